Source: an optimization exercise on an open RTL-to-GDS flow (aim: small area). Production flows keep margins and buffers that such runs may drop. Where RTL was checked, it was by simulation tests only, not by an equivalence proof against the original. Order is by start time. A run may have started before the one above it ended, and the first run may already hold edits. The series may have gaps, and a smaller design here may also do less where the tests do not look. Function not checked in run 3: the RTL went through the layout flow alone. Power and IR drop assume default switching activity.

File: flow/run.sh
#!/bin/bash
# synth_recipe.tcl (not shown) runs the flow's synth.tcl, then flattens the netlist and writes it again
# the make line also repeats each setting of config.mk as NAME=value (left out here)
make -C /OpenROAD-flow-scripts/flow DESIGN_CONFIG=/design/flow/config.mk WORK_HOME=/design/flow/orfs CLKGATE_MAP_FILE= SYNTH_SCRIPT=/design/flow/synth_recipe.tcl finish
File: flow/config.mk
export PLATFORM = sky130hd
export DESIGN_NAME = ym3438
export DESIGN_NICKNAME = ym3438
export VERILOG_FILES = /design/flow/design.v
export SDC_FILE = /design/flow/constraint.sdc
export NUM_CORES = 4
export LEC_CHECK = 0
export CAP_MARGIN = 20
export CORE_MARGIN = 2
export CORE_UTILIZATION = 40
export SLEW_MARGIN = 20
File: flow/constraint.sdc
create_clock -name core_clock -period 10.0 [get_ports {MCLK}]
set_input_delay 2.0000 -clock core_clock [delete_from_list [all_inputs] [get_ports {MCLK}]]
set_output_delay 2.0000 -clock core_clock [all_outputs]
set_load 0.01 [all_outputs]
File: flow/design.v
module ym3438_sr_bit #(parameter SR_LENGTH = 1)
	(
	input MCLK,
	input c1,
	input c2,
	input bit_in,
	output sr_out
	);
	reg [SR_LENGTH-1:0] v1;
	reg [SR_LENGTH-1:0] v2;
	assign sr_out = v2[SR_LENGTH-1];
	always @(posedge MCLK)
	begin
		if (c1)
		begin
			if (SR_LENGTH == 1)
				v1 <= bit_in;
			else
				v1 <= { v2[SR_LENGTH-2:0], bit_in };
		end
		if (c2)
			v2 <= v1;
	end
endmodule
module ym3438_sr_bit_array #(parameter SR_LENGTH = 1, DATA_WIDTH = 16)
	(
	input MCLK,
	input c1,
	input c2,
	input [DATA_WIDTH-1:0] data_in,
	output [DATA_WIDTH-1:0] data_out
	);
	wire out[0:DATA_WIDTH-1];
	generate
		genvar i;
		for (i = 0; i < DATA_WIDTH; i = i + 1)
		begin : l1
			ym3438_sr_bit #(.SR_LENGTH(SR_LENGTH)) sr (
			.MCLK(MCLK),
			.c1(c1),
			.c2(c2),
			.bit_in(data_in[i]),
			.sr_out(out[i])
			);
			assign data_out[i] = out[i];
		end
	endgenerate
endmodule
module ym3438_cnt_bit #(parameter DATA_WIDTH = 1)
	(
	input MCLK,
	input c1,
	input c2,
	input c_in,
	input reset,
	output [DATA_WIDTH-1:0] val,
	output c_out
	);
	wire [DATA_WIDTH-1:0] data_in;
	wire [DATA_WIDTH-1:0] data_out;
	wire [DATA_WIDTH:0] sum;
	ym3438_sr_bit_array #(.DATA_WIDTH(DATA_WIDTH)) mem
		(
		.MCLK(MCLK),
		.c1(c1),
		.c2(c2),
		.data_in(data_in),
		.data_out(data_out)
		);
	assign sum = data_out + c_in;
	assign val = data_out;
	assign data_in = reset ? {DATA_WIDTH{1'h0}} : sum[DATA_WIDTH-1:0];
	assign c_out = sum[DATA_WIDTH];
endmodule
module ym3438_dlatch_1 #(parameter DATA_WIDTH = 1)
	(
	input MCLK,
	input c1,
	input [DATA_WIDTH-1:0] inp,
	output [DATA_WIDTH-1:0] val,
	output [DATA_WIDTH-1:0] nval
	);
	reg [DATA_WIDTH-1:0] mem;
	always @(posedge MCLK)
	begin
		if (c1)
			mem <= inp;
	end
	assign val = mem;
	assign nval = ~mem;
endmodule
module ym3438_dlatch_2 #(parameter DATA_WIDTH = 1)
	(
	input MCLK,
	input c2,
	input [DATA_WIDTH-1:0] inp,
	output [DATA_WIDTH-1:0] val,
	output [DATA_WIDTH-1:0] nval
	);
	reg [DATA_WIDTH-1:0] mem;
	always @(posedge MCLK)
	begin
		if (c2)
			mem <= inp;
	end
	assign val = mem;
	assign nval = ~mem;
endmodule
module ym3438_edge_detect
	(
	input MCLK,
	input c1,
	input inp,
	output outp
	);
	wire prev_out;
	ym3438_dlatch_1 prev
		(
		.MCLK(MCLK),
		.c1(c1),
		.inp(inp),
		.val(prev_out),
		.nval()
		);
	assign outp = ~(prev_out | ~inp);
endmodule
module ym3438_slatch #(parameter DATA_WIDTH = 1)
	(
	input MCLK,
	input en,
	input [DATA_WIDTH-1:0] inp,
	output [DATA_WIDTH-1:0] val,
	output [DATA_WIDTH-1:0] nval
	);
	reg [DATA_WIDTH-1:0] mem;
	always @(posedge MCLK)
	begin
		if (en)
			mem <= inp;
	end
	assign val = mem;
	assign nval = ~mem;
endmodule
module ym3438_rs_trig
	(
	input MCLK,
	input set,
	input rst,
	output reg q,
	output reg nq
	);
	always @(posedge MCLK)
	begin
		if (rst)
			q <= 0;
		else if (set)
			q <= 1;
		if (set)
			nq <= 0;
		else if (rst)
			nq <= 1;
	end
endmodule
module ym3438_rs_trig_sync
	(
	input MCLK,
	input set,
	input rst,
	input c1,
	output reg q,
	output reg nq
	);
	always @(posedge MCLK)
	begin
		if (c1)
		begin
			if (rst)
				q <= 0;
			else if (set)
				q <= 1;
			if (set)
				nq <= 0;
			else if (rst)
				nq <= 1;
		end
	end
endmodule
module ym3438_cnt_bit_load #(parameter DATA_WIDTH = 1)
	(
	input MCLK,
	input c1,
	input c2,
	input c_in,
	input reset,
	input load,
	input [DATA_WIDTH-1:0] load_val,
	output [DATA_WIDTH-1:0] val,
	output c_out
	);
	wire [DATA_WIDTH-1:0] data_in;
	wire [DATA_WIDTH-1:0] data_out;
	wire [DATA_WIDTH:0] sum;
	ym3438_sr_bit_array #(.DATA_WIDTH(DATA_WIDTH)) mem
		(
		.MCLK(MCLK),
		.c1(c1),
		.c2(c2),
		.data_in(data_in),
		.data_out(data_out)
		);
	wire [DATA_WIDTH-1:0] base_val = load ? load_val : data_out;
	assign sum = base_val + c_in;
	assign data_in = reset ? {DATA_WIDTH{1'h0}} : sum[DATA_WIDTH-1:0];
	assign val = data_out;
	assign c_out = sum[DATA_WIDTH];
endmodule
module ym3438_dbg_read #(parameter DATA_WIDTH = 1)
	(
	input MCLK,
	input c1,
	input c2,
	input prev,
	input load,
	input [DATA_WIDTH-1:0] load_val,
	output next
	);
	wire [DATA_WIDTH-1:0] data_in;
	wire [DATA_WIDTH-1:0] data_out;
	ym3438_sr_bit_array #(.DATA_WIDTH(DATA_WIDTH)) mem
		(
		.MCLK(MCLK),
		.c1(c1),
		.c2(c2),
		.data_in(data_in),
		.data_out(data_out)
		);
	wire [DATA_WIDTH-1:0] chain;
	assign data_in = chain | (load ? load_val : {DATA_WIDTH{1'h0}});
	generate
		if (DATA_WIDTH == 1)
			assign chain = prev;
		else
			assign chain = { prev, data_out[DATA_WIDTH-1:1] };
	endgenerate
	assign next = data_out[0];
endmodule
module ym3438_dbg_read_eg #(parameter DATA_WIDTH = 1)
	(
	input MCLK,
	input c1,
	input c2,
	input prev,
	input load,
	input [DATA_WIDTH-1:0] load_val,
	output next
	);
	wire [DATA_WIDTH-1:0] data_in;
	wire [DATA_WIDTH-1:0] data_out;
	ym3438_sr_bit_array #(.DATA_WIDTH(DATA_WIDTH)) mem
		(
		.MCLK(MCLK),
		.c1(c1),
		.c2(c2),
		.data_in(data_in),
		.data_out(data_out)
		);
	wire [DATA_WIDTH-1:0] chain;
	assign data_in = chain | (load ? load_val : {DATA_WIDTH{1'h0}});
	generate
		if (DATA_WIDTH == 1)
			assign chain = prev;
		else
			assign chain = { data_out[DATA_WIDTH-2:0], prev };
	endgenerate
	assign next = data_out[DATA_WIDTH-1];
endmodule
module ym3438_prescaler(
	input MCLK,
	input PHI,
	input IC,
	output c1, c2,
	output reset_fsm
	);
	wire nIC = ~IC;
	wire pc1 = ~PHI;
	wire pc2 = PHI;
	wire ic_latch_out;
	ym3438_sr_bit #(.SR_LENGTH(12)) ic_latch(
		.MCLK(MCLK),
		.bit_in(nIC),
		.sr_out(ic_latch_out),
		.c1(pc1),
		.c2(pc2)
		);
	wire fsm_reset_and = nIC & ~ic_latch_out;
	wire fsm_res_latch_out;
	ym3438_sr_bit #(.SR_LENGTH(4)) fsm_res_latch(
		.MCLK(MCLK),
		.bit_in(fsm_reset_and),
		.sr_out(fsm_res_latch_out),
		.c1(pc1),
		.c2(pc2)
		);
	assign reset_fsm = fsm_res_latch_out;
	wire [5:0] clkgen_sr_in;
	wire [5:0] clkgen_sr_out;
	genvar i;
	generate
		for (i = 0; i < 6; i=i+1)
		begin : l1
			ym3438_sr_bit clkgen_sr(
				.MCLK(MCLK),
				.bit_in(clkgen_sr_in[i]),
				.sr_out(clkgen_sr_out[i]),
				.c1(pc1),
				.c2(pc2)
				);
			if (i != 0)
				assign clkgen_sr_in[i] = clkgen_sr_out[i-1];
		end
	endgenerate
	wire clkgen_bit = ~(fsm_reset_and | (clkgen_sr_out[4:0] != 4'b0));
	assign clkgen_sr_in[0] = clkgen_bit;
	wire c1_in = clkgen_sr_out[0] | clkgen_sr_out[5];
	wire c2_in = clkgen_sr_out[2] | clkgen_sr_out[3];
	ym3438_sr_bit c1_sr(
		.MCLK(MCLK),
		.bit_in(c1_in),
		.sr_out(c1),
		.c1(pc1),
		.c2(pc2)
		);
	ym3438_sr_bit c2_sr(
		.MCLK(MCLK),
		.bit_in(c2_in),
		.sr_out(c2),
		.c1(pc1),
		.c2(pc2)
		);
endmodule
module ym3438_fsm
	(
	input MCLK,
	input c1,
	input c2,
	input fsm_reset,
	input [2:0] connect,
	output fsm_sel0_o,
	output fsm_sel1_o,
	output fsm_sel2_o,
	output fsm_sel23_o,
	output fsm_timer_ed_o,
	output fsm_op1_sel_o,
	output fsm_op2_sel_o,
	output fsm_ch3_sel_o,
	output alg_fb_sel_o,
	output alg_op2_o,
	output alg_cur1_o,
	output alg_cur2_o,
	output alg_op1_0_o,
	output alg_out_o,
	output fsm_dac_load,
	output fsm_dac_out_sel,
	output fsm_dac_ch6
	);
	wire [1:0] cnt_low_out;
	wire [2:0] cnt_high_out;
	wire [4:0] fsm_cnt;
	wire reset_low_cnt = fsm_reset | cnt_low_out[1];
	ym3438_cnt_bit #(.DATA_WIDTH(2)) cnt_low
		(
		.MCLK(MCLK),
		.c1(c1),
		.c2(c2),
		.c_in(1'h1),
		.reset(reset_low_cnt),
		.val(cnt_low_out),
		.c_out()
		);
	ym3438_cnt_bit #(.DATA_WIDTH(3)) cnt_high
		(
		.MCLK(MCLK),
		.c1(c1),
		.c2(c2),
		.c_in(cnt_low_out[1]),
		.reset(fsm_reset),
		.val(cnt_high_out),
		.c_out()
		);
	assign fsm_cnt = { cnt_high_out, cnt_low_out };
	wire [23:0] fsm_sel;
	genvar i, j;
	generate
		for (i = 0; i < 8; i=i+1)
		begin : l1
			for (j = 0; j < 3; j=j+1)
			begin : l2
				assign fsm_sel[i*3+j] = (cnt_high_out == i) & (cnt_low_out == j);
			end
		end
	endgenerate
	wire fsm_sel0 = fsm_sel[0];
	wire fsm_op4_sel = fsm_sel[0] | fsm_sel[1] | fsm_sel[2] | fsm_sel[3] | fsm_sel[4] | fsm_sel[5];
	wire fsm_op1_sel = fsm_sel[6] | fsm_sel[7] | fsm_sel[8] | fsm_sel[9] | fsm_sel[10] | fsm_sel[11];
	wire fsm_op3_sel = fsm_sel[12] | fsm_sel[13] | fsm_sel[14] | fsm_sel[15] | fsm_sel[16] | fsm_sel[17];
	wire fsm_op2_sel = fsm_sel[18] | fsm_sel[19] | fsm_sel[20] | fsm_sel[21] | fsm_sel[22] | fsm_sel[23];
	wire fsm_sel2 = fsm_sel[2];
	wire fsm_sel23 = fsm_sel[23];
	wire fsm_ch3_sel = fsm_sel[2] | fsm_sel[8] | fsm_sel[14] | fsm_sel[20];
	assign fsm_dac_load = fsm_sel[0] | fsm_sel[4] | fsm_sel[8] | fsm_sel[12] | fsm_sel[16] | fsm_sel[20];
	assign fsm_dac_out_sel = fsm_sel[12] | fsm_sel[13] | fsm_sel[14] | fsm_sel[15] | fsm_sel[16] | fsm_sel[17]
							| fsm_sel[18] | fsm_sel[19] | fsm_sel[20] | fsm_sel[21] | fsm_sel[22] | fsm_sel[23];
	assign fsm_dac_ch6 = fsm_sel[4] | fsm_sel[5] | fsm_sel[6] | fsm_sel[7];
	wire fsm_sel1 = fsm_sel[1];
	wire fsm_timer_ed;
	ym3438_edge_detect ed
		(
		.MCLK(MCLK),
		.c1(c1),
		.inp(fsm_sel[2]),
		.outp(fsm_timer_ed)
		);
	wire alg_fb_sel_sr_out;
	wire alg_fb_sel = ~alg_fb_sel_sr_out;
	ym3438_sr_bit alg_fb_sel_sr
		(
		.MCLK(MCLK),
		.c1(c1),
		.c2(c2),
		.bit_in(fsm_op2_sel),
		.sr_out(alg_fb_sel_sr_out)
		);
	wire [7:0] alg_sel;
	generate
		for (i = 0; i < 8; i=i+1)
		begin : l3
			assign alg_sel[i] = connect == i;
		end
	endgenerate
	wire alg_567 = alg_sel[5] | alg_sel[6] | alg_sel[7];
	wire alg_4567 = alg_sel[4] | alg_sel[5] | alg_sel[6] | alg_sel[7];
	wire alg_25 = alg_sel[2] | alg_sel[5];
	wire alg_15 = alg_sel[1] | alg_sel[5];
	wire alg_03456 = alg_sel[0] | alg_sel[3] | alg_sel[4] | alg_sel[5] | alg_sel[6];
	wire alg_0134 = alg_sel[0] | alg_sel[1] | alg_sel[3] | alg_sel[4];
	wire alg_012 = alg_sel[0] | alg_sel[1] | alg_sel[2];
	wire alg_op2 = (fsm_op4_sel & alg_012) | (fsm_op3_sel & alg_sel[3]);
	wire alg_cur1 = (fsm_op3_sel & alg_sel[2]);
	wire alg_cur2 = (fsm_op1_sel & alg_03456) | (fsm_op3_sel & alg_0134);
	wire alg_op1_0 = (fsm_op4_sel & alg_15) | (fsm_op3_sel & alg_25) | fsm_op2_sel;
	wire alg_out = (fsm_op1_sel & alg_sel[7]) | (fsm_op3_sel & alg_567) | (fsm_op2_sel & alg_4567) | fsm_op4_sel;
	assign fsm_sel0_o = fsm_sel0;
	assign fsm_sel1_o = fsm_sel1;
	assign fsm_sel2_o = fsm_sel2;
	assign fsm_sel23_o = fsm_sel23;
	assign fsm_timer_ed_o = fsm_timer_ed;
	assign fsm_op1_sel_o = fsm_op1_sel;
	assign fsm_op2_sel_o = fsm_op2_sel;
	assign fsm_ch3_sel_o = fsm_ch3_sel;
	assign alg_fb_sel_o = alg_fb_sel;
	assign alg_op2_o = alg_op2;
	assign alg_cur1_o = alg_cur1;
	assign alg_cur2_o = alg_cur2;
	assign alg_op1_0_o = alg_op1_0;
	assign alg_out_o = alg_out;
endmodule
module ym3438_io
	(
	input MCLK,
	input c1,
	input c2,
	input [1:0] address,
	input [7:0] data,
	input CS,
	input WR,
	input RD,
	input IC,
	input timer_a,
	input timer_b,
	input [7:0] reg_21,
	input [7:3] reg_2c,
	input pg_dbg,
	input eg_dbg,
	input eg_dbg_inc,
	input [13:0] op_dbg,
	input [8:0] ch_dbg,
	output write_addr_en,
	output write_data_en,
	output [7:0] data_bus,
	output bank,
	output [7:0] data_o,
	output io_dir,
	output irq
	);
	wire read_en = ~RD & IC & ~CS;
	wire write_addr = (~WR & ~CS & ~address[0]) | ~IC;
	wire write_data = ~WR & ~CS & address[0] & IC;
	wire io_IC = IC;
	wire write_a_tr1_q, write_a_tr1_nq;
	wire write_a_sig;
	ym3438_rs_trig write_a_tr1
		(
		.MCLK(MCLK),
		.set(write_addr),
		.rst(write_a_sig),
		.q(write_a_tr1_q),
		.nq(write_a_tr1_nq)
		);
	wire write_a_tr2_q;
	ym3438_rs_trig_sync write_a_tr2
		(
		.MCLK(MCLK),
		.set(write_a_tr1_q),
		.rst(write_a_tr1_nq),
		.c1(c1),
		.q(write_a_tr2_q),
		.nq()
		);
	ym3438_slatch write_a_sl
		(
		.MCLK(MCLK),
		.en(c2),
		.inp(write_a_tr2_q),
		.val(write_a_sig),
		.nval()
		);
	wire write_a_sig_delay;
	ym3438_sr_bit write_a_sr
		(
		.MCLK(MCLK),
		.c1(c1),
		.c2(c2),
		.bit_in(write_a_sig),
		.sr_out(write_a_sig_delay)
		);
	assign write_addr_en = write_a_sig & ~write_a_sig_delay;
	wire write_d_tr1_q, write_d_tr1_nq;
	wire write_d_sig;
	ym3438_rs_trig write_d_tr1
		(
		.MCLK(MCLK),
		.set(write_data),
		.rst(write_d_sig),
		.q(write_d_tr1_q),
		.nq(write_d_tr1_nq)
		);
	wire write_d_tr2_q;
	ym3438_rs_trig_sync write_d_tr2
		(
		.MCLK(MCLK),
		.set(write_d_tr1_q),
		.rst(write_d_tr1_nq),
		.c1(c1),
		.q(write_d_tr2_q),
		.nq()
		);
	ym3438_slatch write_d_sl
		(
		.MCLK(MCLK),
		.en(c2),
		.inp(write_d_tr2_q),
		.val(write_d_sig),
		.nval()
		);
	wire write_d_sig_delay;
	ym3438_sr_bit write_d_sr
		(
		.MCLK(MCLK),
		.c1(c1),
		.c2(c2),
		.bit_in(write_d_sig),
		.sr_out(write_d_sig_delay)
		);
	assign write_data_en = write_d_sig & ~write_d_sig_delay;
	wire [8:0] data_l_out;
	wire [8:0] data_in = { address[1], data };
	wire data_l_en = ~WR & ~CS;
	ym3438_slatch data_l[0:8]
		(
		.MCLK(MCLK),
		.en(data_l_en),
		.inp(data_in),
		.val(data_l_out),
		.nval()
		);
	wire busy_of;
	wire busy_state_o;
	ym3438_cnt_bit #(.DATA_WIDTH(5)) busy_cnt
		(
		.MCLK(MCLK),
		.c1(c1),
		.c2(c2),
		.c_in(~busy_state_o),
		.reset(~io_IC),
		.val(),
		.c_out(busy_of)
		);
	wire busy_state_i = ~(write_data_en | (~busy_state_o & ~(busy_of | ~io_IC)));
	ym3438_sr_bit busy_sr
		(
		.MCLK(MCLK),
		.c1(c1),
		.c2(c2),
		.bit_in(busy_state_i),
		.sr_out(busy_state_o)
		);
	assign io_dir = ~(IC & ~RD & ~CS);
	assign data_bus = (io_dir & IC) ? data_l_out[7:0] : 8'h00;  
	assign bank = data_l_out[8];
	wire read_status = ~reg_21[6] & read_en;
	wire read_debug = reg_21[6] & read_en;
	wire timer_a_status_sl_out;
	ym3438_slatch timer_a_status_sl
		(
		.MCLK(MCLK),
		.en(~read_en),
		.inp(timer_a),
		.val(),
		.nval(timer_a_status_sl_out)
		);
	wire timer_b_status_sl_out;
	ym3438_slatch timer_b_status_sl
		(
		.MCLK(MCLK),
		.en(~read_en),
		.inp(timer_b),
		.val(),
		.nval(timer_b_status_sl_out)
		);
	assign data_o =
		(read_status ? { ~busy_state_o, 5'h0, timer_b_status_sl_out, timer_a_status_sl_out } : 8'h0) |
		(read_debug ? debug_data : 8'h0);
	assign irq = ~(timer_a_status_sl_out | timer_b_status_sl_out);
	wire [7:0] debug_data;
	wire [15:0] debug_data_w;
	wire [6:0] debug_data1_1;
	wire [6:0] debug_data1_2;
	assign debug_data = reg_21[7] ? debug_data_w[15:8] : debug_data_w[7:0];
	wire [8:0] ch_dbg_sr_o;
	ym3438_sr_bit_array #(.DATA_WIDTH(9)) ch_dbg_sr
		(
		.MCLK(MCLK),
		.c1(c1),
		.c2(c2),
		.data_in(ch_dbg),
		.data_out(ch_dbg_sr_o)
		);
	assign debug_data_w[15] = pg_dbg;
	assign debug_data_w[14] = reg_21[0] ? eg_dbg : eg_dbg_inc;
	assign debug_data_w[13:0] = reg_2c[4] ? { 5'h0, ch_dbg_sr_o } : op_dbg;
endmodule
module ym3438_reg_ctrl
	(
	input MCLK,
	input c1,
	input c2,
	input [7:0] data,
	input bank,
	input write_addr_en,
	input write_data_en,
	input IC,
	input fsm_sel_23,
	input fsm_sel_1,
	input timer_ed,
	input ch3_sel,
	input [1:0] rate_sel,
	input fsm_dac_load,
	input fsm_dac_out_sel,
	output [3:0] multi,
	output [2:0] dt,
	output [6:0] tl,
	output [1:0] ks,
	output [4:0] sl,
	output ssg_enable,
	output ssg_inv,
	output ssg_repeat,
	output ssg_holdup,
	output ssg_type0,
	output ssg_type2,
	output ssg_type3,
	output [4:0] rate,
	output [10:0] fnum,
	output [2:0] block,
	output [1:0] note,
	output [2:0] connect,
	output [2:0] fb,
	output [2:0] pms,
	output [1:0] ams,
	output [1:0] pan_o,
	output [7:0] reg_21,
	output [3:0] lfo,
	output [7:0] dac,
	output dac_en,
	output [7:3] reg_2c,
	output kon,
	output kon_csm,
	output mode_csm,
	output timer_a_status,
	output timer_b_status
	);
	wire fm_addr_write = (data[7:4] != 0) & write_addr_en;
	wire fm_addr_sr_o;
	ym3438_sr_bit fm_addr_sr
		(
		.MCLK(MCLK),
		.c1(c1),
		.c2(c2),
		.bit_in(~((~write_addr_en & ~fm_addr_sr_o) | fm_addr_write)),
		.sr_out(fm_addr_sr_o)
		);
	wire fm_data_write = ~fm_addr_sr_o & write_data_en;
	wire fm_data_sr_o2;
	wire fm_data_sr_o = ~fm_data_sr_o2;
	ym3438_sr_bit fm_data_sr
		(
		.MCLK(MCLK),
		.c1(c1),
		.c2(c2),
		.bit_in(~((~write_addr_en & fm_data_sr_o) | fm_data_write)),
		.sr_out(fm_data_sr_o2)
		);
	wire nIC = ~IC;
	wire [8:0] fm_address_in;
	wire [8:0] fm_address_out;
	assign fm_address_in = nIC ? 9'h000 : (fm_addr_write ? { bank, data } : fm_address_out); 
	ym3438_sr_bit_array #(.DATA_WIDTH(9)) fm_address
		(
		.MCLK(MCLK),
		.c1(c1),
		.c2(c2),
		.data_in(fm_address_in),
		.data_out(fm_address_out)
		);
	wire [7:0] fm_data_in;
	wire [7:0] fm_data_out;
	assign fm_data_in = nIC ? 8'h00 : (fm_data_write ? data : fm_data_out); 
	ym3438_sr_bit_array #(.DATA_WIDTH(8)) fm_data
		(
		.MCLK(MCLK),
		.c1(c1),
		.c2(c2),
		.data_in(fm_data_in),
		.data_out(fm_data_out)
		);
	wire [1:0] cnt_low_out;
	wire [2:0] cnt_high_out;
	wire [4:0] reg_cnt = { cnt_high_out, cnt_low_out };
	wire cnt_reset = nIC | fsm_sel_23;
	wire reset_low_cnt = cnt_reset | cnt_low_out[1];
	ym3438_cnt_bit #(.DATA_WIDTH(2)) cnt_low
		(
		.MCLK(MCLK),
		.c1(c1),
		.c2(c2),
		.c_in(1'h1),
		.reset(reset_low_cnt),
		.val(cnt_low_out),
		.c_out()
		);
	ym3438_cnt_bit #(.DATA_WIDTH(3)) cnt_high
		(
		.MCLK(MCLK),
		.c1(c1),
		.c2(c2),
		.c_in(cnt_low_out[1]),
		.reset(cnt_reset),
		.val(cnt_high_out),
		.c_out()
		);
	wire ch_match = ~((reg_cnt[0] ^ fm_address_out[0]) | (reg_cnt[1] ^ fm_address_out[1]) | (reg_cnt[2] ^ fm_address_out[8]));
	wire ch_write = ch_match & fm_data_sr_o;
	wire ch_writeA0 = ch_write & (fm_address_out[7:2] == 6'h28);
	wire ch_writeA4 = ch_write & (fm_address_out[7:2] == 6'h29);
	wire ch_writeA8 = ch_write & (fm_address_out[7:2] == 6'h2a);
	wire ch_writeAC = ch_write & (fm_address_out[7:2] == 6'h2b);
	wire ch_writeB0 = ch_write & (fm_address_out[7:2] == 6'h2c);
	wire ch_writeB4 = ch_write & (fm_address_out[7:2] == 6'h2d);
	wire op_match = ~((reg_cnt[0] ^ fm_address_out[0]) | (reg_cnt[1] ^ fm_address_out[1]) | (reg_cnt[3] ^ fm_address_out[2]) | (reg_cnt[2] ^ fm_address_out[8]));
	wire op_write = op_match & fm_data_sr_o;
	wire op_write30 = op_write & (fm_address_out[7:4] == 4'h3);
	wire op_write40 = op_write & (fm_address_out[7:4] == 4'h4);
	wire op_write50 = op_write & (fm_address_out[7:4] == 4'h5);
	wire op_write60 = op_write & (fm_address_out[7:4] == 4'h6);
	wire op_write70 = op_write & (fm_address_out[7:4] == 4'h7);
	wire op_write80 = op_write & (fm_address_out[7:4] == 4'h8);
	wire op_write90 = op_write & (fm_address_out[7:4] == 4'h9);
	wire [3:0] reg_multi_o;
	ym3438_sr_bit_array #(.DATA_WIDTH(4), .SR_LENGTH(2)) reg_multi_sr
		(
		.MCLK(MCLK),
		.c1(c1),
		.c2(c2),
		.data_in(reg_multi_o),
		.data_out(multi)
		);
	ym3438_op_register #(.DATA_WIDTH(4)) reg_multi
		(
		.MCLK(MCLK),
		.c1(c1),
		.c2(c2),
		.data(fm_data_out[3:0]),
		.write_en(op_write30),
		.rst(nIC),
		.bank(fm_address_out[3]),
		.obank(reg_cnt[4]),
		.data_o(reg_multi_o)
		);
	ym3438_op_register #(.DATA_WIDTH(3)) reg_dt
		(
		.MCLK(MCLK),
		.c1(c1),
		.c2(c2),
		.data(fm_data_out[6:4]),
		.write_en(op_write30),
		.rst(nIC),
		.bank(fm_address_out[3]),
		.obank(reg_cnt[4]),
		.data_o(dt)
		);
	ym3438_op_register #(.DATA_WIDTH(7)) reg_tl
		(
		.MCLK(MCLK),
		.c1(c1),
		.c2(c2),
		.data(fm_data_out[6:0]),
		.write_en(op_write40),
		.rst(nIC),
		.bank(fm_address_out[3]),
		.obank(reg_cnt[4]),
		.data_o(tl)
		);
	wire [4:0] ar;
	ym3438_op_register #(.DATA_WIDTH(5)) reg_ar
		(
		.MCLK(MCLK),
		.c1(c1),
		.c2(c2),
		.data(fm_data_out[4:0]),
		.write_en(op_write50),
		.rst(nIC),
		.bank(fm_address_out[3]),
		.obank(reg_cnt[4]),
		.data_o(ar)
		);
	ym3438_op_register #(.DATA_WIDTH(2)) reg_ks
		(
		.MCLK(MCLK),
		.c1(c1),
		.c2(c2),
		.data(fm_data_out[7:6]),
		.write_en(op_write50),
		.rst(nIC),
		.bank(fm_address_out[3]),
		.obank(reg_cnt[4]),
		.data_o(ks)
		);
	wire [4:0] dr;
	ym3438_op_register #(.DATA_WIDTH(5)) reg_dr
		(
		.MCLK(MCLK),
		.c1(c1),
		.c2(c2),
		.data(fm_data_out[4:0]),
		.write_en(op_write60),
		.rst(nIC),
		.bank(fm_address_out[3]),
		.obank(reg_cnt[4]),
		.data_o(dr)
		);
	wire am;
	ym3438_op_register #(.DATA_WIDTH(1)) reg_am
		(
		.MCLK(MCLK),
		.c1(c1),
		.c2(c2),
		.data(fm_data_out[7:7]),
		.write_en(op_write60),
		.rst(nIC),
		.bank(fm_address_out[3]),
		.obank(reg_cnt[4]),
		.data_o(am)
		);
	wire [4:0] sr;
	ym3438_op_register #(.DATA_WIDTH(5)) reg_sr
		(
		.MCLK(MCLK),
		.c1(c1),
		.c2(c2),
		.data(fm_data_out[4:0]),
		.write_en(op_write70),
		.rst(nIC),
		.bank(fm_address_out[3]),
		.obank(reg_cnt[4]),
		.data_o(sr)
		);
	wire [3:0] rr;
	ym3438_op_register #(.DATA_WIDTH(4)) reg_rr
		(
		.MCLK(MCLK),
		.c1(c1),
		.c2(c2),
		.data(fm_data_out[3:0]),
		.write_en(op_write80),
		.rst(nIC),
		.bank(fm_address_out[3]),
		.obank(reg_cnt[4]),
		.data_o(rr)
		);
	ym3438_op_register #(.DATA_WIDTH(4)) reg_sl
		(
		.MCLK(MCLK),
		.c1(c1),
		.c2(c2),
		.data(fm_data_out[7:4]),
		.write_en(op_write80),
		.rst(nIC),
		.bank(fm_address_out[3]),
		.obank(reg_cnt[4]),
		.data_o(sl[3:0])
		);
	assign sl[4] = sl[3:0] == 4'hf;
	wire [3:0] ssgeg;
	ym3438_op_register #(.DATA_WIDTH(4)) reg_ssgeg
		(
		.MCLK(MCLK),
		.c1(c1),
		.c2(c2),
		.data(fm_data_out[3:0]),
		.write_en(op_write90),
		.rst(nIC),
		.bank(fm_address_out[3]),
		.obank(reg_cnt[4]),
		.data_o(ssgeg)
		);
	assign ssg_enable = ssgeg[3];
	assign ssg_inv = ssgeg[2] & ssg_enable;
	assign ssg_repeat = ~ssgeg[0];
	assign ssg_holdup = ssgeg[2:0] == 3'h3 | ssgeg[2:0] == 3'h5;
	assign ssg_type0 = ssgeg[1:0] == 2'h0;
	assign ssg_type2 = ssgeg[1:0] == 2'h2;
	assign ssg_type3 = ssgeg[1:0] == 2'h3;
	wire [5:0] reg_a4_in;
	wire [5:0] reg_a4_out;
	ym3438_sr_bit_array #(.DATA_WIDTH(6)) reg_a4
		(
		.MCLK(MCLK),
		.c1(c1),
		.c2(c2),
		.data_in(reg_a4_in),
		.data_out(reg_a4_out)
		);
	assign reg_a4_in = nIC ? 6'h00 : (ch_writeA4 ? fm_data_out[5:0] : reg_a4_out);
	wire [5:0] reg_ac_in;
	wire [5:0] reg_ac_out;
	ym3438_sr_bit_array #(.DATA_WIDTH(6)) reg_ac
		(
		.MCLK(MCLK),
		.c1(c1),
		.c2(c2),
		.data_in(reg_ac_in),
		.data_out(reg_ac_out)
		);
	assign reg_ac_in = nIC ? 6'h00 : (ch_writeAC ? fm_data_out[5:0] : reg_ac_out);
	wire [10:0] reg_fnum_o;
	ym3438_ch_register #(.DATA_WIDTH(11)) reg_fnum
		(
		.MCLK(MCLK),
		.c1(c1),
		.c2(c2),
		.data({reg_a4_out[2:0], fm_data_out}),
		.write_en(ch_writeA0),
		.rst(nIC),
		.data_o_4(reg_fnum_o)
		);
	wire [2:0] reg_block_o;
	ym3438_ch_register #(.DATA_WIDTH(3)) reg_block
		(
		.MCLK(MCLK),
		.c1(c1),
		.c2(c2),
		.data(reg_a4_out[5:3]),
		.write_en(ch_writeA0),
		.rst(nIC),
		.data_o_4(reg_block_o)
		);
	wire [10:0] reg_fnum_ch3_o_0;
	wire [10:0] reg_fnum_ch3_o_4;
	wire [10:0] reg_fnum_ch3_o_5;
	ym3438_ch_register #(.DATA_WIDTH(11)) reg_fnum_ch3
		(
		.MCLK(MCLK),
		.c1(c1),
		.c2(c2),
		.data({reg_ac_out[2:0], fm_data_out}),
		.write_en(ch_writeA8),
		.rst(nIC),
		.data_o_0(reg_fnum_ch3_o_0),
		.data_o_4(reg_fnum_ch3_o_4),
		.data_o_5(reg_fnum_ch3_o_5)
		);
	wire [2:0] reg_block_ch3_o_0;
	wire [2:0] reg_block_ch3_o_4;
	wire [2:0] reg_block_ch3_o_5;
	ym3438_ch_register #(.DATA_WIDTH(3)) reg_block_ch3
		(
		.MCLK(MCLK),
		.c1(c1),
		.c2(c2),
		.data(reg_ac_out[5:3]),
		.write_en(ch_writeA8),
		.rst(nIC),
		.data_o_0(reg_block_ch3_o_0),
		.data_o_4(reg_block_ch3_o_4),
		.data_o_5(reg_block_ch3_o_5)
		);
	ym3438_ch_register #(.DATA_WIDTH(3)) reg_connect
		(
		.MCLK(MCLK),
		.c1(c1),
		.c2(c2),
		.data(fm_data_out[2:0]),
		.write_en(ch_writeB0),
		.rst(nIC),
		.data_o_5(connect)
		);
	ym3438_ch_register #(.DATA_WIDTH(3)) reg_fb
		(
		.MCLK(MCLK),
		.c1(c1),
		.c2(c2),
		.data(fm_data_out[5:3]),
		.write_en(ch_writeB0),
		.rst(nIC),
		.data_o_0(fb)
		);
	ym3438_ch_register #(.DATA_WIDTH(3)) reg_pms
		(
		.MCLK(MCLK),
		.c1(c1),
		.c2(c2),
		.data(fm_data_out[2:0]),
		.write_en(ch_writeB4),
		.rst(nIC),
		.data_o_5(pms)
		);
	wire [1:0] ams_o;
	assign ams = am ? ams_o : 2'h0;
	ym3438_ch_register #(.DATA_WIDTH(2)) reg_ams
		(
		.MCLK(MCLK),
		.c1(c1),
		.c2(c2),
		.data(fm_data_out[5:4]),
		.write_en(ch_writeB4),
		.rst(nIC),
		.data_o_5(ams_o)
		);
	wire [1:0] pan_o1;
	wire [1:0] pan_o2;
	ym3438_ch_register #(.DATA_WIDTH(2)) reg_pan
		(
		.MCLK(MCLK),
		.c1(c1),
		.c2(c2),
		.data(~fm_data_out[7:6]),
		.write_en(ch_writeB4),
		.rst(nIC),
		.data_o_4(pan_o1),
		.data_o_5(pan_o2)
		);
	wire [1:0] pan_sel = fsm_dac_out_sel ? ~pan_o2 : ~pan_o1;
	wire load_ed_o;
	ym3438_edge_detect load_ed
		(
		.MCLK(MCLK),
		.c1(c1),
		.inp(fsm_dac_load),
		.outp(load_ed_o)
		);
	ym3438_slatch #(.DATA_WIDTH(2)) pan_lock
		(
		.MCLK(MCLK),
		.en(load_ed_o),
		.inp(pan_sel),
		.val(pan_o),
		.nval()
		);
	wire reg_21_wr;
	ym3438_reg_wr_ctrl #(.REG_ADDRESS(8'h21)) reg_21_ctrl
		(
		.MCLK(MCLK),
		.c1(c1),
		.c2(c2),
		.data(data),
		.bank(bank),
		.write_addr_en(write_addr_en),
		.write_data_en(write_data_en),
		.reg_wr(reg_21_wr)
		);
	ym3438_reg_data #(.DATA_WIDTH(8)) reg_21_data
		(
		.MCLK(MCLK),
		.c1(c1),
		.c2(c2),
		.data(data[7:0]),
		.reg_wr(reg_21_wr),
		.rst(nIC),
		.data_o(reg_21)
		);
	wire reg_22_wr;
	ym3438_reg_wr_ctrl #(.REG_ADDRESS(8'h22)) reg_22_ctrl
		(
		.MCLK(MCLK),
		.c1(c1),
		.c2(c2),
		.data(data),
		.bank(bank),
		.write_addr_en(write_addr_en),
		.write_data_en(write_data_en),
		.reg_wr(reg_22_wr)
		);
	ym3438_reg_data #(.DATA_WIDTH(4)) reg_22_data
		(
		.MCLK(MCLK),
		.c1(c1),
		.c2(c2),
		.data(data[3:0]),
		.reg_wr(reg_22_wr),
		.rst(nIC),
		.data_o(lfo)
		);
	wire [9:0] reg_timer_a_o;
	wire reg_24_wr;
	ym3438_reg_wr_ctrl #(.REG_ADDRESS(8'h24)) reg_24_ctrl
		(
		.MCLK(MCLK),
		.c1(c1),
		.c2(c2),
		.data(data),
		.bank(bank),
		.write_addr_en(write_addr_en),
		.write_data_en(write_data_en),
		.reg_wr(reg_24_wr)
		);
	ym3438_reg_data #(.DATA_WIDTH(8)) reg_24_data
		(
		.MCLK(MCLK),
		.c1(c1),
		.c2(c2),
		.data(data[7:0]),
		.reg_wr(reg_24_wr),
		.rst(nIC),
		.data_o(reg_timer_a_o[9:2])
		);
	wire reg_25_wr;
	ym3438_reg_wr_ctrl #(.REG_ADDRESS(8'h25)) reg_25_ctrl
		(
		.MCLK(MCLK),
		.c1(c1),
		.c2(c2),
		.data(data),
		.bank(bank),
		.write_addr_en(write_addr_en),
		.write_data_en(write_data_en),
		.reg_wr(reg_25_wr)
		);
	ym3438_reg_data #(.DATA_WIDTH(2)) reg_25_data
		(
		.MCLK(MCLK),
		.c1(c1),
		.c2(c2),
		.data(data[1:0]),
		.reg_wr(reg_25_wr),
		.rst(nIC),
		.data_o(reg_timer_a_o[1:0])
		);
	wire [7:0] reg_timer_b_o;
	wire reg_26_wr;
	ym3438_reg_wr_ctrl #(.REG_ADDRESS(8'h26)) reg_26_ctrl
		(
		.MCLK(MCLK),
		.c1(c1),
		.c2(c2),
		.data(data),
		.bank(bank),
		.write_addr_en(write_addr_en),
		.write_data_en(write_data_en),
		.reg_wr(reg_26_wr)
		);
	ym3438_reg_data #(.DATA_WIDTH(8)) reg_26_data
		(
		.MCLK(MCLK),
		.c1(c1),
		.c2(c2),
		.data(data[7:0]),
		.reg_wr(reg_26_wr),
		.rst(nIC),
		.data_o(reg_timer_b_o)
		);
	wire reg_27_wr;
	ym3438_reg_wr_ctrl #(.REG_ADDRESS(8'h27)) reg_27_ctrl
		(
		.MCLK(MCLK),
		.c1(c1),
		.c2(c2),
		.data(data),
		.bank(bank),
		.write_addr_en(write_addr_en),
		.write_data_en(write_data_en),
		.reg_wr(reg_27_wr)
		);
	wire [3:0] reg_27_timer_ctrl_o;
	ym3438_reg_data #(.DATA_WIDTH(4)) reg_27_timer_ctrl
		(
		.MCLK(MCLK),
		.c1(c1),
		.c2(c2),
		.data(data[3:0]),
		.reg_wr(reg_27_wr),
		.rst(nIC),
		.data_o(reg_27_timer_ctrl_o)
		);
	wire [1:0] reg_27_timer_reset_o;
	ym3438_sr_bit_array #(.DATA_WIDTH(2)) reg_27_timer_reset
		(
		.MCLK(MCLK),
		.c1(c1),
		.c2(c2),
		.data_in(reg_27_wr ? data[5:4] : 2'h0),
		.data_out(reg_27_timer_reset_o)
		);
	wire [1:0] reg_27_mode_o;
	ym3438_reg_data #(.DATA_WIDTH(2)) reg_27_mode
		(
		.MCLK(MCLK),
		.c1(c1),
		.c2(c2),
		.data(data[7:6]),
		.reg_wr(reg_27_wr),
		.rst(nIC),
		.data_o(reg_27_mode_o)
		);
	wire reg_28_wr;
	ym3438_reg_wr_ctrl #(.REG_ADDRESS(8'h28)) reg_28_ctrl
		(
		.MCLK(MCLK),
		.c1(c1),
		.c2(c2),
		.data(data),
		.bank(bank),
		.write_addr_en(write_addr_en),
		.write_data_en(write_data_en),
		.reg_wr(reg_28_wr)
		);
	wire [2:0] reg_28_ch_o;
	wire [3:0] reg_28_slot_o;
	ym3438_reg_data #(.DATA_WIDTH(3)) reg_28_ch
		(
		.MCLK(MCLK),
		.c1(c1),
		.c2(c2),
		.data(data[2:0]),
		.reg_wr(reg_28_wr),
		.rst(nIC),
		.data_o(reg_28_ch_o)
		);
	ym3438_reg_data #(.DATA_WIDTH(4)) reg_28_slot
		(
		.MCLK(MCLK),
		.c1(c1),
		.c2(c2),
		.data(data[7:4]),
		.reg_wr(reg_28_wr),
		.rst(nIC),
		.data_o(reg_28_slot_o)
		);
	wire reg_2a_wr;
	ym3438_reg_wr_ctrl #(.REG_ADDRESS(8'h2a)) reg_2a_ctrl
		(
		.MCLK(MCLK),
		.c1(c1),
		.c2(c2),
		.data(data),
		.bank(bank),
		.write_addr_en(write_addr_en),
		.write_data_en(write_data_en),
		.reg_wr(reg_2a_wr)
		);
	ym3438_reg_data #(.DATA_WIDTH(7)) reg_2a_dac
		(
		.MCLK(MCLK),
		.c1(c1),
		.c2(c2),
		.data(data[6:0]),
		.reg_wr(reg_2a_wr),
		.rst(nIC),
		.data_o(dac[6:0])
		);
	wire reg_dac_msb_in;
	wire reg_dac_msb_out;
	ym3438_sr_bit reg_dac_msb
		(
		.MCLK(MCLK),
		.c1(c1),
		.c2(c2),
		.bit_in(reg_dac_msb_in),
		.sr_out(reg_dac_msb_out)
		);
	assign reg_dac_msb_in = nIC ? 1'h0 : (reg_2a_wr ? ~data[7] : reg_dac_msb_out);
	assign dac[7] = ~reg_dac_msb_out;
	wire reg_2b_wr;
	ym3438_reg_wr_ctrl #(.REG_ADDRESS(8'h2b)) reg_2b_ctrl
		(
		.MCLK(MCLK),
		.c1(c1),
		.c2(c2),
		.data(data),
		.bank(bank),
		.write_addr_en(write_addr_en),
		.write_data_en(write_data_en),
		.reg_wr(reg_2b_wr)
		);
	ym3438_reg_data #(.DATA_WIDTH(1)) reg_2b_dac_en
		(
		.MCLK(MCLK),
		.c1(c1),
		.c2(c2),
		.data(data[7]),
		.reg_wr(reg_2b_wr),
		.rst(nIC),
		.data_o(dac_en)
		);
	wire reg_2c_wr;
	ym3438_reg_wr_ctrl #(.REG_ADDRESS(8'h2c)) reg_2c_ctrl
		(
		.MCLK(MCLK),
		.c1(c1),
		.c2(c2),
		.data(data),
		.bank(bank),
		.write_addr_en(write_addr_en),
		.write_data_en(write_data_en),
		.reg_wr(reg_2c_wr)
		);
	ym3438_reg_data #(.DATA_WIDTH(5)) reg_2c_data
		(
		.MCLK(MCLK),
		.c1(c1),
		.c2(c2),
		.data(data[7:3]),
		.reg_wr(reg_2c_wr),
		.rst(nIC),
		.data_o(reg_2c)
		);
	wire kon_sr1_in;
	wire kon_sr1_out;
	ym3438_sr_bit #(.SR_LENGTH(6)) kon_sr1
		(
		.MCLK(MCLK),
		.c1(c1),
		.c2(c2),
		.bit_in(kon_sr1_in),
		.sr_out(kon_sr1_out)
		);
	wire kon_sr2_in;
	wire kon_sr2_out;
	ym3438_sr_bit #(.SR_LENGTH(6)) kon_sr2
		(
		.MCLK(MCLK),
		.c1(c1),
		.c2(c2),
		.bit_in(kon_sr2_in),
		.sr_out(kon_sr2_out)
		);
	wire kon_sr3_in;
	wire kon_sr3_out;
	ym3438_sr_bit #(.SR_LENGTH(6)) kon_sr3
		(
		.MCLK(MCLK),
		.c1(c1),
		.c2(c2),
		.bit_in(kon_sr3_in),
		.sr_out(kon_sr3_out)
		);
	wire kon_sr4_in;
	wire kon_sr4_out;
	ym3438_sr_bit #(.SR_LENGTH(6)) kon_sr4
		(
		.MCLK(MCLK),
		.c1(c1),
		.c2(c2),
		.bit_in(kon_sr4_in),
		.sr_out(kon_sr4_out)
		);
	wire kon_ch_match = ~nIC & (reg_cnt == { 2'h0, reg_28_ch_o });
	assign kon_sr1_in = kon_ch_match ? reg_28_slot_o[0] : (~nIC & kon_sr4_out);
	assign kon_sr2_in = kon_ch_match ? reg_28_slot_o[3] : kon_sr1_out;
	assign kon_sr3_in = kon_ch_match ? reg_28_slot_o[1] : kon_sr2_out;
	assign kon_sr4_in = kon_ch_match ? reg_28_slot_o[2] : kon_sr3_out;
	assign kon = kon_sr4_out | kon_csm;
	assign mode_csm = reg_27_mode_o == 2'b10;
	wire mode_ch3 = reg_27_mode_o != 2'b00;
	wire timer_test = reg_21[2];
	wire timer_a_inc;
	wire timer_a_load;
	wire timer_a_load_cnt;
	wire timer_a_cout;
	wire timer_a_load_sr_o;
	wire timer_a_of_sr_o;
	wire timer_a_load_cnt_i;
	ym3438_cnt_bit_load #(.DATA_WIDTH(10)) timer_a_cnt
		(
		.MCLK(MCLK),
		.c1(c1),
		.c2(c2),
		.c_in(timer_a_inc),
		.reset(~timer_a_load),
		.load(timer_a_load_cnt),
		.load_val(reg_timer_a_o),
		.val(),
		.c_out(timer_a_cout)
		);
	assign timer_a_inc = (timer_a_load & fsm_sel_1) | timer_test;
	ym3438_slatch timer_a_load_l
		(
		.MCLK(MCLK),
		.en(timer_ed),
		.inp(reg_27_timer_ctrl_o[0]),
		.val(timer_a_load),
		.nval()
		);
	ym3438_sr_bit timer_a_load_sr
		(
		.MCLK(MCLK),
		.c1(c1),
		.c2(c2),
		.bit_in(timer_a_load),
		.sr_out(timer_a_load_sr_o)
		);
	ym3438_sr_bit timer_a_of_sr
		(
		.MCLK(MCLK),
		.c1(c1),
		.c2(c2),
		.bit_in(timer_a_cout),
		.sr_out(timer_a_of_sr_o)
		);
	assign timer_a_load_cnt_i = (~timer_a_load_sr_o & timer_a_load) | timer_a_of_sr_o;
	ym3438_sr_bit timer_a_load_cnt_sr
		(
		.MCLK(MCLK),
		.c1(c1),
		.c2(c2),
		.bit_in(timer_a_load_cnt_i),
		.sr_out(timer_a_load_cnt)
		);
	wire timer_a_status_reset = nIC | reg_27_timer_reset_o[0];
	wire timer_a_status_set = ~timer_a_status_reset & timer_a_of_sr_o & reg_27_timer_ctrl_o[2];
	wire timer_a_status_sr_o2;
	wire timer_a_status_sr_o = ~timer_a_status_sr_o2;
	assign timer_a_status = ~timer_a_status_sr_o;
	ym3438_sr_bit timer_a_status_sr
		(
		.MCLK(MCLK),
		.c1(c1),
		.c2(c2),
		.bit_in(~((timer_a_status_sr_o & ~timer_a_status_reset) | timer_a_status_set)),
		.sr_out(timer_a_status_sr_o2)
		);
	wire timer_b_inc;
	wire timer_b_load;
	wire timer_b_load_cnt;
	wire timer_b_sub_cout;
	wire timer_b_cout;
	wire timer_b_load_sr_o;
	wire timer_b_of_sr_o;
	wire timer_b_load_cnt_i;
	wire timer_b_subcnt_of_sr_o;
	ym3438_cnt_bit #(.DATA_WIDTH(4)) timer_b_subcnt
		(
		.MCLK(MCLK),
		.c1(c1),
		.c2(c2),
		.c_in(fsm_sel_1),
		.reset(nIC),
		.val(),
		.c_out(timer_b_sub_cout)
		);
	ym3438_sr_bit timer_b_subcnt_of_sr
		(
		.MCLK(MCLK),
		.c1(c1),
		.c2(c2),
		.bit_in(timer_b_sub_cout),
		.sr_out(timer_b_subcnt_of_sr_o)
		);
	ym3438_cnt_bit_load #(.DATA_WIDTH(8)) timer_b_cnt
		(
		.MCLK(MCLK),
		.c1(c1),
		.c2(c2),
		.c_in(timer_b_inc),
		.reset(~timer_b_load),
		.load(timer_b_load_cnt),
		.load_val(reg_timer_b_o),
		.val(),
		.c_out(timer_b_cout)
		);
	assign timer_b_inc = (timer_b_load & timer_b_subcnt_of_sr_o) | timer_test;
	ym3438_slatch timer_b_load_l
		(
		.MCLK(MCLK),
		.en(timer_ed),
		.inp(reg_27_timer_ctrl_o[1]),
		.val(timer_b_load),
		.nval()
		);
	ym3438_sr_bit timer_b_load_sr
		(
		.MCLK(MCLK),
		.c1(c1),
		.c2(c2),
		.bit_in(timer_b_load),
		.sr_out(timer_b_load_sr_o)
		);
	ym3438_sr_bit timer_b_of_sr
		(
		.MCLK(MCLK),
		.c1(c1),
		.c2(c2),
		.bit_in(timer_b_cout),
		.sr_out(timer_b_of_sr_o)
		);
	assign timer_b_load_cnt_i = (~timer_b_load_sr_o & timer_b_load) | timer_b_of_sr_o;
	ym3438_sr_bit timer_b_load_cnt_sr
		(
		.MCLK(MCLK),
		.c1(c1),
		.c2(c2),
		.bit_in(timer_b_load_cnt_i),
		.sr_out(timer_b_load_cnt)
		);
	wire timer_b_status_reset = nIC | reg_27_timer_reset_o[1];
	wire timer_b_status_set = ~timer_b_status_reset & timer_b_of_sr_o & reg_27_timer_ctrl_o[3];
	wire timer_b_status_sr_o2;
	wire timer_b_status_sr_o = ~timer_b_status_sr_o2;
	assign timer_b_status = ~timer_b_status_sr_o;
	ym3438_sr_bit timer_b_status_sr
		(
		.MCLK(MCLK),
		.c1(c1),
		.c2(c2),
		.bit_in(~((timer_b_status_sr_o & ~timer_b_status_reset) | timer_b_status_set)),
		.sr_out(timer_b_status_sr_o2)
		);
	wire kon_csm_o;
	ym3438_slatch kon_csm_l
		(
		.MCLK(MCLK),
		.en(timer_ed),
		.inp(mode_csm & timer_a_load_cnt_i),
		.val(kon_csm_o),
		.nval()
		);
	assign kon_csm = kon_csm_o & ch3_sel;
	wire [10:0] fnum_mux;
	ym3438_sr_bit_array #(.DATA_WIDTH(11)) fnum_sr
		(
		.MCLK(MCLK),
		.c1(c1),
		.c2(c2),
		.data_in(fnum_mux),
		.data_out(fnum)
		);
	wire ch3_match = reg_cnt[2:0] == 3'h1;
	wire fnum_sel_ch3_1 = (reg_cnt[4:3] == 2'h0) & ch3_match & mode_ch3;
	wire fnum_sel_ch3_2 = (reg_cnt[4:3] == 2'h2) & ch3_match & mode_ch3;
	wire fnum_sel_ch3_3 = (reg_cnt[4:3] == 2'h1) & ch3_match & mode_ch3;
	wire fnum_sel_normal = ~fnum_sel_ch3_1 & ~fnum_sel_ch3_2 & ~fnum_sel_ch3_3;
	assign fnum_mux = (reg_fnum_o & { 11 {fnum_sel_normal}})
		| (reg_fnum_ch3_o_0 & { 11 {fnum_sel_ch3_3}})
		| (reg_fnum_ch3_o_4 & { 11 {fnum_sel_ch3_2}})
		| (reg_fnum_ch3_o_5 & { 11 {fnum_sel_ch3_1}});
	assign block = (reg_block_o & { 3 {fnum_sel_normal}})
		| (reg_block_ch3_o_0 & { 3 {fnum_sel_ch3_3}})
		| (reg_block_ch3_o_4 & { 3 {fnum_sel_ch3_2}})
		| (reg_block_ch3_o_5 & { 3 {fnum_sel_ch3_1}});
	assign note[1] = fnum_mux[10];
	assign note[0] = fnum_mux[10] ? (fnum_mux[9:7] != 3'h0) : (fnum_mux[9:7] ==3'h7);
	wire rate_sel_a = rate_sel == 2'h0;
	wire rate_sel_d = rate_sel == 2'h1;
	wire rate_sel_s = rate_sel == 2'h2;
	wire rate_sel_r = rate_sel == 2'h3;
	assign rate = (
		({5{rate_sel_a}} & ar)
		| ({5{rate_sel_d}} & dr)
		| ({5{rate_sel_s}} & sr)
		| {({4{rate_sel_r}} & rr), rate_sel_r}
		);
endmodule
module ym3438_op_register #(parameter DATA_WIDTH = 1)
	(
	input MCLK,
	input c1,
	input c2,
	input [DATA_WIDTH-1:0] data,
	input write_en,
	input rst,
	input bank,
	input obank,
	output [DATA_WIDTH-1:0] data_o
	);
	wire [DATA_WIDTH-1:0] sr1_in;
	wire [DATA_WIDTH-1:0] sr1_out;
	ym3438_sr_bit_array #(.DATA_WIDTH(DATA_WIDTH), .SR_LENGTH(12)) sr1
		(
		.MCLK(MCLK),
		.c1(c1),
		.c2(c2),
		.data_in(sr1_in),
		.data_out(sr1_out)
		);
	wire [DATA_WIDTH-1:0] sr2_in;
	wire [DATA_WIDTH-1:0] sr2_out;
	ym3438_sr_bit_array #(.DATA_WIDTH(DATA_WIDTH), .SR_LENGTH(12)) sr2
		(
		.MCLK(MCLK),
		.c1(c1),
		.c2(c2),
		.data_in(sr2_in),
		.data_out(sr2_out)
		);
	wire write1 = write_en & ~bank;
	wire write2 = write_en & bank;
	assign sr1_in = rst ? {DATA_WIDTH{1'h0}} : (write1 ? data : sr1_out);
	assign sr2_in = rst ? {DATA_WIDTH{1'h0}} : (write2 ? data : sr2_out);
	assign data_o = obank ? sr2_out : sr1_out;
endmodule
module ym3438_ch_register #(parameter DATA_WIDTH = 1)
	(
	input MCLK,
	input c1,
	input c2,
	input [DATA_WIDTH-1:0] data,
	input write_en,
	input rst,
	output [DATA_WIDTH-1:0] data_o_0,
	output [DATA_WIDTH-1:0] data_o_1,
	output [DATA_WIDTH-1:0] data_o_2,
	output [DATA_WIDTH-1:0] data_o_3,
	output [DATA_WIDTH-1:0] data_o_4,
	output [DATA_WIDTH-1:0] data_o_5
	);
	wire [DATA_WIDTH-1:0] sr_in[0:5];
	wire [DATA_WIDTH-1:0] sr_out[0:5];
	ym3438_sr_bit_array #(.DATA_WIDTH(DATA_WIDTH)) sr_0
		(
		.MCLK(MCLK),
		.c1(c1),
		.c2(c2),
		.data_in(sr_in[0]),
		.data_out(sr_out[0])
		);
	ym3438_sr_bit_array #(.DATA_WIDTH(DATA_WIDTH)) sr_1
		(
		.MCLK(MCLK),
		.c1(c1),
		.c2(c2),
		.data_in(sr_in[1]),
		.data_out(sr_out[1])
		);
	ym3438_sr_bit_array #(.DATA_WIDTH(DATA_WIDTH)) sr_2
		(
		.MCLK(MCLK),
		.c1(c1),
		.c2(c2),
		.data_in(sr_in[2]),
		.data_out(sr_out[2])
		);
	ym3438_sr_bit_array #(.DATA_WIDTH(DATA_WIDTH)) sr_3
		(
		.MCLK(MCLK),
		.c1(c1),
		.c2(c2),
		.data_in(sr_in[3]),
		.data_out(sr_out[3])
		);
	ym3438_sr_bit_array #(.DATA_WIDTH(DATA_WIDTH)) sr_4
		(
		.MCLK(MCLK),
		.c1(c1),
		.c2(c2),
		.data_in(sr_in[4]),
		.data_out(sr_out[4])
		);
	ym3438_sr_bit_array #(.DATA_WIDTH(DATA_WIDTH)) s_5
		(
		.MCLK(MCLK),
		.c1(c1),
		.c2(c2),
		.data_in(sr_in[5]),
		.data_out(sr_out[5])
		);
	assign sr_in[0] = rst ? {DATA_WIDTH{1'h0}} : (write_en ? data : sr_out[5]);
	assign sr_in[1] = sr_out[0]; 
	assign sr_in[2] = sr_out[1]; 
	assign sr_in[3] = sr_out[2]; 
	assign sr_in[4] = sr_out[3]; 
	assign sr_in[5] = sr_out[4];
	assign data_o_0 = sr_out[0];
	assign data_o_1 = sr_out[1];
	assign data_o_2 = sr_out[2];
	assign data_o_3 = sr_out[3];
	assign data_o_4 = sr_out[4];
	assign data_o_5 = sr_out[5];
endmodule
module ym3438_reg_wr_ctrl #(parameter REG_ADDRESS = 0)
	(
	input MCLK,
	input c1,
	input c2,
	input [7:0] data,
	input bank,
	input write_addr_en,
	input write_data_en,
	output reg_wr
	);
	wire reg_addr_o2;
	wire reg_addr_o = ~reg_addr_o2;
	wire reg_addr_sel = ~bank & data == REG_ADDRESS & write_addr_en;
	ym3438_sr_bit reg_addr_sr
		(
		.MCLK(MCLK),
		.c1(c1),
		.c2(c2),
		.bit_in(~(reg_addr_sel | (reg_addr_o & ~write_addr_en))),
		.sr_out(reg_addr_o2)
		);
	assign reg_wr = reg_addr_o & ~bank & write_data_en;
endmodule
module ym3438_reg_data #(parameter DATA_WIDTH = 1)
	(
	input MCLK,
	input c1,
	input c2,
	input [DATA_WIDTH-1:0] data,
	input reg_wr,
	input rst,
	output [DATA_WIDTH-1:0] data_o
	);
	wire [DATA_WIDTH-1:0] reg_sr_in;
	wire [DATA_WIDTH-1:0] reg_sr_out;
	ym3438_sr_bit_array #(.DATA_WIDTH(DATA_WIDTH)) reg_sr
		(
		.MCLK(MCLK),
		.c1(c1),
		.c2(c2),
		.data_in(reg_sr_in),
		.data_out(reg_sr_out)
		);
	assign reg_sr_in = rst ? {DATA_WIDTH{1'h0}} : (reg_wr ? data : reg_sr_out);
	assign data_o = reg_sr_out;
endmodule
module ym3438_lfo
	(
	input MCLK,
	input c1,
	input c2,
	input [3:0] lfo,
	input fsm_sel23,
	input [7:0] reg_21,
	input IC,
	input [2:0] pms,
	input [10:0] fnum,
	output [5:0] lfo_am,
	output [11:0] fnum_lfo
	);
	wire [6:0] lfo_subcnt_sr_in;
	wire [6:0] lfo_subcnt_sr_out;
	ym3438_sr_bit_array #(.DATA_WIDTH(7)) lfo_subcnt_sr
		(
		.MCLK(MCLK),
		.c1(c1),
		.c2(c2),
		.data_in(lfo_subcnt_sr_in),
		.data_out(lfo_subcnt_sr_out)
		);
	wire lfo_subcnt_inc = reg_21[1] | fsm_sel23;
	wire lfo_subcnt_of;
	wire lfo_subcnt_res = ~(lfo_subcnt_of | ~IC);
	wire [6:0] lfo_subcnt_sum = lfo_subcnt_sr_out + lfo_subcnt_inc;
	assign lfo_subcnt_sr_in = lfo_subcnt_res ? lfo_subcnt_sum : 7'h00;
	wire [7:0] lfo_sel;
	genvar i;
	generate
		for (i = 0; i < 8; i=i+1)
		begin : l1
			assign lfo_sel[i] = lfo[2:0] == i;
		end
	endgenerate
	wire [7:0] lfo_of_check;
	assign lfo_of_check[0] = lfo_sel[0] & lfo_subcnt_sr_out[6] & lfo_subcnt_sr_out[5]
		& lfo_subcnt_sr_out[3] & lfo_subcnt_sr_out[2];
	assign lfo_of_check[1] = lfo_sel[1] & lfo_subcnt_sr_out[6] & lfo_subcnt_sr_out[3]
		& lfo_subcnt_sr_out[2] & lfo_subcnt_sr_out[0];
	assign lfo_of_check[2] = lfo_sel[2] & lfo_subcnt_sr_out[6] & lfo_subcnt_sr_out[2]
		& lfo_subcnt_sr_out[1] & lfo_subcnt_sr_out[0];
	assign lfo_of_check[3] = lfo_sel[3] & lfo_subcnt_sr_out[6] & lfo_subcnt_sr_out[1] & lfo_subcnt_sr_out[0];
	assign lfo_of_check[4] = lfo_sel[4] & lfo_subcnt_sr_out[5] & lfo_subcnt_sr_out[4]
		& lfo_subcnt_sr_out[3] & lfo_subcnt_sr_out[2] & lfo_subcnt_sr_out[1];
	assign lfo_of_check[5] = lfo_sel[5] & lfo_subcnt_sr_out[5] & lfo_subcnt_sr_out[3] & lfo_subcnt_sr_out[2];
	assign lfo_of_check[6] = lfo_sel[6] & lfo_subcnt_sr_out[3];
	assign lfo_of_check[7] = lfo_sel[7] & lfo_subcnt_sr_out[2] & lfo_subcnt_sr_out[0];
	assign lfo_subcnt_of = lfo_of_check != 8'h00;
	wire [6:0] lfo_cnt_sr_in;
	wire [6:0] lfo_cnt_sr_out;
	ym3438_sr_bit_array #(.DATA_WIDTH(7)) lfo_cnt_sr
		(
		.MCLK(MCLK),
		.c1(c1),
		.c2(c2),
		.data_in(lfo_cnt_sr_in),
		.data_out(lfo_cnt_sr_out)
		);
	wire [6:0] lfo_cnt_sum = lfo_cnt_sr_out + { 6'h0, lfo_subcnt_of };
	assign lfo_cnt_sr_in = lfo[3] ? lfo_cnt_sum : 7'h00;
	wire fsm_sel0;
	ym3438_sr_bit fsm_sel0_sr
		(
		.MCLK(MCLK),
		.c1(c1),
		.c2(c2),
		.bit_in(fsm_sel23),
		.sr_out(fsm_sel0)
		);
	wire lfo_cnt_load;
	ym3438_edge_detect lfo_ed
		(
		.MCLK(MCLK),
		.c1(c1),
		.inp(fsm_sel0),
		.outp(lfo_cnt_load)
		);
	wire [6:0] lfo_cnt_lock;
	ym3438_slatch #(.DATA_WIDTH(7)) lfo_cnt_l
		(
		.MCLK(MCLK),
		.en(lfo_cnt_load),
		.inp(lfo_cnt_sr_out),
		.val(lfo_cnt_lock),
		.nval()
		);
	assign lfo_am = ~(lfo_cnt_lock[5:0] ^ {6{lfo_cnt_lock[6]}});
	wire lfo_pm_sign_l_o;
	ym3438_dlatch_1 lfo_pm_sign_l
		(
		.MCLK(MCLK),
		.c1(c1),
		.inp(lfo_cnt_lock[6]),
		.val(lfo_pm_sign_l_o),
		.nval()
		);
	wire [2:0] lfo_pm_val = lfo_cnt_lock[4:2] ^ {3{lfo_cnt_lock[5]}};
	wire [7:0] lfo_pm_val_sel;
	generate
		for (i = 0; i < 8; i=i+1)
		begin : l2
			assign lfo_pm_val_sel[i] = lfo_pm_val == i;
		end
	endgenerate
	wire lfo_pms_1 = pms == 3'h1;
	wire lfo_pms_2 = pms == 3'h2;
	wire lfo_pms_3 = pms == 3'h3;
	wire lfo_pms_4 = pms == 3'h4;
	wire lfo_pms_5 = pms == 3'h5;
	wire lfo_pms_6 = pms == 3'h6;
	wire lfo_pms_7 = pms == 3'h7;
	wire lfo_pms_6_7 = lfo_pms_6 | lfo_pms_7;
	wire lfo_pms_5_6_7 = lfo_pms_5 | lfo_pms_6_7;
	wire lfo_pm_sel_sh2_2 = ((lfo_pm_val_sel[3] | lfo_pm_val_sel[6]) & lfo_pms_5_6_7)
		| ((lfo_pm_val_sel[2] | lfo_pm_val_sel[6]) & lfo_pms_4)
		| ((lfo_pm_val_sel[2] | lfo_pm_val_sel[3] | lfo_pm_val_sel[6] | lfo_pm_val_sel[7]) & lfo_pms_3)
		| ((lfo_pm_val_sel[3] | lfo_pm_val_sel[4] | lfo_pm_val_sel[5]) & lfo_pms_2)
		| ((lfo_pm_val_sel[4] | lfo_pm_val_sel[5] | lfo_pm_val_sel[6] | lfo_pm_val_sel[7]) & lfo_pms_1);
	wire lfo_pm_sel_sh2_1 = lfo_pm_val_sel[7] & lfo_pms_5_6_7;
	wire lfo_pm_sel_sh1_1 = ((lfo_pm_val_sel[2] | lfo_pm_val_sel[3]) & lfo_pms_5_6_7)
		| ((lfo_pm_val_sel[3] | lfo_pm_val_sel[4] | lfo_pm_val_sel[5] | lfo_pm_val_sel[6]) & lfo_pms_4)
		| ((lfo_pm_val_sel[4] | lfo_pm_val_sel[5] | lfo_pm_val_sel[6] | lfo_pm_val_sel[7]) & lfo_pms_3)
		| ((lfo_pm_val_sel[6] | lfo_pm_val_sel[7]) & lfo_pms_2);
	wire lfo_pm_sel_sh1_0 = ((lfo_pm_val_sel[4] | lfo_pm_val_sel[5] | lfo_pm_val_sel[6] | lfo_pm_val_sel[7]) & lfo_pms_5_6_7)
		| (lfo_pm_val_sel[7] & lfo_pms_4);
	wire lfo_pms_5_l_o;
	wire lfo_pms_6_l_o;
	wire lfo_pms_7_l_o;
	ym3438_dlatch_1 lfo_pms_5_l
		(
		.MCLK(MCLK),
		.c1(c1),
		.inp(lfo_pms_6_7),
		.val(),
		.nval(lfo_pms_5_l_o)
		);
	ym3438_dlatch_1 lfo_pms_6_l
		(
		.MCLK(MCLK),
		.c1(c1),
		.inp(~lfo_pms_6),
		.val(),
		.nval(lfo_pms_6_l_o)
		);
	ym3438_dlatch_1 lfo_pms_7_l
		(
		.MCLK(MCLK),
		.c1(c1),
		.inp(~lfo_pms_7),
		.val(),
		.nval(lfo_pms_7_l_o)
		);
	wire [6:0] lfo_pm_add_1_i =
		~((fnum[10:4] & {7{lfo_pm_sel_sh1_0}}) | ({1'h0, fnum[10:5] } & {7{lfo_pm_sel_sh1_1}}));
	wire [6:0] lfo_pm_add_2_i =
		~(({ 1'h0, fnum[10:5] } & {7{lfo_pm_sel_sh2_1}}) | ({2'h0, fnum[10:6] } & {7{lfo_pm_sel_sh2_2}}));
	wire [6:0] lfo_pm_add_1_o;
	wire [6:0] lfo_pm_add_2_o;
	ym3438_dlatch_1 #(.DATA_WIDTH(7)) lfo_pm_add_1_l
		(
		.MCLK(MCLK),
		.c1(c1),
		.inp(lfo_pm_add_1_i),
		.val(),
		.nval(lfo_pm_add_1_o)
		);
	ym3438_dlatch_1 #(.DATA_WIDTH(7)) lfo_pm_add_2_l
		(
		.MCLK(MCLK),
		.c1(c1),
		.inp(lfo_pm_add_2_i),
		.val(),
		.nval(lfo_pm_add_2_o)
		);
	wire [7:0] lfo_pm_sum = lfo_pm_add_1_o + lfo_pm_add_2_o;
	wire [7:0] lfo_pm_sum_sh =
		(lfo_pm_sum & {8{lfo_pms_7_l_o}})
		| ({ 1'h0, lfo_pm_sum[7:1] } & {8{lfo_pms_6_l_o}})
		| ({ 2'h0, lfo_pm_sum[7:2] } & {8{lfo_pms_5_l_o}});
	wire [7:0] lfo_pm_sum_xnor = ~(lfo_pm_sum_sh ^ {8{lfo_pm_sign_l_o}});
	wire [7:0] lfo_pm_sum_o;
	ym3438_dlatch_2 #(.DATA_WIDTH(8)) lfo_pm_sum_l
		(
		.MCLK(MCLK),
		.c2(c2),
		.inp(lfo_pm_sum_xnor),
		.val(),
		.nval(lfo_pm_sum_o)
		);
	wire lfo_pm_sign_l2_o;
	ym3438_dlatch_2 lfo_pm_sign_l2
		(
		.MCLK(MCLK),
		.c2(c2),
		.inp(~lfo_pm_sign_l_o),
		.val(),
		.nval(lfo_pm_sign_l2_o)
		);
	wire lfo_pm_sign_l3_o;
	ym3438_dlatch_2 lfo_pm_sign_l3
		(
		.MCLK(MCLK),
		.c2(c2),
		.inp(lfo_pm_sign_l_o),
		.val(lfo_pm_sign_l3_o),
		.nval()
		);
	wire [10:0] fnum_sr_o;
	ym3438_sr_bit_array #(.DATA_WIDTH(11)) fnum_sr
		(
		.MCLK(MCLK),
		.c1(c1),
		.c2(c2),
		.data_in(fnum),
		.data_out(fnum_sr_o)
		);
	wire [11:0] fnum_lfo_add = {fnum_sr_o, 1'h0} + { {4 {lfo_pm_sign_l2_o}}, lfo_pm_sum_o} + lfo_pm_sign_l3_o;
	ym3438_dlatch_1 #(.DATA_WIDTH(12)) fnum_lfo_l
		(
		.MCLK(MCLK),
		.c1(c1),
		.inp(fnum_lfo_add),
		.val(fnum_lfo),
		.nval()
		);
endmodule
module ym3438_detune
	(
	input MCLK,
	input c1,
	input c2,
	input [2:0] dt,
	input [4:0] kcode,
	output dt_sign_1,
	output dt_sign_2,
	output [4:0] dt_value
	);
	wire [2:0] dt_sr_o;
	ym3438_sr_bit_array #(.DATA_WIDTH(3)) dt_sr
		(
		.MCLK(MCLK),
		.c1(c1),
		.c2(c2),
		.data_in(dt),
		.data_out(dt_sr_o)
		);
	assign dt_sign_1 = dt_sr_o[2];
	ym3438_sr_bit dt_sr2
		(
		.MCLK(MCLK),
		.c1(c1),
		.c2(c2),
		.bit_in(dt_sign_1),
		.sr_out(dt_sign_2)
		);
	wire dt_1_2_3 = dt_sr_o[0] | dt_sr_o[1];
	wire dt_3 = dt_sr_o[0] & dt_sr_o[1];
	wire [6:0] dt_sum;
	assign dt_sum[6:2] = 1'h1 + { dt_1_2_3, 1'h0, dt_sr_o[1], dt_3 } + { 1'h0, kcode[4:2] };
	assign dt_sum[1:0] = kcode[4:2] == 3'h7 ? 2'h0 : kcode[1:0];
	wire dt_shift_5 = dt_sum[6:3] == 4'h5 & dt_1_2_3;
	wire dt_shift_6 = dt_sum[6:3] == 4'h6 & dt_1_2_3;
	wire dt_shift_7 = dt_sum[6:3] == 4'h7 & dt_1_2_3;
	wire dt_shift_8 = dt_sum[6:3] == 4'h8 & dt_1_2_3;
	wire dt_shift_9 = dt_sum[6:3] == 4'h9 & dt_1_2_3;
	wire [7:0] dt_index;
	genvar i;
	generate
		for (i = 0; i < 8; i = i + 1)
		begin : l1
			assign dt_index[i] = dt_sum[2:0] == i;
		end
	endgenerate
	wire [3:0] dt_val1;
	assign dt_val1[0] = dt_index[1] | dt_index[2] | dt_index[6] | dt_index[7];
	assign dt_val1[1] = dt_index[2] | dt_index[4] | dt_index[6];
	assign dt_val1[2] = dt_index[3] | dt_index[4] | dt_index[7];
	assign dt_val1[3] = dt_index[5] | dt_index[6] | dt_index[7];
	assign dt_value[0] = (dt_shift_9 & dt_val1[0]) | (dt_shift_8 & dt_val1[1]) | (dt_shift_7 & dt_val1[2])
		 | (dt_shift_6 & dt_val1[3]) | dt_shift_5;
	assign dt_value[1] = (dt_shift_9 & dt_val1[1]) | (dt_shift_8 & dt_val1[2]) | (dt_shift_7 & dt_val1[3])
		 | dt_shift_6;
	assign dt_value[2] = (dt_shift_9 & dt_val1[2]) | (dt_shift_8 & dt_val1[3]) | dt_shift_7;
	assign dt_value[3] = (dt_shift_9 & dt_val1[3]) | dt_shift_8;
	assign dt_value[4] = dt_shift_9;
endmodule
module ym3438_pg
	(
	input MCLK,
	input c1,
	input c2,
	input [11:0] fnum,
	input [2:0] block,
	input dt_sign_1,
	input dt_sign_2,
	input [4:0] dt_value,
	input [3:0] multi,
	input pg_reset,
	input [7:0] reg_21,
	input fsm_sel2,
	input IC,
	output [9:0] pg_out,
	output pg_dbg_o
	);
	wire [2:0] block_sr_o;
	ym3438_sr_bit_array #(.DATA_WIDTH(3)) block_sr
		(
		.MCLK(MCLK),
		.c1(c1),
		.c2(c2),
		.data_in(block),
		.data_out(block_sr_o)
		);
	wire [2:0] block_l_o;
	ym3438_dlatch_1 #(.DATA_WIDTH(3)) block_l
		(
		.MCLK(MCLK),
		.c1(c1),
		.inp(block_sr_o),
		.val(block_l_o),
		.nval()
		);
	wire block_sh0 = block_l_o[1:0] == 2'h0;
	wire block_sh1 = block_l_o[1:0] == 2'h1;
	wire block_sh2 = block_l_o[1:0] == 2'h2;
	wire block_sh3 = block_l_o[1:0] == 2'h3;
	wire [12:0] freq1 = { fnum, 1'h0 };
	wire [15:0] freq2 = ({16{block_sh0}} & { 3'h0, freq1 })
		| ({16{block_sh1}} & { 2'h0, freq1, 1'h0 })
		| ({16{block_sh2}} & { 1'h0, freq1, 2'h0 })
		| ({16{block_sh3}} & { freq1, 3'h0 });
	wire [16:0] freq3 = ~(
		({17{~block_l_o[2]}} & { 4'h0, freq2[15:3] })
		| ({17{block_l_o[2]}} & { freq2, 1'h0 })
		);
	wire [16:0] freq_l_o;
	ym3438_dlatch_2 #(.DATA_WIDTH(17)) freq_l
		(
		.MCLK(MCLK),
		.c2(c2),
		.inp(freq3),
		.val(),
		.nval(freq_l_o)
		);
	wire [4:0] dt_value_sr_o;
	ym3438_sr_bit_array #(.DATA_WIDTH(5)) dt_value_sr
		(
		.MCLK(MCLK),
		.c1(c1),
		.c2(c2),
		.data_in(dt_value ^ {5{dt_sign_1}}),
		.data_out(dt_value_sr_o)
		);
	wire [16:0] dt_add = { {12{dt_sign_2}}, dt_value_sr_o };
	wire [16:0] freq_dt = freq_l_o + dt_add + dt_sign_2;
	wire [16:0] freq_l2_o;
	ym3438_dlatch_1 #(.DATA_WIDTH(17)) freq_l2
		(
		.MCLK(MCLK),
		.c1(c1),
		.inp(freq_dt),
		.val(freq_l2_o),
		.nval()
		);
	wire [15:0] multi_sel;
	genvar i;
	generate
		for (i = 0; i < 16; i = i + 1)
		begin : l1
			assign multi_sel[i] = multi == i;
		end
	endgenerate
	wire multi_sel_1_l_o;
	ym3438_dlatch_1 multi_sel_1_l
		(
		.MCLK(MCLK),
		.c1(c1),
		.inp(multi_sel[14] | multi_sel[15]),
		.val(multi_sel_1_l_o),
		.nval()
		);
	wire multi_sel_2_l_o;
	ym3438_dlatch_1 multi_sel_2_l
		(
		.MCLK(MCLK),
		.c1(c1),
		.inp(multi_sel[8] | multi_sel[9] | multi_sel[10] | multi_sel[11] | multi_sel[12] | multi_sel[13]),
		.val(multi_sel_2_l_o),
		.nval()
		);
	wire multi_sel_3_l_o;
	ym3438_dlatch_1 multi_sel_3_l
		(
		.MCLK(MCLK),
		.c1(c1),
		.inp(multi_sel[4] | multi_sel[5] | multi_sel[6] | multi_sel[7]),
		.val(multi_sel_3_l_o),
		.nval()
		);
	wire multi_sel_4_l_o;
	ym3438_dlatch_1 multi_sel_4_l
		(
		.MCLK(MCLK),
		.c1(c1),
		.inp(multi_sel[1] | multi_sel[3] | multi_sel[5] | multi_sel[7] | multi_sel[9] | multi_sel[11] | multi_sel[13]),
		.val(multi_sel_4_l_o),
		.nval()
		);
	wire multi_sel_5_l_o;
	ym3438_dlatch_1 multi_sel_5_l
		(
		.MCLK(MCLK),
		.c1(c1),
		.inp(multi_sel[12] | multi_sel[13]),
		.val(multi_sel_5_l_o),
		.nval()
		);
	wire multi_sel_6_l_o;
	ym3438_dlatch_1 multi_sel_6_l
		(
		.MCLK(MCLK),
		.c1(c1),
		.inp(multi_sel[14]),
		.val(multi_sel_6_l_o),
		.nval()
		);
	wire multi_sel_7_l_o;
	ym3438_dlatch_1 multi_sel_7_l
		(
		.MCLK(MCLK),
		.c1(c1),
		.inp(multi_sel[2] | multi_sel[3] | multi_sel[6] | multi_sel[7] | multi_sel[10] | multi_sel[11]),
		.val(multi_sel_7_l_o),
		.nval()
		);
	wire multi_sel_8_l_o;
	ym3438_dlatch_1 multi_sel_8_l
		(
		.MCLK(MCLK),
		.c1(c1),
		.inp(multi_sel[15]),
		.val(multi_sel_8_l_o),
		.nval()
		);
	wire multi_sel_9_l_o;
	ym3438_dlatch_1 multi_sel_9_l
		(
		.MCLK(MCLK),
		.c1(c1),
		.inp(multi_sel[0]),
		.val(multi_sel_9_l_o),
		.nval()
		);
	wire [19:0] freq_multi_add1 = ~(
		({20{multi_sel_5_l_o}} & { 1'h0, freq_l2_o, 2'h0 })
		| ({20{multi_sel_6_l_o}} & { 2'h3, ~freq_l2_o, 1'h1 })
		| ({20{multi_sel_7_l_o}} & { 2'h0, freq_l2_o, 1'h0 })
		| ({20{multi_sel_8_l_o}} & { 3'h7, ~freq_l2_o })
		| ({20{multi_sel_9_l_o}} & { 4'h0, freq_l2_o[16:1] })
		);
	wire [17:0] freq_multi_add2 = ~(
		({18{multi_sel_3_l_o}} & { 1'h0, freq_l2_o })
		| ({18{multi_sel_2_l_o}} & { freq_l2_o, 1'h0 })
		| ({18{multi_sel_1_l_o}} & { freq_l2_o[16:0], 2'h0 })
		);
	wire [19:0] freq_multi_add1_l_o;
	ym3438_dlatch_2 #(.DATA_WIDTH(20)) freq_multi_add1_l
		(
		.MCLK(MCLK),
		.c2(c2),
		.inp(freq_multi_add1),
		.val(),
		.nval(freq_multi_add1_l_o)
		);
	wire [17:0] freq_multi_add2_l_o;
	ym3438_dlatch_2 #(.DATA_WIDTH(18)) freq_multi_add2_l
		(
		.MCLK(MCLK),
		.c2(c2),
		.inp(freq_multi_add2),
		.val(),
		.nval(freq_multi_add2_l_o)
		);
	wire multi_c_in;
	ym3438_dlatch_2 multi_c_in_l
		(
		.MCLK(MCLK),
		.c2(c2),
		.inp(~(multi_sel_6_l_o | multi_sel_8_l_o)),
		.val(),
		.nval(multi_c_in)
		);
	wire [19:0] freq_multi_sum = freq_multi_add1_l_o + { freq_multi_add2_l_o, 2'h0 } + multi_c_in;
	wire [19:0] freq_multi_sum_sr_o;
	ym3438_sr_bit_array #(.DATA_WIDTH(20)) freq_multi_sum_sr
		(
		.MCLK(MCLK),
		.c1(c1),
		.c2(c2),
		.data_in(freq_multi_sum),
		.data_out(freq_multi_sum_sr_o)
		);
	wire [16:0] freq_multi_add3_l_o;
	ym3438_dlatch_2 #(.DATA_WIDTH(17)) freq_multi_add3_l
		(
		.MCLK(MCLK),
		.c2(c2),
		.inp(freq_l2_o),
		.val(freq_multi_add3_l_o),
		.nval()
		);
	wire [19:0] freq_multi_add3_sr_o;
	ym3438_sr_bit_array #(.DATA_WIDTH(20)) freq_multi_add3_sr
		(
		.MCLK(MCLK),
		.c1(c1),
		.c2(c2),
		.data_in({3'h0, freq_multi_add3_l_o}),
		.data_out(freq_multi_add3_sr_o)
		);
	wire multi_sel_4_l2_o;
	ym3438_dlatch_2 multi_sel_4_l2
		(
		.MCLK(MCLK),
		.c2(c2),
		.inp(multi_sel_4_l_o),
		.val(multi_sel_4_l2_o),
		.nval()
		);
	wire multi_sel_4_sr_o;
	ym3438_sr_bit multi_sel_4_sr
		(
		.MCLK(MCLK),
		.c1(c1),
		.c2(c2),
		.bit_in(multi_sel_4_l2_o),
		.sr_out(multi_sel_4_sr_o)
		);
	wire multi_sel_4_sr_o_r = multi_sel_4_sr_o & pg_reset;
	wire [19:0] freq_multi_add3_l2_o;
	ym3438_dlatch_1 #(.DATA_WIDTH(20)) freq_multi_add3_l2
		(
		.MCLK(MCLK),
		.c1(c1),
		.inp(~(multi_sel_4_sr_o_r ? freq_multi_add3_sr_o : 20'h00000)),
		.val(),
		.nval(freq_multi_add3_l2_o)
		);
	wire [19:0] freq_multi_sum_l_o;
	ym3438_dlatch_1 #(.DATA_WIDTH(20)) freq_multi_sum_l
		(
		.MCLK(MCLK),
		.c1(c1),
		.inp(~(pg_reset ? freq_multi_sum_sr_o : 20'h00000)),
		.val(),
		.nval(freq_multi_sum_l_o)
		);
	wire [19:0] freq_inc = freq_multi_sum_l_o + freq_multi_add3_l2_o;
	wire [19:0] freq_inc_l_o;
	ym3438_dlatch_2 #(.DATA_WIDTH(20)) freq_inc_l
		(
		.MCLK(MCLK),
		.c2(c2),
		.inp(freq_inc),
		.val(freq_inc_l_o),
		.nval()
		);
	wire pg_reset_sr_o;
	ym3438_sr_bit pg_reset_sr
		(
		.MCLK(MCLK),
		.c1(c1),
		.c2(c2),
		.bit_in(pg_reset),
		.sr_out(pg_reset_sr_o)
		);
	wire pg_reset2 = pg_reset_sr_o & ~reg_21[3];
	wire [19:0] o_phase;
	wire [19:0] phase_acc = (pg_reset2 ? o_phase : 20'h00000) + freq_inc_l_o;
	wire [19:0] phase = IC ? phase_acc : 20'h00000;
	wire [19:0] pg_values_o;
	ym3438_sr_bit_array #(.DATA_WIDTH(20), .SR_LENGTH(20)) pg_values
		(
		.MCLK(MCLK),
		.c1(c1),
		.c2(c2),
		.data_in(phase),
		.data_out(pg_values_o)
		);
	ym3438_sr_bit_array #(.DATA_WIDTH(20), .SR_LENGTH(4)) pg_values2
		(
		.MCLK(MCLK),
		.c1(c1),
		.c2(c2),
		.data_in(pg_values_o),
		.data_out(o_phase)
		);
	assign pg_out = pg_values_o[19:10];
	ym3438_dbg_read #(.DATA_WIDTH(10)) dbg_read
		(
		.MCLK(MCLK),
		.c1(c1),
		.c2(c2),
		.prev(0),
		.load(fsm_sel2),
		.load_val(o_phase[9:0]),
		.next(pg_dbg_o)
		);
endmodule
module ym3438_eg
	(
	input MCLK,
	input c1,
	input c2,
	input fsm_sel0,
	input IC,
	input TEST_i,
	input [7:0] lsi_21,
	input [7:3] lsi_2c,
	input [4:0] rate,
	input [4:0] kcode,
	input [1:0] ks,
	input [4:0] sl,
	input kon,
	input ssg_enable,
	input ssg_inv,
	input ssg_repeat,
	input ssg_holdup,
	input ssg_type0,
	input ssg_type2,
	input ssg_type3,
	input csm_kon,
	input [6:0] tl,
	input [1:0] ams,
	input [5:0] lfo_am,
	input mode_csm,
	input ch3_sel,
	input fsm_sel2,
	output [1:0] rate_sel,
	output pg_reset,
	output test_inc,
	output [9:0] eg_out,
	output eg_dbg
	);
	wire nIC = ~IC;
	wire fsm_sel1;
	ym3438_sr_bit fsm_sel1_sr
		(
		.MCLK(MCLK),
		.c1(c1),
		.c2(c2),
		.bit_in(fsm_sel0),
		.sr_out(fsm_sel1)
		);
	wire fsm_sel12;
	ym3438_sr_bit #(.SR_LENGTH(12)) fsm_sel12_sr
		(
		.MCLK(MCLK),
		.c1(c1),
		.c2(c2),
		.bit_in(fsm_sel0),
		.sr_out(fsm_sel12)
		);
	wire subcnt_rst;
	wire [1:0] subcnt_o;
	ym3438_cnt_bit #(.DATA_WIDTH(2)) subcnt
		(
		.MCLK(MCLK),
		.c1(c1),
		.c2(c2),
		.c_in(fsm_sel0),
		.reset(subcnt_rst),
		.val(subcnt_o),
		.c_out()
		);
	assign subcnt_rst = nIC | (subcnt_o[1] & fsm_sel0);
	wire subcnt_of_l_o;
	ym3438_dlatch_1 subcnt_of_l
		(
		.MCLK(MCLK),
		.c1(c1),
		.inp(subcnt_o[1]),
		.val(subcnt_of_l_o),
		.nval()
		);
	wire subcnt_of_sr_o;
	ym3438_sr_bit subcnt_of_sr
		(
		.MCLK(MCLK),
		.c1(c1),
		.c2(c2),
		.bit_in(subcnt_o[1]),
		.sr_out(subcnt_of_sr_o)
		);
	wire timer_bit;
	wire mask_bit_sr_o;
	wire mask_bit = ~(fsm_sel0 | fsm_sel12 | nIC) & (mask_bit_sr_o | timer_bit);
	ym3438_sr_bit mask_bit_sr
		(
		.MCLK(MCLK),
		.c1(c1),
		.c2(c2),
		.bit_in(mask_bit),
		.sr_out(mask_bit_sr_o)
		);
	wire eg_timer_i;
	wire eg_timer_o1;
	wire eg_timer_o2;
	ym3438_sr_bit #(.SR_LENGTH(11)) eg_timer_sr
		(
		.MCLK(MCLK),
		.c1(c1),
		.c2(c2),
		.bit_in(eg_timer_i),
		.sr_out(eg_timer_o1)
		);
	ym3438_sr_bit eg_timer_sr2
		(
		.MCLK(MCLK),
		.c1(c1),
		.c2(c2),
		.bit_in(eg_timer_o1),
		.sr_out(eg_timer_o2)
		);
	wire carry_sr_i;
	wire carry_sr_o;
	ym3438_sr_bit carry_sr
		(
		.MCLK(MCLK),
		.c1(c1),
		.c2(c2),
		.bit_in(carry_sr_i),
		.sr_out(carry_sr_o)
		);
	wire timer_add = (fsm_sel1 & subcnt_o[1]) | carry_sr_o;
	wire [1:0] timer_ha = eg_timer_o2 + timer_add;
	assign carry_sr_i = timer_ha[1];
	assign eg_timer_i = ~(nIC | lsi_21[5]) & timer_ha[0];
	wire test_in = (TEST_i & lsi_2c[6]);
	assign timer_bit = test_in | eg_timer_i;
	wire timer_bit_masked = timer_bit & ~mask_bit_sr_o;
	wire [11:0] timer_shift_sel;
	wire [11:0] timer_shift_i;
	genvar i;
	generate
		for (i = 11; i >= 0; i = i - 1)
		begin : l1
			if (i == 11)
				assign timer_shift_i[i] = timer_bit_masked;
			else
				assign timer_shift_i[i] = timer_shift_sel[i+1];
			ym3438_sr_bit timer_shift_sr
				(
				.MCLK(MCLK),
				.c1(c1),
				.c2(c2),
				.bit_in(timer_shift_i[i]),
				.sr_out(timer_shift_sel[i])
				);
		end
	endgenerate
	wire eg_cnt_ed_o;
	ym3438_edge_detect eg_cnt_ed
		(
		.MCLK(MCLK),
		.c1(c1),
		.inp(subcnt_of_sr_o & fsm_sel1),
		.outp(eg_cnt_ed_o)
		);
	wire [1:0] eg_cnt_low_o;
	ym3438_slatch #(.DATA_WIDTH(2)) eg_cnt_low
		(
		.MCLK(MCLK),
		.en(eg_cnt_ed_o),
		.inp({ eg_timer_o1, eg_timer_o2}),
		.val(eg_cnt_low_o),
		.nval()
		);
	wire [3:0] eg_cnt_shift_i;
	assign eg_cnt_shift_i[0] = timer_shift_sel[0] | timer_shift_sel[2] | timer_shift_sel[4]
		| timer_shift_sel[6] | timer_shift_sel[8] | timer_shift_sel[10];
	assign eg_cnt_shift_i[1] = timer_shift_sel[1] | timer_shift_sel[2] | timer_shift_sel[5]
		| timer_shift_sel[6] | timer_shift_sel[9] | timer_shift_sel[10];
	assign eg_cnt_shift_i[2] = timer_shift_sel[3] | timer_shift_sel[4] | timer_shift_sel[5]
		| timer_shift_sel[6] | timer_shift_sel[11];
	assign eg_cnt_shift_i[3] = timer_shift_sel[7] | timer_shift_sel[8] | timer_shift_sel[9]
		| timer_shift_sel[10] | timer_shift_sel[11];
	wire [3:0] eg_cnt_shift_o;
	ym3438_slatch #(.DATA_WIDTH(4)) eg_cnt_shift
		(
		.MCLK(MCLK),
		.en(eg_cnt_ed_o),
		.inp(eg_cnt_shift_i),
		.val(eg_cnt_shift_o),
		.nval()
		);
	wire rate_nz_sr_o;
	ym3438_sr_bit rate_nz_sr
		(
		.MCLK(MCLK),
		.c1(c1),
		.c2(c2),
		.bit_in(rate != 5'h0),
		.sr_out(rate_nz_sr_o)
		);
	wire [4:0] rate_l_o;  
	ym3438_dlatch_1 #(.DATA_WIDTH(5)) rate_l
		(
		.MCLK(MCLK),
		.c1(c1),
		.inp(rate),
		.val(),
		.nval(rate_l_o)
		);
	wire [4:0] rate_ks_add;
	assign rate_ks_add[0] = ((ks == 2'h0) & kcode[3]) | ((ks == 2'h1) & kcode[2]) | ((ks == 2'h2) & kcode[1]) | ((ks == 2'h3) & kcode[0]);
	assign rate_ks_add[1] = ((ks == 2'h0) & kcode[4]) | ((ks == 2'h1) & kcode[3]) | ((ks == 2'h2) & kcode[2]) | ((ks == 2'h3) & kcode[1]);
	assign rate_ks_add[2] = ((ks == 2'h1) & kcode[4]) | ((ks == 2'h2) & kcode[3]) | ((ks == 2'h3) & kcode[2]);
	assign rate_ks_add[3] = ((ks == 2'h2) & kcode[4]) | ((ks == 2'h3) & kcode[3]);
	assign rate_ks_add[4] = ((ks == 2'h3) & kcode[4]);
	wire [4:0] rate_ks_add_l_o;  
	ym3438_dlatch_1 #(.DATA_WIDTH(5)) rate_ks_add_l
		(
		.MCLK(MCLK),
		.c1(c1),
		.inp(rate_ks_add),
		.val(),
		.nval(rate_ks_add_l_o)
		);
	wire [6:0] rate_sum = { 1'h0, rate_l_o, 1'h1 } + { 2'h1, rate_ks_add_l_o } + 7'h1;
	wire [6:0] rate_sum_l_o;  
	ym3438_dlatch_2 #(.DATA_WIDTH(7)) rate_sum_l
		(
		.MCLK(MCLK),
		.c2(c2),
		.inp(rate_sum),
		.val(),
		.nval(rate_sum_l_o)
		);
	wire [5:0] rate_sum_clamp = rate_sum_l_o[5:0] | {6{rate_sum_l_o[6]}};
	wire rate_ls12 = rate_sum_clamp[5:4] != 2'h3;
	wire rate_sum_nz = rate_sum_clamp != 6'h00;
	wire [3:0] rate_shift_sum = rate_sum_clamp[5:2] + eg_cnt_shift_o;
	wire step_12 = rate_shift_sum == 4'hc & rate_sum_nz & rate_nz_sr_o & rate_ls12;
	wire step_13 = rate_shift_sum == 4'hd & rate_sum_clamp[1] & rate_nz_sr_o & rate_ls12;
	wire step_14 = rate_shift_sum == 4'he & rate_sum_clamp[0] & rate_nz_sr_o & rate_ls12;
	wire step_comb = ~(step_12 | step_13 | step_14);
	wire step_low_l_o;  
	ym3438_dlatch_1 step_low_l
		(
		.MCLK(MCLK),
		.c1(c1),
		.inp(step_comb),
		.val(),
		.nval(step_low_l_o)
		);
	wire rate_sum_not_max = rate_sum_clamp[5:1] != 5'h1f;
	wire rate_sum_12 = rate_sum_clamp[5:2] != 4'hc;
	wire rate_sum_13 = rate_sum_clamp[5:2] != 4'hd;
	wire rate_sum_14 = rate_sum_clamp[5:2] != 4'he;
	wire rate_sum_15 = rate_sum_clamp[5:2] != 4'hf;
	wire rate_not_max_sr_o;  
	ym3438_sr_bit rate_not_max_sr
		(
		.MCLK(MCLK),
		.c1(c1),
		.c2(c2),
		.bit_in(rate_sum_not_max),
		.sr_out(rate_not_max_sr_o)
		);
	wire rate_12_l_o;  
	wire rate_13_l_o;  
	wire rate_14_l_o;  
	wire rate_15_l_o;  
	ym3438_dlatch_1 rate_12_l
		(
		.MCLK(MCLK),
		.c1(c1),
		.inp(rate_sum_12),
		.val(),
		.nval(rate_12_l_o)
		);
	ym3438_dlatch_1 rate_13_l
		(
		.MCLK(MCLK),
		.c1(c1),
		.inp(rate_sum_13),
		.val(),
		.nval(rate_13_l_o)
		);
	ym3438_dlatch_1 rate_14_l
		(
		.MCLK(MCLK),
		.c1(c1),
		.inp(rate_sum_14),
		.val(),
		.nval(rate_14_l_o)
		);
	ym3438_dlatch_1 rate_15_l
		(
		.MCLK(MCLK),
		.c1(c1),
		.inp(rate_sum_15),
		.val(),
		.nval(rate_15_l_o)
		);
	wire rate_hi_sel = ~(
		(~eg_cnt_low_o[0] & rate_sum_clamp[1])
		| (eg_cnt_low_o == 2'h0 & rate_sum_clamp[1:0] == 2'h1)
		| (eg_cnt_low_o == 2'h1 & rate_sum_clamp[1:0] == 2'h3)
		);
	wire rate_hi_sel_l_o;  
	ym3438_dlatch_1 rate_hi_sel_l
		(
		.MCLK(MCLK),
		.c1(c1),
		.inp(rate_hi_sel),
		.val(),
		.nval(rate_hi_sel_l_o)
		);
	wire inc1 = subcnt_of_l_o & (step_low_l_o | (~rate_hi_sel_l_o & rate_12_l_o));
	wire inc2 = subcnt_of_l_o & (rate_hi_sel_l_o ? rate_12_l_o : rate_13_l_o);
	wire inc3 = subcnt_of_l_o & (rate_hi_sel_l_o ? rate_13_l_o : rate_14_l_o);
	wire inc4 = subcnt_of_l_o & ((rate_hi_sel_l_o & rate_14_l_o) | rate_15_l_o);
	wire inc1_l_o;
	wire inc2_l_o;
	wire inc3_l_o;
	wire inc4_l_o;
	ym3438_dlatch_2 inc1_l
		(
		.MCLK(MCLK),
		.c2(c2),
		.inp(inc1),
		.val(inc1_l_o),
		.nval()
		);
	ym3438_dlatch_2 inc2_l
		(
		.MCLK(MCLK),
		.c2(c2),
		.inp(inc2),
		.val(inc2_l_o),
		.nval()
		);
	ym3438_dlatch_2 inc3_l
		(
		.MCLK(MCLK),
		.c2(c2),
		.inp(inc3),
		.val(inc3_l_o),
		.nval()
		);
	ym3438_dlatch_2 inc4_l
		(
		.MCLK(MCLK),
		.c2(c2),
		.inp(inc4),
		.val(inc4_l_o),
		.nval()
		);
	wire inc_test_i = inc1_l_o | inc2_l_o | inc3_l_o | inc4_l_o;
	ym3438_sr_bit inc_test_sr
		(
		.MCLK(MCLK),
		.c1(c1),
		.c2(c2),
		.bit_in(inc_test_i),
		.sr_out(test_inc)
		);
	wire [4:0] sl_sr_o;
	ym3438_sr_bit_array #(.DATA_WIDTH(5), .SR_LENGTH(2)) sl_sr
		(
		.MCLK(MCLK),
		.c1(c1),
		.c2(c2),
		.data_in(sl),
		.data_out(sl_sr_o)
		);
	wire ssg_pg_reset;
	wire ssg_pg_reset_o;
	ym3438_sr_bit #(.SR_LENGTH(2)) ssg_pg_reset_sr
		(
		.MCLK(MCLK),
		.c1(c1),
		.c2(c2),
		.bit_in(ssg_pg_reset),
		.sr_out(ssg_pg_reset_o)
		);
	wire ssg_toggle;
	wire ssg_toggle_o;
	ym3438_sr_bit #(.SR_LENGTH(2)) ssg_toggle_sr
		(
		.MCLK(MCLK),
		.c1(c1),
		.c2(c2),
		.bit_in(ssg_toggle),
		.sr_out(ssg_toggle_o)
		);
	wire ssg_enable_o;
	ym3438_sr_bit #(.SR_LENGTH(2)) ssg_enable_sr
		(
		.MCLK(MCLK),
		.c1(c1),
		.c2(c2),
		.bit_in(ssg_enable),
		.sr_out(ssg_enable_o)
		);
	wire ssg_holdup_i = ~(ssg_holdup & ssg_enable & kon);
	wire ssg_holdup_o;
	ym3438_sr_bit #(.SR_LENGTH(2)) ssg_holdup_sr
		(
		.MCLK(MCLK),
		.c1(c1),
		.c2(c2),
		.bit_in(ssg_holdup_i),
		.sr_out(ssg_holdup_o)
		);
	wire ssg_inv_i;
	wire ssg_inv_o;
	ym3438_sr_bit #(.SR_LENGTH(24)) ssg_inv_sr
		(
		.MCLK(MCLK),
		.c1(c1),
		.c2(c2),
		.bit_in(ssg_inv_i),
		.sr_out(ssg_inv_o)
		);
	wire csm_kon_o;
	ym3438_sr_bit #(.SR_LENGTH(2)) csm_kon_sr
		(
		.MCLK(MCLK),
		.c1(c1),
		.c2(c2),
		.bit_in(csm_kon),
		.sr_out(csm_kon_o)
		);
	wire [6:0] tl_o;
	wire [6:0] tl_o1;
	ym3438_sr_bit_array #(.DATA_WIDTH(7)) tl_sr_1
		(
		.MCLK(MCLK),
		.c1(c1),
		.c2(c2),
		.data_in(tl),
		.data_out(tl_o)
		);
	ym3438_sr_bit_array #(.DATA_WIDTH(7)) tl_sr_2
		(
		.MCLK(MCLK),
		.c1(c1),
		.c2(c2),
		.data_in(tl_o),
		.data_out(tl_o1)
		);
	wire pg_reset_i;
	ym3438_sr_bit #(.SR_LENGTH(2)) pg_reset_sr
		(
		.MCLK(MCLK),
		.c1(c1),
		.c2(c2),
		.bit_in(pg_reset_i),
		.sr_out(pg_reset)
		);
	wire kon_sr_o;
	ym3438_sr_bit #(.SR_LENGTH(2)) kon_sr
		(
		.MCLK(MCLK),
		.c1(c1),
		.c2(c2),
		.bit_in(kon),
		.sr_out(kon_sr_o)
		);
	wire okon_sr1_o;  
	wire okon_sr_o;  
	ym3438_sr_bit #(.SR_LENGTH(22)) okon_sr1
		(
		.MCLK(MCLK),
		.c1(c1),
		.c2(c2),
		.bit_in(kon_sr_o),
		.sr_out(okon_sr1_o)
		);
	ym3438_sr_bit #(.SR_LENGTH(2)) okon_sr2
		(
		.MCLK(MCLK),
		.c1(c1),
		.c2(c2),
		.bit_in(okon_sr1_o),
		.sr_out(okon_sr_o)
		);
	wire [1:0] state_sr_i;
	wire [1:0] state_sr1_o;
	wire [1:0] state_sr_o;
	ym3438_sr_bit_array #(.DATA_WIDTH(2), .SR_LENGTH(22)) state_sr1
		(
		.MCLK(MCLK),
		.c1(c1),
		.c2(c2),
		.data_in(state_sr_i),
		.data_out(state_sr1_o)
		);
	ym3438_sr_bit_array #(.DATA_WIDTH(2), .SR_LENGTH(2)) state_sr2
		(
		.MCLK(MCLK),
		.c1(c1),
		.c2(c2),
		.data_in(state_sr1_o),
		.data_out(state_sr_o)
		);
	wire [9:0] eg_level_sr_i;
	wire [9:0] eg_level_sr_o1;
	wire [9:0] eg_level_sr_o;
	wire [9:0] eg_level2;
	wire sl_reach = eg_level2[9:5] == sl_sr_o & eg_level2[4] == 1'h0;
	wire zr_reach = eg_level2 == 10'h0;
	wire eg_quiet = eg_level2[9:4] == 6'h3f;
	wire eg_quiet_ssg = ssg_enable_o ? eg_level2[9] : eg_quiet;
	assign ssg_pg_reset = ssg_enable & eg_level_sr_o1[9] & ssg_type0;
	assign ssg_toggle = ssg_enable & eg_level_sr_o1[9] & ssg_repeat;
	assign ssg_inv_i = ssg_enable & okon_sr1_o
		& ((eg_level_sr_o1[9] & ssg_type3) | ((eg_level_sr_o1[9] & ssg_type2) ^ ssg_inv_o));
	wire kon_toggle = kon_sr_o & ~okon_sr_o;
	wire kon_toggle_off = ~kon_sr_o & okon_sr_o;
	wire kon_event_n = ~(kon_toggle | (okon_sr_o & ssg_toggle_o));
	assign pg_reset_i = ~(kon_toggle | ssg_pg_reset_o);
	wire rate_att = ~(okon_sr1_o ? ssg_toggle : kon);
	assign rate_sel = rate_att ? state_sr1_o : 2'h0;
	wire set_release = state_sr_o == 2'h3 & kon_event_n;
	wire set_release_koff = kon_event_n & ~kon_sr_o;
	wire eg_mute = nIC | (eg_quiet_ssg & state_sr_o != 2'h0 & ssg_holdup_o & kon_event_n);
	assign state_sr_i[0] = nIC
		| (state_sr_o == 2'h0 & zr_reach & kon_event_n)
		| (state_sr_o == 2'h1 & ~sl_reach & kon_event_n)
		| set_release
		| eg_mute
		| set_release_koff;
	assign state_sr_i[1] = nIC
		| (state_sr_o == 2'h1 & sl_reach & kon_event_n)
		| (state_sr_o == 2'h2 & kon_event_n)
		| set_release
		| eg_mute
		| set_release_koff;
	ym3438_sr_bit_array #(.DATA_WIDTH(10), .SR_LENGTH(21)) eg_level_sr1
		(
		.MCLK(MCLK),
		.c1(c1),
		.c2(c2),
		.data_in(eg_level_sr_i),
		.data_out(eg_level_sr_o1)
		);
	ym3438_sr_bit_array #(.DATA_WIDTH(10), .SR_LENGTH(2)) eg_level_sr2
		(
		.MCLK(MCLK),
		.c1(c1),
		.c2(c2),
		.data_in(eg_level_sr_o1),
		.data_out(eg_level_sr_o)
		);
	wire [9:0] eg_level_out_sr2_o;
	assign eg_level2 = kon_toggle_off ? eg_level_out_sr2_o : eg_level_sr_o;
	wire eg_linear_step = (kon_event_n & state_sr_o == 2'h1 & ~sl_reach & ~eg_quiet_ssg)
		| (kon_event_n & state_sr_o[1] & ~eg_quiet_ssg);
	wire eg_exp_step = state_sr_o == 2'h0 & kon_sr_o & ~zr_reach & rate_not_max_sr_o;
	wire eg_instantattack = (~rate_not_max_sr_o & kon_event_n) | rate_not_max_sr_o;
	wire eg_invert;
	ym3438_sr_bit eg_invert_sr
		(
		.MCLK(MCLK),
		.c1(c1),
		.c2(c2),
		.bit_in(okon_sr1_o & (ssg_inv ^ ssg_inv_o)),
		.sr_out(eg_invert)
		);
	wire [3:0] eg_add_linear_normal;
	assign eg_add_linear_normal[0] = eg_linear_step & ~ssg_enable_o & inc1_l_o;
	assign eg_add_linear_normal[1] = eg_linear_step & ~ssg_enable_o & inc2_l_o;
	assign eg_add_linear_normal[2] = eg_linear_step & ~ssg_enable_o & inc3_l_o;
	assign eg_add_linear_normal[3] = eg_linear_step & ~ssg_enable_o & inc4_l_o;
	wire [3:0] eg_add_linear_ssg;
	assign eg_add_linear_ssg[0] = eg_linear_step & ssg_enable_o & inc1_l_o;
	assign eg_add_linear_ssg[1] = eg_linear_step & ssg_enable_o & inc2_l_o;
	assign eg_add_linear_ssg[2] = eg_linear_step & ssg_enable_o & inc3_l_o;
	assign eg_add_linear_ssg[3] = eg_linear_step & ssg_enable_o & inc4_l_o;
	wire [9:0] eg_add_exponent_1 = { 4'hf, ~eg_level2[9:4] };
	wire [9:0] eg_add_exponent_2 = { 3'h7, ~eg_level2[9:3] };
	wire [9:0] eg_add_exponent_3 = { 2'h3, ~eg_level2[9:2] };
	wire [9:0] eg_add_exponent_4 = { 1'h1, ~eg_level2[9:1] };
	wire [9:0] eg_add_comb = { 6'h0, eg_add_linear_normal } | { 4'h0, eg_add_linear_ssg, 2'h0 }
		| ({10{inc1_l_o & eg_exp_step}} & eg_add_exponent_1)
		| ({10{inc2_l_o & eg_exp_step}} & eg_add_exponent_2)
		| ({10{inc3_l_o & eg_exp_step}} & eg_add_exponent_3)
		| ({10{inc4_l_o & eg_exp_step}} & eg_add_exponent_4);
	wire [9:0] eg_add_l_o;
	ym3438_dlatch_1 #(.DATA_WIDTH(10)) eg_add_l
		(
		.MCLK(MCLK),
		.c1(c1),
		.inp(eg_add_comb),
		.val(),
		.nval(eg_add_l_o)
		);
	wire [9:0] eg_level_comb;
	assign eg_level_comb = {10{eg_mute}} | ({10{eg_instantattack}} & eg_level2) | { ({7{csm_kon_o}} & tl_o1), 3'h0};
	wire [9:0] eg_level_comb_o;
	ym3438_dlatch_1 #(.DATA_WIDTH(10)) eg_level_comb_l
		(
		.MCLK(MCLK),
		.c1(c1),
		.inp(eg_level_comb),
		.val(),
		.nval(eg_level_comb_o)
		);
	wire [9:0] eg_level_sum = eg_add_l_o + eg_level_comb_o + 10'h1;
	ym3438_dlatch_2 #(.DATA_WIDTH(10)) eg_level_sum_l
		(
		.MCLK(MCLK),
		.c2(c2),
		.inp(eg_level_sum),
		.val(),
		.nval(eg_level_sr_i)
		);
	wire [9:0] eg_level_out_sr_o;
	ym3438_sr_bit_array #(.DATA_WIDTH(10)) eg_level_out_sr
		(
		.MCLK(MCLK),
		.c1(c1),
		.c2(c2),
		.data_in(eg_level_sr_o1),
		.data_out(eg_level_out_sr_o)
		);
	wire [9:0] eg_level_outinv_l1_o;
	ym3438_dlatch_1 #(.DATA_WIDTH(10)) eg_level_outinv_l1
		(
		.MCLK(MCLK),
		.c1(c1),
		.inp(eg_level_sr_o1),
		.val(),
		.nval(eg_level_outinv_l1_o)
		);
	wire [9:0] eg_level_outinv_l2_i = eg_level_outinv_l1_o + 10'h201;
	wire [9:0] eg_level_outinv_l2_o;
	ym3438_dlatch_2 #(.DATA_WIDTH(10)) eg_level_outinv_l2
		(
		.MCLK(MCLK),
		.c2(c2),
		.inp(eg_level_outinv_l2_i),
		.val(eg_level_outinv_l2_o),
		.nval()
		);
	wire [9:0] eg_level_out = eg_invert ? eg_level_outinv_l2_o : eg_level_out_sr_o;
	ym3438_sr_bit_array #(.DATA_WIDTH(10)) eg_level_out_sr2
		(
		.MCLK(MCLK),
		.c1(c1),
		.c2(c2),
		.data_in(eg_level_out),
		.data_out(eg_level_out_sr2_o)
		);
	wire [9:0] eg_level_out_test = lsi_21[5] ? 10'h0 : eg_level_out;
	wire [6:0] eg_lfo_mux;
	wire [1:0] ams_l_o;
	ym3438_dlatch_1 #(.DATA_WIDTH(2)) ams_l
		(
		.MCLK(MCLK),
		.c1(c1),
		.inp(ams),
		.val(ams_l_o),
		.nval()
		);
	wire [5:0] lfo_am_l_o;
	ym3438_dlatch_1 #(.DATA_WIDTH(6)) lfo_am_l
		(
		.MCLK(MCLK),
		.c1(c1),
		.inp(lfo_am),
		.val(lfo_am_l_o),
		.nval()
		);
	wire [3:0] ams_sel;
	assign ams_sel[0] = ams_l_o == 2'h0;
	assign ams_sel[1] = ams_l_o == 2'h1;
	assign ams_sel[2] = ams_l_o == 2'h2;
	assign ams_sel[3] = ams_l_o == 2'h3;
	wire [6:0] lfo_sh0 = { 3'h0, lfo_am_l_o[5:2] };
	wire [6:0] lfo_sh1 = { 2'h0, lfo_am_l_o[5:1] };
	wire [6:0] lfo_sh2 = { 1'h0, lfo_am_l_o };
	wire [6:0] lfo_sh3 = { lfo_am_l_o, 1'h0 };
	assign eg_lfo_mux = ~(
		({7{ams_sel[1]}} & lfo_sh0)
		| ({7{ams_sel[2]}} & lfo_sh2)
		| ({7{ams_sel[3]}} & lfo_sh3)
		);
	wire [6:0] eg_lfo_mux_l_o;
	ym3438_dlatch_2 #(.DATA_WIDTH(7)) eg_lfo_mux_l
		(
		.MCLK(MCLK),
		.c2(c2),
		.inp(eg_lfo_mux),
		.val(),
		.nval(eg_lfo_mux_l_o)
		);
	wire [10:0] eg_level_lfo = { 4'h0, eg_lfo_mux_l_o } + { 1'h0, eg_level_out_test };
	wire [10:0] eg_level_lfo_l_o;
	ym3438_dlatch_1 #(.DATA_WIDTH(11)) eg_level_lfo_l
		(
		.MCLK(MCLK),
		.c1(c1),
		.inp(eg_level_lfo),
		.val(),
		.nval(eg_level_lfo_l_o)
		);
	wire ch3_sel_sr_o;
	ym3438_sr_bit ch3_sel_sr
		(
		.MCLK(MCLK),
		.c1(c1),
		.c2(c2),
		.bit_in(ch3_sel),
		.sr_out(ch3_sel_sr_o)
		);
	wire not_csm = ~(mode_csm & ch3_sel_sr_o);
	wire [6:0] tl_add_l_i = not_csm ? tl_o : 7'h0;
	wire [6:0] tl_add_l_o;
	ym3438_dlatch_1 #(.DATA_WIDTH(7)) tl_add_l
		(
		.MCLK(MCLK),
		.c1(c1),
		.inp(tl_add_l_i),
		.val(),
		.nval(tl_add_l_o)
		);
	wire [10:0] eg_level_tl = { 1'h0, eg_level_lfo_l_o[9:0] } + { 1'h0, tl_add_l_o, 3'h0 } + 11'h8;
	wire eg_level_of = eg_level_tl[10] & eg_level_lfo_l_o[10];
	wire [9:0] eg_level_tl_clamp = eg_level_of ? eg_level_tl[9:0] : 10'h0;
	ym3438_dlatch_2 #(.DATA_WIDTH(10)) eg_out_l
		(
		.MCLK(MCLK),
		.c2(c2),
		.inp(eg_level_tl_clamp),
		.val(),
		.nval(eg_out)
		);
	ym3438_dbg_read_eg #(.DATA_WIDTH(10)) dbg_read
		(
		.MCLK(MCLK),
		.c1(c1),
		.c2(c2),
		.prev(0),
		.load(fsm_sel2),
		.load_val(eg_out),
		.next(eg_dbg)
		);
endmodule
module ym3438_op
	(
	input MCLK,
	input c1,
	input c2,
	input [9:0] pg_phase,
	input [9:0] eg_att,
	input [7:0] reg_21,
	input is_op1,
	input is_op2,
	input add1_cur,
	input add1_op1_2,
	input add1_op2,
	input add2_cur,
	input add2_op1_1,
	input no_fb,
	input [2:0] fb,
	output [13:0] op_output
	);
	wire [9:0] mod_add;
	wire [9:0] phase_sum = mod_add + pg_phase;
	wire [9:0] phase_sr_o;
	ym3438_sr_bit_array #(.DATA_WIDTH(10)) phase_sr
		(
		.MCLK(MCLK),
		.c1(c1),
		.c2(c2),
		.data_in(phase_sum),
		.data_out(phase_sr_o)
		);
	wire [7:0] sin_index = phase_sr_o[7:0] ^ {8{phase_sr_o[8]}};
	wire [4:0] sin_lut_index = sin_index[5:1];
	reg [45:0] sine_lut_out;
	always @(sin_lut_index)
	begin
		case (sin_lut_index)
			5'h1f: sine_lut_out = 46'b0001100001000100100001000010101010101000100101;
			5'h1e: sine_lut_out = 46'b0001100001010100001000000001001001001100010100;
			5'h1d: sine_lut_out = 46'b0001100001010100001000110000101011001100000110;
			5'h1c: sine_lut_out = 46'b0001110000010000000000110011001001001100100111;
			5'h1b: sine_lut_out = 46'b0001110000010000011000000011101010001110010110;
			5'h1a: sine_lut_out = 46'b0001110000010100010001100000001000101110100111;
			5'h19: sine_lut_out = 46'b0001110000010100011001100001001011001110100101;
			5'h18: sine_lut_out = 46'b0001110000011100001001010011101000101111001111;
			5'h17: sine_lut_out = 46'b0001110001011000000001110010101110001101110111;
			5'h16: sine_lut_out = 46'b0001110001011000101000111001100101011001101010;
			5'h15: sine_lut_out = 46'b0001110001011100110000011011100100001010100111;
			5'h14: sine_lut_out = 46'b0001110001011100111000111110100011001001110111;
			5'h13: sine_lut_out = 46'b0100100010010000100001011100100000111001111011;
			5'h12: sine_lut_out = 46'b0100100010010100100001001111000001111110100010;
			5'h11: sine_lut_out = 46'b0100100010010100101001101111110110100101100100;
			5'h10: sine_lut_out = 46'b0100100111000000010000011101000110101110010111;
			5'h0f: sine_lut_out = 46'b0100100111000100010000101110001101001011111110;
			5'h0e: sine_lut_out = 46'b0100100111001100001011011000001001011000011011;
			5'h0d: sine_lut_out = 46'b0100110110001000001011101000001010111011111011;
			5'h0c: sine_lut_out = 46'b0100110110001100010011011010111110110100011000;
			5'h0b: sine_lut_out = 46'b0100110111001000110010111100101010001100010111;
			5'h0a: sine_lut_out = 46'b0100110111001100110110110111110001010111110000;
			5'h09: sine_lut_out = 46'b0111000100000000101111000101010101010101111001;
			5'h08: sine_lut_out = 46'b0111000100000100101111110111011101010010111011;
			5'h07: sine_lut_out = 46'b0111000101010101010100101000110000010010010001;
			5'h06: sine_lut_out = 46'b0111010100011001001100011010011100010000101001;
			5'h05: sine_lut_out = 46'b0111010101011011001001100100010000110100110010;
			5'h04: sine_lut_out = 46'b1010000100011011011001011110010001110010101001;
			5'h03: sine_lut_out = 46'b1010000101011111111100100101011100010010010011;
			5'h02: sine_lut_out = 46'b1010010111110101100010001011110001010100001010;
			5'h01: sine_lut_out = 46'b1011010110110011110111011000011100110000011010;
			5'h00: sine_lut_out = 46'b1110011111010001110111100110011001110101111010;
		endcase
	end
	wire sin_index_top_sel[3:0];
	assign sin_index_top_sel[0] = sin_index[7:6] == 2'h0;
	assign sin_index_top_sel[1] = sin_index[7:6] == 2'h1;
	assign sin_index_top_sel[2] = sin_index[7:6] == 2'h2;
	assign sin_index_top_sel[3] = sin_index[7:6] == 2'h3;
	wire [18:0] sin_lut_mux;
	assign sin_lut_mux[0] = (sine_lut_out[0] & sin_index_top_sel[0]) | (sine_lut_out[1] & sin_index_top_sel[1])
		| (sine_lut_out[2] & sin_index_top_sel[2]) | (sine_lut_out[3] & sin_index_top_sel[3]);
	assign sin_lut_mux[1] = (sine_lut_out[4] & sin_index_top_sel[0]) | (sine_lut_out[5] & sin_index_top_sel[1])
		| (sine_lut_out[6] & sin_index_top_sel[2]) | (sine_lut_out[7] & sin_index_top_sel[3]);
	assign sin_lut_mux[2] = (sine_lut_out[8] & sin_index_top_sel[0]) | (sine_lut_out[9] & sin_index_top_sel[1])
		| (sine_lut_out[10] & sin_index_top_sel[2]);
	assign sin_lut_mux[3] = (sine_lut_out[11] & sin_index_top_sel[0]) | (sine_lut_out[12] & sin_index_top_sel[1])
		| (sine_lut_out[13] & sin_index_top_sel[2]) | (sine_lut_out[14] & sin_index_top_sel[3]);
	assign sin_lut_mux[4] = (sine_lut_out[15] & sin_index_top_sel[0]) | (sine_lut_out[16] & sin_index_top_sel[1]);
	assign sin_lut_mux[5] = (sine_lut_out[17] & sin_index_top_sel[0]) | (sine_lut_out[18] & sin_index_top_sel[1])
		| (sine_lut_out[19] & sin_index_top_sel[2]) | (sine_lut_out[20] & sin_index_top_sel[3]);
	assign sin_lut_mux[6] = sine_lut_out[21] & sin_index_top_sel[0];
	assign sin_lut_mux[7] = (sine_lut_out[22] & sin_index_top_sel[0]) | (sine_lut_out[23] & sin_index_top_sel[1])
		| (sine_lut_out[24] & sin_index_top_sel[2]) | (sine_lut_out[25] & sin_index_top_sel[3]);
	assign sin_lut_mux[8] = sine_lut_out[26] & sin_index_top_sel[0];
	assign sin_lut_mux[9] = (sine_lut_out[27] & sin_index_top_sel[0]) | (sine_lut_out[28] & sin_index_top_sel[1])
		| (sine_lut_out[29] & sin_index_top_sel[2]) | (sine_lut_out[30] & sin_index_top_sel[3]);
	assign sin_lut_mux[10] = sine_lut_out[31] & sin_index_top_sel[0];
	assign sin_lut_mux[11] = (sine_lut_out[32] & sin_index_top_sel[0]) | (sine_lut_out[33] & sin_index_top_sel[1])
		| (sine_lut_out[34] & sin_index_top_sel[2]);
	assign sin_lut_mux[12] = sine_lut_out[35] & sin_index_top_sel[0];
	assign sin_lut_mux[13] = (sine_lut_out[36] & sin_index_top_sel[0]) | (sine_lut_out[37] & sin_index_top_sel[1])
		| (sine_lut_out[38] & sin_index_top_sel[2]);
	assign sin_lut_mux[14] = sine_lut_out[39] & sin_index_top_sel[0];
	assign sin_lut_mux[15] = (sine_lut_out[40] & sin_index_top_sel[0]) | (sine_lut_out[41] & sin_index_top_sel[1]);
	assign sin_lut_mux[16] = (sine_lut_out[42] & sin_index_top_sel[0]) | (sine_lut_out[43] & sin_index_top_sel[1]);
	assign sin_lut_mux[17] = sine_lut_out[44] & sin_index_top_sel[0];
	assign sin_lut_mux[18] = sine_lut_out[45] & sin_index_top_sel[0];
	wire [18:0] sin_lut_sr_o;
	ym3438_sr_bit_array #(.DATA_WIDTH(19)) sin_lut_sr
		(
		.MCLK(MCLK),
		.c1(c1),
		.c2(c2),
		.data_in(sin_lut_mux),
		.data_out(sin_lut_sr_o)
		);
	wire sin_index_0_sr_o;
	ym3438_sr_bit sin_index_0_sr
		(
		.MCLK(MCLK),
		.c1(c1),
		.c2(c2),
		.bit_in(sin_index[0]),
		.sr_out(sin_index_0_sr_o)
		);
	wire [10:0] sin_base = { sin_lut_sr_o[18:15], sin_lut_sr_o[13], sin_lut_sr_o[11], sin_lut_sr_o[9], sin_lut_sr_o[7], sin_lut_sr_o[5], sin_lut_sr_o[3], sin_lut_sr_o[1] };
	wire [7:0] sin_delta = sin_index_0_sr_o ? 8'h0 : { sin_lut_sr_o[14], sin_lut_sr_o[12], sin_lut_sr_o[10], sin_lut_sr_o[8], sin_lut_sr_o[6], sin_lut_sr_o[4], sin_lut_sr_o[2], sin_lut_sr_o[0] };
	wire [11:0] sin_sum = sin_base + { sin_delta[7], sin_delta };
	wire sign_sr_o;
	ym3438_sr_bit #(.SR_LENGTH(3)) sign_sr
		(
		.MCLK(MCLK),
		.c1(c1),
		.c2(c2),
		.bit_in(phase_sr_o[9]),
		.sr_out(sign_sr_o)
		);
	wire [9:0] eg_att_sr_o;
	ym3438_sr_bit_array #(.DATA_WIDTH(10)) eg_att_sr
		(
		.MCLK(MCLK),
		.c1(c1),
		.c2(c2),
		.data_in(eg_att),
		.data_out(eg_att_sr_o)
		);
	wire [12:0] att_sum = sin_sum + { eg_att_sr_o, 2'h0 };
	wire [12:0] att_sum_sr_o;
	ym3438_sr_bit_array #(.DATA_WIDTH(13)) att_sum_sr
		(
		.MCLK(MCLK),
		.c1(c1),
		.c2(c2),
		.data_in(att_sum),
		.data_out(att_sum_sr_o)
		);
	wire [11:0] att_clamp = ~(att_sum_sr_o[12] ? 12'hfff : att_sum_sr_o[11:0]);
	wire [7:0] pow_index = att_clamp[7:0];
	wire [4:0] pow_lut_index = pow_index[5:1];
	reg [47:0] pow_lut_out;
	always @(pow_lut_index)
	begin
		case (pow_lut_index)
			5'h1f: pow_lut_out = 48'b111011111100011111101000111101000001000110011101;
			5'h1e: pow_lut_out = 48'b111011111100011010011111011000001011100010110011;
			5'h1d: pow_lut_out = 48'b111011111100000011110110111101101001110111011010;
			5'h1c: pow_lut_out = 48'b111011111100000011100001111101100101000001010110;
			5'h1b: pow_lut_out = 48'b111011111100000010000110011100100101000001011011;
			5'h1a: pow_lut_out = 48'b111011101001010101011101111101000001111111011101;
			5'h19: pow_lut_out = 48'b111011001011011101111010011111001000011011000000;
			5'h18: pow_lut_out = 48'b111011001011011100100101111100001001001111011110;
			5'h17: pow_lut_out = 48'b111011001011001101000110111101000001101011011010;
			5'h16: pow_lut_out = 48'b111011001011000001110011011101110001010111010100;
			5'h15: pow_lut_out = 48'b111011000011100010111100111100110001110110010101;
			5'h14: pow_lut_out = 48'b111010000111110011001111011101111001110010011011;
			5'h13: pow_lut_out = 48'b111010000111110011000000111001111011001110111101;
			5'h12: pow_lut_out = 48'b111010000100111110110111111100110101101001010001;
			5'h11: pow_lut_out = 48'b111010000100111110110000011100110001001110010011;
			5'h10: pow_lut_out = 48'b111010000100101101011010111101001001110011010101;
			5'h0f: pow_lut_out = 48'b111010000100101100001101011001001011010110110111;
			5'h0e: pow_lut_out = 48'b111010000100100100101010011000000011111010110001;
			5'h0d: pow_lut_out = 48'b111010000000110001110101111000000011011110110011;
			5'h0c: pow_lut_out = 48'b111010000000110000010110011001011011100011110101;
			5'h0b: pow_lut_out = 48'b111010000000010010001001111101011001000110010101;
			5'h0a: pow_lut_out = 48'b101110100010001011101110111000010011101010110101;
			5'h09: pow_lut_out = 48'b101100110011001111111001011000010011001111110011;
			5'h08: pow_lut_out = 48'b101100110011001110010011111001001011100010110001;
			5'h07: pow_lut_out = 48'b100101110111011111010100111001000011000010101010;
			5'h06: pow_lut_out = 48'b100101110111010111100011011000000011101110111000;
			5'h05: pow_lut_out = 48'b100101110111010100101100111100001001001010011010;
			5'h04: pow_lut_out = 48'b100101110111010000011011011100011001000110010000;
			5'h03: pow_lut_out = 48'b100101110111000001011000011001010011101010110001;
			5'h02: pow_lut_out = 48'b100101110101001000100111111001010011001110111011;
			5'h01: pow_lut_out = 48'b100101110101001000100001011101001001000100000000;
			5'h00: pow_lut_out = 48'b100101110001011001000110011000000011101010110000;
		endcase
	end
	wire pow_index_top_sel[3:0];
	assign pow_index_top_sel[0] = pow_index[7:6] == 2'h0;
	assign pow_index_top_sel[1] = pow_index[7:6] == 2'h1;
	assign pow_index_top_sel[2] = pow_index[7:6] == 2'h2;
	assign pow_index_top_sel[3] = pow_index[7:6] == 2'h3;
	wire [12:0] pow_lut_mux;
	assign pow_lut_mux[0] = (pow_lut_out[0] & pow_index_top_sel[0]) | (pow_lut_out[1] & pow_index_top_sel[1])
		| (pow_lut_out[2] & pow_index_top_sel[2]) | (pow_lut_out[3] & pow_index_top_sel[3]);
	assign pow_lut_mux[1] = (pow_lut_out[4] & pow_index_top_sel[0]) | (pow_lut_out[5] & pow_index_top_sel[1])
		| (pow_lut_out[6] & pow_index_top_sel[2]) | (pow_lut_out[7] & pow_index_top_sel[3]);
	assign pow_lut_mux[2] = (pow_lut_out[8] & pow_index_top_sel[0]) | (pow_lut_out[9] & pow_index_top_sel[1])
		| (pow_lut_out[10] & pow_index_top_sel[2]) | (pow_lut_out[11] & pow_index_top_sel[3]);
	assign pow_lut_mux[3] = (pow_lut_out[12] & pow_index_top_sel[0]) | (pow_lut_out[13] & pow_index_top_sel[1])
		| (pow_lut_out[14] & pow_index_top_sel[3]);
	assign pow_lut_mux[4] = (pow_lut_out[15] & pow_index_top_sel[0]) | (pow_lut_out[16] & pow_index_top_sel[1])
		| (pow_lut_out[17] & pow_index_top_sel[2]) | (pow_lut_out[18] & pow_index_top_sel[3]);
	assign pow_lut_mux[5] = (pow_lut_out[19] & pow_index_top_sel[0]) | (pow_lut_out[20] & pow_index_top_sel[1])
		| (pow_lut_out[21] & pow_index_top_sel[2]) | (pow_lut_out[22] & pow_index_top_sel[3]);
	assign pow_lut_mux[6] = (pow_lut_out[23] & pow_index_top_sel[0]) | (pow_lut_out[24] & pow_index_top_sel[1])
		| (pow_lut_out[25] & pow_index_top_sel[2]) | (pow_lut_out[26] & pow_index_top_sel[3]);
	assign pow_lut_mux[7] = (pow_lut_out[27] & pow_index_top_sel[0]) | (pow_lut_out[28] & pow_index_top_sel[1])
		| (pow_lut_out[29] & pow_index_top_sel[2]) | (pow_lut_out[30] & pow_index_top_sel[3]);
	assign pow_lut_mux[8] = (pow_lut_out[31] & pow_index_top_sel[0]) | (pow_lut_out[32] & pow_index_top_sel[1])
		| (pow_lut_out[33] & pow_index_top_sel[2]) | (pow_lut_out[34] & pow_index_top_sel[3]);
	assign pow_lut_mux[9] = (pow_lut_out[35] & pow_index_top_sel[0]) | (pow_lut_out[36] & pow_index_top_sel[1])
		| (pow_lut_out[37] & pow_index_top_sel[2]) | (pow_lut_out[38] & pow_index_top_sel[3]);
	assign pow_lut_mux[10] = (pow_lut_out[39] & pow_index_top_sel[0]) | (pow_lut_out[40] & pow_index_top_sel[1])
		| (pow_lut_out[41] & pow_index_top_sel[2]) | (pow_lut_out[42] & pow_index_top_sel[3]);
	assign pow_lut_mux[11] = (pow_lut_out[43] & pow_index_top_sel[1])
		| (pow_lut_out[44] & pow_index_top_sel[2]) | (pow_lut_out[45] & pow_index_top_sel[3]);
	assign pow_lut_mux[12] = (pow_lut_out[46] & pow_index_top_sel[2]) | (pow_lut_out[47] & pow_index_top_sel[3]);
	wire [12:0] pow_lut_sr_o;
	ym3438_sr_bit_array #(.DATA_WIDTH(13)) pow_lut_sr
		(
		.MCLK(MCLK),
		.c1(c1),
		.c2(c2),
		.data_in(pow_lut_mux),
		.data_out(pow_lut_sr_o)
		);
	wire pow_index_0_sr_o;
	ym3438_sr_bit pow_index_0_sr
		(
		.MCLK(MCLK),
		.c1(c1),
		.c2(c2),
		.bit_in(pow_index[0]),
		.sr_out(pow_index_0_sr_o)
		);
	wire [9:0] pow_base = { pow_lut_sr_o[12:6], pow_lut_sr_o[4], pow_lut_sr_o[2], pow_lut_sr_o[0] };
	wire [2:0] pow_delta = pow_index_0_sr_o ? { pow_lut_sr_o[5], pow_lut_sr_o[3], pow_lut_sr_o[1] } : 3'h0;
	wire [9:0] pow_sum = pow_base + pow_delta;
	wire [3:0] pow_shift_sr_o;
	ym3438_sr_bit_array #(.DATA_WIDTH(4)) pow_shift_sr
		(
		.MCLK(MCLK),
		.c1(c1),
		.c2(c2),
		.data_in(att_clamp[11:8]),
		.data_out(pow_shift_sr_o)
		);
	wire [3:0] sh_sel1;
	assign sh_sel1[0] = pow_shift_sr_o[1:0] == 2'h0;
	assign sh_sel1[1] = pow_shift_sr_o[1:0] == 2'h1;
	assign sh_sel1[2] = pow_shift_sr_o[1:0] == 2'h2;
	assign sh_sel1[3] = pow_shift_sr_o[1:0] == 2'h3;
	wire [3:0] sh_sel2;
	assign sh_sel2[0] = pow_shift_sr_o[3:2] == 2'h0;
	assign sh_sel2[1] = pow_shift_sr_o[3:2] == 2'h1;
	assign sh_sel2[2] = pow_shift_sr_o[3:2] == 2'h2;
	assign sh_sel2[3] = pow_shift_sr_o[3:2] == 2'h3;
	wire [12:0] pow_shift1 = ({13{sh_sel1[3]}} & { 1'h1, pow_sum, 2'h0 })
		| ({13{sh_sel1[2]}} & { 1'h1, pow_sum, 1'h0 })
		| ({13{sh_sel1[1]}} & { 1'h1, pow_sum })
		| ({13{sh_sel1[0]}} & { 1'h1, pow_sum[9:1] });
	wire [12:0] pow_shift2 = ({13{sh_sel2[3]}} & pow_shift1 )
		| ({13{sh_sel2[2]}} & pow_shift1[12:4] )
		| ({13{sh_sel2[1]}} & pow_shift1[12:8] )
		| ({13{sh_sel2[1]}} & pow_shift1[12:12] );
	wire [13:0] op_value1 = { reg_21[4], pow_shift2 };
	wire [13:0] op_value2 = (op_value1 ^ {14{sign_sr_o}}) + sign_sr_o;
	wire [13:0] op_value_sr_o;
	assign op_output = op_value_sr_o;
	ym3438_sr_bit_array #(.DATA_WIDTH(14)) op_value_sr
		(
		.MCLK(MCLK),
		.c1(c1),
		.c2(c2),
		.data_in(op_value2),
		.data_out(op_value_sr_o)
		);
	wire [13:0] op_op1_1_sr_i;
	wire [13:0] op_op1_1_sr_o;
	ym3438_sr_bit_array #(.DATA_WIDTH(14), .SR_LENGTH(6)) op_op1_1_sr
		(
		.MCLK(MCLK),
		.c1(c1),
		.c2(c2),
		.data_in(op_op1_1_sr_i),
		.data_out(op_op1_1_sr_o)
		);
	assign op_op1_1_sr_i = is_op1 ? op_value_sr_o : op_op1_1_sr_o;
	wire [13:0] op_op1_2_sr_i;
	wire [13:0] op_op1_2_sr_o;
	ym3438_sr_bit_array #(.DATA_WIDTH(14), .SR_LENGTH(6)) op_op1_2_sr
		(
		.MCLK(MCLK),
		.c1(c1),
		.c2(c2),
		.data_in(op_op1_2_sr_i),
		.data_out(op_op1_2_sr_o)
		);
	assign op_op1_2_sr_i = is_op1 ? op_op1_1_sr_o : op_op1_2_sr_o;
	wire [13:0] op_op2_sr_i;
	wire [13:0] op_op2_sr_o;
	ym3438_sr_bit_array #(.DATA_WIDTH(14), .SR_LENGTH(6)) op_op2_sr
		(
		.MCLK(MCLK),
		.c1(c1),
		.c2(c2),
		.data_in(op_op2_sr_i),
		.data_out(op_op2_sr_o)
		);
	assign op_op2_sr_i = is_op2 ? op_value_sr_o : op_op2_sr_o;
	wire [13:0] op_add1;
	wire [13:0] op_add2;
	assign op_add1 = ({14{add1_cur}} & op_value_sr_o)
		| ({14{add1_op1_2}} & op_op1_2_sr_o)
		| ({14{add1_op2}} & op_op2_sr_o);
	assign op_add2 = ({14{add2_cur}} & op_value_sr_o)
		| ({14{add2_op1_1}} & op_op1_1_sr_o);
	wire [14:0] op_sum = { op_add1[13], op_add1 } + { op_add2[13], op_add2 };
	wire [13:0] op_sum_sr_o;
	ym3438_sr_bit_array #(.DATA_WIDTH(14)) op_sum_sr
		(
		.MCLK(MCLK),
		.c1(c1),
		.c2(c2),
		.data_in(op_sum[14:1]),
		.data_out(op_sum_sr_o)
		);
	wire is_fb = ~no_fb;
	wire [7:1] fb_sel;
	genvar i;
	generate
		for (i = 1; i < 8; i = i + 1)
		begin : l1
			assign fb_sel[i] = is_fb & (fb == i);
		end
	endgenerate
	wire [9:0] op_fm_value;
	assign op_fm_value = ({10{no_fb}} & op_sum_sr_o[9:0])
		| ({10{fb_sel[1]}} & {{4{op_sum_sr_o[13]}}, op_sum_sr_o[13:8]})
		| ({10{fb_sel[2]}} & {{3{op_sum_sr_o[13]}}, op_sum_sr_o[13:7]})
		| ({10{fb_sel[3]}} & {{2{op_sum_sr_o[13]}}, op_sum_sr_o[13:6]})
		| ({10{fb_sel[4]}} & {{1{op_sum_sr_o[13]}}, op_sum_sr_o[13:5]})
		| ({10{fb_sel[5]}} & op_sum_sr_o[13:4])
		| ({10{fb_sel[6]}} & op_sum_sr_o[12:3])
		| ({10{fb_sel[7]}} & op_sum_sr_o[11:2]);
	ym3438_sr_bit_array #(.DATA_WIDTH(10), .SR_LENGTH(6)) op_fm_sr
		(
		.MCLK(MCLK),
		.c1(c1),
		.c2(c2),
		.data_in(op_fm_value),
		.data_out(mod_add)
		);
endmodule
module ym3438_ch
	(
	input MCLK,
	input c1,
	input c2,
	input [8:0] op_value,
	input op_out,
	input dac_en,
	input [7:0] dac,
	input [7:3] reg_2c,
	input op1_sel,
	input fsm_dac_load,
	input fsm_dac_out_sel,
	input fsm_dac_ch6,
	input [1:0] pan,
	output [8:0] ch_dbg,
	output [8:0] ch_out,
	output [1:0] ch_pan,
	output [1:0] ch_pan_2612
	);
	wire dac_test = reg_2c[5];
	wire op_out_2 = op_out & ~dac_test;
	wire [8:0] op_value_mask = op_out_2 ? op_value : 9'h000;
	wire [8:0] ch_accm_sr_i;
	wire [8:0] ch_accm_sr_o;
	ym3438_sr_bit_array #(.DATA_WIDTH(9), .SR_LENGTH(6)) ch_accm_sr
		(
		.MCLK(MCLK),
		.c1(c1),
		.c2(c2),
		.data_in(ch_accm_sr_i),
		.data_out(ch_accm_sr_o)
		);
	wire ch_load_accm = ~(dac_test | op1_sel);
	wire accm_clear = ~(dac_test | ch_load_accm);
	wire [8:0] ch_accm_masked = ~(ch_accm_sr_o | {9{accm_clear}});
	wire [8:0] ch_accm_sum = ch_accm_masked + op_value_mask + dac_test;
	wire ch_accm_uf = ch_accm_masked[8] & op_value_mask[8] & ~ch_accm_sum[8];
	wire ch_accm_of = ~ch_accm_masked[8] & ~op_value_mask[8] & ch_accm_sum[8];
	assign ch_accm_sr_i[7:0] = ~((ch_accm_sum[7:0] & {8{~ch_accm_uf}}) | {8{ch_accm_of}});
	assign ch_accm_sr_i[8] = ~((ch_accm_sum[8] & ~ch_accm_of) | ch_accm_uf);
	wire [8:0] ch_value_sr_i;
	wire [8:0] ch_value_sr_o1;
	wire [8:0] ch_value_sr_o2;
	ym3438_sr_bit_array #(.DATA_WIDTH(9), .SR_LENGTH(5)) ch_value_sr1
		(
		.MCLK(MCLK),
		.c1(c1),
		.c2(c2),
		.data_in(ch_value_sr_i),
		.data_out(ch_value_sr_o1)
		);
	ym3438_sr_bit_array #(.DATA_WIDTH(9)) ch_value_sr2
		(
		.MCLK(MCLK),
		.c1(c1),
		.c2(c2),
		.data_in(ch_value_sr_o1),
		.data_out(ch_value_sr_o2)
		);
	wire ch_sel = ~(dac_test | fsm_dac_out_sel);
	wire load_ed_o;
	ym3438_edge_detect load_ed
		(
		.MCLK(MCLK),
		.c1(c1),
		.inp(fsm_dac_load),
		.outp(load_ed_o)
		);
	wire ch_lock = ~(dac_test | load_ed_o);
	wire dac_sel = ~(dac_test | (fsm_dac_ch6 & dac_en));
	assign ch_value_sr_i = ch_load_accm ? ch_value_sr_o2 : ~ch_accm_sr_o;
	wire [8:0] ch_value_o = ch_sel ? ch_value_sr_o1 : ch_value_sr_o2;
	wire [8:0] ch_value_lock_o;
	ym3438_slatch #(.DATA_WIDTH(9)) ch_value_lock
		(
		.MCLK(MCLK),
		.en(~ch_lock),
		.inp(ch_value_o),
		.val(ch_value_lock_o),
		.nval()
		);
	assign ch_dbg = ch_value_lock_o;
	wire [8:0] ch_dac_value = { ~dac[7], dac[6:0], reg_2c[3] };
	wire [8:0] ch_out_i = dac_sel ? ch_value_lock_o : ch_dac_value;
	assign ch_out = { ~ch_out_i[8], ch_out_i[7:0] };
	wire dac_out_enable = dac_test | ~fsm_dac_load;
	assign ch_pan = dac_out_enable ? pan : 2'h0;
	wire dac_out_enable_2612 = dac_test | fsm_dac_load;
	assign ch_pan_2612 = dac_out_enable_2612 ? pan : 2'h0;
endmodule
module ym3438(
	input MCLK,
	input PHI,
	input [7:0] DATA_i,
	output [7:0] DATA_o,
	output DATA_o_z,
	input TEST_i,
	output TEST_o,
	output TEST_o_z,
	input IC, CS, WR, RD,
	input [1:0] ADDRESS,
	output IRQ,
	output [8:0] MOL, MOR,
	output d_c1,
	output d_c2,
	output [9:0] MOL_2612, MOR_2612
	);
	wire c1, c2;
	wire reset_fsm;
	ym3438_prescaler prescaler(
		.MCLK(MCLK),
		.PHI(PHI),
		.IC(IC),
		.c1(c1),
		.c2(c2),
		.reset_fsm(reset_fsm)
		);
	wire fsm_sel0;
	wire fsm_sel1;
	wire fsm_sel2;
	wire fsm_sel23;
	wire fsm_timer_ed;
	wire fsm_op1_sel;
	wire fsm_op2_sel;
	wire fsm_ch3_sel;
	wire alg_fb_sel;
	wire alg_op2;
	wire alg_cur1;
	wire alg_cur2;
	wire alg_op1_0;
	wire alg_out;
	wire fsm_dac_load;
	wire fsm_dac_out_sel;
	wire fsm_dac_ch6;
	wire [2:0] connect;
	ym3438_fsm fsm(
		.MCLK(MCLK),
		.c1(c1),
		.c2(c2),
		.fsm_reset(reset_fsm),
		.connect(connect),
		.fsm_sel0_o(fsm_sel0),
		.fsm_sel1_o(fsm_sel1),
		.fsm_sel2_o(fsm_sel2),
		.fsm_sel23_o(fsm_sel23),
		.fsm_timer_ed_o(fsm_timer_ed),
		.fsm_op1_sel_o(fsm_op1_sel),
		.fsm_op2_sel_o(fsm_op2_sel),
		.fsm_ch3_sel_o(fsm_ch3_sel),
		.alg_fb_sel_o(alg_fb_sel),
		.alg_op2_o(alg_op2),
		.alg_cur1_o(alg_cur1),
		.alg_cur2_o(alg_cur2),
		.alg_op1_0_o(alg_op1_0),
		.alg_out_o(alg_out),
		.fsm_dac_load(fsm_dac_load),
		.fsm_dac_out_sel(fsm_dac_out_sel),
		.fsm_dac_ch6(fsm_dac_ch6)
		);
	wire [7:0] data_bus;
	wire bank;
	wire write_addr_en;
	wire write_data_en;
	wire timer_a_status;
	wire timer_b_status;
	wire [7:0] reg_21;
	wire [7:3] reg_2c;
	wire pg_dbg;
	wire eg_dbg;
	wire eg_dbg_inc;
	wire [13:0] op_dbg;
	wire [8:0] ch_dbg;
	assign TEST_o = fsm_sel23;
	assign TEST_o_z = reg_2c[7];
	ym3438_io io(
		.MCLK(MCLK),
		.c1(c1),
		.c2(c2),
		.address(ADDRESS),
		.data(DATA_i),
		.CS(CS),
		.WR(WR),
		.RD(RD),
		.IC(IC),
		.timer_a(timer_a_status),
		.timer_b(timer_b_status),
		.reg_21(reg_21),
		.reg_2c(reg_2c),
		.pg_dbg(pg_dbg),
		.eg_dbg(eg_dbg),
		.eg_dbg_inc(eg_dbg_inc),
		.op_dbg(op_dbg),
		.ch_dbg(ch_dbg),
		.write_addr_en(write_addr_en),
		.write_data_en(write_data_en),
		.data_bus(data_bus),
		.bank(bank),
		.data_o(DATA_o),
		.io_dir(DATA_o_z),
		.irq(IRQ)
		);
	wire [3:0] reg_lfo;
	wire [2:0] reg_pms;
	wire [10:0] reg_fnum;
	wire [4:0] reg_kcode;
	wire [2:0] reg_dt;
	wire [3:0] reg_multi;
	wire [4:0] reg_rate;
	wire [1:0] reg_ks;
	wire [1:0] rate_sel;
	wire [4:0] reg_sl;
	wire kon;
	wire kon_csm;
	wire ssg_enable;
	wire ssg_inv;
	wire ssg_repeat;
	wire ssg_holdup;
	wire ssg_type0;
	wire ssg_type2;
	wire ssg_type3;
	wire [6:0] reg_tl;
	wire [1:0] reg_ams;
	wire [2:0] reg_fb;
	wire mode_csm;
	wire dac_en;
	wire [7:0] dac;
	wire [1:0] pan;
	ym3438_reg_ctrl reg_ctrl(
		.MCLK(MCLK),
		.c1(c1),
		.c2(c2),
		.data(data_bus),
		.bank(bank),
		.write_addr_en(write_addr_en),
		.write_data_en(write_data_en),
		.IC(IC),
		.fsm_sel_23(fsm_sel23),
		.fsm_sel_1(fsm_sel1),
		.timer_ed(fsm_timer_ed),
		.ch3_sel(fsm_ch3_sel),
		.reg_21(reg_21),
		.reg_2c(reg_2c),
		.lfo(reg_lfo),
		.pms(reg_pms),
		.fnum(reg_fnum),
		.block(reg_kcode[4:2]),
		.note(reg_kcode[1:0]),
		.dt(reg_dt),
		.multi(reg_multi),
		.rate(reg_rate),
		.ks(reg_ks),
		.rate_sel(rate_sel),
		.sl(reg_sl),
		.kon(kon),
		.kon_csm(kon_csm),
		.ssg_enable(ssg_enable),
		.ssg_inv(ssg_inv),
		.ssg_repeat(ssg_repeat),
		.ssg_holdup(ssg_holdup),
		.ssg_type0(ssg_type0),
		.ssg_type2(ssg_type2),
		.ssg_type3(ssg_type3),
		.tl(reg_tl),
		.ams(reg_ams),
		.mode_csm(mode_csm),
		.fb(reg_fb),
		.dac(dac),
		.dac_en(dac_en),
		.fsm_dac_load(fsm_dac_load),
		.fsm_dac_out_sel(fsm_dac_out_sel),
		.pan_o(pan),
		.timer_a_status(timer_a_status),
		.timer_b_status(timer_b_status),
		.connect(connect)
		);
	wire [11:0] fnum_lfo;
	wire [5:0] lfo_am;
	ym3438_lfo lfo
		(
		.MCLK(MCLK),
		.c1(c1),
		.c2(c2),
		.lfo(reg_lfo),
		.fsm_sel23(fsm_sel23),
		.reg_21(reg_21),
		.pms(reg_pms),
		.IC(IC),
		.fnum(reg_fnum),
		.fnum_lfo(fnum_lfo),
		.lfo_am(lfo_am)
		);
	wire [4:0] kcode_sr1_o;
	wire [4:0] kcode_sr2_o;
	ym3438_sr_bit_array #(.DATA_WIDTH(5)) kcode_sr1
		(
		.MCLK(MCLK),
		.c1(c1),
		.c2(c2),
		.data_in(reg_kcode),
		.data_out(kcode_sr1_o)
		);
	ym3438_sr_bit_array #(.DATA_WIDTH(5)) kcode_sr2
		(
		.MCLK(MCLK),
		.c1(c1),
		.c2(c2),
		.data_in(kcode_sr1_o),
		.data_out(kcode_sr2_o)
		);
	wire dt_sign_1;
	wire dt_sign_2;
	wire [4:0] dt_value;
	ym3438_detune detune
		(
		.MCLK(MCLK),
		.c1(c1),
		.c2(c2),
		.dt(reg_dt),
		.kcode(kcode_sr2_o),
		.dt_sign_1(dt_sign_1),
		.dt_sign_2(dt_sign_2),
		.dt_value(dt_value)
		);
	wire [9:0] pg_out;
	wire pg_reset;
	ym3438_pg pg
		(
		.MCLK(MCLK),
		.c1(c1),
		.c2(c2),
		.fnum(fnum_lfo),
		.block(kcode_sr1_o[4:2]),
		.dt_sign_1(dt_sign_1),
		.dt_sign_2(dt_sign_2),
		.dt_value(dt_value),
		.multi(reg_multi),
		.pg_reset(pg_reset),
		.reg_21(reg_21),
		.fsm_sel2(fsm_sel2),
		.IC(IC),
		.pg_out(pg_out),
		.pg_dbg_o(pg_dbg)
		);
	wire [9:0] eg_out;
	ym3438_eg eg
		(
		.MCLK(MCLK),
		.c1(c1),
		.c2(c2),
		.fsm_sel0(fsm_sel0),
		.fsm_sel2(fsm_sel2),
		.IC(IC),
		.TEST_i(TEST_i),
		.lsi_21(reg_21),
		.lsi_2c(reg_2c),
		.rate(reg_rate),
		.ks(reg_ks),
		.kcode(kcode_sr1_o),
		.sl(reg_sl),
		.kon(kon),
		.csm_kon(kon_csm),
		.ssg_enable(ssg_enable),
		.ssg_inv(ssg_inv),
		.ssg_repeat(ssg_repeat),
		.ssg_holdup(ssg_holdup),
		.ssg_type0(ssg_type0),
		.ssg_type2(ssg_type2),
		.ssg_type3(ssg_type3),
		.tl(reg_tl),
		.ams(reg_ams),
		.lfo_am(lfo_am),
		.mode_csm(mode_csm),
		.ch3_sel(fsm_ch3_sel),
		.rate_sel(rate_sel),
		.pg_reset(pg_reset),
		.eg_out(eg_out),
		.test_inc(eg_dbg_inc),
		.eg_dbg(eg_dbg)
		);
	wire [13:0] op_output;
	assign op_dbg = op_output;
	ym3438_op op
		(
		.MCLK(MCLK),
		.c1(c1),
		.c2(c2),
		.pg_phase(pg_out),
		.eg_att(eg_out),
		.reg_21(reg_21),
		.is_op1(fsm_op1_sel),
		.is_op2(fsm_op2_sel),
		.add1_cur(alg_cur1),
		.add1_op1_2(fsm_op2_sel),
		.add1_op2(alg_op2),
		.add2_cur(alg_cur2),
		.add2_op1_1(alg_op1_0),
		.no_fb(alg_fb_sel),
		.fb(reg_fb),
		.op_output(op_output)
		);
	wire [8:0] ch_out;
	wire [1:0] ch_pan;
	wire [1:0] ch_pan_2612;
	ym3438_ch ch
		(
		.MCLK(MCLK),
		.c1(c1),
		.c2(c2),
		.op_value(op_output[13:5]),
		.op_out(alg_out),
		.dac_en(dac_en),
		.dac(dac),
		.reg_2c(reg_2c),
		.op1_sel(fsm_op1_sel),
		.fsm_dac_load(fsm_dac_load),
		.fsm_dac_out_sel(fsm_dac_out_sel),
		.fsm_dac_ch6(fsm_dac_ch6),
		.pan(pan),
		.ch_dbg(ch_dbg),
		.ch_out(ch_out),
		.ch_pan(ch_pan),
		.ch_pan_2612(ch_pan_2612)
		);
	assign MOR = ch_pan[0] ? ch_out : 9'h100;
	assign MOL = ch_pan[1] ? ch_out : 9'h100;
	assign d_c1 = c1;
	assign d_c2 = c2;
	wire DAC_2612_sign = ~ch_out[8];
	wire [9:0] DAC_2612_matrix_out = DAC_2612_sign ? { 2'h3, ch_out[7:0] } : ({ 2'h0, ch_out[7:0] } + 10'h1);
	wire [9:0] DAC_2612_silent = DAC_2612_sign ? 10'h3ff : 10'h1;
	assign MOR_2612 = ch_pan_2612[0] ? DAC_2612_matrix_out : DAC_2612_silent;
	assign MOL_2612 = ch_pan_2612[1] ? DAC_2612_matrix_out : DAC_2612_silent;
endmodule
==> metrics.yaml, run 1 <==
run_status:
  status: "complete, no violations"
floorplan:
  die_y_um: 746.1
  placementRows: 272
  dieWidth_um: 746.1
  start_util: 0.4015
  dieArea_um2: 556600
  core_area_um2: 548600
  boundaryPins: 69
timing:
  fin_crit_sh: 0.7358
  worstMarginPinSlew_ps: 1137
  clock.fmax_mhz: 135.9
  slew_headroom: 0.2421
  setup-tns-final_ps: 0
  hold_viol: 0
  setup_viol: 0
  skew_ps: 69.00
  period_minus_slack_ps: 7358
  slew_viol_final: 0
  rsz0062_at_grt: "false"
route:
  post_drt_wl_per_cell_um: 19.89
  drtAntennaViolNets: 0
  wl_mm: 375.2
  vias: 94214
  remaining_drc_errors: 0
  drtIter0Drc: 10073
  dr.pass1.iters: 9
  viasPerCell: 4.993
place:
  portBuffers: 68
  hpwl_mm: 206.4
  dpl.cell_count: 17798
  gp_congestion: 0.8160
setup_path:
  end_kind: "primary output"
  critPathLaunchType: "register"
  crit_fanout: 23
  worstPathArrival_ps: 5360
  path_class: "reg -> out"
  cp_data_required_time_ps: 8000
clock_tree:
  clock_latency_ps: 1060
  cts.sinks: 6461
  cts_tree: "done"
  post_cts_resize_count: 0
  clk_pin_slew_ps: 60
  postCtsSetupBuffers: 0
  cts_hold_buf: 0
  clockBufferDepth: 4
  cts_inserted_buffers: 594
  clockRootBuffer: "clkbuf_16"
  h-tree-depth: 6
finish:
  area_growth_pct: 13.00
  nNetsFinal: 11404
  final_util: 0.4537
  drive_gt1_frac: 0.09568
  layout.cells.non_filler: 18869
yosys:
  synth_area_per_cell_um2: 20.70
  yosysWarnings: 77
  yosysSeqAreaShare: 0.8806
  synth_edf_count: 6457
  synthCells: 10640
  ys_types: 95
  synth_area_um2: 220300
  dominantRegCellSynth: "edfxtp_1"
  ys_ff_latch: 6461
  synthArstFlopShare: 0
  syn_nets: 10910
min_path:
  hold_path.class: "reg -> reg"
job:
  drv_cap: 0
power_and_ir_drop:
  powerDensity_nw_per_um2: 232.3
  leakage_uw: 0.08670
  peakVddDrop_v: 0.0001724
global_route:
  grt_pass1_vias: 94226
  track_usage: 0.1289
  grt_max_degree: 191
  gr-total-overflow: 0
  grt_pass1_wl_mm: 570.5
  antenna_found_initial: 12
registers in the layout, indices dropped and copies added (netlist names), 80 cells and up:
name	count
reg_ctrl.reg_tl.sr1.l1.sr.v1	84
op.op_op2_sr.l1.sr.v1	84
pg.pg_values2.l1.sr.v2	80
reg_ctrl.reg_tl.sr2.l1.sr.v1	84
op.op_op1_2_sr.l1.sr.v1	84
eg.eg_level_sr1.l1.sr.v1	210
eg.eg_level_sr1.l1.sr.v2	210
pg.pg_values2.l1.sr.v1	80
pg.pg_values.l1.sr.v2	400
op.op_op1_1_sr.l1.sr.v1	84
reg_ctrl.reg_tl.sr1.l1.sr.v2	84
op.op_op1_2_sr.l1.sr.v2	84
pg.pg_values.l1.sr.v1	400
op.op_op1_1_sr.l1.sr.v2	84
op.op_op2_sr.l1.sr.v2	84
reg_ctrl.reg_tl.sr2.l1.sr.v2	84
cells in the mapped netlist (all sizes together), types with 16 or more instances:
master	n	area, µm²
a22o	21	183.9
nor3b	20	150.1
a221oi	25	242.7
o22ai	25	156.4
o211ai	34	255.2
nand2	462	1734
a22oi	60	450.4
xor2	78	683.2
inv	338	1269
nand3	90	460.4
mux2i	235	2352
nor2b	80	500.5
a21boi	17	127.6
or2	28	175.2
o21a	20	150.1
buf	48	207.7
or3	27	168.9
a21o	68	510.5
nor2	523	1963
mux2	102	1149
a222oi	43	430.4
ha	228	2853
a211oi	34	270.3
o21bai	30	225.2
edfxtp	6457	193900
clkbuf	237	890.9
and3	37	231.5
o21ai	222	1115
xnor2	161	1410
o211a	16	160.2
a31oi	54	344.1
a21oi	319	1600
nand2b	50	312.8
fa	25	500.5
and2	102	640.6
nor3	101	505.5
metrics by stage:
step / setup slack [ps] / area (µm²) / hold WS (ps) / total power (µW)
floorplan: -60150 / 220300 / 400.3 / 38310
global placement: 3670 / 230200 / 400.0 / 36500
detailed placement: 3751 / 230200 / 404.5 / 36590
CTS: 2597 / 248900 / 380.2 / 58530
global route: 2332 / 248900 / 387.3 / 60020
finish: 2642 / 248900 / 385.9 / 57830
worst paths after layout:
path | startpoint | end | slack, ps | cells past startpoint
worst max-delay path | fsm.cnt_low.mem.l1[1].sr.v2 | MOR_2612[7] | 2640 | 14
worst min register to register | pg.pg_values.l1[12].sr.v2[0] | pg.pg_values.l1[12].sr.v1[1] | 390 | 0
worst min-delay path | pg.pg_values.l1[12].sr.v2[0] | pg.pg_values.l1[12].sr.v1[1] | 390 | 0
worst max register to register | fsm.cnt_low.mem.l1[0].sr.v2 | op.op_sum_sr.l1[13].sr.v1 | 4820 | 17
cell type report:
type	count	area (µm²)
Sequential cell	6461	194000
Multi-Input combinational cell	3551	24010
Fill cell	45309	299700
Clock inverter	329	3060
Clock buffer	734	15620
Antenna cell	7	17.52
Timing Repair Buffer	183	1839
Tap cell	7261	9085
Inverter	343	1295
kinds of logic (layout without fill, tap and decap cells):
family | after synthesis | in the layout | share of synthesized area
AO/OA/AOI/OAI | 1140 | 1140 | 0.03462
XOR/XNOR | 239 | 239 | 0.009503
adder cells (fa/ha/maj) | 253 | 253 | 0.01522
buffers and inverters | 628 | 1589 | 0.01083
flip-flops | 6461 | 6461 | 0.8806
multiplexers | 339 | 339 | 0.01610
other | 0 | 7 | 0
AND/OR/NAND/NOR | 1580 | 1580 | 0.03313
placed cells by master, fill, tap and decap left out, types with 28 or more instances in the layout:
master,netlist,routed
buf_4,2,91
nor2_1,523,517
bufinv_16,0,38
nor3_1,101,100
nand2b_1,50,50
a211oi_1,31,31
xor2_1,78,75
ha_1,228,228
nand2_1,462,461
and2_1,100,100
and3_1,37,37
clkbuf_1,236,129
inv_1,338,338
nand3_1,88,88
o211ai_1,34,34
nor2b_1,80,78
a31oi_1,53,53
o21ai_0,215,214
a22oi_1,60,60
o21bai_1,30,30
mux2i_1,235,234
clkdlybuf4s50_1,0,65
mux2_2,102,102
a21oi_1,318,316
xnor2_1,161,159
or2_2,28,28
clkinv_1,5,126
clkbuf_16,0,605
edfxtp_1,6457,6457
a222oi_1,43,43
a21o_1,68,68
clkinv_2,0,99
critical path, stage by stage (launching register included):
cell,delay (ps)
edfxtp_1,430
inv_1,90
ha_1,270
o21ai_0,170
o22ai_1,100
a31oi_1,180
buf_4,250
mux2i_1,410
inv_1,400
nor4_1,670
nand2b_1,210
nor3_1,230
xor2_1,140
o21ai_0,200
clkdlybuf4s50_1,570
power by group:
part	leakage [µW]	switching [µW]	internal, µW	total, µW
Clock	0.00913	9600	12200	21800
Sequential	0.0643	864	32100	33000
Combinational	0.0133	2050	1050	3100
per-layer routing:
metal / GRT usage / up-vias / share of wire / wire [µm]
li1: - / 42376 / - / -
met1: 0.1940 / 48458 / 0.47 / 178200
met2: 0.1946 / 2686 / 0.45 / 168600
met3: 0.01907 / 694 / 0.050 / 18630
met4: 0.03994 / 0 / 0.026 / 9862
met5: 0 / - / 0 / 0
## Run 2: large edit since run 1, in outline
flow/design.v: 3915 -> 3901 lines; modules unchanged: 4
  ym3438_sr_bit: edited, 24 -> 55 lines
  ym3438_sr_bit_array: edited, 24 -> 25 lines
  ym3438_cnt_bit: edited, 26 -> 27 lines
  ym3438_dlatch_1: edited, 17 -> 26 lines
  ym3438_dlatch_2: edited, 17 -> 18 lines
  ym3438_cnt_bit_load: edited, 29 -> 30 lines
  ym3438_dbg_read: edited, 30 -> 31 lines
  ym3438_dbg_read_eg: edited, 30 -> 31 lines
  ym3438_prescaler: edited, 64 -> 74 lines
  ym3438_fsm: edited, 126 -> 124 lines
  ym3438_io: edited, 185 -> 192 lines
  ym3438_reg_ctrl: edited, 949 -> 923 lines, shown in part
  ym3438_op_register: edited, 38 -> 37 lines
  ym3438_ch_register: edited, 78 -> 73 lines
  ym3438_reg_wr_ctrl: edited, 24 -> 24 lines
  ym3438_reg_data: edited, 23 -> 23 lines
  ym3438_lfo: edited, 229 -> 227 lines
  ym3438_detune: edited, 60 -> 59 lines
  ym3438_pg: edited, 323 -> 316 lines, not shown
  ym3438_eg: edited, 744 -> 714 lines, not shown
  ym3438_op: edited, 362 -> 348 lines, not shown
  ym3438_ch: edited, 91 -> 89 lines
  ym3438: edited, 343 -> 356 lines
==> module ym3438_sr_bit as of run 2 <==
module ym3438_sr_bit #(parameter SR_LENGTH = 1, NOV1 = 0)
	(
	input MCLK,
	input c1,
	input c2,
	input c2f,
	input bit_in,
	output sr_out
	);
	generate
		if (NOV1)
		begin : n
			reg [SR_LENGTH-1:0] w2;
			assign sr_out = w2[SR_LENGTH-1];
			if (SR_LENGTH == 1)
			begin : l
				always @(posedge MCLK)
					if (c2f)
						w2 <= bit_in;
			end
			else
			begin : l
				always @(posedge MCLK)
					if (c2f)
						w2 <= { w2[SR_LENGTH-2:0], bit_in };
			end
		end
		else
		begin : o
			reg v1;
			reg [SR_LENGTH-1:0] v2;
			assign sr_out = v2[SR_LENGTH-1];
			if (SR_LENGTH == 1)
			begin : l
				always @(posedge MCLK)
				begin
					if (c1)
						v1 <= bit_in;
					if (c2f)
						v2 <= v1;
				end
			end
			else
			begin : l
				always @(posedge MCLK)
				begin
					if (c1)
						v1 <= bit_in;
					if (c2f)
						v2 <= { v2[SR_LENGTH-2:0], v1 };
				end
			end
		end
	endgenerate
endmodule
==> module ym3438_sr_bit_array as of run 2 <==
module ym3438_sr_bit_array #(parameter SR_LENGTH = 1, DATA_WIDTH = 16, NOV1 = 0)
	(
	input MCLK,
	input c1,
	input c2,
	input c2f,
	input [DATA_WIDTH-1:0] data_in,
	output [DATA_WIDTH-1:0] data_out
	);
	wire out[0:DATA_WIDTH-1];
	generate
		genvar i;
		for (i = 0; i < DATA_WIDTH; i = i + 1)
		begin : l1
			ym3438_sr_bit #(.SR_LENGTH(SR_LENGTH), .NOV1(NOV1)) sr (
			.MCLK(MCLK),
			.c1(c1),
			.c2f(c2f), .c2(c2),
			.bit_in(data_in[i]),
			.sr_out(out[i])
			);
			assign data_out[i] = out[i];
		end
	endgenerate
endmodule
==> module ym3438_cnt_bit as of run 2 <==
module ym3438_cnt_bit #(parameter DATA_WIDTH = 1, NOV1 = 0)
	(
	input MCLK,
	input c1,
	input c2,
	input c2f,
	input c_in,
	input reset,
	output [DATA_WIDTH-1:0] val,
	output c_out
	);
	wire [DATA_WIDTH-1:0] data_in;
	wire [DATA_WIDTH-1:0] data_out;
	wire [DATA_WIDTH:0] sum;
	ym3438_sr_bit_array #(.DATA_WIDTH(DATA_WIDTH), .NOV1(NOV1)) mem
		(
		.MCLK(MCLK),
		.c1(c1),
		.c2f(c2f), .c2(c2),
		.data_in(data_in),
		.data_out(data_out)
		);
	assign sum = data_out + c_in;
	assign val = data_out;
	assign data_in = reset ? {DATA_WIDTH{1'h0}} : sum[DATA_WIDTH-1:0];
	assign c_out = sum[DATA_WIDTH];
endmodule
==> module ym3438_dlatch_1 as of run 2 <==
module ym3438_dlatch_1 #(parameter DATA_WIDTH = 1, BYP = 0)
	(
	input MCLK,
	input c1,
	input [DATA_WIDTH-1:0] inp,
	output [DATA_WIDTH-1:0] val,
	output [DATA_WIDTH-1:0] nval
	);
	generate
		if (BYP)
		begin : b
			assign val = inp;
		end
		else
		begin : l
			reg [DATA_WIDTH-1:0] mem;
			always @(posedge MCLK)
			begin
				if (c1)
					mem <= inp;
			end
			assign val = mem;
		end
	endgenerate
	assign nval = ~val;
endmodule
==> module ym3438_dlatch_2 as of run 2 <==
module ym3438_dlatch_2 #(parameter DATA_WIDTH = 1)
	(
	input MCLK,
	input c2,
	input c2f,
	input [DATA_WIDTH-1:0] inp,
	output [DATA_WIDTH-1:0] val,
	output [DATA_WIDTH-1:0] nval
	);
	reg [DATA_WIDTH-1:0] mem;
	always @(posedge MCLK)
	begin
		if (c2f)
			mem <= inp;
	end
	assign val = mem;
	assign nval = ~mem;
endmodule
==> module ym3438_cnt_bit_load as of run 2 <==
module ym3438_cnt_bit_load #(parameter DATA_WIDTH = 1, NOV1 = 0)
	(
	input MCLK,
	input c1,
	input c2,
	input c2f,
	input c_in,
	input reset,
	input load,
	input [DATA_WIDTH-1:0] load_val,
	output [DATA_WIDTH-1:0] val,
	output c_out
	);
	wire [DATA_WIDTH-1:0] data_in;
	wire [DATA_WIDTH-1:0] data_out;
	wire [DATA_WIDTH:0] sum;
	ym3438_sr_bit_array #(.DATA_WIDTH(DATA_WIDTH), .NOV1(NOV1)) mem
		(
		.MCLK(MCLK),
		.c1(c1),
		.c2f(c2f), .c2(c2),
		.data_in(data_in),
		.data_out(data_out)
		);
	wire [DATA_WIDTH-1:0] base_val = load ? load_val : data_out;
	assign sum = base_val + c_in;
	assign data_in = reset ? {DATA_WIDTH{1'h0}} : sum[DATA_WIDTH-1:0];
	assign val = data_out;
	assign c_out = sum[DATA_WIDTH];
endmodule
==> module ym3438_dbg_read as of run 2 <==
module ym3438_dbg_read #(parameter DATA_WIDTH = 1, NOV1 = 0)
	(
	input MCLK,
	input c1,
	input c2,
	input c2f,
	input prev,
	input load,
	input [DATA_WIDTH-1:0] load_val,
	output next
	);
	wire [DATA_WIDTH-1:0] data_in;
	wire [DATA_WIDTH-1:0] data_out;
	ym3438_sr_bit_array #(.DATA_WIDTH(DATA_WIDTH), .NOV1(NOV1)) mem
		(
		.MCLK(MCLK),
		.c1(c1),
		.c2f(c2f), .c2(c2),
		.data_in(data_in),
		.data_out(data_out)
		);
	wire [DATA_WIDTH-1:0] chain;
	assign data_in = chain | (load ? load_val : {DATA_WIDTH{1'h0}});
	generate
		if (DATA_WIDTH == 1)
			assign chain = prev;
		else
			assign chain = { prev, data_out[DATA_WIDTH-1:1] };
	endgenerate
	assign next = data_out[0];
endmodule
==> module ym3438_dbg_read_eg as of run 2 <==
module ym3438_dbg_read_eg #(parameter DATA_WIDTH = 1, NOV1 = 0)
	(
	input MCLK,
	input c1,
	input c2,
	input c2f,
	input prev,
	input load,
	input [DATA_WIDTH-1:0] load_val,
	output next
	);
	wire [DATA_WIDTH-1:0] data_in;
	wire [DATA_WIDTH-1:0] data_out;
	ym3438_sr_bit_array #(.DATA_WIDTH(DATA_WIDTH), .NOV1(NOV1)) mem
		(
		.MCLK(MCLK),
		.c1(c1),
		.c2f(c2f), .c2(c2),
		.data_in(data_in),
		.data_out(data_out)
		);
	wire [DATA_WIDTH-1:0] chain;
	assign data_in = chain | (load ? load_val : {DATA_WIDTH{1'h0}});
	generate
		if (DATA_WIDTH == 1)
			assign chain = prev;
		else
			assign chain = { data_out[DATA_WIDTH-2:0], prev };
	endgenerate
	assign next = data_out[DATA_WIDTH-1];
endmodule
==> module ym3438_prescaler as of run 2 <==
module ym3438_prescaler(
	input MCLK,
	input PHI,
	input IC,
	output c1, c2,
	output c2f,
	output reset_fsm
	);
	wire nIC = ~IC;
	wire pc1 = ~PHI;
	wire pc2 = PHI;
	reg phi_d;
	reg c2_d;
	always @(posedge MCLK)
	begin
		phi_d <= PHI;
		c2_d <= c2;
	end
	wire pc2f = PHI & ~phi_d;
	assign c2f = c2 & ~c2_d;
	wire ic_latch_out;
	ym3438_sr_bit #(.SR_LENGTH(12)) ic_latch(
		.MCLK(MCLK),
		.bit_in(nIC),
		.sr_out(ic_latch_out),
		.c1(pc1),
		.c2f(pc2f), .c2(pc2)
		);
	wire fsm_reset_and = nIC & ~ic_latch_out;
	wire fsm_res_latch_out;
	ym3438_sr_bit #(.SR_LENGTH(4)) fsm_res_latch(
		.MCLK(MCLK),
		.bit_in(fsm_reset_and),
		.sr_out(fsm_res_latch_out),
		.c1(pc1),
		.c2f(pc2f), .c2(pc2)
		);
	assign reset_fsm = fsm_res_latch_out;
	wire [5:0] clkgen_sr_in;
	wire [5:0] clkgen_sr_out;
	genvar i;
	generate
		for (i = 0; i < 6; i=i+1)
		begin : l1
			ym3438_sr_bit clkgen_sr(
				.MCLK(MCLK),
				.bit_in(clkgen_sr_in[i]),
				.sr_out(clkgen_sr_out[i]),
				.c1(pc1),
				.c2f(pc2f), .c2(pc2)
				);
			if (i != 0)
				assign clkgen_sr_in[i] = clkgen_sr_out[i-1];
		end
	endgenerate
	wire clkgen_bit = ~(fsm_reset_and | (clkgen_sr_out[4:0] != 4'b0));
	assign clkgen_sr_in[0] = clkgen_bit;
	wire c1_in = clkgen_sr_out[0] | clkgen_sr_out[5];
	wire c2_in = clkgen_sr_out[2] | clkgen_sr_out[3];
	ym3438_sr_bit c1_sr(
		.MCLK(MCLK),
		.bit_in(c1_in),
		.sr_out(c1),
		.c1(pc1),
		.c2f(pc2f), .c2(pc2)
		);
	ym3438_sr_bit c2_sr(
		.MCLK(MCLK),
		.bit_in(c2_in),
		.sr_out(c2),
		.c1(pc1),
		.c2f(pc2f), .c2(pc2)
		);
endmodule
==> module ym3438_fsm, changes in run 2 <==
@@ -3,6 +3,7 @@
 	input MCLK,
 	input c1,
 	input c2,
+	input c2f,
 	input fsm_reset,
 	input [2:0] connect,
 	output fsm_sel0_o,
@@ -27,21 +28,19 @@
 	wire [2:0] cnt_high_out;
 	wire [4:0] fsm_cnt;
 	wire reset_low_cnt = fsm_reset | cnt_low_out[1];
-	ym3438_cnt_bit #(.DATA_WIDTH(2)) cnt_low
-		(
+	ym3438_cnt_bit #(.DATA_WIDTH(2), .NOV1(1)) cnt_low (
 		.MCLK(MCLK),
 		.c1(c1),
-		.c2(c2),
+		.c2f(c2f), .c2(c2),
 		.c_in(1'h1),
 		.reset(reset_low_cnt),
 		.val(cnt_low_out),
 		.c_out()
 		);
-	ym3438_cnt_bit #(.DATA_WIDTH(3)) cnt_high
-		(
+	ym3438_cnt_bit #(.DATA_WIDTH(3), .NOV1(1)) cnt_high (
 		.MCLK(MCLK),
 		.c1(c1),
-		.c2(c2),
+		.c2f(c2f), .c2(c2),
 		.c_in(cnt_low_out[1]),
 		.reset(fsm_reset),
 		.val(cnt_high_out),
@@ -82,11 +81,10 @@
 		);
 	wire alg_fb_sel_sr_out;
 	wire alg_fb_sel = ~alg_fb_sel_sr_out;
-	ym3438_sr_bit alg_fb_sel_sr
-		(
+	ym3438_sr_bit #(.NOV1(1)) alg_fb_sel_sr (
 		.MCLK(MCLK),
 		.c1(c1),
-		.c2(c2),
+		.c2f(c2f), .c2(c2),
 		.bit_in(fsm_op2_sel),
 		.sr_out(alg_fb_sel_sr_out)
 		);
==> module ym3438_io, changes in run 2 <==
@@ -3,12 +3,14 @@
 	input MCLK,
 	input c1,
 	input c2,
+	input c2f,
 	input [1:0] address,
 	input [7:0] data,
 	input CS,
 	input WR,
 	input RD,
 	input IC,
+	input IC_s,
 	input timer_a,
 	input timer_b,
 	input [7:0] reg_21,
@@ -29,7 +31,7 @@
 	wire read_en = ~RD & IC & ~CS;
 	wire write_addr = (~WR & ~CS & ~address[0]) | ~IC;
 	wire write_data = ~WR & ~CS & address[0] & IC;
-	wire io_IC = IC;
+	wire io_IC = IC_s;
 	wire write_a_tr1_q, write_a_tr1_nq;
 	wire write_a_sig;
 	ym3438_rs_trig write_a_tr1
@@ -53,17 +55,16 @@
 	ym3438_slatch write_a_sl
 		(
 		.MCLK(MCLK),
-		.en(c2),
+		.en(c2f),
 		.inp(write_a_tr2_q),
 		.val(write_a_sig),
 		.nval()
 		);
 	wire write_a_sig_delay;
-	ym3438_sr_bit write_a_sr
-		(
+	ym3438_sr_bit #(.NOV1(1)) write_a_sr (
 		.MCLK(MCLK),
 		.c1(c1),
-		.c2(c2),
+		.c2f(c2f), .c2(c2),
 		.bit_in(write_a_sig),
 		.sr_out(write_a_sig_delay)
 		);
@@ -91,17 +92,16 @@
 	ym3438_slatch write_d_sl
 		(
 		.MCLK(MCLK),
-		.en(c2),
+		.en(c2f),
 		.inp(write_d_tr2_q),
 		.val(write_d_sig),
 		.nval()
 		);
 	wire write_d_sig_delay;
-	ym3438_sr_bit write_d_sr
-		(
+	ym3438_sr_bit #(.NOV1(1)) write_d_sr (
 		.MCLK(MCLK),
 		.c1(c1),
-		.c2(c2),
+		.c2f(c2f), .c2(c2),
 		.bit_in(write_d_sig),
 		.sr_out(write_d_sig_delay)
 		);
@@ -119,28 +119,36 @@
 		);
 	wire busy_of;
 	wire busy_state_o;
-	ym3438_cnt_bit #(.DATA_WIDTH(5)) busy_cnt
-		(
+	ym3438_cnt_bit #(.DATA_WIDTH(5), .NOV1(1)) busy_cnt (
 		.MCLK(MCLK),
 		.c1(c1),
-		.c2(c2),
+		.c2f(c2f), .c2(c2),
 		.c_in(~busy_state_o),
 		.reset(~io_IC),
 		.val(),
 		.c_out(busy_of)
 		);
 	wire busy_state_i = ~(write_data_en | (~busy_state_o & ~(busy_of | ~io_IC)));
-	ym3438_sr_bit busy_sr
-		(
+	ym3438_sr_bit #(.NOV1(1)) busy_sr (
 		.MCLK(MCLK),
 		.c1(c1),
-		.c2(c2),
+		.c2f(c2f), .c2(c2),
 		.bit_in(busy_state_i),
 		.sr_out(busy_state_o)
 		);
 	assign io_dir = ~(IC & ~RD & ~CS);
-	assign data_bus = (io_dir & IC) ? data_l_out[7:0] : 8'h00;  
-	assign bank = data_l_out[8];
+	reg [7:0] data_bus_s;
+	reg bank_s;
+	always @(posedge MCLK)
+	begin
+		if (c1)
+		begin
+			data_bus_s <= (io_dir & IC) ? data_l_out[7:0] : 8'h00;  
+			bank_s <= data_l_out[8];
+		end
+	end
+	assign data_bus = data_bus_s;
+	assign bank = bank_s;
 	wire read_status = ~reg_21[6] & read_en;
 	wire read_debug = reg_21[6] & read_en;
 	wire timer_a_status_sl_out;
@@ -171,11 +179,10 @@
 	wire [6:0] debug_data1_2;
 	assign debug_data = reg_21[7] ? debug_data_w[15:8] : debug_data_w[7:0];
 	wire [8:0] ch_dbg_sr_o;
-	ym3438_sr_bit_array #(.DATA_WIDTH(9)) ch_dbg_sr
-		(
+	ym3438_sr_bit_array #(.DATA_WIDTH(9), .NOV1(1)) ch_dbg_sr (
 		.MCLK(MCLK),
 		.c1(c1),
-		.c2(c2),
+		.c2f(c2f), .c2(c2),
 		.data_in(ch_dbg),
 		.data_out(ch_dbg_sr_o)
 		);
==> module ym3438_reg_ctrl, changes in run 2, first 71 of 753 lines <==
@@ -3,11 +3,13 @@
 	input MCLK,
 	input c1,
 	input c2,
+	input c2f,
 	input [7:0] data,
 	input bank,
 	input write_addr_en,
 	input write_data_en,
 	input IC,
+	input IC_s,
 	input fsm_sel_23,
 	input fsm_sel_1,
 	input timer_ed,
@@ -49,45 +51,41 @@
 	);
 	wire fm_addr_write = (data[7:4] != 0) & write_addr_en;
 	wire fm_addr_sr_o;
-	ym3438_sr_bit fm_addr_sr
-		(
+	ym3438_sr_bit #(.NOV1(1)) fm_addr_sr (
 		.MCLK(MCLK),
 		.c1(c1),
-		.c2(c2),
+		.c2f(c2f), .c2(c2),
 		.bit_in(~((~write_addr_en & ~fm_addr_sr_o) | fm_addr_write)),
 		.sr_out(fm_addr_sr_o)
 		);
 	wire fm_data_write = ~fm_addr_sr_o & write_data_en;
 	wire fm_data_sr_o2;
 	wire fm_data_sr_o = ~fm_data_sr_o2;
-	ym3438_sr_bit fm_data_sr
-		(
+	ym3438_sr_bit #(.NOV1(1)) fm_data_sr (
 		.MCLK(MCLK),
 		.c1(c1),
-		.c2(c2),
+		.c2f(c2f), .c2(c2),
 		.bit_in(~((~write_addr_en & fm_data_sr_o) | fm_data_write)),
 		.sr_out(fm_data_sr_o2)
 		);
-	wire nIC = ~IC;
+	wire nIC = ~IC_s;
 	wire [8:0] fm_address_in;
 	wire [8:0] fm_address_out;
 	assign fm_address_in = nIC ? 9'h000 : (fm_addr_write ? { bank, data } : fm_address_out); 
-	ym3438_sr_bit_array #(.DATA_WIDTH(9)) fm_address
-		(
+	ym3438_sr_bit_array #(.DATA_WIDTH(9), .NOV1(1)) fm_address (
 		.MCLK(MCLK),
 		.c1(c1),
-		.c2(c2),
+		.c2f(c2f), .c2(c2),
 		.data_in(fm_address_in),
 		.data_out(fm_address_out)
 		);
 	wire [7:0] fm_data_in;
 	wire [7:0] fm_data_out;
 	assign fm_data_in = nIC ? 8'h00 : (fm_data_write ? data : fm_data_out); 
-	ym3438_sr_bit_array #(.DATA_WIDTH(8)) fm_data
-		(
+	ym3438_sr_bit_array #(.DATA_WIDTH(8), .NOV1(1)) fm_data (
 		.MCLK(MCLK),
 		.c1(c1),
-		.c2(c2),
+		.c2f(c2f), .c2(c2),
 		.data_in(fm_data_in),
 		.data_out(fm_data_out)
 		);
@@ -96,21 +94,19 @@
 	wire [4:0] reg_cnt = { cnt_high_out, cnt_low_out };
==> module ym3438_op_register as of run 2 <==
module ym3438_op_register #(parameter DATA_WIDTH = 1)
	(
	input MCLK,
	input c1,
	input c2,
	input c2f,
	input [DATA_WIDTH-1:0] data,
	input write_en,
	input rst,
	input bank,
	input obank,
	output [DATA_WIDTH-1:0] data_o
	);
	wire [DATA_WIDTH-1:0] sr1_in;
	wire [DATA_WIDTH-1:0] sr1_out;
	ym3438_sr_bit_array #(.DATA_WIDTH(DATA_WIDTH), .SR_LENGTH(12), .NOV1(1)) sr1 (
		.MCLK(MCLK),
		.c1(c1),
		.c2f(c2f), .c2(c2),
		.data_in(sr1_in),
		.data_out(sr1_out)
		);
	wire [DATA_WIDTH-1:0] sr2_in;
	wire [DATA_WIDTH-1:0] sr2_out;
	ym3438_sr_bit_array #(.DATA_WIDTH(DATA_WIDTH), .SR_LENGTH(12), .NOV1(1)) sr2 (
		.MCLK(MCLK),
		.c1(c1),
		.c2f(c2f), .c2(c2),
		.data_in(sr2_in),
		.data_out(sr2_out)
		);
	wire write1 = write_en & ~bank;
	wire write2 = write_en & bank;
	assign sr1_in = rst ? {DATA_WIDTH{1'h0}} : (write1 ? data : sr1_out);
	assign sr2_in = rst ? {DATA_WIDTH{1'h0}} : (write2 ? data : sr2_out);
	assign data_o = obank ? sr2_out : sr1_out;
endmodule
==> module ym3438_ch_register as of run 2 <==
module ym3438_ch_register #(parameter DATA_WIDTH = 1)
	(
	input MCLK,
	input c1,
	input c2,
	input c2f,
	input [DATA_WIDTH-1:0] data,
	input write_en,
	input rst,
	output [DATA_WIDTH-1:0] data_o_0,
	output [DATA_WIDTH-1:0] data_o_1,
	output [DATA_WIDTH-1:0] data_o_2,
	output [DATA_WIDTH-1:0] data_o_3,
	output [DATA_WIDTH-1:0] data_o_4,
	output [DATA_WIDTH-1:0] data_o_5
	);
	wire [DATA_WIDTH-1:0] sr_in[0:5];
	wire [DATA_WIDTH-1:0] sr_out[0:5];
	ym3438_sr_bit_array #(.DATA_WIDTH(DATA_WIDTH), .NOV1(1)) sr_0 (
		.MCLK(MCLK),
		.c1(c1),
		.c2f(c2f), .c2(c2),
		.data_in(sr_in[0]),
		.data_out(sr_out[0])
		);
	ym3438_sr_bit_array #(.DATA_WIDTH(DATA_WIDTH), .NOV1(1)) sr_1 (
		.MCLK(MCLK),
		.c1(c1),
		.c2f(c2f), .c2(c2),
		.data_in(sr_in[1]),
		.data_out(sr_out[1])
		);
	ym3438_sr_bit_array #(.DATA_WIDTH(DATA_WIDTH), .NOV1(1)) sr_2 (
		.MCLK(MCLK),
		.c1(c1),
		.c2f(c2f), .c2(c2),
		.data_in(sr_in[2]),
		.data_out(sr_out[2])
		);
	ym3438_sr_bit_array #(.DATA_WIDTH(DATA_WIDTH), .NOV1(1)) sr_3 (
		.MCLK(MCLK),
		.c1(c1),
		.c2f(c2f), .c2(c2),
		.data_in(sr_in[3]),
		.data_out(sr_out[3])
		);
	ym3438_sr_bit_array #(.DATA_WIDTH(DATA_WIDTH), .NOV1(1)) sr_4 (
		.MCLK(MCLK),
		.c1(c1),
		.c2f(c2f), .c2(c2),
		.data_in(sr_in[4]),
		.data_out(sr_out[4])
		);
	ym3438_sr_bit_array #(.DATA_WIDTH(DATA_WIDTH), .NOV1(1)) s_5 (
		.MCLK(MCLK),
		.c1(c1),
		.c2f(c2f), .c2(c2),
		.data_in(sr_in[5]),
		.data_out(sr_out[5])
		);
	assign sr_in[0] = rst ? {DATA_WIDTH{1'h0}} : (write_en ? data : sr_out[5]);
	assign sr_in[1] = sr_out[0]; 
	assign sr_in[2] = sr_out[1]; 
	assign sr_in[3] = sr_out[2]; 
	assign sr_in[4] = sr_out[3]; 
	assign sr_in[5] = sr_out[4];
	assign data_o_0 = sr_out[0];
	assign data_o_1 = sr_out[1];
	assign data_o_2 = sr_out[2];
	assign data_o_3 = sr_out[3];
	assign data_o_4 = sr_out[4];
	assign data_o_5 = sr_out[5];
endmodule
==> module ym3438_reg_wr_ctrl as of run 2 <==
module ym3438_reg_wr_ctrl #(parameter REG_ADDRESS = 0)
	(
	input MCLK,
	input c1,
	input c2,
	input c2f,
	input [7:0] data,
	input bank,
	input write_addr_en,
	input write_data_en,
	output reg_wr
	);
	wire reg_addr_o2;
	wire reg_addr_o = ~reg_addr_o2;
	wire reg_addr_sel = ~bank & data == REG_ADDRESS & write_addr_en;
	ym3438_sr_bit #(.NOV1(1)) reg_addr_sr (
		.MCLK(MCLK),
		.c1(c1),
		.c2f(c2f), .c2(c2),
		.bit_in(~(reg_addr_sel | (reg_addr_o & ~write_addr_en))),
		.sr_out(reg_addr_o2)
		);
	assign reg_wr = reg_addr_o & ~bank & write_data_en;
endmodule
==> module ym3438_reg_data as of run 2 <==
module ym3438_reg_data #(parameter DATA_WIDTH = 1)
	(
	input MCLK,
	input c1,
	input c2,
	input c2f,
	input [DATA_WIDTH-1:0] data,
	input reg_wr,
	input rst,
	output [DATA_WIDTH-1:0] data_o
	);
	wire [DATA_WIDTH-1:0] reg_sr_in;
	wire [DATA_WIDTH-1:0] reg_sr_out;
	ym3438_sr_bit_array #(.DATA_WIDTH(DATA_WIDTH), .NOV1(1)) reg_sr (
		.MCLK(MCLK),
		.c1(c1),
		.c2f(c2f), .c2(c2),
		.data_in(reg_sr_in),
		.data_out(reg_sr_out)
		);
	assign reg_sr_in = rst ? {DATA_WIDTH{1'h0}} : (reg_wr ? data : reg_sr_out);
	assign data_o = reg_sr_out;
endmodule
==> module ym3438_lfo, changes in run 2 <==
@@ -3,10 +3,12 @@
 	input MCLK,
 	input c1,
 	input c2,
+	input c2f,
 	input [3:0] lfo,
 	input fsm_sel23,
 	input [7:0] reg_21,
 	input IC,
+	input IC_s,
 	input [2:0] pms,
 	input [10:0] fnum,
 	output [5:0] lfo_am,
@@ -14,17 +16,16 @@
 	);
 	wire [6:0] lfo_subcnt_sr_in;
 	wire [6:0] lfo_subcnt_sr_out;
-	ym3438_sr_bit_array #(.DATA_WIDTH(7)) lfo_subcnt_sr
-		(
-		.MCLK(MCLK),
-		.c1(c1),
-		.c2(c2),
+	ym3438_sr_bit_array #(.DATA_WIDTH(7), .NOV1(1)) lfo_subcnt_sr (
+		.MCLK(MCLK),
+		.c1(c1),
+		.c2f(c2f), .c2(c2),
 		.data_in(lfo_subcnt_sr_in),
 		.data_out(lfo_subcnt_sr_out)
 		);
 	wire lfo_subcnt_inc = reg_21[1] | fsm_sel23;
 	wire lfo_subcnt_of;
-	wire lfo_subcnt_res = ~(lfo_subcnt_of | ~IC);
+	wire lfo_subcnt_res = ~(lfo_subcnt_of | ~IC_s);
 	wire [6:0] lfo_subcnt_sum = lfo_subcnt_sr_out + lfo_subcnt_inc;
 	assign lfo_subcnt_sr_in = lfo_subcnt_res ? lfo_subcnt_sum : 7'h00;
 	wire [7:0] lfo_sel;
@@ -51,22 +52,20 @@
 	assign lfo_subcnt_of = lfo_of_check != 8'h00;
 	wire [6:0] lfo_cnt_sr_in;
 	wire [6:0] lfo_cnt_sr_out;
-	ym3438_sr_bit_array #(.DATA_WIDTH(7)) lfo_cnt_sr
-		(
-		.MCLK(MCLK),
-		.c1(c1),
-		.c2(c2),
+	ym3438_sr_bit_array #(.DATA_WIDTH(7), .NOV1(1)) lfo_cnt_sr (
+		.MCLK(MCLK),
+		.c1(c1),
+		.c2f(c2f), .c2(c2),
 		.data_in(lfo_cnt_sr_in),
 		.data_out(lfo_cnt_sr_out)
 		);
 	wire [6:0] lfo_cnt_sum = lfo_cnt_sr_out + { 6'h0, lfo_subcnt_of };
 	assign lfo_cnt_sr_in = lfo[3] ? lfo_cnt_sum : 7'h00;
 	wire fsm_sel0;
-	ym3438_sr_bit fsm_sel0_sr
-		(
-		.MCLK(MCLK),
-		.c1(c1),
-		.c2(c2),
+	ym3438_sr_bit #(.NOV1(1)) fsm_sel0_sr (
+		.MCLK(MCLK),
+		.c1(c1),
+		.c2f(c2f), .c2(c2),
 		.bit_in(fsm_sel23),
 		.sr_out(fsm_sel0)
 		);
@@ -89,7 +88,7 @@
 		);
 	assign lfo_am = ~(lfo_cnt_lock[5:0] ^ {6{lfo_cnt_lock[6]}});
 	wire lfo_pm_sign_l_o;
-	ym3438_dlatch_1 lfo_pm_sign_l
+	ym3438_dlatch_1 #(.BYP(1)) lfo_pm_sign_l
 		(
 		.MCLK(MCLK),
 		.c1(c1),
@@ -129,7 +128,7 @@
 	wire lfo_pms_5_l_o;
 	wire lfo_pms_6_l_o;
 	wire lfo_pms_7_l_o;
-	ym3438_dlatch_1 lfo_pms_5_l
+	ym3438_dlatch_1 #(.BYP(1)) lfo_pms_5_l
 		(
 		.MCLK(MCLK),
 		.c1(c1),
@@ -137,7 +136,7 @@
 		.val(),
 		.nval(lfo_pms_5_l_o)
 		);
-	ym3438_dlatch_1 lfo_pms_6_l
+	ym3438_dlatch_1 #(.BYP(1)) lfo_pms_6_l
 		(
 		.MCLK(MCLK),
 		.c1(c1),
@@ -145,7 +144,7 @@
 		.val(),
 		.nval(lfo_pms_6_l_o)
 		);
-	ym3438_dlatch_1 lfo_pms_7_l
+	ym3438_dlatch_1 #(.BYP(1)) lfo_pms_7_l
 		(
 		.MCLK(MCLK),
 		.c1(c1),
@@ -159,7 +158,7 @@
 		~(({ 1'h0, fnum[10:5] } & {7{lfo_pm_sel_sh2_1}}) | ({2'h0, fnum[10:6] } & {7{lfo_pm_sel_sh2_2}}));
 	wire [6:0] lfo_pm_add_1_o;
 	wire [6:0] lfo_pm_add_2_o;
-	ym3438_dlatch_1 #(.DATA_WIDTH(7)) lfo_pm_add_1_l
+	ym3438_dlatch_1 #(.DATA_WIDTH(7), .BYP(1)) lfo_pm_add_1_l
 		(
 		.MCLK(MCLK),
 		.c1(c1),
@@ -167,7 +166,7 @@
 		.val(),
 		.nval(lfo_pm_add_1_o)
 		);
-	ym3438_dlatch_1 #(.DATA_WIDTH(7)) lfo_pm_add_2_l
+	ym3438_dlatch_1 #(.DATA_WIDTH(7), .BYP(1)) lfo_pm_add_2_l
 		(
 		.MCLK(MCLK),
 		.c1(c1),
@@ -185,7 +184,7 @@
 	ym3438_dlatch_2 #(.DATA_WIDTH(8)) lfo_pm_sum_l
 		(
 		.MCLK(MCLK),
-		.c2(c2),
+		.c2f(c2f), .c2(c2),
 		.inp(lfo_pm_sum_xnor),
 		.val(),
 		.nval(lfo_pm_sum_o)
@@ -194,7 +193,7 @@
 	ym3438_dlatch_2 lfo_pm_sign_l2
 		(
 		.MCLK(MCLK),
-		.c2(c2),
+		.c2f(c2f), .c2(c2),
 		.inp(~lfo_pm_sign_l_o),
 		.val(),
 		.nval(lfo_pm_sign_l2_o)
@@ -203,22 +202,21 @@
 	ym3438_dlatch_2 lfo_pm_sign_l3
 		(
 		.MCLK(MCLK),
-		.c2(c2),
+		.c2f(c2f), .c2(c2),
 		.inp(lfo_pm_sign_l_o),
 		.val(lfo_pm_sign_l3_o),
 		.nval()
 		);
 	wire [10:0] fnum_sr_o;
-	ym3438_sr_bit_array #(.DATA_WIDTH(11)) fnum_sr
-		(
-		.MCLK(MCLK),
-		.c1(c1),
-		.c2(c2),
+	ym3438_sr_bit_array #(.DATA_WIDTH(11), .NOV1(1)) fnum_sr (
+		.MCLK(MCLK),
+		.c1(c1),
+		.c2f(c2f), .c2(c2),
 		.data_in(fnum),
 		.data_out(fnum_sr_o)
 		);
 	wire [11:0] fnum_lfo_add = {fnum_sr_o, 1'h0} + { {4 {lfo_pm_sign_l2_o}}, lfo_pm_sum_o} + lfo_pm_sign_l3_o;
-	ym3438_dlatch_1 #(.DATA_WIDTH(12)) fnum_lfo_l
+	ym3438_dlatch_1 #(.DATA_WIDTH(12), .BYP(1)) fnum_lfo_l
 		(
 		.MCLK(MCLK),
 		.c1(c1),
==> module ym3438_detune, changes in run 2 <==
@@ -3,6 +3,7 @@
 	input MCLK,
 	input c1,
 	input c2,
+	input c2f,
 	input [2:0] dt,
 	input [4:0] kcode,
 	output dt_sign_1,
@@ -10,20 +11,18 @@
 	output [4:0] dt_value
 	);
 	wire [2:0] dt_sr_o;
-	ym3438_sr_bit_array #(.DATA_WIDTH(3)) dt_sr
-		(
+	ym3438_sr_bit_array #(.DATA_WIDTH(3), .NOV1(1)) dt_sr (
 		.MCLK(MCLK),
 		.c1(c1),
-		.c2(c2),
+		.c2f(c2f), .c2(c2),
 		.data_in(dt),
 		.data_out(dt_sr_o)
 		);
 	assign dt_sign_1 = dt_sr_o[2];
-	ym3438_sr_bit dt_sr2
-		(
+	ym3438_sr_bit #(.NOV1(1)) dt_sr2 (
 		.MCLK(MCLK),
 		.c1(c1),
-		.c2(c2),
+		.c2f(c2f), .c2(c2),
 		.bit_in(dt_sign_1),
 		.sr_out(dt_sign_2)
 		);
==> module ym3438_ch, changes in run 2 <==
@@ -3,6 +3,7 @@
 	input MCLK,
 	input c1,
 	input c2,
+	input c2f,
 	input [8:0] op_value,
 	input op_out,
 	input dac_en,
@@ -23,11 +24,10 @@
 	wire [8:0] op_value_mask = op_out_2 ? op_value : 9'h000;
 	wire [8:0] ch_accm_sr_i;
 	wire [8:0] ch_accm_sr_o;
-	ym3438_sr_bit_array #(.DATA_WIDTH(9), .SR_LENGTH(6)) ch_accm_sr
-		(
+	ym3438_sr_bit_array #(.DATA_WIDTH(9), .SR_LENGTH(6), .NOV1(1)) ch_accm_sr (
 		.MCLK(MCLK),
 		.c1(c1),
-		.c2(c2),
+		.c2f(c2f), .c2(c2),
 		.data_in(ch_accm_sr_i),
 		.data_out(ch_accm_sr_o)
 		);
@@ -42,19 +42,17 @@
 	wire [8:0] ch_value_sr_i;
 	wire [8:0] ch_value_sr_o1;
 	wire [8:0] ch_value_sr_o2;
-	ym3438_sr_bit_array #(.DATA_WIDTH(9), .SR_LENGTH(5)) ch_value_sr1
-		(
+	ym3438_sr_bit_array #(.DATA_WIDTH(9), .SR_LENGTH(5), .NOV1(1)) ch_value_sr1 (
 		.MCLK(MCLK),
 		.c1(c1),
-		.c2(c2),
+		.c2f(c2f), .c2(c2),
 		.data_in(ch_value_sr_i),
 		.data_out(ch_value_sr_o1)
 		);
-	ym3438_sr_bit_array #(.DATA_WIDTH(9)) ch_value_sr2
-		(
+	ym3438_sr_bit_array #(.DATA_WIDTH(9), .NOV1(1)) ch_value_sr2 (
 		.MCLK(MCLK),
 		.c1(c1),
-		.c2(c2),
+		.c2f(c2f), .c2(c2),
 		.data_in(ch_value_sr_o1),
 		.data_out(ch_value_sr_o2)
 		);
==> module ym3438, changes in run 2 <==
@@ -15,14 +15,24 @@
 	output d_c2,
 	output [9:0] MOL_2612, MOR_2612
 	);
-	wire c1, c2;
+	wire c1, c2, c2f;
 	wire reset_fsm;
+	reg ic_s, test_s, reset_fsm_s;
+	always @(posedge MCLK)
+	begin
+		if (c1)
+		begin
+			ic_s <= IC;
+			test_s <= TEST_i;
+			reset_fsm_s <= reset_fsm;
+		end
+	end
 	ym3438_prescaler prescaler(
 		.MCLK(MCLK),
 		.PHI(PHI),
 		.IC(IC),
 		.c1(c1),
-		.c2(c2),
+		.c2f(c2f), .c2(c2),
 		.reset_fsm(reset_fsm)
 		);
 	wire fsm_sel0;
@@ -46,8 +56,8 @@
 	ym3438_fsm fsm(
 		.MCLK(MCLK),
 		.c1(c1),
-		.c2(c2),
-		.fsm_reset(reset_fsm),
+		.c2f(c2f), .c2(c2),
+		.fsm_reset(reset_fsm_s),
 		.connect(connect),
 		.fsm_sel0_o(fsm_sel0),
 		.fsm_sel1_o(fsm_sel1),
@@ -85,13 +95,14 @@
 	ym3438_io io(
 		.MCLK(MCLK),
 		.c1(c1),
-		.c2(c2),
+		.c2f(c2f), .c2(c2),
 		.address(ADDRESS),
 		.data(DATA_i),
 		.CS(CS),
 		.WR(WR),
 		.RD(RD),
 		.IC(IC),
+		.IC_s(ic_s),
 		.timer_a(timer_a_status),
 		.timer_b(timer_b_status),
 		.reg_21(reg_21),
@@ -138,12 +149,13 @@
 	ym3438_reg_ctrl reg_ctrl(
 		.MCLK(MCLK),
 		.c1(c1),
-		.c2(c2),
+		.c2f(c2f), .c2(c2),
 		.data(data_bus),
 		.bank(bank),
 		.write_addr_en(write_addr_en),
 		.write_data_en(write_data_en),
 		.IC(IC),
+		.IC_s(ic_s),
 		.fsm_sel_23(fsm_sel23),
 		.fsm_sel_1(fsm_sel1),
 		.timer_ed(fsm_timer_ed),
@@ -189,31 +201,30 @@
 		(
 		.MCLK(MCLK),
 		.c1(c1),
-		.c2(c2),
+		.c2f(c2f), .c2(c2),
 		.lfo(reg_lfo),
 		.fsm_sel23(fsm_sel23),
 		.reg_21(reg_21),
 		.pms(reg_pms),
 		.IC(IC),
+		.IC_s(ic_s),
 		.fnum(reg_fnum),
 		.fnum_lfo(fnum_lfo),
 		.lfo_am(lfo_am)
 		);
 	wire [4:0] kcode_sr1_o;
 	wire [4:0] kcode_sr2_o;
-	ym3438_sr_bit_array #(.DATA_WIDTH(5)) kcode_sr1
-		(
+	ym3438_sr_bit_array #(.DATA_WIDTH(5), .NOV1(1)) kcode_sr1 (
 		.MCLK(MCLK),
 		.c1(c1),
-		.c2(c2),
+		.c2f(c2f), .c2(c2),
 		.data_in(reg_kcode),
 		.data_out(kcode_sr1_o)
 		);
-	ym3438_sr_bit_array #(.DATA_WIDTH(5)) kcode_sr2
-		(
+	ym3438_sr_bit_array #(.DATA_WIDTH(5), .NOV1(1)) kcode_sr2 (
 		.MCLK(MCLK),
 		.c1(c1),
-		.c2(c2),
+		.c2f(c2f), .c2(c2),
 		.data_in(kcode_sr1_o),
 		.data_out(kcode_sr2_o)
 		);
@@ -224,7 +235,7 @@
 		(
 		.MCLK(MCLK),
 		.c1(c1),
-		.c2(c2),
+		.c2f(c2f), .c2(c2),
 		.dt(reg_dt),
 		.kcode(kcode_sr2_o),
 		.dt_sign_1(dt_sign_1),
@@ -237,7 +248,7 @@
 		(
 		.MCLK(MCLK),
 		.c1(c1),
-		.c2(c2),
+		.c2f(c2f), .c2(c2),
 		.fnum(fnum_lfo),
 		.block(kcode_sr1_o[4:2]),
 		.dt_sign_1(dt_sign_1),
@@ -248,6 +259,7 @@
 		.reg_21(reg_21),
 		.fsm_sel2(fsm_sel2),
 		.IC(IC),
+		.IC_s(ic_s),
 		.pg_out(pg_out),
 		.pg_dbg_o(pg_dbg)
 		);
@@ -256,11 +268,12 @@
 		(
 		.MCLK(MCLK),
 		.c1(c1),
-		.c2(c2),
+		.c2f(c2f), .c2(c2),
 		.fsm_sel0(fsm_sel0),
 		.fsm_sel2(fsm_sel2),
 		.IC(IC),
-		.TEST_i(TEST_i),
+		.IC_s(ic_s),
+		.TEST_i(test_s),
 		.lsi_21(reg_21),
 		.lsi_2c(reg_2c),
 		.rate(reg_rate),
@@ -293,7 +306,7 @@
 		(
 		.MCLK(MCLK),
 		.c1(c1),
-		.c2(c2),
+		.c2f(c2f), .c2(c2),
 		.pg_phase(pg_out),
 		.eg_att(eg_out),
 		.reg_21(reg_21),
@@ -315,7 +328,7 @@
 		(
 		.MCLK(MCLK),
 		.c1(c1),
-		.c2(c2),
+		.c2f(c2f), .c2(c2),
 		.op_value(op_output[13:5]),
 		.op_out(alg_out),
 		.dac_en(dac_en),
==> metrics.yaml, run 2 <==
yosys:
  syn_nets: 7441  # -32%
  synth_top_area_frac: 0.7957  # -0.08449
  ys_types: 93  # -2.1%
  synthCells: 7171  # -33%
  synth_top_area_cell: "edfxtp_1"
  synthArstFlopShare: 0  # unchanged
  synth.most_common_cell: "edfxtp_1"
  yosysWarnings: 73  # -5.2%
  ys_top_cells_by_area: "edfxtp_1 (80%), ha_1 (2.3%), mux2i_1 (1.9%)"
  yosys-top-cells-count: "edfxtp_1 (3270), nor2_1 (509), nand2_1 (321)"
  synth_area_um2: 123400  # -44%
  dominantRegCellSynth: "edfxtp_1"
  yosysSeqAreaShare: 0.7967  # -0.08388
  synth_edf_count: 3270  # -49%
  ys_ff_latch: 3276  # -49%
  synth_area_per_cell_um2: 17.21  # -17%
global_route:
  grt_pass1_vias: 58583  # -38%
  track_usage: 0.1435  # +0.01461
  top_usage_layer: "met2"
  antenna_found_initial: 7  # -5
  grtUsageMet2: 0.2214  # +0.02680
  gr-total-overflow: 0  # unchanged
  use_met1: 0.2112  # +0.01719
  use_met3: 0.01893  # -0.0001386
  grt_max_degree: 202  # +5.8%
  grt_pass1_wl_mm: 353.1  # -38%
timing:
  whs_ps: 388.2  # +2.322 ps
  skew_ps: 37.81  # -31.19 ps
  slew_headroom: 0.2330  # -0.009129
  slew_viol_final: 0  # unchanged
  setup-tns-final_ps: 0  # unchanged
  rsz0062_at_grt: "false"
  worstMarginPinSlew_ps: 1138  # +1.663 ps
  clock.fmax_mhz: 143.1  # +5.3%
  period_minus_slack_ps: 6987  # -370.5 ps
  setup_viol: 0  # unchanged
  fin_crit_sh: 0.6987  # -0.03705
  hold_viol: 0  # unchanged
finish:
  drive_gt1_frac: 0.09117  # -0.004511
  largest-register: "pg.pg_values.l1.sr.n.w2"
  multiInputGateArea_um2: 23300  # -3.0%
  nFillCells: 26282  # -42%
  mostFrequentLayoutCell: "edfxtp_1"
  nNetsFinal: 7684  # -33%
  area_growth_pct: 13.20
  reg_top3: "pg.pg_values.l1.sr.n.w2 x400, eg.eg_level_sr1.l1.sr.n.w2 x210"
  largest_reg_flops: 400
  seq_area_um2: 98310  # -49%
  layout.cells.most_common_list: "edfxtp_1 (3270), nor2_1 (502), clkbuf_16 (333)"
  layout.cells.non_filler: 11770  # -38%
floorplan:
  placementRows: 203  # -25%
  boundaryPins: 69  # unchanged
  core_area_um2: 306300  # -44%
  start_util: 0.4029  # +0.001328
  dieWidth_um: 559.4  # -25%
  dieArea_um2: 313000  # -44%
  die_y_um: 559.4  # -25%
route:
  dr.pass1.iters: 7  # -2
  drtAntennaViolNets: 0  # unchanged
  post_drt_wl_per_cell_um: 19.76  # -0.65%
  wl_mm: 232.5  # -38%
  viasPerCell: 5.121  # +2.6%
  drtIter0Drc: 5845  # -42%
  remaining_drc_errors: 0  # unchanged
  vias: 60277  # -36%
clock_tree:
  cts_tree: "done"
  clockBufferDepth: 4  # unchanged
  cts.sinks: 3276  # -49%
  clk_pin_slew_ps: 60  # about the same
  postCtsSetupBuffers: 0  # unchanged
  clockRootBuffer: "clkbuf_16"
  cts_hold_buf: 0  # unchanged
  cts_inserted_buffers: 328  # -45%
  clock_latency_ps: 860  # -200 ps
  h-tree-depth: 5  # -1
  post_cts_resize_count: 0  # unchanged
min_path:
  hold-path-cell-count: 0  # unchanged
  hold_end: "reg_ctrl.reg_dr.sr2.l1[0].sr.n.w2[8]"
  hold_path.class: "reg -> reg"
  worstHoldStart: "reg_ctrl.reg_dr.sr2.l1[0].sr.n.w2[7]"
run_status:
  status: "complete, no violations"
power_and_ir_drop:
  powerDensity_nw_per_um2: 205.4  # -12%
  power.total_uw: 28690  # -50%
  leakage_uw: 0.04784  # -45%
  peakVddDrop_v: 0.0001745  # +1.2%
setup_path:
  reg2reg_slack_ps: 4660  # -160 ps
  path_class: "reg -> out"
  crit_fanout: 24  # +4.3%
  cp_data_required_time_ps: 8000  # about the same
  end_kind: "primary output"
  r2r_end: "eg.eg_level_sum_l.mem[9]"
  critPathLaunchType: "register"
  timing.rr.start: "eg.kon_sr.n.w2[1]"
  worstPathArrival_ps: 4990  # -370 ps
  r2r_cells: 20  # +3
place:
  hpwl_mm: 142.2  # -31%
  portBuffers: 68  # unchanged
  gp_congestion: 0.8486  # +4.0%
  dpl.cell_count: 11183  # -37%
job:
  drv_cap: 0  # unchanged
## run 2: changes by cell type in the layout (fill, tap and decap cells not counted), sizes merged, moves of 52 or more
cell	delta
edfxtp	-3187
clkbuf	-340
nand2	-141
clkinv	-110
inv	-97
a21oi	-52
## run 2: area by class of cell
class	count	share of cell area
clock inverters	189	0.01369
clock buffers	394	0.06136
well taps	4100	0.03672
diodes	3	0.00005374
repair buffers	148	0.01026
flip-flops and latches	3276	0.7038
inverters	271	0.007345
multi-input cells	3389	0.1668
## run 2: worst max-delay path, cell delays in order, from the launching register on
cell and delay, ps:
edfxtp_1 420, inv_1 90, ha_1 250, o21ai_0 190, o22ai_1 110, a31oi_2 250
buf_4 300, mux2i_1 300, inv_1 360, nor4_1 580, nand2_1 170, nor2_1 170
xor2_1 110, o21ai_0 230, clkdlybuf4s50_1 580
## run 2: worst max path at each step
stage	startpoint	endpoint	slack, ps	cells past startpoint
global route	fsm.cnt_low.mem.l1[1].sr.n.w2	MOL_2612[7]	2540	14
CTS	fsm.cnt_low.mem.l1[1].sr.n.w2	MOL_2612[7]	2890	14
finish	fsm.cnt_low.mem.l1[1].sr.n.w2	MOL_2612[7]	3010	14
floorplan	prescaler.c2_sr.o.v2	ch.ch_accm_sr.l1[0].sr.n.w2[0]	-37490	2
global placement	IC	DATA_o[6]	3620	7
detailed placement	IC	DATA_o[6]	3620	7
## run 2: kinds of logic (layout without fill, tap and decap cells)
kind of cell,after synthesis,count (layout),share of synthesized area
mux,335,335,0.02855
flops,3276,3276,0.7967
compound gates,1101,1101,0.05829
fa+ha+maj,253,253,0.02717
other cells,0,3,0
simple gates,1461,1461,0.05664
xor+xnor,239,239,0.01696
buf+inv,506,1002,0.01567
## run 2: where the power goes
group / total [µW] / internal (µW) / switching (µW)
Combinational: 1080 / 358 / 721
Clock: 12000 / 6960 / 5020
Sequential: 15600 / 15500 / 174
Total: 28700 / 22800 / 5910
## run 2: metal layers
metal | wire length (µm) | up-vias | share of wire
li1 | - | 27961 | -
met1 | 109800 | 30415 | 0.47
met2 | 106100 | 1469 | 0.46
met3 | 10080 | 432 | 0.043
met4 | 6549 | 0 | 0.028
met5 | 0 | - | 0
## run 2: metrics by stage
step | worst slack, ps | cell area (µm²) | utilization
6_report | 3013 | 139700 | 0.4560
2_1_floorplan | -37490 | 123400 | -
3_3_place_gp | 3621 | 129100 | 0.4215
4_1_cts | 2889 | 139600 | 0.4558
5_1_grt | 2539 | 139700 | 0.4560
3_5_place_dp | 3623 | 129100 | 0.4216
==> run 3, diff against run 2 <==
--- a/flow/design.v
+++ b/flow/design.v
@@ -2145,104 +2145,33 @@
 		);
 	wire [16:0] dt_add = { {12{dt_sign_2}}, dt_value_sr_o };
 	wire [16:0] freq_dt = freq_l_o + dt_add + dt_sign_2;
-	wire [16:0] freq_l2_o;
-	ym3438_dlatch_1 #(.DATA_WIDTH(17), .BYP(1)) freq_l2
-		(
-		.MCLK(MCLK),
-		.c1(c1),
-		.inp(freq_dt),
-		.val(freq_l2_o),
-		.nval()
-		);
+	reg [16:0] freq_l2_o;
+	reg [3:0] multi_l;
+	always @(posedge MCLK)
+	begin
+		if (c2f)
+		begin
+			freq_l2_o <= freq_dt;
+			multi_l <= multi;
+		end
+	end
 	wire [15:0] multi_sel;
 	genvar i;
 	generate
 		for (i = 0; i < 16; i = i + 1)
 		begin : l1
-			assign multi_sel[i] = multi == i;
+			assign multi_sel[i] = multi_l == i;
 		end
 	endgenerate
-	wire multi_sel_1_l_o;
-	ym3438_dlatch_1 #(.BYP(1)) multi_sel_1_l
-		(
-		.MCLK(MCLK),
-		.c1(c1),
-		.inp(multi_sel[14] | multi_sel[15]),
-		.val(multi_sel_1_l_o),
-		.nval()
-		);
-	wire multi_sel_2_l_o;
-	ym3438_dlatch_1 #(.BYP(1)) multi_sel_2_l
-		(
-		.MCLK(MCLK),
-		.c1(c1),
-		.inp(multi_sel[8] | multi_sel[9] | multi_sel[10] | multi_sel[11] | multi_sel[12] | multi_sel[13]),
-		.val(multi_sel_2_l_o),
-		.nval()
-		);
-	wire multi_sel_3_l_o;
-	ym3438_dlatch_1 #(.BYP(1)) multi_sel_3_l
-		(
-		.MCLK(MCLK),
-		.c1(c1),
-		.inp(multi_sel[4] | multi_sel[5] | multi_sel[6] | multi_sel[7]),
-		.val(multi_sel_3_l_o),
-		.nval()
-		);
-	wire multi_sel_4_l_o;
-	ym3438_dlatch_1 #(.BYP(1)) multi_sel_4_l
-		(
-		.MCLK(MCLK),
-		.c1(c1),
-		.inp(multi_sel[1] | multi_sel[3] | multi_sel[5] | multi_sel[7] | multi_sel[9] | multi_sel[11] | multi_sel[13]),
-		.val(multi_sel_4_l_o),
-		.nval()
-		);
-	wire multi_sel_5_l_o;
-	ym3438_dlatch_1 #(.BYP(1)) multi_sel_5_l
-		(
-		.MCLK(MCLK),
-		.c1(c1),
-		.inp(multi_sel[12] | multi_sel[13]),
-		.val(multi_sel_5_l_o),
-		.nval()
-		);
-	wire multi_sel_6_l_o;
-	ym3438_dlatch_1 #(.BYP(1)) multi_sel_6_l
-		(
-		.MCLK(MCLK),
-		.c1(c1),
-		.inp(multi_sel[14]),
-		.val(multi_sel_6_l_o),
-		.nval()
-		);
-	wire multi_sel_7_l_o;
-	ym3438_dlatch_1 #(.BYP(1)) multi_sel_7_l
-		(
-		.MCLK(MCLK),
-		.c1(c1),
-		.inp(multi_sel[2] | multi_sel[3] | multi_sel[6] | multi_sel[7] | multi_sel[10] | multi_sel[11]),
-		.val(multi_sel_7_l_o),
-		.nval()
-		);
-	wire multi_sel_8_l_o;
-	ym3438_dlatch_1 #(.BYP(1)) multi_sel_8_l
-		(
-		.MCLK(MCLK),
-		.c1(c1),
-		.inp(multi_sel[15]),
-		.val(multi_sel_8_l_o),
-		.nval()
-		);
-	wire multi_sel_9_l_o;
-	ym3438_dlatch_1 #(.BYP(1)) multi_sel_9_l
-		(
-		.MCLK(MCLK),
-		.c1(c1),
-		.inp(multi_sel[0]),
-		.val(multi_sel_9_l_o),
-		.nval()
-		);
+	wire multi_sel_1_l_o = multi_sel[14] | multi_sel[15];
+	wire multi_sel_2_l_o = multi_sel[8] | multi_sel[9] | multi_sel[10] | multi_sel[11] | multi_sel[12] | multi_sel[13];
+	wire multi_sel_3_l_o = multi_sel[4] | multi_sel[5] | multi_sel[6] | multi_sel[7];
+	wire multi_sel_4_l_o = multi_sel[1] | multi_sel[3] | multi_sel[5] | multi_sel[7] | multi_sel[9] | multi_sel[11] | multi_sel[13];
+	wire multi_sel_5_l_o = multi_sel[12] | multi_sel[13];
+	wire multi_sel_6_l_o = multi_sel[14];
+	wire multi_sel_7_l_o = multi_sel[2] | multi_sel[3] | multi_sel[6] | multi_sel[7] | multi_sel[10] | multi_sel[11];
+	wire multi_sel_8_l_o = multi_sel[15];
+	wire multi_sel_9_l_o = multi_sel[0];
 	wire [19:0] freq_multi_add1 = ~(
 		({20{multi_sel_5_l_o}} & { 1'h0, freq_l2_o, 2'h0 })
 		| ({20{multi_sel_6_l_o}} & { 2'h3, ~freq_l2_o, 1'h1 })
@@ -2255,96 +2184,18 @@
 		| ({18{multi_sel_2_l_o}} & { freq_l2_o, 1'h0 })
 		| ({18{multi_sel_1_l_o}} & { freq_l2_o[16:0], 2'h0 })
 		);
-	wire [19:0] freq_multi_add1_l_o;
-	ym3438_dlatch_2 #(.DATA_WIDTH(20)) freq_multi_add1_l
-		(
-		.MCLK(MCLK),
-		.c2f(c2f), .c2(c2),
-		.inp(freq_multi_add1),
-		.val(),
-		.nval(freq_multi_add1_l_o)
-		);
-	wire [17:0] freq_multi_add2_l_o;
-	ym3438_dlatch_2 #(.DATA_WIDTH(18)) freq_multi_add2_l
-		(
-		.MCLK(MCLK),
-		.c2f(c2f), .c2(c2),
-		.inp(freq_multi_add2),
-		.val(),
-		.nval(freq_multi_add2_l_o)
-		);
-	wire multi_c_in;
-	ym3438_dlatch_2 multi_c_in_l
-		(
-		.MCLK(MCLK),
-		.c2f(c2f), .c2(c2),
-		.inp(~(multi_sel_6_l_o | multi_sel_8_l_o)),
-		.val(),
-		.nval(multi_c_in)
-		);
+	wire [19:0] freq_multi_add1_l_o = ~freq_multi_add1;
+	wire [17:0] freq_multi_add2_l_o = ~freq_multi_add2;
+	wire multi_c_in = multi_sel_6_l_o | multi_sel_8_l_o;
 	wire [19:0] freq_multi_sum = freq_multi_add1_l_o + { freq_multi_add2_l_o, 2'h0 } + multi_c_in;
-	wire [19:0] freq_multi_sum_sr_o;
-	ym3438_sr_bit_array #(.DATA_WIDTH(20), .NOV1(1)) freq_multi_sum_sr (
-		.MCLK(MCLK),
-		.c1(c1),
-		.c2f(c2f), .c2(c2),
-		.data_in(freq_multi_sum),
-		.data_out(freq_multi_sum_sr_o)
-		);
-	wire [16:0] freq_multi_add3_l_o;
-	ym3438_dlatch_2 #(.DATA_WIDTH(17)) freq_multi_add3_l
-		(
-		.MCLK(MCLK),
-		.c2f(c2f), .c2(c2),
-		.inp(freq_l2_o),
-		.val(freq_multi_add3_l_o),
-		.nval()
-		);
-	wire [19:0] freq_multi_add3_sr_o;
-	ym3438_sr_bit_array #(.DATA_WIDTH(20), .NOV1(1)) freq_multi_add3_sr (
-		.MCLK(MCLK),
-		.c1(c1),
-		.c2f(c2f), .c2(c2),
-		.data_in({3'h0, freq_multi_add3_l_o}),
-		.data_out(freq_multi_add3_sr_o)
-		);
-	wire multi_sel_4_l2_o;
-	ym3438_dlatch_2 multi_sel_4_l2
-		(
-		.MCLK(MCLK),
-		.c2f(c2f), .c2(c2),
-		.inp(multi_sel_4_l_o),
-		.val(multi_sel_4_l2_o),
-		.nval()
-		);
-	wire multi_sel_4_sr_o;
-	ym3438_sr_bit #(.NOV1(1)) multi_sel_4_sr (
-		.MCLK(MCLK),
-		.c1(c1),
-		.c2f(c2f), .c2(c2),
-		.bit_in(multi_sel_4_l2_o),
-		.sr_out(multi_sel_4_sr_o)
-		);
-	wire multi_sel_4_sr_o_r = multi_sel_4_sr_o & pg_reset;
-	wire [19:0] freq_multi_add3_l2_o;
-	ym3438_dlatch_1 #(.DATA_WIDTH(20), .BYP(1)) freq_multi_add3_l2
-		(
-		.MCLK(MCLK),
-		.c1(c1),
-		.inp(~(multi_sel_4_sr_o_r ? freq_multi_add3_sr_o : 20'h00000)),
-		.val(),
-		.nval(freq_multi_add3_l2_o)
-		);
-	wire [19:0] freq_multi_sum_l_o;
-	ym3438_dlatch_1 #(.DATA_WIDTH(20), .BYP(1)) freq_multi_sum_l
-		(
-		.MCLK(MCLK),
-		.c1(c1),
-		.inp(~(pg_reset ? freq_multi_sum_sr_o : 20'h00000)),
-		.val(),
-		.nval(freq_multi_sum_l_o)
-		);
-	wire [19:0] freq_inc = freq_multi_sum_l_o + freq_multi_add3_l2_o;
+	wire [19:0] freq_multi_prod = freq_multi_sum + (multi_sel_4_l_o ? { 3'h0, freq_l2_o } : 20'h00000);
+	reg [19:0] freq_multi_prod_l;
+	always @(posedge MCLK)
+	begin
+		if (c2f)
+			freq_multi_prod_l <= freq_multi_prod;
+	end
+	wire [19:0] freq_inc = pg_reset ? freq_multi_prod_l : 20'h00000;
 	wire [19:0] freq_inc_l_o;
 	ym3438_dlatch_2 #(.DATA_WIDTH(20)) freq_inc_l
 		(
--- a/flow/config.mk
+++ b/flow/config.mk
@@ -7,5 +7,7 @@
 export LEC_CHECK = 0
 export CAP_MARGIN = 20
 export CORE_MARGIN = 2
-export CORE_UTILIZATION = 40
+export CORE_UTILIZATION = 60
+export CTS_CLUSTER_DIAMETER = 80
+export CTS_CLUSTER_SIZE = 30
 export SLEW_MARGIN = 20
==> metrics.yaml, run 3 <==
route:
  viasPerCell: 5.878  # +15%
  wl_mm: 220.3  # -5.3%
  dr.pass1.iters: 6  # -1
  drtAntennaViolNets: 0  # unchanged
  post_drt_wl_per_cell_um: 22.49  # +14%
  vias: 57591  # -4.5%
  remaining_drc_errors: 0  # unchanged
  drtIter0Drc: 6101  # +4.4%
floorplan:
  die_y_um: 453.5  # -19%
  start_util: 0.6054  # +0.2025
  boundaryPins: 69  # unchanged
  placementRows: 164  # -19%
  dieArea_um2: 205700  # -34%
  dieWidth_um: 453.5  # -19%
  core_area_um2: 200300  # -35%
place:
  gp_congestion: 0.8321  # -1.9%
  portBuffers: 68  # unchanged
  place_area_um2: 125200  # -3.1%
  post-place-ws_ps: 3378  # -244.6 ps
  hpwl_mm: 140.9  # -0.89%
finish:
  nFillCells: 13808  # -47%
  seq_area_um2: 96720  # -1.6%
  reg_top3: "pg.pg_values.l1.sr.n.w2 x400, eg.eg_level_sr1.l1.sr.n.w2 x210"
  drive_gt1_frac: 0.06810  # -0.02307
  final_cell_area_um2: 129700  # -7.1%
  largest-register: "pg.pg_values.l1.sr.n.w2"
  nNetsFinal: 7340  # -4.5%
  layout.cells.most_common_list: "edfxtp_1 (3217), nor2_1 (434), nand2_1 (396)"
  mostFrequentLayoutCell: "edfxtp_1"
  area_growth_pct: 6.993
  largest_reg_flops: 400  # unchanged
  multiInputGateArea_um2: 22760  # -2.3%
min_path:
  worstHoldStart: "pg.pg_values.l1[0].sr.n.w2[1]"
  hold_path.class: "reg -> reg"
yosys:
  synthArstFlopShare: 0  # unchanged
  synth_top_area_cell: "edfxtp_1"
  ys_top_cells_by_area: "edfxtp_1 (80%), ha_1 (2.2%), mux2i_1 (1.5%)"
  synthCells: 7023  # -2.1%
  synth_top_area_frac: 0.7968  # +0.001063
  ys_ff_latch: 3223  # -1.6%
  synth.most_common_cell: "edfxtp_1"
  syn_nets: 7294  # -2.0%
  dominantRegCellSynth: "edfxtp_1"
  synth_area_um2: 121200  # -1.8%
  ys_types: 92  # -1.1%
  yosysWarnings: 72  # -1.4%
  yosys-top-cells-count: "edfxtp_1 (3217), nor2_1 (437), nand2_1 (396)"
  yosysSeqAreaShare: 0.7978  # +0.001081
  synth_area_per_cell_um2: 17.26  # +0.32%
  synth_edf_count: 3217  # -1.6%
clock_tree:
  post_cts_resize_count: 0  # unchanged
  cts_hold_buf: 0  # unchanged
  clk_pin_slew_ps: 110  # +50 ps
  cts.sinks: 3223  # -1.6%
  clock_latency_ps: 850  # about the same
  cts_inserted_buffers: 141  # -57%
  postCtsSetupBuffers: 0  # unchanged
  cts_tree: "done"
  clockBufferDepth: 3  # -1
  clockRootBuffer: "clkbuf_16"
  h-tree-depth: 4  # -1
timing:
  hold_viol: 0  # unchanged
  worstMarginPinSlew_ps: 1141  # +2.471 ps
  timing.final.ws_setup_ps: 3304  # +291.3 ps
  slew_headroom: 0.2394  # +0.006373
  fin_crit_sh: 0.6696  # -0.02912
  clock.fmax_mhz: 149.3  # +4.3%
  setup-tns-final_ps: 0  # unchanged
  period_minus_slack_ps: 6696  # -291.2 ps
  setup_viol: 0  # unchanged
  skew_ps: 31.36  # -6.454 ps
  slew_viol_final: 0  # unchanged
  rsz0062_at_grt: "false"
setup_path:
  worstPathArrival_ps: 4700  # -290 ps
  path_class: "reg -> out"
  cp_data_required_time_ps: 8000  # about the same
  timing.rr.start: "pg.multi_l[3]"
  end_kind: "primary output"
  critPathLaunch: "fsm.cnt_low.mem.l1[1].sr.n.w2"
  crit_fanout: 15  # -38%
  critPathLaunchType: "register"
global_route:
  grt_pass1_vias: 54215  # -7.5%
  grt_max_degree: 201  # -0.50%
  track_usage: 0.2114  # +0.06792
  antenna_found_initial: 6  # -1
  grt_pass1_wl_mm: 329.8  # -6.6%
  gr-total-overflow: 0  # unchanged
power_and_ir_drop:
  powerDensity_nw_per_um2: 180.3  # -12%
  peakVddDrop_v: 0.0002109  # +21%
  leakage_uw: 0.04398  # -8.1%
run_status:
  status: "complete, no violations"
job:
  drv_cap: 0  # unchanged
run 3: worst max-delay path, stage by stage, from the launching register on:
cell             delay, ps
edfxtp_1               450
inv_1                   90
ha_1                   270
o21ai_0                170
o22ai_1                100
a31oi_2                190
buf_4                  280
mux2i_1                320
inv_1                  270
nor4_1                 600
nand2_1                150
xnor2_1                180
o21ai_0                200
clkdlybuf4s50_1        560
run 3: kinds of logic (layout without fill, tap and decap cells):
logic type	Yosys count	count (layout)	synth area share
flip-flops	3223	3223	0.7978
XOR/XNOR	218	218	0.01587
AO/OA/AOI/OAI	1085	1085	0.05831
other	0	4	0
multiplexers	302	302	0.02688
AND/OR/NAND/NOR	1445	1445	0.05683
buffers and inverters	496	610	0.01555
adder cells (fa/ha/maj)	254	254	0.02875
run 3: layout make-up:
class | instances | area share
Multi-Input combinational cell | 3304 | 0.1754
Tap cell | 2656 | 0.02562
Sequential cell | 3223 | 0.7457
Antenna cell | 4 | 0.00007717
Clock buffer | 150 | 0.02812
Clock inverter | 61 | 0.006723
Timing Repair Buffer | 161 | 0.01141
Inverter | 238 | 0.006955
run 3: path summary, 6_finish.rpt:
check / slack, ps / to / cells after the start
worst max register to register: 4160 / pg.freq_multi_prod_l[18] / 17
worst min-delay path: 400 / pg.pg_values.l1[0].sr.n.w2[2] / 0
worst min register to register: 400 / pg.pg_values.l1[0].sr.n.w2[2] / 0
worst max-delay path: 3300 / MOL_2612[7] / 13
run 3: metrics by stage:
step	util	hold slack (ps)	power, µW	instances
after floorplan	-	400.3	17010	7023
after global placement	0.6249	400.1	16710	9581
after detailed placement	0.6250	404.5	16730	9582
after CTS	0.6475	404.6	23640	9793
after global routing	0.6477	408.2	24190	9795
final	0.6477	403.6	23390	9797
run 3: power breakdown:
| part | internal, µW | switching (µW) | total (µW) | leakage [µW] |
|---|---|---|---|---|
| clock network | 2920 | 4050 | 6960 | 0.00219 |
| logic | 364 | 694 | 1060 | 0.0115 |
| registers | 15200 | 181 | 15400 | 0.0303 |
run 3: layer usage:
metal,track usage,part of all wire
met1,0.3313,0.48
met4,0.05347,0.022
met2,0.3219,0.46
met5,0,0
met3,0.02363,0.041
==> run 4, diff against run 3 <==
--- a/flow/design.v
+++ b/flow/design.v
@@ -329,70 +329,42 @@
 	output reset_fsm
 	);
 	wire nIC = ~IC;
-	wire pc1 = ~PHI;
-	wire pc2 = PHI;
 	reg phi_d;
 	reg c2_d;
+	reg nic_l;
 	always @(posedge MCLK)
 	begin
 		phi_d <= PHI;
 		c2_d <= c2;
+		if (~PHI)
+			nic_l <= nIC;
 	end
 	wire pc2f = PHI & ~phi_d;
 	assign c2f = c2 & ~c2_d;
-	wire ic_latch_out;
-	ym3438_sr_bit #(.SR_LENGTH(12)) ic_latch(
-		.MCLK(MCLK),
-		.bit_in(nIC),
-		.sr_out(ic_latch_out),
-		.c1(pc1),
-		.c2f(pc2f), .c2(pc2)
-		);
-	wire fsm_reset_and = nIC & ~ic_latch_out;
-	wire fsm_res_latch_out;
-	ym3438_sr_bit #(.SR_LENGTH(4)) fsm_res_latch(
-		.MCLK(MCLK),
-		.bit_in(fsm_reset_and),
-		.sr_out(fsm_res_latch_out),
-		.c1(pc1),
-		.c2f(pc2f), .c2(pc2)
-		);
-	assign reset_fsm = fsm_res_latch_out;
-	wire [5:0] clkgen_sr_in;
-	wire [5:0] clkgen_sr_out;
-	genvar i;
-	generate
-		for (i = 0; i < 6; i=i+1)
-		begin : l1
-			ym3438_sr_bit clkgen_sr(
-				.MCLK(MCLK),
-				.bit_in(clkgen_sr_in[i]),
-				.sr_out(clkgen_sr_out[i]),
-				.c1(pc1),
-				.c2f(pc2f), .c2(pc2)
-				);
-			if (i != 0)
-				assign clkgen_sr_in[i] = clkgen_sr_out[i-1];
+	reg [11:0] ic_latch;
+	reg [3:0] fsm_res_latch;
+	reg [5:0] clkgen_sr;
+	reg c1_sr;
+	reg c2_sr;
+	wire ic_latch_out = ic_latch[11];
+	wire fsm_reset_and = nic_l & ~ic_latch_out;
+	assign reset_fsm = fsm_res_latch[3];
+	wire clkgen_bit = ~(fsm_reset_and | (clkgen_sr[4:0] != 5'b0));
+	wire c1_in = clkgen_sr[0] | clkgen_sr[5];
+	wire c2_in = clkgen_sr[2] | clkgen_sr[3];
+	always @(posedge MCLK)
+	begin
+		if (pc2f)
+		begin
+			ic_latch <= { ic_latch[10:0], nic_l };
+			fsm_res_latch <= { fsm_res_latch[2:0], fsm_reset_and };
+			clkgen_sr <= { clkgen_sr[4:0], clkgen_bit };
+			c1_sr <= c1_in;
+			c2_sr <= c2_in;
 		end
-	endgenerate
-	wire clkgen_bit = ~(fsm_reset_and | (clkgen_sr_out[4:0] != 4'b0));
-	assign clkgen_sr_in[0] = clkgen_bit;
-	wire c1_in = clkgen_sr_out[0] | clkgen_sr_out[5];
-	wire c2_in = clkgen_sr_out[2] | clkgen_sr_out[3];
-	ym3438_sr_bit c1_sr(
-		.MCLK(MCLK),
-		.bit_in(c1_in),
-		.sr_out(c1),
-		.c1(pc1),
-		.c2f(pc2f), .c2(pc2)
-		);
-	ym3438_sr_bit c2_sr(
-		.MCLK(MCLK),
-		.bit_in(c2_in),
-		.sr_out(c2),
-		.c1(pc1),
-		.c2f(pc2f), .c2(pc2)
-		);
+	end
+	assign c1 = c1_sr;
+	assign c2 = c2_sr;
 endmodule
 module ym3438_fsm
 	(
@@ -2837,25 +2809,7 @@
 		.data_in(eg_level_sr_o1),
 		.data_out(eg_level_out_sr_o)
 		);
-	wire [9:0] eg_level_outinv_l1_o;
-	ym3438_dlatch_1 #(.DATA_WIDTH(10), .BYP(1)) eg_level_outinv_l1
-		(
-		.MCLK(MCLK),
-		.c1(c1),
-		.inp(eg_level_sr_o1),
-		.val(),
-		.nval(eg_level_outinv_l1_o)
-		);
-	wire [9:0] eg_level_outinv_l2_i = eg_level_outinv_l1_o + 10'h201;
-	wire [9:0] eg_level_outinv_l2_o;
-	ym3438_dlatch_2 #(.DATA_WIDTH(10)) eg_level_outinv_l2
-		(
-		.MCLK(MCLK),
-		.c2f(c2f), .c2(c2),
-		.inp(eg_level_outinv_l2_i),
-		.val(eg_level_outinv_l2_o),
-		.nval()
-		);
+	wire [9:0] eg_level_outinv_l2_o = ~eg_level_out_sr_o + 10'h201;
 	wire [9:0] eg_level_out = eg_invert ? eg_level_outinv_l2_o : eg_level_out_sr_o;
 	ym3438_sr_bit_array #(.DATA_WIDTH(10), .NOV1(1)) eg_level_out_sr2 (
 		.MCLK(MCLK),
@@ -2987,7 +2941,13 @@
 		.data_in(phase_sum),
 		.data_out(phase_sr_o)
 		);
-	wire [7:0] sin_index = phase_sr_o[7:0] ^ {8{phase_sr_o[8]}};
+	reg [8:0] phase_l;
+	always @(posedge MCLK)
+	begin
+		if (c2f)
+			phase_l <= phase_sr_o[8:0];
+	end
+	wire [7:0] sin_index = phase_l[7:0] ^ {8{phase_l[8]}};
 	wire [4:0] sin_lut_index = sin_index[5:1];
 	reg [45:0] sine_lut_out;
 	always @(sin_lut_index)
@@ -3061,22 +3021,8 @@
 	assign sin_lut_mux[16] = (sine_lut_out[42] & sin_index_top_sel[0]) | (sine_lut_out[43] & sin_index_top_sel[1]);
 	assign sin_lut_mux[17] = sine_lut_out[44] & sin_index_top_sel[0];
 	assign sin_lut_mux[18] = sine_lut_out[45] & sin_index_top_sel[0];
-	wire [18:0] sin_lut_sr_o;
-	ym3438_sr_bit_array #(.DATA_WIDTH(19), .NOV1(1)) sin_lut_sr (
-		.MCLK(MCLK),
-		.c1(c1),
-		.c2f(c2f), .c2(c2),
-		.data_in(sin_lut_mux),
-		.data_out(sin_lut_sr_o)
-		);
-	wire sin_index_0_sr_o;
-	ym3438_sr_bit #(.NOV1(1)) sin_index_0_sr (
-		.MCLK(MCLK),
-		.c1(c1),
-		.c2f(c2f), .c2(c2),
-		.bit_in(sin_index[0]),
-		.sr_out(sin_index_0_sr_o)
-		);
+	wire [18:0] sin_lut_sr_o = sin_lut_mux;
+	wire sin_index_0_sr_o = sin_index[0];
 	wire [10:0] sin_base = { sin_lut_sr_o[18:15], sin_lut_sr_o[13], sin_lut_sr_o[11], sin_lut_sr_o[9], sin_lut_sr_o[7], sin_lut_sr_o[5], sin_lut_sr_o[3], sin_lut_sr_o[1] };
 	wire [7:0] sin_delta = sin_index_0_sr_o ? 8'h0 : { sin_lut_sr_o[14], sin_lut_sr_o[12], sin_lut_sr_o[10], sin_lut_sr_o[8], sin_lut_sr_o[6], sin_lut_sr_o[4], sin_lut_sr_o[2], sin_lut_sr_o[0] };
 	wire [11:0] sin_sum = sin_base + { sin_delta[7], sin_delta };
@@ -3106,7 +3052,14 @@
 		.data_out(att_sum_sr_o)
 		);
 	wire [11:0] att_clamp = ~(att_sum_sr_o[12] ? 12'hfff : att_sum_sr_o[11:0]);
-	wire [7:0] pow_index = att_clamp[7:0];
+	reg [12:0] att_sum_l;
+	always @(posedge MCLK)
+	begin
+		if (c2f)
+			att_sum_l <= att_sum_sr_o;
+	end
+	wire [11:0] att_clamp_l = ~(att_sum_l[12] ? 12'hfff : att_sum_l[11:0]);
+	wire [7:0] pow_index = att_clamp_l[7:0];
 	wire [4:0] pow_lut_index = pow_index[5:1];
 	reg [47:0] pow_lut_out;
 	always @(pow_lut_index)
@@ -3177,33 +3130,12 @@
 	assign pow_lut_mux[11] = (pow_lut_out[43] & pow_index_top_sel[1])
 		| (pow_lut_out[44] & pow_index_top_sel[2]) | (pow_lut_out[45] & pow_index_top_sel[3]);
 	assign pow_lut_mux[12] = (pow_lut_out[46] & pow_index_top_sel[2]) | (pow_lut_out[47] & pow_index_top_sel[3]);
-	wire [12:0] pow_lut_sr_o;
-	ym3438_sr_bit_array #(.DATA_WIDTH(13), .NOV1(1)) pow_lut_sr (
-		.MCLK(MCLK),
-		.c1(c1),
-		.c2f(c2f), .c2(c2),
-		.data_in(pow_lut_mux),
-		.data_out(pow_lut_sr_o)
-		);
-	wire pow_index_0_sr_o;
-	ym3438_sr_bit #(.NOV1(1)) pow_index_0_sr (
-		.MCLK(MCLK),
-		.c1(c1),
-		.c2f(c2f), .c2(c2),
-		.bit_in(pow_index[0]),
-		.sr_out(pow_index_0_sr_o)
-		);
+	wire [12:0] pow_lut_sr_o = pow_lut_mux;
+	wire pow_index_0_sr_o = pow_index[0];
 	wire [9:0] pow_base = { pow_lut_sr_o[12:6], pow_lut_sr_o[4], pow_lut_sr_o[2], pow_lut_sr_o[0] };
 	wire [2:0] pow_delta = pow_index_0_sr_o ? { pow_lut_sr_o[5], pow_lut_sr_o[3], pow_lut_sr_o[1] } : 3'h0;
 	wire [9:0] pow_sum = pow_base + pow_delta;
-	wire [3:0] pow_shift_sr_o;
-	ym3438_sr_bit_array #(.DATA_WIDTH(4), .NOV1(1)) pow_shift_sr (
-		.MCLK(MCLK),
-		.c1(c1),
-		.c2f(c2f), .c2(c2),
-		.data_in(att_clamp[11:8]),
-		.data_out(pow_shift_sr_o)
-		);
+	wire [3:0] pow_shift_sr_o = att_clamp_l[11:8];
 	wire [3:0] sh_sel1;
 	assign sh_sel1[0] = pow_shift_sr_o[1:0] == 2'h0;
 	assign sh_sel1[1] = pow_shift_sr_o[1:0] == 2'h1;
--- a/flow/config.mk
+++ b/flow/config.mk
@@ -5,6 +5,7 @@
 export SDC_FILE = /design/flow/constraint.sdc
 export NUM_CORES = 4
 export LEC_CHECK = 0
+export ABC_AREA = 1
 export CAP_MARGIN = 20
 export CORE_MARGIN = 2
 export CORE_UTILIZATION = 60
==> metrics.yaml, run 4 <==
timing:
  skew_ps: 45.79  # +14.44 ps
  setup_viol: 0  # unchanged
  rsz0062_at_grt: "false"
  slew_headroom: 0.2982  # +0.05884
  clock.fmax_mhz: 140.5  # -5.9%
  fin_crit_sh: 0.7117  # +0.04206
  worstMarginPinSlew_ps: 1053  # -88.25 ps
  hold_viol: 0  # unchanged
  period_minus_slack_ps: 7117  # +420.6 ps
  setup-tns-final_ps: 0  # unchanged
  slew_viol_final: 0  # unchanged
floorplan:
  start_util: 0.6028  # -0.002562
  dieWidth_um: 448.9  # -1.0%
  placementRows: 163  # -0.61%
  die_y_um: 448.9  # -1.0%
  dieArea_um2: 201500  # -2.0%
  core_area_um2: 197000  # -1.6%
  boundaryPins: 69  # unchanged
yosys:
  ys_top_cells_by_area: "edfxtp_1 (80%), nand2_1 (3.0%), inv_1 (2.5%)"
  synth_edf_count: 3182  # -1.1%
  synth-compound-area-share: 0.05588  # -0.002428
  synthMuxAreaShare: 0.002929  # -0.02396
  synth.most_common_cell: "edfxtp_1"
  synthCells: 7546  # +7.4%
  dominantRegCellSynth: "edfxtp_1"
  synth_area_per_cell_um2: 15.74  # -8.8%
  synth_top_family_by_area: "simple AND/OR/NAND/NOR gates"
  yosysSeqAreaShare: 0.8056  # +0.007801
  ys_types: 65  # -29%
  synth_top_area_frac: 0.8046  # +0.007780
  yosys-top-cells-count: "edfxtp_1 (3182), nand2_1 (962), inv_1 (805)"
  synthAdderAreaFrac: 0.02893  # +0.0001787
  synthArstFlopShare: 0  # unchanged
  synth_area_um2: 118800  # -2.0%
  yosysWarnings: 68  # -5.6%
  ys_ff_latch: 3188  # -1.1%
  synth-xor-area-share: 0.01231  # -0.003567
  yosys.area_share.simple: 0.06351  # +0.006675
  synth_top_area_cell: "edfxtp_1"
  syn_nets: 7813  # +7.1%
run_status:
  status: "complete, no violations"
route:
  wl_met2_mm: 102.2  # +1.3%
  viasPerCell: 5.614  # -4.5%
  routed-wl-met3_mm: 9.946  # +9.2%
  remaining_drc_errors: 0  # unchanged
  dr.pass1.iters: 6  # unchanged
  maxUsedRoutingLayer: "met5"
  wl_mm: 217.9  # -1.1%
  vias: 58424  # +1.4%
  drtIter0Drc: 6457  # +5.8%
  drtAntennaViolNets: 0  # unchanged
  post_drt_wl_per_cell_um: 20.94  # -6.9%
  met1Wirelength_mm: 99.49  # -5.6%
global_route:
  antenna_found_initial: 3  # -3
  gr-total-overflow: 0  # unchanged
  grt_pass1_vias: 55551  # +2.5%
  track_usage: 0.2138  # +0.002402
  grt_max_degree: 204  # +1.5%
  grt_pass1_wl_mm: 330.0  # about the same
finish:
  largest_reg_flops: 400  # unchanged
  layout.cells.most_common_list: "edfxtp_1 (3182), nand2_1 (962), inv_1 (804)"
  drive_gt1_frac: 0.04789  # -0.02020
  area_growth_pct: 7.303
  largest-register: "pg.pg_values.l1.sr.n.w2"
  reg_top3: "pg.pg_values.l1.sr.n.w2 x400, eg.eg_level_sr1.l1.sr.n.w2 x210"
  nNetsFinal: 7967  # +8.5%
  mostFrequentLayoutCell: "edfxtp_1"
  antenna_cells: 0  # -4
setup_path:
  crit_fanout: 13  # -2
  path_class: "reg -> out"
  critPathLaunchType: "register"
  end_kind: "primary output"
  worstPathArrival_ps: 5120  # +420 ps
  cp_data_required_time_ps: 8000  # about the same
place:
  portBuffers: 68  # unchanged
  hpwl_mm: 144.5  # +2.6%
  gp_congestion: 0.8859  # +6.5%
clock_tree:
  cts_tree: "done"
  clockBufferDepth: 3  # unchanged
  clock_latency_ps: 830  # -20 ps
  h-tree-depth: 4  # unchanged
  cts.sinks: 3188  # -1.1%
  cts_hold_buf: 0  # unchanged
  postCtsSetupBuffers: 0  # unchanged
  cts_inserted_buffers: 140  # -0.71%
  clk_pin_slew_ps: 110  # about the same
  post_cts_resize_count: 0  # unchanged
  clockRootBuffer: "clkbuf_16"
power_and_ir_drop:
  powerDensity_nw_per_um2: 178.8  # -0.83%
  leakage_uw: 0.04514  # +2.6%
  power.total_uw: 22780  # -2.6%
  peakVddDrop_v: 0.0001745  # -17%
job:
  drv_cap: 0  # unchanged
min_path:
  hold_path.class: "reg -> reg"
-- run 4: cell count changes after synthesis, moves of 75 or more --
| cell | previous run | this run |
|---|---|---|
| a21oi_1 | 330 | 409 |
| and2_1 | 119 | 3 |
| xnor2_1 | 151 | 50 |
| clkbuf_1 | 228 | 110 |
| mux2_2 | 119 | 14 |
| nand2_1 | 396 | 962 |
| inv_1 | 233 | 805 |
| mux2i_1 | 176 | 19 |
| nand3_1 | 93 | 180 |
| o21ai_0 | 196 | 407 |
| nor2b_1 | 75 | 0 |
-- run 4: power by group --
group / switching (µW) / total [µW] / internal (µW)
Combinational: 620 / 874 / 254
Sequential: 128 / 15100 / 15000
Clock: 3940 / 6820 / 2870
Total: 4690 / 22800 / 18100
-- run 4: final timing paths --
| path | startpoint | to | slack (ps) | cells past startpoint |
|---|---|---|---|---|
| worst max register to register | op.att_sum_l[12] | op.op_value_sr.l1[6].sr.n.w2 | 4000 | 30 |
| worst max-delay path | fsm.cnt_low.mem.l1[1].sr.n.w2 | MOL_2612[7] | 2880 | 15 |
| worst min register to register | op.op_op1_2_sr.l1[9].sr.n.w2[2] | op.op_op1_2_sr.l1[9].sr.n.w2[3] | 380 | 0 |
| worst min-delay path | op.op_op1_2_sr.l1[9].sr.n.w2[2] | op.op_op1_2_sr.l1[9].sr.n.w2[3] | 380 | 0 |
-- run 4: cell type report --
class / instances / area (µm²)
sequential: 3188 / 95670
multi-input combinational: 3395 / 19510
clock buffer: 160 / 3674
fill: 13885 / 69580
clock inverter: 49 / 755.7
timing repair buffer: 146 / 1408
tap: 2640 / 3303
inverter: 829 / 3112
-- run 4: cell families after synthesis --
kind of cell	after synthesis
compound gates	1158
flops	3188
xor+xnor	166
buf+inv	963
mux	33
simple gates	1788
fa+ha+maj	250
-- run 4: critical path: stages, from the launching register on --
cell             delay (ps)
edfxtp_1                440
inv_1                    80
ha_1                    250
o21ai_0                 190
o22ai_1                 110
nand2_1                 100
nand2_1                 290
o21ai_0                 580
clkinv_1                410
nor4_1                  500
nand2_1                 160
nor3_1                  200
xnor2_1                 140
inv_1                    60
o21ai_0                 200
clkdlybuf4s50_1         580
-- run 4: metal layers --
metal / track usage / up-vias
met5: 0 / -
li1: - / 27633
met3: 0.02640 / 328
met1: 0.3193 / 28973
met4: 0.06339 / 2
met2: 0.3363 / 1488
-- run 4: metrics by stage --
step	std cells	area (µm²)	hold slack [ps]	setup slack (ps)	utilization
after floorplan	7546	118800	400.3	-50160	-
after global placement	10198	123000	400.3	3832	0.6242
after detailed placement	10198	123000	404.5	3858	0.6243
after CTS	10407	127400	376.3	2915	0.6468
after global routing	10407	127400	381.5	2376	0.6468
final	10407	127400	375.3	2883	0.6468
==> run 5, diff against run 4 <==
--- a/flow/design.v
+++ b/flow/design.v
@@ -131,7 +131,7 @@
 	endgenerate
 	assign nval = ~val;
 endmodule
-module ym3438_dlatch_2 #(parameter DATA_WIDTH = 1)
+module ym3438_dlatch_2 #(parameter DATA_WIDTH = 1, INV = 0)
 	(
 	input MCLK,
 	input c2,
@@ -144,10 +144,10 @@
 	always @(posedge MCLK)
 	begin
 		if (c2f)
-			mem <= inp;
+			mem <= INV ? ~inp : inp;
 	end
-	assign val = mem;
-	assign nval = ~mem;
+	assign val = INV ? ~mem : mem;
+	assign nval = INV ? mem : ~mem;
 endmodule
 module ym3438_edge_detect
 	(
@@ -1945,7 +1945,7 @@
 		| ({ 2'h0, lfo_pm_sum[7:2] } & {8{lfo_pms_5_l_o}});
 	wire [7:0] lfo_pm_sum_xnor = ~(lfo_pm_sum_sh ^ {8{lfo_pm_sign_l_o}});
 	wire [7:0] lfo_pm_sum_o;
-	ym3438_dlatch_2 #(.DATA_WIDTH(8)) lfo_pm_sum_l
+	ym3438_dlatch_2 #(.DATA_WIDTH(8), .INV(1)) lfo_pm_sum_l
 		(
 		.MCLK(MCLK),
 		.c2f(c2f), .c2(c2),
@@ -1954,7 +1954,7 @@
 		.nval(lfo_pm_sum_o)
 		);
 	wire lfo_pm_sign_l2_o;
-	ym3438_dlatch_2 lfo_pm_sign_l2
+	ym3438_dlatch_2 #(.DATA_WIDTH(1), .INV(1)) lfo_pm_sign_l2
 		(
 		.MCLK(MCLK),
 		.c2f(c2f), .c2(c2),
@@ -2068,14 +2068,7 @@
 	output [9:0] pg_out,
 	output pg_dbg_o
 	);
-	wire [2:0] block_sr_o;
-	ym3438_sr_bit_array #(.DATA_WIDTH(3), .NOV1(1)) block_sr (
-		.MCLK(MCLK),
-		.c1(c1),
-		.c2f(c2f), .c2(c2),
-		.data_in(block),
-		.data_out(block_sr_o)
-		);
+	wire [2:0] block_sr_o = block;
 	wire [2:0] block_l_o;
 	ym3438_dlatch_1 #(.DATA_WIDTH(3), .BYP(1)) block_l
 		(
@@ -2099,7 +2092,7 @@
 		| ({17{block_l_o[2]}} & { freq2, 1'h0 })
 		);
 	wire [16:0] freq_l_o;
-	ym3438_dlatch_2 #(.DATA_WIDTH(17)) freq_l
+	ym3438_dlatch_2 #(.DATA_WIDTH(17), .INV(1)) freq_l
 		(
 		.MCLK(MCLK),
 		.c2f(c2f), .c2(c2),
@@ -2430,7 +2423,7 @@
 		);
 	wire [6:0] rate_sum = { 1'h0, rate_l_o, 1'h1 } + { 2'h1, rate_ks_add_l_o } + 7'h1;
 	wire [6:0] rate_sum_l_o;  
-	ym3438_dlatch_2 #(.DATA_WIDTH(7)) rate_sum_l
+	ym3438_dlatch_2 #(.DATA_WIDTH(7), .INV(1)) rate_sum_l
 		(
 		.MCLK(MCLK),
 		.c2f(c2f), .c2(c2),
@@ -2732,11 +2725,12 @@
 		.data_in(eg_level_sr_i),
 		.data_out(eg_level_sr_o1)
 		);
-	ym3438_sr_bit_array #(.DATA_WIDTH(10), .SR_LENGTH(2), .NOV1(1)) eg_level_sr2 (
+	wire [9:0] eg_level_out_sr_o;
+	ym3438_sr_bit_array #(.DATA_WIDTH(10), .NOV1(1)) eg_level_sr2 (
 		.MCLK(MCLK),
 		.c1(c1),
 		.c2f(c2f), .c2(c2),
-		.data_in(eg_level_sr_o1),
+		.data_in(eg_level_out_sr_o),
 		.data_out(eg_level_sr_o)
 		);
 	wire [9:0] eg_level_out_sr2_o;
@@ -2793,7 +2787,7 @@
 		.nval(eg_level_comb_o)
 		);
 	wire [9:0] eg_level_sum = eg_add_l_o + eg_level_comb_o + 10'h1;
-	ym3438_dlatch_2 #(.DATA_WIDTH(10)) eg_level_sum_l
+	ym3438_dlatch_2 #(.DATA_WIDTH(10), .INV(1)) eg_level_sum_l
 		(
 		.MCLK(MCLK),
 		.c2f(c2f), .c2(c2),
@@ -2801,7 +2795,6 @@
 		.val(),
 		.nval(eg_level_sr_i)
 		);
-	wire [9:0] eg_level_out_sr_o;
 	ym3438_sr_bit_array #(.DATA_WIDTH(10), .NOV1(1)) eg_level_out_sr (
 		.MCLK(MCLK),
 		.c1(c1),
@@ -2811,13 +2804,15 @@
 		);
 	wire [9:0] eg_level_outinv_l2_o = ~eg_level_out_sr_o + 10'h201;
 	wire [9:0] eg_level_out = eg_invert ? eg_level_outinv_l2_o : eg_level_out_sr_o;
-	ym3438_sr_bit_array #(.DATA_WIDTH(10), .NOV1(1)) eg_level_out_sr2 (
+	wire eg_invert_d;
+	ym3438_sr_bit #(.NOV1(1)) eg_invert_d_sr (
 		.MCLK(MCLK),
 		.c1(c1),
 		.c2f(c2f), .c2(c2),
-		.data_in(eg_level_out),
-		.data_out(eg_level_out_sr2_o)
+		.bit_in(eg_invert),
+		.sr_out(eg_invert_d)
 		);
+	assign eg_level_out_sr2_o = eg_invert_d ? (~eg_level_sr_o + 10'h201) : eg_level_sr_o;
 	wire [9:0] eg_level_out_test = lsi_21[5] ? 10'h0 : eg_level_out;
 	wire [6:0] eg_lfo_mux;
 	wire [1:0] ams_l_o;
@@ -2853,7 +2848,7 @@
 		| ({7{ams_sel[3]}} & lfo_sh3)
 		);
 	wire [6:0] eg_lfo_mux_l_o;
-	ym3438_dlatch_2 #(.DATA_WIDTH(7)) eg_lfo_mux_l
+	ym3438_dlatch_2 #(.DATA_WIDTH(7), .INV(1)) eg_lfo_mux_l
 		(
 		.MCLK(MCLK),
 		.c2f(c2f), .c2(c2),
@@ -2893,7 +2888,7 @@
 	wire [10:0] eg_level_tl = { 1'h0, eg_level_lfo_l_o[9:0] } + { 1'h0, tl_add_l_o, 3'h0 } + 11'h8;
 	wire eg_level_of = eg_level_tl[10] & eg_level_lfo_l_o[10];
 	wire [9:0] eg_level_tl_clamp = eg_level_of ? eg_level_tl[9:0] : 10'h0;
-	ym3438_dlatch_2 #(.DATA_WIDTH(10)) eg_out_l
+	ym3438_dlatch_2 #(.DATA_WIDTH(10), .INV(1)) eg_out_l
 		(
 		.MCLK(MCLK),
 		.c2f(c2f), .c2(c2),
@@ -3578,7 +3573,7 @@
 		.c1(c1),
 		.c2f(c2f), .c2(c2),
 		.fnum(fnum_lfo),
-		.block(kcode_sr1_o[4:2]),
+		.block(kcode_sr2_o[4:2]),
 		.dt_sign_1(dt_sign_1),
 		.dt_sign_2(dt_sign_2),
 		.dt_value(dt_value),
==> metrics.yaml, run 5 <==
run_status:
  status: "complete, no violations"
power_and_ir_drop:
  powerDensity_nw_per_um2: 178.5  # -0.14%
  peakVddDrop_v: 0.0002229  # +28%
  leakage_uw: 0.04468  # -1.0%
global_route:
  antenna_found_initial: 9  # +6
  grt_max_degree: 213  # +4.4%
  gr-total-overflow: 0  # unchanged
  grt_pass1_vias: 55625  # +0.13%
  track_usage: 0.2169  # +0.003097
  grt_pass1_wl_mm: 328.3  # -0.53%
timing:
  timing.final.ws_setup_ps: 2367  # -516.6 ps
  fin_crit_sh: 0.7633  # +0.05166
  setup_viol: 0  # unchanged
  setup-tns-final_ps: 0  # unchanged
  skew_ps: 48.88  # +3.083 ps
  worstMarginPinSlew_ps: 1214  # +160.9 ps
  period_minus_slack_ps: 7633  # +516.6 ps
  slew_viol_final: 0  # unchanged
  rsz0062_at_grt: "false"
  slew_headroom: 0.1909  # -0.1073
  hold_viol: 0  # unchanged
  clock.fmax_mhz: 131.0  # -6.8%
clock_tree:
  cts_inserted_buffers: 138  # -1.4%
  post_cts_resize_count: 0  # unchanged
  clock_latency_ps: 840  # about the same
  clockRootBuffer: "clkbuf_16"
  postCtsSetupBuffers: 0  # unchanged
  clockBufferDepth: 3  # unchanged
  h-tree-depth: 4  # unchanged
  clk_pin_slew_ps: 100  # about the same
  cts_tree: "done"
  cts.sinks: 3179  # -0.28%
  cts_hold_buf: 0  # unchanged
finish:
  largest_reg_flops: 400  # unchanged
  area_growth_pct: 7.309  # about the same
  layout.cells.most_common_list: "edfxtp_1 (3173), nand2_1 (954), inv_1 (712)"
  mostFrequentLayoutCell: "edfxtp_1"
  largest-register: "pg.pg_values.l1.sr.n.w2"
  drive_gt1_frac: 0.04800  # +0.0001019
  nNetsFinal: 7899  # -0.85%
  reg_top3: "pg.pg_values.l1.sr.n.w2 x400, eg.eg_level_sr1.l1.sr.n.w2 x210"
min_path:
  hold-path-cell-count: 0  # unchanged
  hold_end: "pg.pg_values.l1[0].sr.n.w2[2]"
  worstHoldStart: "pg.pg_values.l1[0].sr.n.w2[1]"
  hold_path.class: "reg -> reg"
place:
  gp_congestion: 0.8555  # -3.4%
  hpwl_mm: 144.9  # +0.26%
  post-place-ws_ps: 3237  # -621.5 ps
  portBuffers: 68  # unchanged
floorplan:
  die_y_um: 448.0  # -0.21%
  boundaryPins: 69  # unchanged
  core_area_um2: 195400  # -0.82%
  dieWidth_um: 448.0  # -0.21%
  start_util: 0.6052  # +0.002405
  placementRows: 162  # -0.61%
  dieArea_um2: 200700  # -0.42%
yosys:
  synth_edf_count: 3173  # -0.28%
  ys_ff_latch: 3179  # -0.28%
  synthCells: 7472  # -0.98%
  synth_area_um2: 118300  # -0.42%
  synth_area_per_cell_um2: 15.83  # +0.56%
  yosysWarnings: 68  # unchanged
  ys_top_cells_by_area: "edfxtp_1 (81%), nand2_1 (3.0%), inv_1 (2.3%)"
  syn_nets: 7740  # -0.93%
  synth_top_area_frac: 0.8057  # +0.001137
  dominantRegCellSynth: "edfxtp_1"
  synth_top_area_cell: "edfxtp_1"
  yosys-top-cells-count: "edfxtp_1 (3173), nand2_1 (954), inv_1 (713)"
  synth.most_common_cell: "edfxtp_1"
  ys_types: 65  # unchanged
  yosysSeqAreaShare: 0.8067  # +0.001141
  synthArstFlopShare: 0  # unchanged
route:
  dr.pass1.iters: 6  # unchanged
  remaining_drc_errors: 0  # unchanged
  drtIter0Drc: 6110  # -5.4%
  post_drt_wl_per_cell_um: 21.34  # +1.9%
  viasPerCell: 5.670  # +1.0%
  vias: 58492  # +0.12%
  drtAntennaViolNets: 0  # unchanged
  wl_mm: 220.1  # +1.0%
setup_path:
  crit_fanout: 12  # -1
  reg2reg_slack_ps: 4230  # +230 ps
  timing.rr.start: "op.phase_l[8]"
  critPathLaunchType: "register"
  path_class: "reg -> out"
  worstPathArrival_ps: 5630  # +510 ps
  r2r_end: "op.att_sum_sr.l1[12].sr.n.w2"
  r2r_cells: 23  # -23%
  cp_data_required_time_ps: 8000  # about the same
  end_kind: "primary output"
job:
  drv_cap: 0  # unchanged
## run 5: how the worst max path moves through the flow
stage,slack (ps),to,from
6_report,2370,MOL_2612[7],fsm.cnt_high.mem.l1[2].sr.n.w2
5_1_grt,1740,MOL_2612[7],fsm.cnt_high.mem.l1[2].sr.n.w2
4_1_cts,2300,MOL_2612[7],fsm.cnt_high.mem.l1[2].sr.n.w2
3_5_place_dp,3240,MOL_2612[7],fsm.cnt_high.mem.l1[2].sr.n.w2
3_3_place_gp,3120,MOR_2612[7],fsm.cnt_high.mem.l1[2].sr.n.w2
2_1_floorplan,-49990,reg_ctrl.reg_21_data.reg_sr.l1[0].sr.n.w2,prescaler.c2_sr
## run 5: final cells by class
class                   instances  area (µm²)
clock buffers                 147        3593
fillers                     13711       68500
flip-flops and latches       3179       95400
diodes                          4       10.01
well taps                    2624        3283
multi-input cells            3433       19670
inverters                     727        2729
repair buffers                152        1489
clock inverters                50       719.4
## run 5: stage by stage
stage	instances	utilization	instance area, µm²	hold slack (ps)	total power [µW]
floorplan	7472	-	118300	400.3	16360
global route	10315	0.6494	126900	398.1	23440
finish	10316	0.6494	126900	400.5	22660
global placement	10113	0.6270	122500	400.1	16210
CTS	10310	0.6491	126800	408.5	22900
detailed placement	10113	0.6270	122500	404.5	16230
## run 5: worst max-delay path, cell delays in order (launching register included)
cell and delay (ps):
edfxtp_1 540, nor2_1 740, inv_1 180, nor2_1 130, inv_1 70, nor2_1 90, o21ai_0 160, nand2_1 410
nand2_1 110, o21ai_1 300, clkinv_1 370, nor4_1 590, nand3_1 170, xor2_1 190, inv_1 60, o21ai_0 140
clkdlybuf4s50_1 560
## run 5: layer usage
layer / GRT usage / wire, µm / vias to the layer above
met3: 0.02811 / 10430 / 325
met5: 0 / 27 / -
met2: 0.3358 / 101500 / 1501
met1: 0.3245 / 101300 / 29129
li1: - / - / 27533
met4: 0.07183 / 6859 / 4
## run 5: logic make-up after synthesis
family | count (synthesis) | synth area share
AND/OR/NAND/NOR | 1819 | 0.06434
XOR/XNOR | 162 | 0.01200
AO/OA/AOI/OAI | 1168 | 0.05719
adder cells (fa/ha/maj) | 251 | 0.02916
buffers and inverters | 860 | 0.02764
flip-flops | 3179 | 0.8067
multiplexers | 33 | 0.002941
## run 5: report_power, final
group | internal, µW | switching [µW]
logic | 256 | 609
clock network | 2840 | 3890
registers | 14900 | 133
==> run 6, diff against run 5 <==
--- a/flow/config.mk
+++ b/flow/config.mk
@@ -6,9 +6,9 @@
 export NUM_CORES = 4
 export LEC_CHECK = 0
 export ABC_AREA = 1
-export CAP_MARGIN = 20
+export CAP_MARGIN = 5
 export CORE_MARGIN = 2
 export CORE_UTILIZATION = 60
 export CTS_CLUSTER_DIAMETER = 80
 export CTS_CLUSTER_SIZE = 30
-export SLEW_MARGIN = 20
+export SLEW_MARGIN = 5
==> metrics.yaml, run 6 <==
timing:
  clock.fmax_mhz: 130.1  # -0.66%
  fin_crit_sh: 0.7684  # +0.005047
  slew_viol_final: 0  # unchanged
  setup_viol: 0  # unchanged
  worstMarginPinSlew_ps: 1194  # -19.92 ps
  setup-tns-final_ps: 0  # unchanged
  slew_headroom: 0.2042  # +0.01328
  period_minus_slack_ps: 7684  # +50.47 ps
  hold_viol: 0  # unchanged
  timing.final.ws_setup_ps: 2316  # -50.47 ps
  skew_ps: 49.07  # +0.1937 ps
  rsz0062_at_grt: "false"
clock_tree:
  postCtsSetupBuffers: 0  # unchanged
  clockRootBuffer: "clkbuf_16"
  cts_hold_buf: 0  # unchanged
  clk_pin_slew_ps: 110  # about the same
  clockBufferDepth: 3  # unchanged
  h-tree-depth: 4  # unchanged
  post_cts_resize_count: 0  # unchanged
  cts_inserted_buffers: 138  # unchanged
  cts_tree: "done"
  cts.sinks: 3179  # unchanged
  clock_latency_ps: 840  # about the same
finish:
  reg_top3: "pg.pg_values.l1.sr.n.w2 x400, eg.eg_level_sr1.l1.sr.n.w2 x210"
  mostFrequentLayoutCell: "edfxtp_1"
  area_growth_pct: 7.261  # about the same
  layout.cells.most_common_list: "edfxtp_1 (3173), nand2_1 (954), inv_1 (712)"
  final_util: 0.6491  # about the same
  largest-register: "pg.pg_values.l1.sr.n.w2"
  largest_reg_flops: 400  # unchanged
  drive_gt1_frac: 0.04775  # -0.0002477
  nNetsFinal: 7897  # -0.025%
floorplan:
  core_area_um2: 195400  # unchanged
  start_util: 0.6052  # unchanged
  boundaryPins: 69  # unchanged
  placementRows: 162  # unchanged
  die_y_um: 448.0  # unchanged
  dieWidth_um: 448.0  # unchanged
  dieArea_um2: 200700  # unchanged
place:
  gp_congestion: 0.8555  # unchanged
  post-place-ws_ps: 3237  # unchanged
  hpwl_mm: 144.9  # unchanged
  portBuffers: 68  # unchanged
route:
  drtAntennaViolNets: 0  # unchanged
  drtIter0Drc: 6091  # -0.31%
  vias: 58547  # +0.094%
  viasPerCell: 5.677  # +0.12%
  post_drt_wl_per_cell_um: 21.35  # about the same
  dr.pass1.iters: 5  # -1
  remaining_drc_errors: 0  # unchanged
  wl_mm: 220.1  # about the same
setup_path:
  end_kind: "primary output"
  critPathLaunch: "fsm.cnt_high.mem.l1[2].sr.n.w2"
  crit_fanout: 12  # unchanged
  timing.rr.start: "op.phase_l[8]"
  cp_data_required_time_ps: 8000  # about the same
  worstPathArrival_ps: 5680  # +50 ps
  critPathLaunchType: "register"
  path_class: "reg -> out"
global_route:
  grt_pass1_wl_mm: 328.3  # unchanged
  grt_max_degree: 213  # unchanged
  grt_pass1_vias: 55625  # unchanged
  gr-total-overflow: 0  # unchanged
  track_usage: 0.2169  # unchanged
  antenna_found_initial: 9  # unchanged
power_and_ir_drop:
  powerDensity_nw_per_um2: 178.7  # about the same
  leakage_uw: 0.04466  # about the same
  peakVddDrop_v: 0.0002227  # about the same
yosys:
  synth_area_um2: 118300  # unchanged
  synthCells: 7472  # unchanged
  synth_top_area_frac: 0.8057  # unchanged
  dominantRegCellSynth: "edfxtp_1"
  synth_area_per_cell_um2: 15.83  # unchanged
  yosys-top-cells-count: "edfxtp_1 (3173), nand2_1 (954), inv_1 (713)"
  synth.most_common_cell: "edfxtp_1"
  ys_types: 65  # unchanged
  yosysWarnings: 68  # unchanged
  ys_ff_latch: 3179  # unchanged
  synthArstFlopShare: 0  # unchanged
  ys_top_cells_by_area: "edfxtp_1 (81%), nand2_1 (3.0%), inv_1 (2.3%)"
  synth_edf_count: 3173  # unchanged
  synth_top_area_cell: "edfxtp_1"
  yosysSeqAreaShare: 0.8067  # unchanged
  syn_nets: 7740  # unchanged
min_path:
  worstHoldStart: "pg.pg_values.l1[0].sr.n.w2[1]"
  hold_path.class: "reg -> reg"
run_status:
  status: "complete, no violations"
job:
  drv_cap: 0  # unchanged
-- run 6: layer usage --
metal	global-route usage	wire length, µm	vias to the layer above
met1	0.3245	101300	29237
met2	0.3358	101800	1472
met3	0.02811	10190	313
met4	0.07183	6795	4
met5	0	27	-
li1	-	-	27521
-- run 6: cell type report --
cell class | instances | area (µm²)
clock buffer | 147 | 3593
tap | 2624 | 3283
sequential | 3179 | 95400
fill | 13720 | 68560
multi-input combinational | 3433 | 19670
inverter | 727 | 2729
timing repair buffer | 150 | 1434
clock inverter | 50 | 719.4
antenna | 3 | 7.507
-- run 6: worst paths after layout --
kind                                    to  depth (start not counted)  slack [ps]
min reg2reg  pg.pg_values.l1[0].sr.n.w2[2]                          0         400
min          pg.pg_values.l1[0].sr.n.w2[2]                          0         400
max                            MOL_2612[7]                         16        2320
max reg2reg   op.att_sum_sr.l1[12].sr.n.w2                         23        4180
-- run 6: where the power goes --
group,internal [µW],leakage (µW),switching (µW)
logic,255,0.0127,609
registers,14900,0.0299,133
clock network,2840,0.00210,3900
total,18000,0.0447,4640
-- run 6: critical path, cell delays in order (launching register included) --
cell and delay, ps:
edfxtp_1 540, nor2_1 740, inv_1 180, nor2_1 130, inv_1 70, nor2_1 90
o21ai_0 170, nand2_1 420, nand2_1 110, o21ai_1 300, clkinv_1 370, nor4_1 600
nand3_1 180, xor2_1 190, inv_1 60, o21ai_0 140, clkdlybuf4s50_1 560
-- run 6: logic make-up (layout without fill, tap and decap cells) --
family / count (synthesis) / after routing / synth area share
AND/OR/NAND/NOR: 1819 / 1819 / 0.06434
buffers and inverters: 860 / 1074 / 0.02764
multiplexers: 33 / 33 / 0.002941
other: 0 / 3 / 0
flip-flops: 3179 / 3179 / 0.8067
XOR/XNOR: 162 / 162 / 0.01200
adder cells (fa/ha/maj): 251 / 251 / 0.02916
AO/OA/AOI/OAI: 1168 / 1168 / 0.05719
-- run 6: metrics by stage --
stage                     hold WS, ps  cell area (µm²)  cells  power, µW
after floorplan                 400.3           118300   7472      16360
after global placement          400.1           122500  10113      16210
after detailed placement        404.5           122500  10113      16230
after CTS                       408.5           126800  10310      22900
after global routing            398.1           126800  10313      23440
final                           400.7           126800  10313      22660
==> run 7, diff against run 6 <==
==> flow/config.mk (replaced) <==
export PLATFORM = sky130hd
export DESIGN_NAME = ym3438
export DESIGN_NICKNAME = ym3438
export VERILOG_FILES = /design/flow/design.v
export SDC_FILE = /design/flow/constraint.sdc
export NUM_CORES = 4
export LEC_CHECK = 0
export ABC_AREA = 1
export CAP_MARGIN = 20
export CORE_MARGIN = 2
export CORE_UTILIZATION = 60
export CTS_BUF_LIST = sky130_fd_sc_hd__clkbuf_8 sky130_fd_sc_hd__clkbuf_16
export CTS_CLUSTER_DIAMETER = 70
export CTS_CLUSTER_SIZE = 24
export SLEW_MARGIN = 20
==> metrics.yaml, run 7 <==
run_status:
  status: "complete, no violations"
power_and_ir_drop:
  power.total_uw: 23490  # +3.7%
  leakage_uw: 0.04522  # +1.3%
  peakVddDrop_v: 0.0002044  # -8.2%
  powerDensity_nw_per_um2: 183.6  # +2.8%
global_route:
  top_usage_layer: "met2"
  track_usage: 0.2174  # +0.0005525
  use_met3: 0.02534  # -0.002769
  grt_max_degree: 213  # unchanged
  grt_pass1_wl_mm: 330.2  # +0.59%
  antenna_found_initial: 5  # -4
  grt_pass1_vias: 55916  # +0.52%
  grtUsageMet2: 0.3391  # +0.003282
  gr-total-overflow: 0  # unchanged
  use_met1: 0.3269  # +0.002470
floorplan:
  start_util: 0.6052  # unchanged
  boundaryPins: 69  # unchanged
  placementRows: 162  # unchanged
  die_y_um: 448.0  # unchanged
  dieWidth_um: 448.0  # unchanged
  core_area_um2: 195400  # unchanged
  dieArea_um2: 200700  # unchanged
setup_path:
  timing.rr.start: "op.phase_l[8]"
  reg2reg_slack_ps: 4220  # +40 ps
  slowest_stage: "nor2_1"
  r2r_cells: 23  # unchanged
  cp_cell_sequence: "nor2_1 -> inv_1 -> nor2_1 -> inv_1 -> nor2_1 -> o21ai_0 -> nand2_1 -> nand2_1 -> o21ai_1 -> clkinv_1 -> nor4_1 -> nand3_1 -> xor2_1 -> inv_1 -> o21ai_0 -> clkdlybuf4s50_1"
  path_class: "reg -> out"
  r2r_end: "op.att_sum_sr.l1[12].sr.n.w2"
  worstPathArrival_ps: 5690  # about the same
  slowest_delay_ps: 760  # +20 ps
  crit_fanout: 12  # unchanged
  end_kind: "primary output"
  critPathLaunchType: "register"
  cp_data_required_time_ps: 8000  # about the same
route:
  remaining_drc_errors: 0  # unchanged
  drtIter0Drc: 6354  # +4.3%
  wl_mm: 220.9  # +0.36%
  dr.pass1.iters: 6  # +1
  vias: 58727  # +0.31%
  post_drt_wl_per_cell_um: 21.31  # -0.15%
  drtAntennaViolNets: 0  # unchanged
  viasPerCell: 5.665  # -0.21%
yosys:
  ys_types: 65  # unchanged
  synthArstFlopShare: 0  # unchanged
  yosys-top-cells-count: "edfxtp_1 (3173), nand2_1 (954), inv_1 (713)"
  yosysSeqAreaShare: 0.8067  # unchanged
  ys_top_cells_by_area: "edfxtp_1 (81%), nand2_1 (3.0%), inv_1 (2.3%)"
  dominantRegCellSynth: "edfxtp_1"
  synth_top_area_frac: 0.8057  # unchanged
  synth_top_area_cell: "edfxtp_1"
  synth_area_per_cell_um2: 15.83  # unchanged
  synthAdderAreaFrac: 0.02916  # unchanged
  synthCells: 7472  # unchanged
  yosys.area_share.simple: 0.06434  # unchanged
  yosysWarnings: 68  # unchanged
  syn_nets: 7740  # unchanged
  synth-compound-area-share: 0.05719  # unchanged
  synth-xor-area-share: 0.01200  # unchanged
  synth_edf_count: 3173  # unchanged
  ys_ff_latch: 3179  # unchanged
  synth_area_um2: 118300  # unchanged
  synth_top_family_by_area: "simple AND/OR/NAND/NOR gates"
  synthMuxAreaShare: 0.002941  # unchanged
  synth.most_common_cell: "edfxtp_1"
job:
  drv_cap: 0  # unchanged
timing:
  rsz0062_at_grt: "false"
  period_minus_slack_ps: 7687  # +3.060 ps
  fin_crit_sh: 0.7687  # about the same
  slew_headroom: 0.2790  # +0.07479
  whs_ps: 379.2  # -21.47 ps
  slew_viol_final: 0  # unchanged
  skew_ps: 61.67  # +12.60 ps
  setup_viol: 0  # unchanged
  clock.fmax_mhz: 130.1  # about the same
  worstMarginPinSlew_ps: 1081  # -112.2 ps
  hold_viol: 0  # unchanged
  setup-tns-final_ps: 0  # unchanged
place:
  dpl.cell_count: 10113  # unchanged
  portBuffers: 68  # unchanged
  hpwl_mm: 144.9  # unchanged
  gp_congestion: 0.8555  # unchanged
finish:
  drive_gt1_frac: 0.05361  # +0.005861
  nNetsFinal: 7932  # +0.44%
  layout.cells.most_common_list: "edfxtp_1 (3173), nand2_1 (954), inv_1 (726)"
  final_util: 0.6548  # +0.005667
  reg_top3: "pg.pg_values.l1.sr.n.w2 x400, eg.eg_level_sr1.l1.sr.n.w2 x210"
  layout.cells.non_filler: 10366  # +0.51%
  mostFrequentLayoutCell: "edfxtp_1"
  largest-register: "pg.pg_values.l1.sr.n.w2"
  largest_reg_flops: 400  # unchanged
  area_growth_pct: 8.197
clock_tree:
  cts_inserted_buffers: 171  # +24%
  cts_tree: "done"
  clockBufferDepth: 3  # unchanged
  clk_pin_slew_ps: 90  # -20 ps
  clock_latency_ps: 820  # -20 ps
  cts_hold_buf: 0  # unchanged
  post_cts_resize_count: 0  # unchanged
  cts.sinks: 3179  # unchanged
  h-tree-depth: 4  # unchanged
  clockRootBuffer: "clkbuf_16"
  postCtsSetupBuffers: 0  # unchanged
min_path:
  worstHoldStart: "op.op_op1_1_sr.l1[6].sr.n.w2[3]"
  hold-path-cell-count: 0  # unchanged
  hold_path.class: "reg -> reg"
  hold_end: "op.op_op1_1_sr.l1[6].sr.n.w2[4]"
## run 7: how the worst max path moves through the flow
stage,startpoint,end,slack [ps],cells past startpoint
4_1_cts,fsm.cnt_high.mem.l1[2].sr.n.w2,MOL_2612[7],2320,16
2_1_floorplan,prescaler.c2_sr,reg_ctrl.reg_21_data.reg_sr.l1[0].sr.n.w2,-49990,4
5_1_grt,fsm.cnt_high.mem.l1[2].sr.n.w2,MOL_2612[7],1750,16
6_report,fsm.cnt_high.mem.l1[2].sr.n.w2,MOL_2612[7],2310,16
3_3_place_gp,fsm.cnt_high.mem.l1[2].sr.n.w2,MOR_2612[7],3120,16
3_5_place_dp,fsm.cnt_high.mem.l1[2].sr.n.w2,MOL_2612[7],3240,16
## run 7: power breakdown
| group | switching [µW] | leakage [µW] | internal [µW] | total (µW) |
|---|---|---|---|---|
| Combinational | 610 | 0.0127 | 256 | 866 |
| Sequential | 133 | 0.0299 | 14900 | 15100 |
| Clock | 4110 | 0.00263 | 3450 | 7570 |
| Total | 4860 | 0.0452 | 18600 | 23500 |
## run 7: cell type report
class,instances,area (µm²)
tap,2624,3283
antenna,1,2.502
multi-input combinational,3433,19670
inverter,727,2729
fill,13587,67450
timing repair buffer,152,1496
clock buffer,175,4379
clock inverter,75,983.4
sequential,3179,95400
## run 7: layer usage
layer,vias to the layer above,routed length [µm],part of all wire
met5,-,0,0
met4,0,6651,0.030
met3,324,9939,0.045
met2,1537,102500,0.46
met1,29233,101800,0.46
li1,27633,-,-
## run 7: cells by family after synthesis
logic type | count (synthesis)
DFF | 3179
buffers and inverters | 860
and+or+nand+nor | 1819
adders and majority gates | 251
AOI/OAI and AO/OA | 1168
muxes | 33
xor gates and xnor gates | 162
## run 7: critical path: cells and delay by family (launching register included)
| kind | cells | cell delay (ps) |
|---|---|---|
| AO/OA/AOI/OAI | 3 | 620 |
| XOR/XNOR | 1 | 190 |
| buffers and inverters | 5 | 1270 |
| flip-flops | 1 | 540 |
| AND/OR/NAND/NOR | 7 | 2270 |
## run 7: per-stage QoR
step | setup WS (ps) | area, µm²
after floorplan | -49990 | 118300
after global placement | 3120 | 122500
after detailed placement | 3237 | 122500
after CTS | 2318 | 127900
after global routing | 1755 | 127900
final | 2313 | 127900
==> run 8, diff against run 7 <==
--- a/flow/config.mk
+++ b/flow/config.mk
@@ -9,7 +9,7 @@
 export CAP_MARGIN = 20
 export CORE_MARGIN = 2
 export CORE_UTILIZATION = 60
-export CTS_BUF_LIST = sky130_fd_sc_hd__clkbuf_8 sky130_fd_sc_hd__clkbuf_16
-export CTS_CLUSTER_DIAMETER = 70
-export CTS_CLUSTER_SIZE = 24
+export CTS_BUF_LIST = sky130_fd_sc_hd__clkbuf_8
+export CTS_CLUSTER_DIAMETER = 60
+export CTS_CLUSTER_SIZE = 18
 export SLEW_MARGIN = 20
==> metrics.yaml, run 8 <==
timing:
  fin_crit_sh: 0.7824  # +0.01369
  clock.fmax_mhz: 127.8  # -1.7%
  rsz0062_at_grt: "false"
  hold_viol: 0  # unchanged
  skew_ps: 70.24  # +8.570 ps
  setup-tns-final_ps: 0  # unchanged
  period_minus_slack_ps: 7824  # +136.9 ps
  setup_viol: 0  # unchanged
  timing.final.ws_setup_ps: 2176  # -136.9 ps
  worstMarginPinSlew_ps: 1121  # +39.66 ps
  slew_headroom: 0.2526  # -0.02644
  slew_viol_final: 0  # unchanged
power_and_ir_drop:
  p_comb_frac: 0.039  # +0.002
  internal_power_uw: 17300  # -7.1%
  peakVddDrop_v: 0.0001421  # -30%
  power.share.sequential: 0.688  # +0.047
  switching_power_uw: 4595  # -5.4%
  powerDensity_nw_per_um2: 173.4  # -5.5%
  switching_share: 0.2098  # +0.003123
  clkPwrFrac: 0.273  # -0.049
  leakage_uw: 0.04454  # -1.5%
clock_tree:
  clock_latency_ps: 980  # +160 ps
  clk_pin_slew_ps: 100  # about the same
  cts_tree: "done"
  clockRootBuffer: "clkbuf_8"
  cts.sinks: 3179  # unchanged
  cts_hold_buf: 0  # unchanged
  clockBufferDepth: 3  # unchanged
  cts_inserted_buffers: 211  # +23%
  post_cts_resize_count: 0  # unchanged
  h-tree-depth: 4  # unchanged
  postCtsSetupBuffers: 0  # unchanged
yosys:
  synth_edf_count: 3173  # unchanged
  ys_ff_latch: 3179  # unchanged
  synth.most_common_cell: "edfxtp_1"
  yosysWarnings: 68  # unchanged
  dominantRegCellSynth: "edfxtp_1"
  syn_nets: 7740  # unchanged
  synth_area_um2: 118300  # unchanged
  synth_area_per_cell_um2: 15.83  # unchanged
  ys_top_cells_by_area: "edfxtp_1 (81%), nand2_1 (3.0%), inv_1 (2.3%)"
  yosys-top-cells-count: "edfxtp_1 (3173), nand2_1 (954), inv_1 (713)"
  yosysSeqAreaShare: 0.8067  # unchanged
  synth_top_area_cell: "edfxtp_1"
  synthCells: 7472  # unchanged
  ys_types: 65  # unchanged
  synthArstFlopShare: 0  # unchanged
  synth_top_area_frac: 0.8057  # unchanged
floorplan:
  die_y_um: 448.0  # unchanged
  placementRows: 162  # unchanged
  dieWidth_um: 448.0  # unchanged
  dieArea_um2: 200700  # unchanged
  boundaryPins: 69  # unchanged
  start_util: 0.6052  # unchanged
  core_area_um2: 195400  # unchanged
setup_path:
  slowest_stage: "nor2_1"
  critPathLaunchType: "register"
  crit_fanout: 12  # unchanged
  cp_data_required_time_ps: 8000  # about the same
  end_kind: "primary output"
  path_class: "reg -> out"
  worstPathArrival_ps: 5820  # +130 ps
  slowest_delay_ps: 760  # about the same
  cp_cell_sequence: "nor2_1 -> inv_1 -> nor2_1 -> inv_1 -> nor2_1 -> o21ai_0 -> nand2_1 -> nand2_1 -> o21ai_1 -> clkinv_1 -> nor4_1 -> nand3_1 -> xor2_1 -> inv_1 -> o21ai_0 -> clkdlybuf4s50_1"
  crit_family: "simple AND/OR/NAND/NOR gates"
  path_buf_inv: 5  # unchanged
global_route:
  grt_pass1_vias: 56233  # +0.57%
  antenna_found_initial: 6  # +1
  gr-total-overflow: 0  # unchanged
  grt_max_degree: 213  # unchanged
  track_usage: 0.2175  # about the same
  grt_pass1_wl_mm: 329.9  # about the same
min_path:
  hold_path.class: "reg -> reg"
run_status:
  status: "complete, no violations"
finish:
  largest-register: "pg.pg_values.l1.sr.n.w2"
  largest_reg_flops: 400  # unchanged
  layout.cells.most_common_list: "edfxtp_1 (3173), nand2_1 (954), inv_1 (736)"
  multiInputGateArea_um2: 19670  # unchanged
  drive_gt1_frac: 0.05717  # +0.003558
  mostFrequentLayoutCell: "edfxtp_1"
  area_growth_pct: 6.761
  reg_top3: "pg.pg_values.l1.sr.n.w2 x400, eg.eg_level_sr1.l1.sr.n.w2 x210"
  nFillCells: 13749  # +1.2%
  nNetsFinal: 7972  # +0.50%
  seq_area_um2: 95400  # unchanged
route:
  vias: 58775  # +0.082%
  drtIter0Drc: 6161  # -3.0%
  remaining_drc_errors: 0  # unchanged
  dr.pass1.iters: 5  # -1
  viasPerCell: 5.644  # -0.37%
  wl_mm: 221.0  # about the same
  post_drt_wl_per_cell_um: 21.22  # -0.41%
  drtAntennaViolNets: 0  # unchanged
place:
  gp_congestion: 0.8555  # unchanged
  post-place-ws_ps: 3237  # unchanged
  portBuffers: 68  # unchanged
  hpwl_mm: 144.9  # unchanged
job:
  drv_cap: 0  # unchanged
[run 8: cell types whose count changed in the layout (fill, tap and decap cells not counted), moves of 4 or more]
cell,delta
clkbuf_16,-175
clkbuf_8,+215
clkinv_2,+7
clkinvlp_4,-5
diode_2,+4
inv_1,+10
inv_16,-11
[run 8: metal layers]
| layer | global-route usage | vias up | share of wire |
|---|---|---|---|
| met5 | 0 | - | 0 |
| met3 | 0.02914 | 354 | 0.047 |
| met1 | 0.3250 | 29186 | 0.46 |
| met4 | 0.07167 | 0 | 0.030 |
| met2 | 0.3365 | 1553 | 0.46 |
| li1 | - | 27682 | - |
[run 8: final timing paths]
kind | from | end | slack [ps] | cells past startpoint
min reg2reg | pg.pg_values.l1[15].sr.n.w2[9] | pg.pg_values.l1[15].sr.n.w2[10] | 400 | 0
max reg2reg | op.phase_l[8] | op.att_sum_sr.l1[12].sr.n.w2 | 4260 | 23
min | pg.pg_values.l1[15].sr.n.w2[9] | pg.pg_values.l1[15].sr.n.w2[10] | 400 | 0
max | fsm.cnt_high.mem.l1[2].sr.n.w2 | MOL_2612[7] | 2180 | 16
[run 8: final cells by class]
cell class | instances | share of cell area
antenna | 5 | 0.00009910
clock buffer | 215 | 0.02344
clock inverter | 78 | 0.005510
inverter | 727 | 0.02161
multi-input combinational | 3433 | 0.1558
sequential | 3179 | 0.7556
tap | 2624 | 0.02600
timing repair buffer | 152 | 0.01185
[run 8: cells by family (layout without fill, tap and decap cells)]
family | after synthesis | after routing | synth area share
flops | 3179 | 3179 | 0.8067
simple gates | 1819 | 1819 | 0.06434
compound gates | 1168 | 1168 | 0.05719
buf+inv | 860 | 1172 | 0.02764
fa+ha+maj | 251 | 251 | 0.02916
xor+xnor | 162 | 162 | 0.01200
mux | 33 | 33 | 0.002941
other cells | 0 | 5 | 0
[run 8: power by group through the flow]
stage	logic, µW	clock network [µW]	registers [µW]
after CTS	871	6220	15100
final	865	5970	15100
after detailed placement	867	0	15400
after floorplan	591	0	15800
after global routing	971	6650	15100
after global placement	857	0	15400
[run 8: worst register-to-register path: cells and delay by family, from the launching register on]
kind            cells  cell delay (ps)
fa+ha+maj           2              770
compound gates     11             1910
flops               1              590
simple gates        6             1360
buf+inv             4              910
[run 8: metrics by stage]
stage	instance area, µm²	hold slack (ps)	utilization	total power, µW	cells
2_1_floorplan	118300	400.3	-	16360	7472
3_3_place_gp	122500	400.1	0.6270	16210	10113
4_1_cts	126200	377.9	0.6457	22150	10406
6_report	126300	395.2	0.6461	21900	10413
3_5_place_dp	122500	404.5	0.6270	16230	10113
5_1_grt	126200	389.9	0.6461	22710	10411

==> separate check: timing with driven ports <==
How much do the figures lean on ideal ports? The routed layouts below were timed once more, with nothing changed but the port constraints.
Step 1 (the two cells are an assumption about what drives the block):
set clk [get_ports {MCLK}]
set_driving_cell -lib_cell sky130_fd_sc_hd__clkbuf_16 $clk
set_driving_cell -lib_cell sky130_fd_sc_hd__buf_2 [delete_from_list [all_inputs] $clk]
Step 2 moves the port delays by t, midway between the first and last clock arrival at a register: inputs arrive t later, outputs are due t later. That takes back most of the time a late clock gives input paths.
Slacks: ideal / step 1 / step 2; pairs: ideal / step 1.
run | t (ns) | setup slack, ns | hold slack, ns | worst setup path at the end
run 1 | 1.146 | 2.642 / 2.520 / 3.666 | 0.386 / 0.386 / 0.386 | register to output
run 2 | 0.941 | 3.013 / 2.917 / 3.553 | 0.388 / 0.388 / 0.388 | input to output
run 3 | 0.917 | 3.304 / 3.216 / 3.334 | 0.404 / 0.404 / 0.404 | input to output
run 4 | 0.903 | 2.883 / 2.788 / 3.691 | 0.375 / 0.375 / 0.375 | register to output
run 5 | 0.904 | 2.367 / 2.278 / 3.182 | 0.400 / 0.400 / 0.400 | register to output
run 6 | 0.903 | 2.316 / 2.228 / 3.131 | 0.401 / 0.401 / 0.401 | register to output
run 7 | 0.881 | 2.313 / 2.226 / 3.106 | 0.379 / 0.379 / 0.379 | register to output
run 8 | 1.026 | 2.176 / 2.090 / 3.116 | 0.395 / 0.395 / 0.395 | register to output
After both steps setup and hold are still met in every run listed.
